Background: an optimization exercise with open tools, aiming at small area. Do not read the settings as production practice. Only simulation tests tie the RTL to the original design; equivalence was not proved. Order is by start time. A run may have started before the one above it ended, and the first run may already hold edits. Not every run is shown, and edits may drop behaviour that the tests do not exercise.

### flow/config.mk
export PLATFORM = sky130hd
export DESIGN_NAME = mario
export DESIGN_NICKNAME = mario
export VERILOG_FILES = /design/flow/design.v
export SDC_FILE = /design/flow/constraint.sdc
export NUM_CORES = 4
export LEC_CHECK = 0
export CAP_MARGIN = 20
export CORE_MARGIN = 2
export CORE_UTILIZATION = 40
export SLEW_MARGIN = 20
export SYNTH_MEMORY_MAX_BITS = 16384
### flow/constraint.sdc
create_clock -name core_clock -period 30.0 [get_ports {clk}]
set_input_delay 6.0000 -clock core_clock [delete_from_list [all_inputs] [get_ports {clk}]]
set_output_delay 6.0000 -clock core_clock [all_outputs]
set_load 0.01 [all_outputs]
### flow/design.v
`timescale 1ns/1ps
module vga_sync(
	input wire clk, reset,
	output wire hsync, vsync, video_on, p_tick,
	output wire [9:0] pixel_x, pixel_y);
	localparam HD = 640;	
	localparam VD = 480;	
	localparam tamCont = 2;
	localparam HF = 16;		 
	localparam HB = 16;		 
	localparam HR = 96;		 
	localparam VF = 10;		 
	localparam VB = 33;		 
	localparam VR = 2;		 
	reg [tamCont-1:0] mod2_reg;
	reg [tamCont-1:0] mod2_next;
	reg [9:0] h_count_reg, h_count_next;
	reg [9:0] v_count_reg, v_count_next;
	reg v_sync_reg, h_sync_reg;
	wire v_sync_next, h_sync_next;
	wire h_end, v_end;
	reg pixel_tick_next, pixel_tick;
	always @(posedge clk) begin
		if(reset) begin
			mod2_reg <= {tamCont{1'b0}};
			v_count_reg <= 0;
			h_count_reg <= 0;
			v_sync_reg <= 1'b0;
			h_sync_reg <= 1'b0;
			pixel_tick <= 1'b0;
		end
		else begin
			pixel_tick <= pixel_tick_next;
			mod2_reg <= mod2_next;
			v_count_reg <= v_count_next;
			h_count_reg <= h_count_next;
			v_sync_reg <= v_sync_next;
			h_sync_reg <= h_sync_next;
		end
	end
	always @(*) begin
		mod2_next = mod2_reg + 1'b1;
		if(mod2_reg == {tamCont{1'b0}}) 
			pixel_tick_next = 1'b1;
		else
			pixel_tick_next = 1'b0;
	end
	assign h_end = (h_count_reg == (HD+HF+HB+HR-1));
	assign v_end = (v_count_reg == (VD+VF+VB+VR-1));
	always @(*) begin
		if(pixel_tick)
			if(h_end)
				h_count_next = 0;
			else
				h_count_next = h_count_reg + 1'b1;
		else
			h_count_next = h_count_reg;
	end
	always @*
		if(pixel_tick & h_end)
			if(v_end)
				v_count_next = 0;
			else
				v_count_next = v_count_reg + 1'b1;
		else
			v_count_next = v_count_reg;
	assign h_sync_next = (h_count_reg >= (HD+HB) && h_count_reg <= (HD+HB+HR-1));
	assign v_sync_next = (v_count_reg >= (VD+VB)&& v_count_reg <= (VD+VB+VR-1));
	assign video_on = (h_count_reg < HD) && (v_count_reg < VD);
	assign hsync = h_sync_reg;
	assign vsync = v_sync_reg;
	assign pixel_x = (h_count_reg > HF & h_count_reg <= (HD+HF) & v_count_reg > VF & v_count_reg <= (VD+VF)) ? h_count_reg - HF : {10{1'b0}};
	assign pixel_y = (v_count_reg > VF & v_count_reg <= (VD+VF)) ? v_count_reg - VF : {10{1'b0}};
	assign p_tick = (h_count_reg > HF & h_count_reg <= (HD+HF) & v_count_reg > VF & v_count_reg <= (VD+VF)) ? pixel_tick : 1'b0;
endmodule
`timescale 1ns / 1ps
module map(
	input  clk, en,
	input [11-1:0] addr,
	output reg [5-1:0] dataout );
	parameter RAM_WIDTH = 5;
	parameter RAM_ADDR_BITS = 11;
	reg [RAM_WIDTH-1:0] map [2047:0];
	initial
	$readmemb("map.mem", map, 0, 2047);
	always @(posedge clk) begin
		if (en) begin
			dataout <= map[addr];
		end
	end
endmodule
`timescale 1ns / 1ps
module mario_movement(
    input wire clk, reset,
    input wire umovable, dmovable,
    input wire up, input wire backward, input wire forward, input wire down, input wire stop,
    input wire [7:0] shift_map,
    input wire vga_clk,
    input wire [1:0] game_state,
    output reg beginning,
    output reg [2:0] mario_movement,
    output reg [4:0] mario_x, mario_y
);
    parameter UP = 3'd0;
	parameter BACKWARD = 3'd1;
	parameter FORWARD = 3'd2;
	parameter DOWN = 3'd3;
	parameter UP_FORWARD = 3'd4;
	parameter UP_BACKWARD = 3'd5;
	parameter STOP = 3'd6;
	parameter OTHER = 3'd7;
	parameter GAME_END = 2'd0;
	parameter GAME_ING = 2'd1;
	parameter GAME_START = 2'd2;
	reg [4:0] mario_next_x;
	reg [4:0] mario_next_y;
	reg [2:0] up_counter, next_up_counter;
	reg [2:0] next_mario_movement;
	always @(posedge clk) begin
		if (reset || game_state == GAME_START) begin
			mario_movement <= OTHER;
		end
		else begin
			mario_movement <= next_mario_movement;
		end
	end
	always @(*) begin
		case (mario_movement)
			UP: begin
				if (game_state == GAME_END) begin
					if (up_counter == 3)  
						next_mario_movement = DOWN;
					else 
						next_mario_movement = UP;
				end
				else begin
					if (up_counter == 6 || !umovable)  
						next_mario_movement = DOWN;
					else 
						next_mario_movement = UP;
				end
			end
			DOWN: begin
				if (!dmovable || mario_y == 15)  
					next_mario_movement = OTHER;
				else 
					next_mario_movement = DOWN;			
			end
			OTHER: begin
				if (game_state == GAME_END) 
					next_mario_movement = UP;
				else if (up) 
					next_mario_movement = UP;
				else if (dmovable)
					next_mario_movement = DOWN;
				else 
					next_mario_movement = OTHER;
			end
			default: next_mario_movement = OTHER;
		endcase
	end
	always @* begin
		if (beginning) begin
			if (forward) begin
				mario_next_x = mario_x + 1;
			end
			else if (backward && mario_x > 1) begin
				mario_next_x = mario_x - 1;
			end
			else mario_next_x = mario_x;
		end
		else if (shift_map <= 0 && backward && mario_x >= 1) begin
			mario_next_x = mario_x - 1;
		end
		else mario_next_x = mario_x;
	end
    always @* begin
		if (mario_x <= 10) begin
			beginning = 1;
		end
		else begin
			beginning = 0;
		end
	end
    always @(posedge clk) begin
		if (reset || game_state == GAME_START) begin
			mario_x <= 1;
			mario_y <= 12;
		end
		else begin
			mario_x <= mario_next_x;
			mario_y <= mario_next_y;
		end
	end
	always @(posedge clk) begin
		if (reset || game_state == GAME_START) begin
			up_counter <= 1;
		end
		else begin
			up_counter <= next_up_counter;
		end
	end
	always @(*) begin
		case (mario_movement)
			UP: begin
				if (up_counter == 6 || !umovable)  
					next_up_counter = 1;
				else 
					next_up_counter = (vga_clk == 1)? up_counter + 1 : up_counter;
			end
			DOWN: begin
				next_up_counter = up_counter;
			end
			OTHER: begin
				next_up_counter = 1;
			end
			default: begin
				next_up_counter = up_counter;
			end
		endcase
	end	
	always @* begin
		case (mario_movement)
			UP: begin
				mario_next_y = mario_y - vga_clk;
			end
			DOWN: begin
				mario_next_y = mario_y + vga_clk;
			end
			OTHER: begin
				mario_next_y = mario_y;
			end
			default: begin
				mario_next_y = mario_y;
			end
		endcase
	end
endmodule
`timescale 1ns / 1ps
module bitmap_gen(
	input wire clk, reset,
	input wire video_on,
	input wire up, input wire backward, input wire forward, input wire down, input wire stop,
	input wire beginning,
	input wire [4:0] mario_x, mario_y,
	input wire [2:0] mario_movement,
	input wire [9:0] pix_x, pix_y,
	input wire coin_display,
	input wire mario_dir_in,
	input wire [11:0] sprite1_out, sprite2_out,
	output wire [13:0] sprite_addr,
	output reg [11:0] bit_rgb,
	output reg [7:0] shift_map,
	output reg vga_clk,
	output reg umovable, 
	output reg dmovable,
	output reg [1:0] game_state,
	output reg [15:0] game_time 
);  
	parameter TRANSPARENT_COLOR = 12'b111101001111;
    parameter SKY_COLOR = 12'b001010011000; 
    parameter UP = 3'd0;
	parameter BACKWARD = 3'd1;
	parameter FORWARD = 3'd2;
	parameter DOWN = 3'd3;
	parameter UP_FORWARD = 3'd4;
	parameter UP_BACKWARD = 3'd5;
	parameter STOP = 3'd6;
	parameter OTHER = 3'd7;
	parameter GAME_END = 2'd0;
	parameter GAME_ING = 2'd1;
	parameter GAME_START = 2'd2;
	parameter GAME_TICK = 2000;
	parameter [29:0] MS_TICK = 30'd50;
	wire [7:0] shift_map_next;
	wire [10:0] mario_front_addr = shift_map * 15 + 15 * mario_x + mario_y - 1;
	wire [10:0] mario_back_addr = shift_map * 15 + 15 * (mario_x - 2) + mario_y - 1;
	wire [4:0] mario_front_sprite;
	wire [4:0] mario_back_sprite;
	wire [10:0] mario_up_addr = shift_map * 15 + 15*(mario_x - 1) + mario_y - 2;
	wire [10:0] mario_down_addr = shift_map * 15 + 15*(mario_x - 1) + mario_y;
	wire [4:0] mario_up_sprite;
	wire [4:0] mario_down_sprite;
	reg rmovable;
	reg lmovable;
	wire [14-1:0] addr_next;
	wire [10:0] addr_map_next;
	reg sum1, sum2;
	reg [13:0] addr_map_next_reg;
	reg [1:0] next_game_state;
	wire [4:0] sprite_block;
	parameter [8:0] KEY_CODES_a = 9'b0_0001_1100;  
    parameter [8:0] KEY_CODES_d = 9'b0_0010_0011;  
	reg [30:0] vga_counter, next_vga_counter;
	always @* begin
		vga_clk = (vga_counter == GAME_TICK)? 1 : 0;
	end
	wire restart = (mario_y == 15)|| (mario_down_sprite == 13)||
					(mario_down_sprite == 1)|| (mario_up_sprite == 1)|| (mario_front_sprite == 1)|| (mario_back_sprite == 1);
	reg [5:0] restart_counter, next_restart_counter;
	reg [15:0] next_game_time;
	reg [29:0] ms_counter, next_ms_counter;
	always @(posedge clk) begin
		if (reset || game_state == GAME_START) begin
			vga_counter <= 1;
		end
		else begin
			vga_counter <= next_vga_counter;
		end
	end
	always @(*) begin
		if (mario_movement == UP || mario_movement == DOWN || game_state == GAME_END) begin
			if (vga_counter == GAME_TICK)
				next_vga_counter = 1;
			else 
				next_vga_counter = vga_counter+1;
		end
		else begin
			next_vga_counter = 1;
		end
	end
	map map1(.clk(clk), .en(1'b1), .addr(addr_map_next), .dataout(sprite_block));
	assign sprite_addr = addr_next;
	always @(posedge clk) begin
		if (reset) begin
			game_state <= GAME_START;
			restart_counter <= 1;
		end
		else begin
			game_state <= next_game_state;
			restart_counter <= next_restart_counter;
		end
	end
	always @(*) begin
		case (game_state)
			GAME_START: begin 
				next_game_state = (up|| down|| forward|| backward)? GAME_ING : GAME_START;
			end
			GAME_ING: begin
				if (restart)
					next_game_state = GAME_END;
				else 
					next_game_state = GAME_ING;
			end
			GAME_END: begin
				if (restart_counter == 6)  
					next_game_state = GAME_START;
				else 
					next_game_state = GAME_END;			
			end
			default: next_game_state = game_state;
		endcase
	end
	always @(*) begin
		case (game_state)
			GAME_START: begin 
				next_restart_counter = 1;
			end
			GAME_ING: begin
				next_restart_counter = 1;
			end
			GAME_END: begin
				next_restart_counter = restart_counter + vga_clk;
			end
			default: next_restart_counter = restart_counter;
		endcase
	end
	always @(*) begin
		if (pix_x >= 32 * (mario_x - 1) && pix_x < 32 * mario_x - 1 && pix_y >= 32 * (mario_y - 1)  && pix_y <= 32 * mario_y - 1) begin
			if (mario_dir_in == 0) begin
				addr_map_next_reg = 1497;
			end
			else begin
				addr_map_next_reg = 1499;
			end
		end
		else
			addr_map_next_reg = shift_map*15+((pix_x >>5)*15)+(pix_y>>5);
	end
	assign addr_map_next = addr_map_next_reg;
	assign addr_next = (pix_x % 32)+((pix_y%32)<<5)+(sprite_block-1)*32*32;
	map mario_check_front(.clk(clk), .en(1'b1), .addr(mario_front_addr), .dataout(mario_front_sprite));
	map mario_check_back(.clk(clk), .en(1'b1), .addr(mario_back_addr), .dataout(mario_back_sprite));
	map mario_check_up(.clk(clk), .en(1'b1), .addr(mario_up_addr), .dataout(mario_up_sprite));
	map mario_check_down(.clk(clk), .en(1'b1), .addr(mario_down_addr), .dataout(mario_down_sprite));
	always @* begin
		if (beginning) begin
			rmovable = 0;
		end
		else if (
			game_state == GAME_END ||
			mario_front_sprite == 1 ||
			mario_front_sprite == 3 ||
			mario_front_sprite == 5 ||
			mario_front_sprite == 6 ||
			mario_front_sprite == 11 ||
			mario_front_sprite == 14 ||
			mario_front_sprite == 20 ||
			mario_front_sprite == 21 ||
			mario_front_sprite == 22 ||
			mario_front_sprite == 23 ||
			mario_front_sprite == 26 ||
			mario_front_sprite == 27 ||
			mario_front_sprite == 28 ||
			mario_front_sprite == 15 ||
			mario_front_sprite == 29 
		) begin
			rmovable = 0;
		end
		else rmovable = 1;
	end
	always @* begin
		if (beginning) begin
			lmovable = 0;
		end
		else if (
			game_state == GAME_END||
			mario_back_sprite == 1 ||
			mario_back_sprite == 3 ||
			mario_back_sprite == 5 ||
			mario_back_sprite == 6 ||
			mario_back_sprite == 11 ||
			mario_back_sprite == 14 ||
			mario_back_sprite == 20 ||
			mario_back_sprite == 21 ||
			mario_back_sprite == 22 ||
			mario_back_sprite == 23 ||
			mario_back_sprite == 26 ||
			mario_back_sprite == 27 ||
			mario_back_sprite == 28 ||
			mario_back_sprite == 15 ||
			mario_back_sprite == 29 
		) begin
			lmovable = 0;
		end
		else lmovable = 1;
	end
	always @* begin
		if (
			mario_up_sprite == 1 ||
			mario_up_sprite == 3 ||
			mario_up_sprite == 5 ||
			mario_up_sprite == 6 ||
			mario_up_sprite == 11 ||
			mario_up_sprite == 14 ||
			mario_up_sprite == 20 ||
			mario_up_sprite == 21 ||
			mario_up_sprite == 22 ||
			mario_up_sprite == 23 ||
			mario_up_sprite == 26 ||
			mario_up_sprite == 27 ||
			mario_up_sprite == 28 ||
			mario_up_sprite == 15 ||
			mario_up_sprite == 29 
		) begin
			umovable = 0;
		end
		else umovable = 1;
	end
	always @* begin
		if (
			mario_down_sprite == 1 ||
			mario_down_sprite == 3 ||
			mario_down_sprite == 5 ||
			mario_down_sprite == 6 ||
			mario_down_sprite == 11 ||
			mario_down_sprite == 14 ||
			mario_down_sprite == 20 ||
			mario_down_sprite == 21 ||
			mario_down_sprite == 22 ||
			mario_down_sprite == 23 ||
			mario_down_sprite == 26 ||
			mario_down_sprite == 27 ||
			mario_down_sprite == 28 ||
			mario_down_sprite == 15 ||
			mario_down_sprite == 29 
		) begin
			dmovable = 0;
		end
		else dmovable = 1;
	end
	always @* begin
		if (rmovable) begin
			sum1 = shift_map < 80? forward:0;
		end
		else sum1 = 0;
	end
	always @* begin
		if (lmovable) begin
			sum2 = shift_map > 0? backward:0;
		end
		else sum2 = 0;
	end	
	assign shift_map_next = shift_map + sum1 - sum2; 
	always @(posedge clk)
		if (reset || game_state == GAME_START) begin
			shift_map <= 0;
		end
		else begin
			shift_map <= shift_map_next;
		end
	wire is_sprite2, is_sky;
	assign is_sprite2 = (sprite_block > 16);
	assign is_sky = (sprite_block == 5'b00000) ||
					(!coin_display && sprite_block == 5'b01100) ||
					(is_sprite2 && (sprite2_out == TRANSPARENT_COLOR)) ||
					((!is_sprite2) && sprite1_out == TRANSPARENT_COLOR);
	always @(*) begin
		bit_rgb = 12'b000000000000;
		if (video_on)begin
			if (is_sky)
				bit_rgb = SKY_COLOR;
			else 
				bit_rgb = (is_sprite2) ? sprite2_out : sprite1_out;
		end
	end	
	always @(*) begin
        if (ms_counter == MS_TICK) next_ms_counter = 30'd0;
        else begin
            if (game_state == GAME_ING) next_ms_counter = ms_counter + 1;
            else next_ms_counter = 30'd0;    
        end
    end
	always @(posedge clk) begin
		if (reset || (game_state == GAME_START && (up|| down|| forward|| backward))) begin
			game_time <= 0;
			ms_counter <= 0;
		end
		else begin
			game_time <= next_game_time;
			ms_counter <= next_ms_counter;
		end
	end
	always @(*) begin
		case (game_state)
			GAME_START :
				next_game_time = game_time;
			GAME_ING :
				next_game_time = (ms_counter == MS_TICK) ? game_time + 1 : game_time;
			GAME_END : 
				next_game_time = game_time; 
			default :
				next_game_time = game_time;
		endcase
	end
endmodule
module toBCD(out, out_BCD);
    input [3:0] out;
    output [6:0] out_BCD;
    reg [6:0] out_BCD;
    always @(*) begin
        case (out)
            4'd0: out_BCD = 7'b0000001;   
            4'd1: out_BCD = 7'b1001111; 
            4'd2: out_BCD = 7'b0010010;  
            4'd3: out_BCD = 7'b0000110; 
            4'd4: out_BCD = 7'b1001100; 
            4'd5: out_BCD = 7'b0100100;  
            4'd6: out_BCD = 7'b0100000; 
            4'd7: out_BCD = 7'b0001111; 
            4'd8: out_BCD = 7'b0000000;  
            4'd9: out_BCD = 7'b0000100;
            4'd10: out_BCD = 7'b1111111;  
            default: out_BCD = 7'b1111110;  
        endcase
    end
endmodule
module Clock_Divider (clk, reset, display_clk);
    input clk, reset;
    output reg display_clk;
    reg [16:0] d_counter;
    always @(posedge clk) begin
        d_counter <= (reset)? 1'b0 : d_counter + 1'b1;
    end
    always @(posedge clk) begin
        display_clk <= (reset)? 1'b0 : (d_counter == 17'b0);
    end
endmodule
module display_7seg (clk, reset, game_state, game_time, seg, an);
    input clk, reset;
    input [1:0] game_state;
    input [15:0] game_time; 
    output [6:0] seg;
    output [3:0] an;
    wire [6:0] next_seg;
    reg [6:0] seg;
    reg [3:0] an, next_an;
    reg [1:0] an_index;
    reg [3:0] displayed_item;
    reg [3:0] digit_00_01, digit_00_10, digit_01_00, digit_10_00;
    wire display_clk;
    Clock_Divider  c(clk, reset, display_clk);
    toBCD t(displayed_item, next_seg);
    wire [1:0] next_an_index = (display_clk == 1) ? an_index + 1 : an_index;
    always @(*) begin
        digit_00_01 = game_time % 16'd10;
        digit_00_10 = (game_time/16'd10) % 16'd10;
        digit_01_00 = (game_time/16'd100) % 16'd10;
        digit_10_00 = game_time/16'd1000;
    end
    always @(posedge clk) begin
        if (reset) begin
            seg <= 7'b1111111;
            an_index <= 2'b0;
            an <= 4'b1111;
        end
        else begin
            seg <= next_seg;
            an_index <= next_an_index;
            an <= next_an;
        end
    end
    always @(*) begin
        case (an_index)
            2'b11 : displayed_item = digit_10_00;
            2'b10 : displayed_item = digit_01_00;
            2'b01 : displayed_item = digit_00_10; 
            2'b00 : displayed_item = digit_00_01; 
        endcase
    end
    always @(*) begin
        case (an_index)
            2'b00 : next_an = 4'b1110; 
            2'b01 : next_an = 4'b1101; 
            2'b10 : next_an = 4'b1011; 
            2'b11 : next_an = 4'b0111; 
            default : next_an = 4'b1111;
        endcase 
    end
endmodule
`timescale 1ns / 1ps
module mario(
	input wire clk, reset,
	input wire key_valid,           
	input wire [8:0] key_code,      
	input wire key_is_down,         
	input wire coin_display,
	output wire [13:0] sprite_addr,
	input wire [11:0] sprite1_data,
	input wire [11:0] sprite2_data,
	output wire hsync, vsync,
	output wire [11:0] rgb,
	output [6:0] seg,
    output [3:0] an
    );
	wire [9:0] pixel_x, pixel_y;
	wire video_on, pixel_tick;
	reg [11:0] rgb_reg;
	wire [11:0] rgb_next;
	reg [2:0] direction;
	reg up, backward, forward, down, stop;
    wire [8:0] last_change = key_code;
    wire been_ready = key_valid;
	wire beginning;
	wire [2:0] mario_movement;
	wire [7:0] shift_map;
	wire [4:0] mario_x, mario_y;
	wire [1:0] game_state;
	wire [15:0] game_time;
	wire vga_clk;
	wire umovable, dmovable;
	reg mario_dir, mario_next_dir;
	wire mario_dir_in = mario_dir;
    parameter [8:0] KEY_CODES_w = 9'b0_0001_1101;  
    parameter [8:0] KEY_CODES_a = 9'b0_0001_1100;  
    parameter [8:0] KEY_CODES_s = 9'b0_0001_1011;  
    parameter [8:0] KEY_CODES_d = 9'b0_0010_0011;  
	vga_sync vga_unit(
		.clk(clk), .reset(reset), .hsync(hsync), .vsync(vsync),
		.video_on(video_on), .p_tick(pixel_tick),
		.pixel_x(pixel_x), .pixel_y(pixel_y)
	);
	mario_movement mario_move(
		.clk(clk),
		.reset(reset),
		.umovable(umovable),
		.dmovable(dmovable),
		.up(up),
		.backward(backward),
		.forward(forward),
		.down(down),
		.stop(stop),
		.shift_map(shift_map),
		.vga_clk(vga_clk),
		.beginning(beginning),
		.mario_movement(mario_movement),
		.mario_x(mario_x), .mario_y(mario_y),
		.game_state(game_state)
	);
	bitmap_gen bitmap_unit(
		.clk(clk), .reset(reset),
		.up(up), .backward(backward), .forward(forward), .down(down), .stop(stop),
		.beginning(beginning),
		.mario_x(mario_x),
		.mario_y(mario_y),
		.mario_movement(mario_movement),
		.video_on(video_on), .pix_x(pixel_x),
		.pix_y(pixel_y), .bit_rgb(rgb_next),
		.coin_display(coin_display),
		.shift_map(shift_map),
		.vga_clk(vga_clk),
		.umovable(umovable), 
		.dmovable(dmovable),
		.game_state(game_state),
		.game_time(game_time),
		.mario_dir_in(mario_dir_in),
		.sprite1_out(sprite1_data), .sprite2_out(sprite2_data),
		.sprite_addr(sprite_addr)
	);
	display_7seg display(.clk(clk), .reset(reset), 
						 .game_state(game_state), .game_time(game_time), 
						 .seg(seg), .an(an));
    always @ (*) begin
        case (last_change)
            KEY_CODES_w : direction = 3'b000;
            KEY_CODES_a : direction = 3'b001;
            KEY_CODES_s : direction = 3'b010;
            KEY_CODES_d : direction = 3'b011;
            default     : direction = 3'b100;
        endcase
    end
	always @ (*) begin
		up = 0;
		backward = 0;
		forward = 0;
		down = 0;
		stop = 0;
		if (been_ready && key_is_down == 1'b1) begin
			case (direction)
				3'd0: up = 1;
				3'd1: backward = 1;
				3'd2: down = 1;
				3'd3: forward = 1;
				3'd4: stop = 1;
			endcase
		end
	end
	always @(posedge clk) begin
		if (reset)
			rgb_reg <= 12'd0;
		else if (pixel_tick)
			rgb_reg <=  rgb_next;
	end
	always @* begin
		if (last_change == KEY_CODES_d)	begin
			mario_next_dir = 1;
		end
		else if (last_change == KEY_CODES_a) begin
			mario_next_dir = 0;
		end
		else mario_next_dir = mario_dir;
	end
	always @(posedge clk) begin
		if (reset) begin
			mario_dir <= 1;
		end
		else mario_dir <= mario_next_dir;
	end
	assign rgb = rgb_reg;
endmodule
### flow/map.mem
00000
00000
00000
00000
00000
00000
00000
00000
00000
00000
00000
10001
00110
00110
00110
00000
00000
00000
00000
00000
00000
00000
00000
00000
00000
00000
10010
00110
00110
00110
00000
00000
00111
01000
00000
00000
00000
00000
00000
00000
00000
10011
00110
00110
00110
00000
00000
01001
01010
00000
00000
00000
00000
00000
00000
00000
00000
00110
00110
00110
00000
00000
00000
00000
00000
00000
00000
00000
00000
00000
00000
00100
00110
00110
00110
00000
00000
00000
00000
00000
00000
00000
00000
00000
00000
00000
00000
00110
00110
00110
00000
00000
00000
00000
00000
00000
00000
00000
00000
00000
00000
10001
00110
00110
00110
00000
00000
00000
00000
00000
00000
00000
00000
00000
00000
00000
10010
00110
00110
00110
00000
00000
00000
00000
00000
00000
00000
00000
00000
00000
00000
10011
00110
00110
00110
00000
00000
00000
00000
00000
00000
00000
00000
00000
00000
00000
00000
00110
00110
00110
00111
01000
00000
00000
00000
00000
00000
00000
00000
00000
00000
01100
00110
00110
00110
01001
01010
00000
00000
00000
00000
00000
00000
00000
00000
00000
00000
00110
00110
00110
00000
00000
00000
00000
00000
00000
00000
00000
00000
00000
00000
00001
00110
00110
00110
00000
00000
00000
00000
00000
00000
00000
00000
00000
00000
10100
10111
00110
00110
00110
00000
00000
00000
00000
00000
00000
00000
00000
00000
01100
10101
10110
00110
00110
00110
00000
00000
00000
00000
00000
00000
00000
00000
00000
00000
00000
00000
00110
00110
00110
00000
00000
00000
00111
01000
00000
00000
00000
00000
00000
00000
10001
00110
00110
00110
00000
00000
00000
01001
01010
00000
00000
00000
00000
00000
00000
10010
00110
00110
00110
00000
00000
00000
00000
00000
00000
00000
00000
00000
00000
00000
10011
00110
00110
00110
00000
00000
00000
00000
00000
00000
00000
00000
00000
00000
00000
00000
00110
00110
00110
00000
00000
00000
00000
00000
00000
00000
00000
00000
00000
00000
00000
00110
00110
00110
00000
00000
00000
00000
00000
00000
00000
00000
01100
10100
10111
10111
10111
10111
10111
00000
00000
00000
00000
00000
00000
00000
00000
00000
10101
10110
10110
10110
10110
10110
00000
00000
00000
00000
00000
00000
00000
00000
00000
00000
00000
00100
00110
00110
00110
00000
00000
00000
00000
00000
00000
00000
00000
00000
00000
00000
00100
00110
00110
00110
00000
00000
00000
00000
00000
00000
00000
00000
00000
00000
00000
00100
00110
00110
00110
00000
00000
00000
00000
00000
00000
00000
00000
10100
10111
10111
10111
10111
10111
10111
00000
00000
00000
00000
00000
00000
00000
00000
10101
10110
10110
10110
10110
10110
10110
00000
00000
00000
00000
00000
00000
00000
00000
00000
00000
00000
11110
00110
00110
00110
00000
00000
00000
00000
00000
00000
00000
00000
00000
00000
00000
11111
00110
00110
00110
00000
00000
00000
00000
00000
00000
00000
00000
00000
00000
00000
00000
00110
00110
00110
00000
00000
00000
00000
00000
00000
00000
00000
01100
10100
10111
10111
10111
10111
10111
00000
00000
00000
00111
01000
00000
00000
00000
00000
10101
10110
10110
10110
10110
10110
00000
00000
00000
01001
01010
00000
00000
00000
00000
00000
00000
00000
00110
00110
00110
00000
00000
00000
00000
00000
00000
00000
00000
00000
00000
00000
00000
00110
00110
00110
00000
00000
00000
00000
00000
00000
00000
00000
00000
00000
00000
00000
00000
00000
00000
00000
00000
00000
00000
00000
00000
00000
00000
00000
00000
00000
00000
00000
00000
00000
00000
00000
00000
00000
00000
00000
00000
00000
00000
00000
00000
00000
00110
00110
00110
00000
00000
00000
00000
00000
00000
00000
00000
00000
00000
00000
00000
00110
00110
00110
00000
00000
00000
00000
00000
00000
00000
00000
00000
00000
00000
01100
00110
00110
00110
00000
00000
00000
00000
00000
00000
00000
00000
00000
00000
00000
00000
00001
01011
01011
00000
00111
01000
00000
00000
00000
00000
00000
00000
00000
01110
00000
00001
01011
01011
00000
01001
01010
00000
00000
00000
00000
00000
00000
00000
00000
00000
00001
01011
01011
00000
00000
00000
00000
00000
00000
00000
00000
00000
01100
01110
00000
00001
01011
01011
00000
00000
00000
00000
00000
00000
00000
00000
00000
00000
00000
00000
00001
01011
01011
00000
00000
00000
00000
00000
00000
00000
00000
00000
00000
00000
00000
00001
01011
01011
00000
00000
00000
00000
00000
00000
00000
00000
00000
00000
00000
00000
00001
01011
01011
00000
00000
00000
00000
00000
00000
00000
00000
00000
01100
01110
00000
00001
01011
01011
00000
00000
00111
01000
00000
00000
00000
00000
00000
00000
00000
00000
00001
01011
01011
00000
00000
01001
01010
00000
00000
00000
00000
00000
00000
00000
00000
00001
01011
01011
00000
00000
00000
00000
00000
00000
00000
00000
00000
00000
01110
00000
00001
01011
01011
00000
00000
00000
00000
00000
00000
00000
00000
00000
00000
00000
00000
00001
01011
01011
00000
00000
00000
00000
00000
00000
00000
00000
00000
00000
00000
00000
00001
01011
01011
00000
00000
00000
00000
00000
00000
00000
00000
00000
01100
01110
00000
00001
01011
01011
00000
00000
00000
00111
01000
00000
00000
00000
00000
00000
00000
00000
00001
01011
01011
00000
00000
00000
01001
01010
00000
00000
00000
00000
00000
00000
00000
00001
01011
01011
00000
00000
00000
00000
00000
00000
00000
00000
00000
00000
00000
00000
00001
01011
01011
00000
00000
00000
00000
00000
00000
00000
00000
00000
00000
00000
00000
00001
01011
01011
00000
00000
00000
00000
00000
00000
00000
00000
00000
01100
01110
00000
00001
01011
01011
00000
00000
00000
00000
00000
00000
00000
00000
00000
00000
00000
00000
00001
01011
01011
00000
00000
00000
00000
00000
00000
00000
00000
00000
00000
00000
00000
00110
00110
00110
00000
00000
00000
00000
00000
00000
00000
00000
00000
00000
00000
00000
00110
00110
00110
00000
00000
00000
00000
00000
00000
00000
00000
00000
00000
00000
00000
00110
00110
00110
00000
00000
00000
00000
00000
00000
00000
01100
00011
00000
00000
00000
00110
00110
00110
00000
00000
00000
00000
00000
00000
00000
00000
00011
00000
00000
00000
00110
00110
00110
00000
00000
00000
00000
00000
00000
00000
01100
00011
00000
00000
00000
00110
00110
00110
00000
00000
00000
00000
00000
00000
00000
00011
00000
00000
00000
00000
00110
00110
00110
00000
00000
00000
00000
00000
00000
00000
00101
00000
00000
00000
00000
00110
00110
00110
00000
00000
00000
00000
00000
00000
00000
00011
00000
00000
00000
00100
00110
00110
00110
00000
00000
00000
00000
00000
01100
00011
00000
00000
00000
00000
00100
00110
00110
00110
00000
00000
00000
00000
00000
00000
00011
00000
00000
00000
00000
00100
00110
00110
00110
00000
00000
00000
00000
00000
00000
00011
00000
00000
00000
00000
00000
00110
00110
00110
00000
00000
00000
00000
00000
00000
11010
00000
00000
00000
00000
00000
00110
00110
00110
00000
00000
00000
00000
00000
00000
11011
11101
11101
11101
11101
11101
00110
00110
00110
00000
00000
00000
00000
00000
00000
11011
11101
11101
11101
11101
11101
00110
00110
00110
00000
00000
00000
00000
00000
01100
11100
00000
00000
00000
00000
00000
00110
00110
00110
00000
00000
00000
00000
00000
00000
00000
00000
00000
00000
00000
00000
00110
00110
00110
00000
00000
00000
00000
00000
00000
00000
00000
00000
00000
00000
00000
00110
00110
00110
00000
00000
00000
00000
00000
00000
00000
00000
00000
00000
00000
00000
00110
00110
00110
00000
00000
00000
00000
00000
00000
00000
00000
00000
00000
00000
00000
00110
00110
00110
00000
00000
00000
00000
00000
00000
00000
00000
00000
00000
00000
00100
00011
00011
00011
00000
00000
01111
10000
00000
00000
00000
00000
00000
00000
00000
00100
00011
00011
00011
00000
00000
00000
00000
00000
00000
00000
01100
11010
00000
00000
00000
00011
00011
00011
00000
00000
00000
00000
00000
00000
00000
00000
11011
11101
11101
11101
00011
00011
00011
00000
00000
00000
00000
00000
00000
00000
00000
11100
00000
00000
00000
00011
00011
00011
00000
00000
00000
00000
00000
00000
00000
00000
00000
00000
00000
00000
00011
00011
00011
00000
00000
00000
00000
00000
00000
00000
00000
00000
00000
00000
00000
00000
00000
00000
00000
00000
01111
10000
00000
00000
00000
00000
00000
00000
00000
00000
00000
00000
00000
00000
00000
00000
00000
00000
00000
00000
00101
00101
00101
00101
00011
00011
00011
00011
00000
00000
00000
00000
00000
00000
00000
00000
00000
00000
01101
00011
00011
00011
00011
00101
00101
00101
00101
00101
00101
00101
00101
00101
00101
00101
00011
00011
00011
00011
00101
00101
01011
01011
01011
00101
00101
01011
00101
00101
00101
00011
00011
00011
00011
00101
00101
01011
00101
01011
01011
01011
01011
00101
00101
00101
00011
00011
00011
00011
00101
00101
00101
00101
00101
00101
00101
00101
00101
00101
00101
00011
00011
00011
00011
00101
00101
01011
01011
01011
00101
00101
01011
00101
00101
00101
00011
00011
00011
00011
00101
00101
01011
00101
01011
01011
01011
01011
00101
00101
00101
10111
10111
10111
10111
00101
00101
00101
00101
00101
00101
00101
00101
00101
00101
00101
10110
10110
10110
10110
00101
00101
01011
01011
01011
00101
00101
01011
00101
00101
00101
00011
00011
00011
00011
00101
00101
01011
00101
01011
01011
01011
01011
00101
00101
00101
10111
10111
10111
10111
00101
00101
00101
00101
00101
00101
00101
00101
00101
00101
00101
10110
11000
00001
00010
00000
00000
00000
00000
00000
00000
00000
00000
00000
00000
00000
00000
00000
00000
00000
00000
00000
00000
00000
00000
00000
00000
00000
00000
00000
00000
00000
00000
00000
00000
00000
00000
00000
00000
00000
00000
00000
00000
00000
00000
00000
00000
00000
00000
00000
00000
00000
00000
00000
00000
00000
00000
00000
00000
00000
00000
00000
00000
00000
00000
00000
00000
00000
00000
00000
00000
00000
00000
00000
00000
00000
00000
00000
00000
00000
00000
00000
00000
00000
00000
00000
00000
00000
00000
00000
00000
00000
00000
00000
00000
00000
00000
00000
00000
00000
00000
00000
00000
00000
00000
00000
00000
00000
00000
00000
00000
00000
00000
00000
00000
00000
00000
00000
00000
00000
00000
00000
00000
00000
00000
00000
00000
00000
00000
00000
00000
00000
00000
00000
00000
00000
00000
00000
00000
00000
00000
00000
00000
00000
00000
00000
00000
00000
00000
00000
00000
00000
00000
00000
00000
00000
00000
00000
00000
00000
00000
00000
00000
00000
00000
00000
00000
00000
00000
00000
00000
00000
00000
00000
00000
00000
00000
00000
00000
00000
00000
00000
00000
00000
00000
00000
00000
00000
00000
00000
00000
00000
00000
00000
00000
00000
00000
00000
00000
00000
00000
00000
00000
00000
00000
00000
00000
00000
00000
00000
00000
00000
00000
00000
00000
00000
00000
00000
00000
00000
00000
00000
00000
00000
00000
00000
00000
00000
00000
00000
00000
00000
00000
00000
00000
00000
00000
00000
00000
00000
00000
00000
00000
00000
00000
00000
00000
00000
00000
00000
00000
00000
00000
00000
00000
00000
00000
00000
00000
00000
00000
00000
00000
00000
00000
00000
00000
00000
00000
00000
00000
00000
00000
00000
00000
00000
00000
00000
00000
00000
00000
00000
00000
00000
00000
00000
00000
00000
00000
00000
00000
00000
00000
00000
00000
00000
00000
00000
00000
00000
00000
00000
00000
00000
00000
00000
00000
00000
00000
00000
00000
00000
00000
00000
00000
00000
00000
00000
00000
00000
00000
00000
00000
00000
00000
00000
00000
00000
00000
00000
00000
00000
00000
00000
00000
00000
00000
00000
00000
00000
00000
00000
00000
00000
00000
00000
00000
00000
00000
00000
00000
00000
00000
00000
00000
00000
00000
00000
00000
00000
00000
00000
00000
00000
00000
00000
00000
00000
00000
00000
00000
00000
00000
00000
00000
00000
00000
00000
00000
00000
00000
00000
00000
00000
00000
00000
00000
00000
00000
00000
00000
00000
00000
00000
00000
00000
00000
00000
00000
00000
00000
00000
00000
00000
00000
00000
00000
00000
00000
00000
00000
00000
00000
00000
00000
00000
00000
00000
00000
00000
00000
00000
00000
00000
00000
00000
00000
00000
00000
00000
00000
00000
00000
00000
00000
00000
00000
00000
00000
00000
00000
00000
00000
00000
00000
00000
00000
00000
00000
00000
00000
00000
00000
00000
00000
00000
00000
00000
00000
00000
00000
00000
00000
00000
00000
00000
00000
00000
00000
00000
00000
00000
00000
00000
00000
00000
00000
00000
00000
00000
00000
00000
00000
00000
00000
00000
00000
00000
00000
00000
00000
00000
00000
00000
00000
00000
00000
00000
00000
00000
00000
00000
00000
00000
00000
00000
00000
00000
00000
00000
00000
00000
00000
00000
00000
00000
00000
00000
00000
00000
00000
00000
00000
00000
00000
00000
00000
00000
00000
00000
00000
00000
00000
00000
00000
00000
00000
00000
00000
00000
00000
00000
00000
00000
00000
00000
00000
00000
00000
00000
00000
00000
00000
### flow/run.sh
#!/bin/bash
# synth_recipe.tcl (not shown) runs the flow's synth.tcl, then flattens the netlist and writes it again
# the make line also repeats each setting of config.mk as NAME=value (left out here)
make -C /OpenROAD-flow-scripts/flow DESIGN_CONFIG=/design/flow/config.mk WORK_HOME=/design/flow/orfs CLKGATE_MAP_FILE= SYNTH_SCRIPT=/design/flow/synth_recipe.tcl finish
==> results.yml, run 1 <==
status:
  outcome: "no timing/DRC/antenna violations"
worst_setup_path:
  path_buf_inv: 3
  crit_fanout: 15
  startpoint: "display.an_index[0]"
  start_kind: "flip-flop"
  critical-path-top-delay-family: "compound AO/OA/AOI/OAI gates"
  path_common_cell: "ha_1"
  end_kind: "flip-flop"
  critPathKind: "reg2reg"
  cp_data_arrival_time_ps: 28180
  critPathMaxStageDelay_ps: 520
  cp_slowest_cell: "or3b_2"
  r2r-start: "display.an_index[0]"
  required_ps: 30500
synthesis:
  syn-mean-instance-area_um2: 6.58
  synth_mux_area_share_pct: 3.02
  synth_nets: 6815
  synthMostInstantiatedCell: "nand2_1"
  yosysTopAreaCellShare_pct: 10.7
  synth_commonest_cells: "734 x nand2_1, 692 x nor2_1, 580 x a21oi_1, 555 x o21ai_0, 439 x clkbuf_1"
  synth_area_um2: 41700
  yosysWarnings: 8
  ys.flop_type: "dfxtp_1"
  synthSimpleGateAreaFrac_pct: 25.1
  synth_cell_types: 119
  yosysTopAreaCell: "ha_1"
  synth_compound_area_share_pct: 34.5
  seq_area_frac_synth_pct: 9.70
  async_reset_ff_share_pct: 0
  synth_adder_area_share_pct: 14.7
  syn-instance-count: 6337
  synth_xor_area_share_pct: 5.80
  ys_ff_latch: 202
  synth_top_family_by_area: "compound AO/OA/AOI/OAI gates"
  synth_edf_count: 0
  synth_area_leaders: "ha_1 11%, dfxtp_1 9.7%, a21oi_1 7.0%"
floorplan:
  rows: 118
  dieArea_um2: 107000
  io_pins: 77
  start_util_pct: 40.3
  die_h_um: 327
  core_um2: 103000
  fp.dieW_um: 327
clock_tree:
  cts_root_buf: "clkbuf_16"
  cts_sinks: 202
  htree_levels: 1
  clk_path_buf_depth: 3
  numCtsBuffers: 28
  cts_tree: "yes"
  clk_pin_slew_ps: 60
  hold_buffers: 0
  clk_latency_ps: 610
route:
  vias_per_cell: 6.65
  drt_iter0_drc: 8460
  drt.antenna.violating_nets: 0
  firstDrtPassIters: 10
  vias: 49500
  drcViolationCount: 0
  wl_per_cell_um: 22.3
  wl_um: 166000
finish:
  drive_gt1_share_pct: 5.56
  largest_register_ffs: 31
  max_flop_register: "bitmap_unit.vga_counter"
  syn2layout_area_growth_pct: 6.85
  final_cell_area_um2: 44600
  n_antenna_cell: 0
  nets: 6517
hold_path:
  hp-class: "reg2reg"
  hold_start: "vga_unit.mod2_reg[0]"
global_routing:
  groute.usage.overall_pct: 29.3
  grt_start_max_net_pins: 81
  grt_pass1_vias: 44900
  antenna_found_initial: 0
  grt_overflow_total: 0
  grt_pass1_wl_um: 258000
sta:
  fin_crit_ps: 27680
  layout_setup_ws_ps: 2320
  finalSetupViolations: 0
  finClkSkew_ps: 40.8
  slew_violations: 0
  slew_headroom_pct: 22.4
  fin_crit_sh_pct: 92.3
  worst_pin_slew_ps: 1160
  finalHoldViolCount: 0
  max_freq_ghz: 0.0361
  fin_setup_tns_ps: 0
  rsz0062_at_grt: "no"
placement:
  placed_cell_area_um2: 43500
  place.gp.congestion: 1.02
  pre_cts_slack_ps: 1170
  post-dp-hpwl_um: 116000
  port_buffers: 76
job:
  cap_violations: 0
[what timing repair did]
action                                 in CTS  in global routing
setup buffers                               0                  1
setup endpoints to repair                   0                  7
gates resized for setup                     0                 15
endpoints found under the hold margin       0                  0
[worst paths after layout]
path / end / slack (ps) / cells past startpoint
setup / recovery: display.seg[3] / 2320 / 113
hold / removal: vga_unit.mod2_reg[0] / 410 / 1
setup reg to reg: display.seg[3] / 2320 / 113
hold reg to reg: vga_unit.mod2_reg[0] / 410 / 1
[metrics by stage]
step / util (%) / hold slack [ps] / std cells
after floorplan: - / 393 / 6337
after CTS: 43.0 / 410 / 7439
final: 43.1 / 409 / 7440
after global placement: 42.0 / 402 / 7388
after global routing: 43.1 / 470 / 7440
after detailed placement: 42.0 / 402 / 7388
[layer usage]
metal | routed length [um] | vias to the layer above | GRT usage [%]
met3 | 20100 | 686 | 6.31
met4 | 8080 | 0 | 12.3
met2 | 69200 | 3332 | 43.6
met5 | 0 | - | 0
li1 | - | 22600 | -
met1 | 68500 | 22800 | 40.6
[area by class of cell]
type | count | area, um^2
Timing Repair Buffer | 189 | 1600
Clock buffer | 34 | 773
Tap cell | 1380 | 1730
Sequential cell | 202 | 4040
Inverter | 261 | 980
Multi-Input combinational cell | 5357 | 35200
Clock inverter | 17 | 221
Fill cell | 10700 | 58900
[cell usage in the layout (no fill, tap or decap), types with 36 or more instances in the layout]
| cell | count |
|---|---|
| ha_1 | 355 |
| a311oi_1 | 62 |
| nand2b_1 | 61 |
| xor2_1 | 102 |
| nor2_1 | 687 |
| a21o_1 | 50 |
| and2_1 | 41 |
| fa_1 | 80 |
| inv_1 | 256 |
| a31oi_1 | 151 |
| xnor2_1 | 134 |
| a21oi_1 | 580 |
| o211ai_1 | 117 |
| nand3_1 | 233 |
| nor2b_1 | 39 |
| nand2_1 | 734 |
| nand4_1 | 42 |
| o22ai_1 | 65 |
| nor3_1 | 201 |
| a211oi_1 | 103 |
| buf_4 | 113 |
| dfxtp_1 | 202 |
| mux2i_1 | 68 |
| nor4_1 | 51 |
| o21ai_0 | 554 |
| clkdlybuf4s50_1 | 75 |
| o21a_1 | 36 |
| a221oi_1 | 38 |
| o221ai_1 | 39 |
| o21bai_1 | 38 |
| o311ai_0 | 60 |
| and3_1 | 61 |
[logic make-up (layout without fill, tap and decap cells)]
family / count (synthesis) / count (layout)
mux: 105 / 105
flops: 202 / 202
fa+ha+maj: 441 / 441
buf+inv: 778 / 501
xor+xnor: 276 / 276
simple gates: 2297 / 2297
compound gates: 2238 / 2238
Power of run 1 is not shown: the default activity estimate is doubtful for this run.
==> run 2: changes to the inputs <==
==> flow/design.v (replaced) <==
`timescale 1ns/1ps
module vga_sync(
	input wire clk, reset,
	input wire [1:0] phase,
	output wire hsync, vsync, video_on, p_tick,
	output wire [9:0] pixel_x, pixel_y);
	reg [9:0] h_count, v_count;
	wire pixel_tick = (phase == 2'd1);
	wire h_end = (h_count == 10'd767);
	wire v_end = (v_count == 10'd524);
	always @(posedge clk) begin
		if (reset) begin
			h_count <= 10'd0;
			v_count <= 10'd0;
		end
		else if (pixel_tick) begin
			h_count <= h_end ? 10'd0 : h_count + 10'd1;
			if (h_end)
				v_count <= v_end ? 10'd0 : v_count + 10'd1;
		end
	end
	wire h_new = (phase == 2'd2);
	wire v_new = h_new && (h_count == 10'd0);
	assign hsync = h_new ? (h_count >= 10'd657 && h_count <= 10'd752)
	                     : (h_count >= 10'd656 && h_count <= 10'd751);
	assign vsync = v_new ? (v_count == 10'd514 || v_count == 10'd515)
	                     : (v_count == 10'd513 || v_count == 10'd514);
	wire h_in = (h_count > 10'd16) && (h_count <= 10'd656);
	wire v_in = (v_count > 10'd10) && (v_count <= 10'd490);
	assign video_on = (h_count < 10'd640) && (v_count < 10'd480);
	assign pixel_x = (h_in && v_in) ? h_count - 10'd16 : 10'd0;
	assign pixel_y = v_in ? v_count - 10'd10 : 10'd0;
	assign p_tick = h_in && v_in && pixel_tick;
endmodule
module map_pix(
	input wire [6:0] col,
	input wire [3:0] row,
	output reg [4:0] q
);
	always @* begin
		case ({col, row})
			11'd11: q = 5'd17;
			11'd12: q = 5'd6;
			11'd13: q = 5'd6;
			11'd14: q = 5'd6;
			11'd27: q = 5'd18;
			11'd28: q = 5'd6;
			11'd29: q = 5'd6;
			11'd30: q = 5'd6;
			11'd34: q = 5'd7;
			11'd35: q = 5'd8;
			11'd43: q = 5'd19;
			11'd44: q = 5'd6;
			11'd45: q = 5'd6;
			11'd46: q = 5'd6;
			11'd50: q = 5'd9;
			11'd51: q = 5'd10;
			11'd60: q = 5'd6;
			11'd61: q = 5'd6;
			11'd62: q = 5'd6;
			11'd75: q = 5'd4;
			11'd76: q = 5'd6;
			11'd77: q = 5'd6;
			11'd78: q = 5'd6;
			11'd92: q = 5'd6;
			11'd93: q = 5'd6;
			11'd94: q = 5'd6;
			11'd107: q = 5'd17;
			11'd108: q = 5'd6;
			11'd109: q = 5'd6;
			11'd110: q = 5'd6;
			11'd123: q = 5'd18;
			11'd124: q = 5'd6;
			11'd125: q = 5'd6;
			11'd126: q = 5'd6;
			11'd139: q = 5'd19;
			11'd140: q = 5'd6;
			11'd141: q = 5'd6;
			11'd142: q = 5'd6;
			11'd156: q = 5'd6;
			11'd157: q = 5'd6;
			11'd158: q = 5'd6;
			11'd159: q = 5'd7;
			11'd160: q = 5'd7;
			11'd161: q = 5'd8;
			11'd171: q = 5'd12;
			11'd172: q = 5'd6;
			11'd173: q = 5'd6;
			11'd174: q = 5'd6;
			11'd175: q = 5'd9;
			11'd176: q = 5'd9;
			11'd177: q = 5'd10;
			11'd188: q = 5'd6;
			11'd189: q = 5'd6;
			11'd190: q = 5'd6;
			11'd203: q = 5'd1;
			11'd204: q = 5'd6;
			11'd205: q = 5'd6;
			11'd206: q = 5'd6;
			11'd218: q = 5'd20;
			11'd219: q = 5'd23;
			11'd220: q = 5'd6;
			11'd221: q = 5'd6;
			11'd222: q = 5'd6;
			11'd233: q = 5'd12;
			11'd234: q = 5'd21;
			11'd235: q = 5'd22;
			11'd236: q = 5'd6;
			11'd237: q = 5'd6;
			11'd238: q = 5'd6;
			11'd252: q = 5'd6;
			11'd253: q = 5'd6;
			11'd254: q = 5'd6;
			11'd259: q = 5'd7;
			11'd260: q = 5'd8;
			11'd267: q = 5'd17;
			11'd268: q = 5'd6;
			11'd269: q = 5'd6;
			11'd270: q = 5'd6;
			11'd275: q = 5'd9;
			11'd276: q = 5'd10;
			11'd283: q = 5'd18;
			11'd284: q = 5'd6;
			11'd285: q = 5'd6;
			11'd286: q = 5'd6;
			11'd299: q = 5'd19;
			11'd300: q = 5'd6;
			11'd301: q = 5'd6;
			11'd302: q = 5'd6;
			11'd316: q = 5'd6;
			11'd317: q = 5'd6;
			11'd318: q = 5'd6;
			11'd332: q = 5'd6;
			11'd333: q = 5'd6;
			11'd334: q = 5'd6;
			11'd344: q = 5'd12;
			11'd345: q = 5'd20;
			11'd346: q = 5'd23;
			11'd347: q = 5'd23;
			11'd348: q = 5'd23;
			11'd349: q = 5'd23;
			11'd350: q = 5'd23;
			11'd361: q = 5'd21;
			11'd362: q = 5'd22;
			11'd363: q = 5'd22;
			11'd364: q = 5'd22;
			11'd365: q = 5'd22;
			11'd366: q = 5'd22;
			11'd379: q = 5'd4;
			11'd380: q = 5'd6;
			11'd381: q = 5'd6;
			11'd382: q = 5'd6;
			11'd395: q = 5'd4;
			11'd396: q = 5'd6;
			11'd397: q = 5'd6;
			11'd398: q = 5'd6;
			11'd411: q = 5'd4;
			11'd412: q = 5'd6;
			11'd413: q = 5'd6;
			11'd414: q = 5'd6;
			11'd424: q = 5'd20;
			11'd425: q = 5'd23;
			11'd426: q = 5'd23;
			11'd427: q = 5'd23;
			11'd428: q = 5'd23;
			11'd429: q = 5'd23;
			11'd430: q = 5'd23;
			11'd440: q = 5'd21;
			11'd441: q = 5'd22;
			11'd442: q = 5'd22;
			11'd443: q = 5'd22;
			11'd444: q = 5'd22;
			11'd445: q = 5'd22;
			11'd446: q = 5'd22;
			11'd459: q = 5'd30;
			11'd460: q = 5'd6;
			11'd461: q = 5'd6;
			11'd462: q = 5'd6;
			11'd475: q = 5'd31;
			11'd476: q = 5'd6;
			11'd477: q = 5'd6;
			11'd478: q = 5'd6;
			11'd492: q = 5'd6;
			11'd493: q = 5'd6;
			11'd494: q = 5'd6;
			11'd504: q = 5'd12;
			11'd505: q = 5'd20;
			11'd506: q = 5'd23;
			11'd507: q = 5'd23;
			11'd508: q = 5'd23;
			11'd509: q = 5'd23;
			11'd510: q = 5'd23;
			11'd515: q = 5'd7;
			11'd516: q = 5'd8;
			11'd521: q = 5'd21;
			11'd522: q = 5'd22;
			11'd523: q = 5'd22;
			11'd524: q = 5'd22;
			11'd525: q = 5'd22;
			11'd526: q = 5'd22;
			11'd531: q = 5'd9;
			11'd532: q = 5'd10;
			11'd540: q = 5'd6;
			11'd541: q = 5'd6;
			11'd542: q = 5'd6;
			11'd556: q = 5'd6;
			11'd557: q = 5'd6;
			11'd558: q = 5'd6;
			11'd604: q = 5'd6;
			11'd605: q = 5'd6;
			11'd606: q = 5'd6;
			11'd620: q = 5'd6;
			11'd621: q = 5'd6;
			11'd622: q = 5'd6;
			11'd635: q = 5'd12;
			11'd636: q = 5'd6;
			11'd637: q = 5'd6;
			11'd638: q = 5'd6;
			11'd652: q = 5'd1;
			11'd653: q = 5'd11;
			11'd654: q = 5'd11;
			11'd657: q = 5'd7;
			11'd658: q = 5'd8;
			11'd666: q = 5'd14;
			11'd668: q = 5'd1;
			11'd669: q = 5'd11;
			11'd670: q = 5'd11;
			11'd673: q = 5'd9;
			11'd674: q = 5'd10;
			11'd684: q = 5'd1;
			11'd685: q = 5'd11;
			11'd686: q = 5'd11;
			11'd697: q = 5'd12;
			11'd698: q = 5'd14;
			11'd700: q = 5'd1;
			11'd701: q = 5'd11;
			11'd702: q = 5'd11;
			11'd716: q = 5'd1;
			11'd717: q = 5'd11;
			11'd718: q = 5'd11;
			11'd732: q = 5'd1;
			11'd733: q = 5'd11;
			11'd734: q = 5'd11;
			11'd748: q = 5'd1;
			11'd749: q = 5'd11;
			11'd750: q = 5'd11;
			11'd761: q = 5'd12;
			11'd762: q = 5'd14;
			11'd764: q = 5'd1;
			11'd765: q = 5'd11;
			11'd766: q = 5'd11;
			11'd770: q = 5'd7;
			11'd771: q = 5'd8;
			11'd780: q = 5'd1;
			11'd781: q = 5'd11;
			11'd782: q = 5'd11;
			11'd786: q = 5'd9;
			11'd787: q = 5'd10;
			11'd796: q = 5'd1;
			11'd797: q = 5'd11;
			11'd798: q = 5'd11;
			11'd810: q = 5'd14;
			11'd812: q = 5'd1;
			11'd813: q = 5'd11;
			11'd814: q = 5'd11;
			11'd828: q = 5'd1;
			11'd829: q = 5'd11;
			11'd830: q = 5'd11;
			11'd844: q = 5'd1;
			11'd845: q = 5'd11;
			11'd846: q = 5'd11;
			11'd857: q = 5'd12;
			11'd858: q = 5'd14;
			11'd860: q = 5'd1;
			11'd861: q = 5'd11;
			11'd862: q = 5'd11;
			11'd867: q = 5'd7;
			11'd868: q = 5'd8;
			11'd876: q = 5'd1;
			11'd877: q = 5'd11;
			11'd878: q = 5'd11;
			11'd883: q = 5'd9;
			11'd884: q = 5'd10;
			11'd892: q = 5'd1;
			11'd893: q = 5'd11;
			11'd894: q = 5'd11;
			11'd908: q = 5'd1;
			11'd909: q = 5'd11;
			11'd910: q = 5'd11;
			11'd924: q = 5'd1;
			11'd925: q = 5'd11;
			11'd926: q = 5'd11;
			11'd937: q = 5'd12;
			11'd938: q = 5'd14;
			11'd940: q = 5'd1;
			11'd941: q = 5'd11;
			11'd942: q = 5'd11;
			11'd956: q = 5'd1;
			11'd957: q = 5'd11;
			11'd958: q = 5'd11;
			11'd972: q = 5'd6;
			11'd973: q = 5'd6;
			11'd974: q = 5'd6;
			11'd988: q = 5'd6;
			11'd989: q = 5'd6;
			11'd990: q = 5'd6;
			11'd1004: q = 5'd6;
			11'd1005: q = 5'd6;
			11'd1006: q = 5'd6;
			11'd1015: q = 5'd12;
			11'd1016: q = 5'd3;
			11'd1020: q = 5'd6;
			11'd1021: q = 5'd6;
			11'd1022: q = 5'd6;
			11'd1032: q = 5'd3;
			11'd1036: q = 5'd6;
			11'd1037: q = 5'd6;
			11'd1038: q = 5'd6;
			11'd1047: q = 5'd12;
			11'd1048: q = 5'd3;
			11'd1052: q = 5'd6;
			11'd1053: q = 5'd6;
			11'd1054: q = 5'd6;
			11'd1063: q = 5'd3;
			11'd1068: q = 5'd6;
			11'd1069: q = 5'd6;
			11'd1070: q = 5'd6;
			11'd1079: q = 5'd5;
			11'd1084: q = 5'd6;
			11'd1085: q = 5'd6;
			11'd1086: q = 5'd6;
			11'd1095: q = 5'd3;
			11'd1099: q = 5'd4;
			11'd1100: q = 5'd6;
			11'd1101: q = 5'd6;
			11'd1102: q = 5'd6;
			11'd1109: q = 5'd12;
			11'd1110: q = 5'd3;
			11'd1115: q = 5'd4;
			11'd1116: q = 5'd6;
			11'd1117: q = 5'd6;
			11'd1118: q = 5'd6;
			11'd1126: q = 5'd3;
			11'd1131: q = 5'd4;
			11'd1132: q = 5'd6;
			11'd1133: q = 5'd6;
			11'd1134: q = 5'd6;
			11'd1142: q = 5'd3;
			11'd1148: q = 5'd6;
			11'd1149: q = 5'd6;
			11'd1150: q = 5'd6;
			11'd1158: q = 5'd26;
			11'd1164: q = 5'd6;
			11'd1165: q = 5'd6;
			11'd1166: q = 5'd6;
			11'd1174: q = 5'd27;
			11'd1175: q = 5'd29;
			11'd1176: q = 5'd29;
			11'd1177: q = 5'd29;
			11'd1178: q = 5'd29;
			11'd1179: q = 5'd29;
			11'd1180: q = 5'd6;
			11'd1181: q = 5'd6;
			11'd1182: q = 5'd6;
			11'd1190: q = 5'd27;
			11'd1191: q = 5'd29;
			11'd1192: q = 5'd29;
			11'd1193: q = 5'd29;
			11'd1194: q = 5'd29;
			11'd1195: q = 5'd29;
			11'd1196: q = 5'd6;
			11'd1197: q = 5'd6;
			11'd1198: q = 5'd6;
			11'd1205: q = 5'd12;
			11'd1206: q = 5'd28;
			11'd1212: q = 5'd6;
			11'd1213: q = 5'd6;
			11'd1214: q = 5'd6;
			11'd1228: q = 5'd6;
			11'd1229: q = 5'd6;
			11'd1230: q = 5'd6;
			11'd1244: q = 5'd6;
			11'd1245: q = 5'd6;
			11'd1246: q = 5'd6;
			11'd1260: q = 5'd6;
			11'd1261: q = 5'd6;
			11'd1262: q = 5'd6;
			11'd1276: q = 5'd6;
			11'd1277: q = 5'd6;
			11'd1278: q = 5'd6;
			11'd1291: q = 5'd4;
			11'd1292: q = 5'd3;
			11'd1293: q = 5'd3;
			11'd1294: q = 5'd3;
			11'd1298: q = 5'd15;
			11'd1299: q = 5'd16;
			11'd1307: q = 5'd4;
			11'd1308: q = 5'd3;
			11'd1309: q = 5'd3;
			11'd1310: q = 5'd3;
			11'd1319: q = 5'd12;
			11'd1320: q = 5'd26;
			11'd1324: q = 5'd3;
			11'd1325: q = 5'd3;
			11'd1326: q = 5'd3;
			11'd1336: q = 5'd27;
			11'd1337: q = 5'd29;
			11'd1338: q = 5'd29;
			11'd1339: q = 5'd29;
			11'd1340: q = 5'd3;
			11'd1341: q = 5'd3;
			11'd1342: q = 5'd3;
			11'd1352: q = 5'd28;
			11'd1356: q = 5'd3;
			11'd1357: q = 5'd3;
			11'd1358: q = 5'd3;
			11'd1372: q = 5'd3;
			11'd1373: q = 5'd3;
			11'd1374: q = 5'd3;
			11'd1394: q = 5'd15;
			11'd1395: q = 5'd16;
			11'd1415: q = 5'd5;
			11'd1416: q = 5'd5;
			11'd1417: q = 5'd5;
			11'd1418: q = 5'd5;
			11'd1419: q = 5'd3;
			11'd1420: q = 5'd3;
			11'd1421: q = 5'd3;
			11'd1422: q = 5'd3;
			11'd1434: q = 5'd13;
			11'd1435: q = 5'd3;
			11'd1436: q = 5'd3;
			11'd1437: q = 5'd3;
			11'd1438: q = 5'd3;
			11'd1439: q = 5'd5;
			11'd1440: q = 5'd5;
			11'd1441: q = 5'd5;
			11'd1442: q = 5'd5;
			11'd1443: q = 5'd5;
			11'd1444: q = 5'd5;
			11'd1445: q = 5'd5;
			11'd1446: q = 5'd5;
			11'd1447: q = 5'd5;
			11'd1448: q = 5'd5;
			11'd1449: q = 5'd5;
			11'd1450: q = 5'd5;
			11'd1451: q = 5'd3;
			11'd1452: q = 5'd3;
			11'd1453: q = 5'd3;
			11'd1454: q = 5'd3;
			11'd1455: q = 5'd5;
			11'd1456: q = 5'd5;
			11'd1457: q = 5'd5;
			11'd1458: q = 5'd11;
			11'd1459: q = 5'd11;
			11'd1460: q = 5'd11;
			11'd1461: q = 5'd5;
			11'd1462: q = 5'd5;
			11'd1463: q = 5'd11;
			11'd1464: q = 5'd5;
			11'd1465: q = 5'd5;
			11'd1466: q = 5'd5;
			11'd1467: q = 5'd3;
			11'd1468: q = 5'd3;
			11'd1469: q = 5'd3;
			11'd1470: q = 5'd3;
			11'd1471: q = 5'd5;
			11'd1472: q = 5'd5;
			11'd1473: q = 5'd5;
			11'd1474: q = 5'd11;
			11'd1475: q = 5'd5;
			11'd1476: q = 5'd11;
			11'd1477: q = 5'd11;
			11'd1478: q = 5'd11;
			11'd1479: q = 5'd11;
			11'd1480: q = 5'd5;
			11'd1481: q = 5'd5;
			11'd1482: q = 5'd5;
			11'd1483: q = 5'd3;
			11'd1484: q = 5'd3;
			11'd1485: q = 5'd3;
			11'd1486: q = 5'd3;
			11'd1487: q = 5'd5;
			11'd1488: q = 5'd5;
			11'd1489: q = 5'd5;
			11'd1490: q = 5'd5;
			11'd1491: q = 5'd5;
			11'd1492: q = 5'd5;
			11'd1493: q = 5'd5;
			11'd1494: q = 5'd5;
			11'd1495: q = 5'd5;
			11'd1496: q = 5'd5;
			11'd1497: q = 5'd5;
			11'd1498: q = 5'd5;
			11'd1499: q = 5'd3;
			11'd1500: q = 5'd3;
			11'd1501: q = 5'd3;
			11'd1502: q = 5'd3;
			11'd1503: q = 5'd5;
			11'd1504: q = 5'd5;
			11'd1505: q = 5'd5;
			11'd1506: q = 5'd11;
			11'd1507: q = 5'd11;
			11'd1508: q = 5'd11;
			11'd1509: q = 5'd5;
			11'd1510: q = 5'd5;
			11'd1511: q = 5'd11;
			11'd1512: q = 5'd5;
			11'd1513: q = 5'd5;
			11'd1514: q = 5'd5;
			11'd1515: q = 5'd3;
			11'd1516: q = 5'd3;
			11'd1517: q = 5'd3;
			11'd1518: q = 5'd3;
			11'd1519: q = 5'd5;
			11'd1520: q = 5'd5;
			11'd1521: q = 5'd5;
			11'd1522: q = 5'd11;
			11'd1523: q = 5'd5;
			11'd1524: q = 5'd11;
			11'd1525: q = 5'd11;
			11'd1526: q = 5'd11;
			11'd1527: q = 5'd11;
			11'd1528: q = 5'd5;
			11'd1529: q = 5'd5;
			11'd1530: q = 5'd5;
			11'd1531: q = 5'd23;
			11'd1532: q = 5'd23;
			11'd1533: q = 5'd23;
			11'd1534: q = 5'd23;
			11'd1535: q = 5'd5;
			11'd1536: q = 5'd5;
			11'd1537: q = 5'd5;
			11'd1538: q = 5'd5;
			11'd1539: q = 5'd5;
			11'd1540: q = 5'd5;
			11'd1541: q = 5'd5;
			11'd1542: q = 5'd5;
			11'd1543: q = 5'd5;
			11'd1544: q = 5'd5;
			11'd1545: q = 5'd5;
			11'd1546: q = 5'd5;
			11'd1547: q = 5'd22;
			11'd1548: q = 5'd22;
			11'd1549: q = 5'd22;
			11'd1550: q = 5'd22;
			11'd1551: q = 5'd5;
			11'd1552: q = 5'd5;
			11'd1553: q = 5'd5;
			11'd1554: q = 5'd11;
			11'd1555: q = 5'd11;
			11'd1556: q = 5'd11;
			11'd1557: q = 5'd5;
			11'd1558: q = 5'd5;
			11'd1559: q = 5'd11;
			11'd1560: q = 5'd5;
			11'd1561: q = 5'd5;
			11'd1562: q = 5'd5;
			11'd1563: q = 5'd3;
			11'd1564: q = 5'd3;
			11'd1565: q = 5'd3;
			11'd1566: q = 5'd3;
			11'd1567: q = 5'd5;
			11'd1568: q = 5'd5;
			11'd1569: q = 5'd5;
			11'd1570: q = 5'd11;
			11'd1571: q = 5'd5;
			11'd1572: q = 5'd11;
			11'd1573: q = 5'd11;
			11'd1574: q = 5'd11;
			11'd1575: q = 5'd11;
			11'd1576: q = 5'd5;
			11'd1577: q = 5'd5;
			11'd1578: q = 5'd5;
			11'd1579: q = 5'd23;
			11'd1580: q = 5'd23;
			11'd1581: q = 5'd23;
			11'd1582: q = 5'd23;
			11'd1583: q = 5'd5;
			11'd1584: q = 5'd5;
			11'd1585: q = 5'd5;
			11'd1586: q = 5'd5;
			11'd1587: q = 5'd5;
			11'd1588: q = 5'd5;
			11'd1589: q = 5'd5;
			11'd1590: q = 5'd5;
			11'd1591: q = 5'd5;
			11'd1592: q = 5'd5;
			11'd1593: q = 5'd5;
			11'd1594: q = 5'd5;
			11'd1595: q = 5'd22;
			11'd1596: q = 5'd24;
			11'd1597: q = 5'd1;
			11'd1598: q = 5'd2;
			default: q = 5'd0;
		endcase
	end
endmodule
module map_solid(
	input wire [6:0] col,
	input wire [3:0] row,
	output reg [0:0] q
);
	always @* begin
		case ({col, row})
			11'd12: q = 1'd1;
			11'd13: q = 1'd1;
			11'd14: q = 1'd1;
			11'd28: q = 1'd1;
			11'd29: q = 1'd1;
			11'd30: q = 1'd1;
			11'd44: q = 1'd1;
			11'd45: q = 1'd1;
			11'd46: q = 1'd1;
			11'd60: q = 1'd1;
			11'd61: q = 1'd1;
			11'd62: q = 1'd1;
			11'd76: q = 1'd1;
			11'd77: q = 1'd1;
			11'd78: q = 1'd1;
			11'd92: q = 1'd1;
			11'd93: q = 1'd1;
			11'd94: q = 1'd1;
			11'd108: q = 1'd1;
			11'd109: q = 1'd1;
			11'd110: q = 1'd1;
			11'd124: q = 1'd1;
			11'd125: q = 1'd1;
			11'd126: q = 1'd1;
			11'd140: q = 1'd1;
			11'd141: q = 1'd1;
			11'd142: q = 1'd1;
			11'd156: q = 1'd1;
			11'd157: q = 1'd1;
			11'd158: q = 1'd1;
			11'd172: q = 1'd1;
			11'd173: q = 1'd1;
			11'd174: q = 1'd1;
			11'd188: q = 1'd1;
			11'd189: q = 1'd1;
			11'd190: q = 1'd1;
			11'd203: q = 1'd1;
			11'd204: q = 1'd1;
			11'd205: q = 1'd1;
			11'd206: q = 1'd1;
			11'd218: q = 1'd1;
			11'd219: q = 1'd1;
			11'd220: q = 1'd1;
			11'd221: q = 1'd1;
			11'd222: q = 1'd1;
			11'd234: q = 1'd1;
			11'd235: q = 1'd1;
			11'd236: q = 1'd1;
			11'd237: q = 1'd1;
			11'd238: q = 1'd1;
			11'd252: q = 1'd1;
			11'd253: q = 1'd1;
			11'd254: q = 1'd1;
			11'd268: q = 1'd1;
			11'd269: q = 1'd1;
			11'd270: q = 1'd1;
			11'd284: q = 1'd1;
			11'd285: q = 1'd1;
			11'd286: q = 1'd1;
			11'd300: q = 1'd1;
			11'd301: q = 1'd1;
			11'd302: q = 1'd1;
			11'd316: q = 1'd1;
			11'd317: q = 1'd1;
			11'd318: q = 1'd1;
			11'd332: q = 1'd1;
			11'd333: q = 1'd1;
			11'd334: q = 1'd1;
			11'd345: q = 1'd1;
			11'd346: q = 1'd1;
			11'd347: q = 1'd1;
			11'd348: q = 1'd1;
			11'd349: q = 1'd1;
			11'd350: q = 1'd1;
			11'd361: q = 1'd1;
			11'd362: q = 1'd1;
			11'd363: q = 1'd1;
			11'd364: q = 1'd1;
			11'd365: q = 1'd1;
			11'd366: q = 1'd1;
			11'd380: q = 1'd1;
			11'd381: q = 1'd1;
			11'd382: q = 1'd1;
			11'd396: q = 1'd1;
			11'd397: q = 1'd1;
			11'd398: q = 1'd1;
			11'd412: q = 1'd1;
			11'd413: q = 1'd1;
			11'd414: q = 1'd1;
			11'd424: q = 1'd1;
			11'd425: q = 1'd1;
			11'd426: q = 1'd1;
			11'd427: q = 1'd1;
			11'd428: q = 1'd1;
			11'd429: q = 1'd1;
			11'd430: q = 1'd1;
			11'd440: q = 1'd1;
			11'd441: q = 1'd1;
			11'd442: q = 1'd1;
			11'd443: q = 1'd1;
			11'd444: q = 1'd1;
			11'd445: q = 1'd1;
			11'd446: q = 1'd1;
			11'd460: q = 1'd1;
			11'd461: q = 1'd1;
			11'd462: q = 1'd1;
			11'd476: q = 1'd1;
			11'd477: q = 1'd1;
			11'd478: q = 1'd1;
			11'd492: q = 1'd1;
			11'd493: q = 1'd1;
			11'd494: q = 1'd1;
			11'd505: q = 1'd1;
			11'd506: q = 1'd1;
			11'd507: q = 1'd1;
			11'd508: q = 1'd1;
			11'd509: q = 1'd1;
			11'd510: q = 1'd1;
			11'd521: q = 1'd1;
			11'd522: q = 1'd1;
			11'd523: q = 1'd1;
			11'd524: q = 1'd1;
			11'd525: q = 1'd1;
			11'd526: q = 1'd1;
			11'd540: q = 1'd1;
			11'd541: q = 1'd1;
			11'd542: q = 1'd1;
			11'd556: q = 1'd1;
			11'd557: q = 1'd1;
			11'd558: q = 1'd1;
			11'd604: q = 1'd1;
			11'd605: q = 1'd1;
			11'd606: q = 1'd1;
			11'd620: q = 1'd1;
			11'd621: q = 1'd1;
			11'd622: q = 1'd1;
			11'd636: q = 1'd1;
			11'd637: q = 1'd1;
			11'd638: q = 1'd1;
			11'd652: q = 1'd1;
			11'd653: q = 1'd1;
			11'd654: q = 1'd1;
			11'd666: q = 1'd1;
			11'd668: q = 1'd1;
			11'd669: q = 1'd1;
			11'd670: q = 1'd1;
			11'd684: q = 1'd1;
			11'd685: q = 1'd1;
			11'd686: q = 1'd1;
			11'd698: q = 1'd1;
			11'd700: q = 1'd1;
			11'd701: q = 1'd1;
			11'd702: q = 1'd1;
			11'd716: q = 1'd1;
			11'd717: q = 1'd1;
			11'd718: q = 1'd1;
			11'd732: q = 1'd1;
			11'd733: q = 1'd1;
			11'd734: q = 1'd1;
			11'd748: q = 1'd1;
			11'd749: q = 1'd1;
			11'd750: q = 1'd1;
			11'd762: q = 1'd1;
			11'd764: q = 1'd1;
			11'd765: q = 1'd1;
			11'd766: q = 1'd1;
			11'd780: q = 1'd1;
			11'd781: q = 1'd1;
			11'd782: q = 1'd1;
			11'd796: q = 1'd1;
			11'd797: q = 1'd1;
			11'd798: q = 1'd1;
			11'd810: q = 1'd1;
			11'd812: q = 1'd1;
			11'd813: q = 1'd1;
			11'd814: q = 1'd1;
			11'd828: q = 1'd1;
			11'd829: q = 1'd1;
			11'd830: q = 1'd1;
			11'd844: q = 1'd1;
			11'd845: q = 1'd1;
			11'd846: q = 1'd1;
			11'd858: q = 1'd1;
			11'd860: q = 1'd1;
			11'd861: q = 1'd1;
			11'd862: q = 1'd1;
			11'd876: q = 1'd1;
			11'd877: q = 1'd1;
			11'd878: q = 1'd1;
			11'd892: q = 1'd1;
			11'd893: q = 1'd1;
			11'd894: q = 1'd1;
			11'd908: q = 1'd1;
			11'd909: q = 1'd1;
			11'd910: q = 1'd1;
			11'd924: q = 1'd1;
			11'd925: q = 1'd1;
			11'd926: q = 1'd1;
			11'd938: q = 1'd1;
			11'd940: q = 1'd1;
			11'd941: q = 1'd1;
			11'd942: q = 1'd1;
			11'd956: q = 1'd1;
			11'd957: q = 1'd1;
			11'd958: q = 1'd1;
			11'd972: q = 1'd1;
			11'd973: q = 1'd1;
			11'd974: q = 1'd1;
			11'd988: q = 1'd1;
			11'd989: q = 1'd1;
			11'd990: q = 1'd1;
			11'd1004: q = 1'd1;
			11'd1005: q = 1'd1;
			11'd1006: q = 1'd1;
			11'd1016: q = 1'd1;
			11'd1020: q = 1'd1;
			11'd1021: q = 1'd1;
			11'd1022: q = 1'd1;
			11'd1032: q = 1'd1;
			11'd1036: q = 1'd1;
			11'd1037: q = 1'd1;
			11'd1038: q = 1'd1;
			11'd1048: q = 1'd1;
			11'd1052: q = 1'd1;
			11'd1053: q = 1'd1;
			11'd1054: q = 1'd1;
			11'd1063: q = 1'd1;
			11'd1068: q = 1'd1;
			11'd1069: q = 1'd1;
			11'd1070: q = 1'd1;
			11'd1079: q = 1'd1;
			11'd1084: q = 1'd1;
			11'd1085: q = 1'd1;
			11'd1086: q = 1'd1;
			11'd1095: q = 1'd1;
			11'd1100: q = 1'd1;
			11'd1101: q = 1'd1;
			11'd1102: q = 1'd1;
			11'd1110: q = 1'd1;
			11'd1116: q = 1'd1;
			11'd1117: q = 1'd1;
			11'd1118: q = 1'd1;
			11'd1126: q = 1'd1;
			11'd1132: q = 1'd1;
			11'd1133: q = 1'd1;
			11'd1134: q = 1'd1;
			11'd1142: q = 1'd1;
			11'd1148: q = 1'd1;
			11'd1149: q = 1'd1;
			11'd1150: q = 1'd1;
			11'd1158: q = 1'd1;
			11'd1164: q = 1'd1;
			11'd1165: q = 1'd1;
			11'd1166: q = 1'd1;
			11'd1174: q = 1'd1;
			11'd1175: q = 1'd1;
			11'd1176: q = 1'd1;
			11'd1177: q = 1'd1;
			11'd1178: q = 1'd1;
			11'd1179: q = 1'd1;
			11'd1180: q = 1'd1;
			11'd1181: q = 1'd1;
			11'd1182: q = 1'd1;
			11'd1190: q = 1'd1;
			11'd1191: q = 1'd1;
			11'd1192: q = 1'd1;
			11'd1193: q = 1'd1;
			11'd1194: q = 1'd1;
			11'd1195: q = 1'd1;
			11'd1196: q = 1'd1;
			11'd1197: q = 1'd1;
			11'd1198: q = 1'd1;
			11'd1206: q = 1'd1;
			11'd1212: q = 1'd1;
			11'd1213: q = 1'd1;
			11'd1214: q = 1'd1;
			11'd1228: q = 1'd1;
			11'd1229: q = 1'd1;
			11'd1230: q = 1'd1;
			11'd1244: q = 1'd1;
			11'd1245: q = 1'd1;
			11'd1246: q = 1'd1;
			11'd1260: q = 1'd1;
			11'd1261: q = 1'd1;
			11'd1262: q = 1'd1;
			11'd1276: q = 1'd1;
			11'd1277: q = 1'd1;
			11'd1278: q = 1'd1;
			11'd1292: q = 1'd1;
			11'd1293: q = 1'd1;
			11'd1294: q = 1'd1;
			11'd1298: q = 1'd1;
			11'd1308: q = 1'd1;
			11'd1309: q = 1'd1;
			11'd1310: q = 1'd1;
			11'd1320: q = 1'd1;
			11'd1324: q = 1'd1;
			11'd1325: q = 1'd1;
			11'd1326: q = 1'd1;
			11'd1336: q = 1'd1;
			11'd1337: q = 1'd1;
			11'd1338: q = 1'd1;
			11'd1339: q = 1'd1;
			11'd1340: q = 1'd1;
			11'd1341: q = 1'd1;
			11'd1342: q = 1'd1;
			11'd1352: q = 1'd1;
			11'd1356: q = 1'd1;
			11'd1357: q = 1'd1;
			11'd1358: q = 1'd1;
			11'd1372: q = 1'd1;
			11'd1373: q = 1'd1;
			11'd1374: q = 1'd1;
			11'd1394: q = 1'd1;
			11'd1415: q = 1'd1;
			11'd1416: q = 1'd1;
			11'd1417: q = 1'd1;
			11'd1418: q = 1'd1;
			11'd1419: q = 1'd1;
			11'd1420: q = 1'd1;
			11'd1421: q = 1'd1;
			11'd1422: q = 1'd1;
			11'd1435: q = 1'd1;
			11'd1436: q = 1'd1;
			11'd1437: q = 1'd1;
			11'd1438: q = 1'd1;
			11'd1440: q = 1'd1;
			11'd1441: q = 1'd1;
			11'd1442: q = 1'd1;
			11'd1443: q = 1'd1;
			11'd1444: q = 1'd1;
			11'd1445: q = 1'd1;
			11'd1446: q = 1'd1;
			11'd1447: q = 1'd1;
			11'd1448: q = 1'd1;
			11'd1449: q = 1'd1;
			11'd1450: q = 1'd1;
			11'd1451: q = 1'd1;
			11'd1452: q = 1'd1;
			11'd1453: q = 1'd1;
			11'd1454: q = 1'd1;
			11'd1456: q = 1'd1;
			11'd1457: q = 1'd1;
			11'd1458: q = 1'd1;
			11'd1459: q = 1'd1;
			11'd1460: q = 1'd1;
			11'd1461: q = 1'd1;
			11'd1462: q = 1'd1;
			11'd1463: q = 1'd1;
			11'd1464: q = 1'd1;
			11'd1465: q = 1'd1;
			11'd1466: q = 1'd1;
			11'd1467: q = 1'd1;
			11'd1468: q = 1'd1;
			11'd1469: q = 1'd1;
			11'd1470: q = 1'd1;
			11'd1472: q = 1'd1;
			11'd1473: q = 1'd1;
			11'd1474: q = 1'd1;
			11'd1475: q = 1'd1;
			11'd1476: q = 1'd1;
			11'd1477: q = 1'd1;
			11'd1478: q = 1'd1;
			11'd1479: q = 1'd1;
			11'd1480: q = 1'd1;
			11'd1481: q = 1'd1;
			11'd1482: q = 1'd1;
			11'd1483: q = 1'd1;
			11'd1484: q = 1'd1;
			11'd1485: q = 1'd1;
			11'd1486: q = 1'd1;
			11'd1488: q = 1'd1;
			11'd1489: q = 1'd1;
			11'd1490: q = 1'd1;
			11'd1491: q = 1'd1;
			11'd1492: q = 1'd1;
			11'd1493: q = 1'd1;
			11'd1494: q = 1'd1;
			11'd1495: q = 1'd1;
			11'd1496: q = 1'd1;
			11'd1497: q = 1'd1;
			11'd1498: q = 1'd1;
			11'd1499: q = 1'd1;
			11'd1500: q = 1'd1;
			11'd1501: q = 1'd1;
			11'd1502: q = 1'd1;
			11'd1504: q = 1'd1;
			11'd1505: q = 1'd1;
			11'd1506: q = 1'd1;
			11'd1507: q = 1'd1;
			11'd1508: q = 1'd1;
			11'd1509: q = 1'd1;
			11'd1510: q = 1'd1;
			11'd1511: q = 1'd1;
			11'd1512: q = 1'd1;
			11'd1513: q = 1'd1;
			11'd1514: q = 1'd1;
			11'd1515: q = 1'd1;
			11'd1516: q = 1'd1;
			11'd1517: q = 1'd1;
			11'd1518: q = 1'd1;
			11'd1520: q = 1'd1;
			11'd1521: q = 1'd1;
			11'd1522: q = 1'd1;
			11'd1523: q = 1'd1;
			11'd1524: q = 1'd1;
			11'd1525: q = 1'd1;
			11'd1526: q = 1'd1;
			11'd1527: q = 1'd1;
			11'd1528: q = 1'd1;
			11'd1529: q = 1'd1;
			11'd1530: q = 1'd1;
			11'd1531: q = 1'd1;
			11'd1532: q = 1'd1;
			11'd1533: q = 1'd1;
			11'd1534: q = 1'd1;
			11'd1536: q = 1'd1;
			11'd1537: q = 1'd1;
			11'd1538: q = 1'd1;
			11'd1539: q = 1'd1;
			11'd1540: q = 1'd1;
			11'd1541: q = 1'd1;
			11'd1542: q = 1'd1;
			11'd1543: q = 1'd1;
			11'd1544: q = 1'd1;
			11'd1545: q = 1'd1;
			11'd1546: q = 1'd1;
			11'd1547: q = 1'd1;
			11'd1548: q = 1'd1;
			11'd1549: q = 1'd1;
			11'd1550: q = 1'd1;
			11'd1552: q = 1'd1;
			11'd1553: q = 1'd1;
			11'd1554: q = 1'd1;
			11'd1555: q = 1'd1;
			11'd1556: q = 1'd1;
			11'd1557: q = 1'd1;
			11'd1558: q = 1'd1;
			11'd1559: q = 1'd1;
			11'd1560: q = 1'd1;
			11'd1561: q = 1'd1;
			11'd1562: q = 1'd1;
			11'd1563: q = 1'd1;
			11'd1564: q = 1'd1;
			11'd1565: q = 1'd1;
			11'd1566: q = 1'd1;
			11'd1568: q = 1'd1;
			11'd1569: q = 1'd1;
			11'd1570: q = 1'd1;
			11'd1571: q = 1'd1;
			11'd1572: q = 1'd1;
			11'd1573: q = 1'd1;
			11'd1574: q = 1'd1;
			11'd1575: q = 1'd1;
			11'd1576: q = 1'd1;
			11'd1577: q = 1'd1;
			11'd1578: q = 1'd1;
			11'd1579: q = 1'd1;
			11'd1580: q = 1'd1;
			11'd1581: q = 1'd1;
			11'd1582: q = 1'd1;
			11'd1584: q = 1'd1;
			11'd1585: q = 1'd1;
			11'd1586: q = 1'd1;
			11'd1587: q = 1'd1;
			11'd1588: q = 1'd1;
			11'd1589: q = 1'd1;
			11'd1590: q = 1'd1;
			11'd1591: q = 1'd1;
			11'd1592: q = 1'd1;
			11'd1593: q = 1'd1;
			11'd1594: q = 1'd1;
			11'd1595: q = 1'd1;
			11'd1597: q = 1'd1;
			default: q = 1'd0;
		endcase
	end
endmodule
module map_one(
	input wire [6:0] col,
	input wire [3:0] row,
	output reg [0:0] q
);
	always @* begin
		case ({col, row})
			11'd203: q = 1'd1;
			11'd652: q = 1'd1;
			11'd668: q = 1'd1;
			11'd684: q = 1'd1;
			11'd700: q = 1'd1;
			11'd716: q = 1'd1;
			11'd732: q = 1'd1;
			11'd748: q = 1'd1;
			11'd764: q = 1'd1;
			11'd780: q = 1'd1;
			11'd796: q = 1'd1;
			11'd812: q = 1'd1;
			11'd828: q = 1'd1;
			11'd844: q = 1'd1;
			11'd860: q = 1'd1;
			11'd876: q = 1'd1;
			11'd892: q = 1'd1;
			11'd908: q = 1'd1;
			11'd924: q = 1'd1;
			11'd940: q = 1'd1;
			11'd956: q = 1'd1;
			11'd1597: q = 1'd1;
			default: q = 1'd0;
		endcase
	end
endmodule
module map_one13(
	input wire [6:0] col,
	input wire [3:0] row,
	output reg [0:0] q
);
	always @* begin
		case ({col, row})
			11'd203: q = 1'd1;
			11'd652: q = 1'd1;
			11'd668: q = 1'd1;
			11'd684: q = 1'd1;
			11'd700: q = 1'd1;
			11'd716: q = 1'd1;
			11'd732: q = 1'd1;
			11'd748: q = 1'd1;
			11'd764: q = 1'd1;
			11'd780: q = 1'd1;
			11'd796: q = 1'd1;
			11'd812: q = 1'd1;
			11'd828: q = 1'd1;
			11'd844: q = 1'd1;
			11'd860: q = 1'd1;
			11'd876: q = 1'd1;
			11'd892: q = 1'd1;
			11'd908: q = 1'd1;
			11'd924: q = 1'd1;
			11'd940: q = 1'd1;
			11'd956: q = 1'd1;
			11'd1434: q = 1'd1;
			11'd1597: q = 1'd1;
			default: q = 1'd0;
		endcase
	end
endmodule
`timescale 1ns / 1ps
module mario_movement(
    input wire clk, reset,
    input wire umovable, dmovable,
    input wire up, input wire backward, input wire forward,
    input wire shift_zero,
    input wire vga_clk,
    input wire [1:0] game_state,
    output wire beginning,
    output reg mv_up, mv_down,
    output reg [3:0] mario_x,
    output reg [4:0] mario_y
);
	parameter GAME_END = 2'd0;
	parameter GAME_START = 2'd2;
	wire game_end = (game_state == GAME_END);
	wire start = (game_state == GAME_START);
	reg [2:0] up_counter;
	assign beginning = (mario_x <= 4'd10);
	wire up_stop = (up_counter == 3'd6) || !umovable;
	reg n_up, n_down;
	always @* begin
		n_up = 1'b0;
		n_down = 1'b0;
		if (mv_up) begin
			if (game_end ? (up_counter == 3'd3) : up_stop) n_down = 1'b1;
			else n_up = 1'b1;
		end
		else if (mv_down) begin
			n_down = dmovable && (mario_y != 5'd15);
		end
		else begin
			if (game_end || up) n_up = 1'b1;
			else n_down = dmovable;
		end
	end
	always @(posedge clk) begin
		if (reset || start) begin
			mv_up <= 1'b0;
			mv_down <= 1'b0;
			mario_x <= 4'd1;
			mario_y <= 5'd12;
			up_counter <= 3'd1;
		end
		else begin
			mv_up <= n_up;
			mv_down <= n_down;
			if (beginning) begin
				if (forward) mario_x <= mario_x + 4'd1;
				else if (backward && mario_x > 4'd1) mario_x <= mario_x - 4'd1;
			end
			else if (shift_zero && backward)
				mario_x <= mario_x - 4'd1;
			if (mv_up) begin
				mario_y <= mario_y - vga_clk;
				if (up_stop) up_counter <= 3'd1;
				else up_counter <= up_counter + vga_clk;
			end
			else if (mv_down)
				mario_y <= mario_y + vga_clk;
			else
				up_counter <= 3'd1;
		end
	end
endmodule
`timescale 1ns / 1ps
module bitmap_gen(
	input wire clk, reset,
	input wire video_on,
	input wire up, input wire backward, input wire forward, input wire down,
	input wire beginning,
	input wire [3:0] mario_x,
	input wire [4:0] mario_y,
	input wire mv_up, mv_down,
	input wire [9:0] pix_x, pix_y,
	input wire coin_display,
	input wire mario_dir_in,
	input wire [11:0] sprite1_out, sprite2_out,
	output wire [13:0] sprite_addr,
	output wire [11:0] bit_rgb,
	output wire shift_zero,
	output wire vga_clk,
	output wire umovable,
	output wire dmovable,
	output reg [1:0] game_state,
	output reg [3:0] d0, d1, d2,
	output reg [6:0] thou
);
	parameter TRANSPARENT_COLOR = 12'b111101001111;
	parameter SKY_COLOR = 12'b001010011000;
	parameter GAME_END = 2'd0;
	parameter GAME_ING = 2'd1;
	parameter GAME_START = 2'd2;
	wire st_end = (game_state == GAME_END);
	wire st_ing = (game_state == GAME_ING);
	wire st_start = (game_state == GAME_START);
	wire anykey = up || down || forward || backward;
	reg [6:0] shift_map;           
	assign shift_zero = (shift_map == 7'd0);
	reg [10:0] vga_counter;
	assign vga_clk = (vga_counter == 11'd2000);
	always @(posedge clk) begin
		if (reset || st_start || !(mv_up || mv_down || st_end) || vga_clk)
			vga_counter <= 11'd1;
		else
			vga_counter <= vga_counter + 11'd1;
	end
	wire [6:0] c = shift_map + {3'b0, mario_x} - 7'd1;
	function [6:0] rowfix;    
		input [5:0] r;        
		begin
			if (r[5])                rowfix = {3'b111, r[3:0] + 4'd15};
			else if (r < 6'd15)      rowfix = {3'b000, r[3:0]};
			else if (r < 6'd30)      rowfix = {3'b001, r[3:0] - 4'd15};
			else                     rowfix = {3'b010, r[3:0] - 4'd14};
		end
	endfunction
	wire [6:0] rf_m1 = rowfix({1'b0, mario_y} - 6'd1);
	wire [6:0] rf_m2 = rowfix({1'b0, mario_y} - 6'd2);
	wire [6:0] rf_0  = rowfix({1'b0, mario_y});
	wire [7:0] col_f = {1'b0, c} + 8'd1 + {{5{rf_m1[6]}}, rf_m1[6:4]};
	wire [7:0] col_b = {1'b0, c} - 8'd1 + {{5{rf_m1[6]}}, rf_m1[6:4]};
	wire [7:0] col_u = {1'b0, c} + {{5{rf_m2[6]}}, rf_m2[6:4]};
	wire [7:0] col_d = {1'b0, c} + {{5{rf_0[6]}}, rf_0[6:4]};
	wire sf, sb, su, sd, of, ob, ou, od;
	map_solid  solid_f(.col(col_f[6:0]), .row(rf_m1[3:0]), .q(sf));
	map_solid  solid_b(.col(col_b[6:0]), .row(rf_m1[3:0]), .q(sb));
	map_solid  solid_u(.col(col_u[6:0]), .row(rf_m2[3:0]), .q(su));
	map_solid  solid_d(.col(col_d[6:0]), .row(rf_0[3:0]),  .q(sd));
	map_one    one_f(.col(col_f[6:0]), .row(rf_m1[3:0]), .q(of));
	map_one    one_b(.col(col_b[6:0]), .row(rf_m1[3:0]), .q(ob));
	map_one    one_u(.col(col_u[6:0]), .row(rf_m2[3:0]), .q(ou));
	map_one13  one_d(.col(col_d[6:0]), .row(rf_0[3:0]),  .q(od));
	reg front_solid, back_solid, up_solid, down_solid, hit;
	always @(posedge clk) begin
		front_solid <= sf && !col_f[7];
		back_solid  <= sb && !col_b[7];
		up_solid    <= su && !col_u[7];
		down_solid  <= sd && !col_d[7];
		hit <= (of && !col_f[7]) || (ob && !col_b[7]) || (ou && !col_u[7]) || (od && !col_d[7]);
	end
	assign umovable = !up_solid;
	assign dmovable = !down_solid;
	wire rmovable = !beginning && !st_end && !front_solid;
	wire lmovable = !beginning && !st_end && !back_solid;
	wire restart = (mario_y == 5'd15) || hit;
	reg [2:0] restart_counter;
	always @(posedge clk) begin
		if (reset) begin
			game_state <= GAME_START;
			restart_counter <= 3'd1;
		end
		else begin
			case (game_state)
				GAME_START: game_state <= anykey ? GAME_ING : GAME_START;
				GAME_ING:   game_state <= restart ? GAME_END : GAME_ING;
				GAME_END:   game_state <= (restart_counter == 3'd6) ? GAME_START : GAME_END;
				default:    game_state <= game_state;
			endcase
			if (st_end) restart_counter <= restart_counter + vga_clk;
			else restart_counter <= 3'd1;
		end
	end
	always @(posedge clk) begin
		if (reset || st_start)
			shift_map <= 7'd0;
		else if (rmovable && forward && shift_map < 7'd80)
			shift_map <= shift_map + 7'd1;
		else if (lmovable && backward && !shift_zero)
			shift_map <= shift_map - 7'd1;
	end
	wire [4:0] cx = pix_x[9:5];
	wire [4:0] cy = pix_y[9:5];
	wire in_mario = (cx == {1'b0, mario_x} - 5'd1) && (pix_x[4:0] != 5'd31) &&
	                (cy == mario_y - 5'd1);
	wire [6:0] pcol = shift_map + {2'b0, cx};
	wire [4:0] pix_code;
	map_pix pix_rom(.col(pcol), .row(cy[3:0]), .q(pix_code));
	reg [4:0] sprite_block;
	always @(posedge clk)
		sprite_block <= in_mario ? (mario_dir_in ? 5'd2 : 5'd24) : pix_code;
	wire [4:0] sbm1 = sprite_block - 5'd1;
	assign sprite_addr = {sbm1[3:0], pix_y[4:0], pix_x[4:0]};
	wire is_sprite2 = (sprite_block > 5'd16);
	wire [11:0] spr = is_sprite2 ? sprite2_out : sprite1_out;
	wire is_sky = (sprite_block == 5'd0) || (!coin_display && sprite_block == 5'd12) ||
	              (spr == TRANSPARENT_COLOR);
	assign bit_rgb = !video_on ? 12'd0 : is_sky ? SKY_COLOR : spr;
	reg [5:0] ms_counter;
	wire ms_tick = (ms_counter == 6'd50);
	wire time_clear = reset || (st_start && anykey);
	always @(posedge clk) begin
		if (time_clear || ms_tick || !st_ing)
			ms_counter <= 6'd0;
		else
			ms_counter <= ms_counter + 6'd1;
	end
	wire t_wrap = (thou == 7'd65) && (d2 == 4'd5) && (d1 == 4'd3) && (d0 == 4'd5);
	always @(posedge clk) begin
		if (time_clear || (st_ing && ms_tick && t_wrap)) begin
			d0 <= 4'd0; d1 <= 4'd0; d2 <= 4'd0; thou <= 7'd0;
		end
		else if (st_ing && ms_tick) begin
			if (d0 != 4'd9) d0 <= d0 + 4'd1;
			else begin
				d0 <= 4'd0;
				if (d1 != 4'd9) d1 <= d1 + 4'd1;
				else begin
					d1 <= 4'd0;
					if (d2 != 4'd9) d2 <= d2 + 4'd1;
					else begin
						d2 <= 4'd0;
						thou <= thou + 7'd1;
					end
				end
			end
		end
	end
endmodule
module toBCD(out, out_BCD);
    input [3:0] out;
    output [6:0] out_BCD;
    reg [6:0] out_BCD;
    always @(*) begin
        case (out)
            4'd0: out_BCD = 7'b0000001;
            4'd1: out_BCD = 7'b1001111;
            4'd2: out_BCD = 7'b0010010;
            4'd3: out_BCD = 7'b0000110;
            4'd4: out_BCD = 7'b1001100;
            4'd5: out_BCD = 7'b0100100;
            4'd6: out_BCD = 7'b0100000;
            4'd7: out_BCD = 7'b0001111;
            4'd8: out_BCD = 7'b0000000;
            4'd9: out_BCD = 7'b0000100;
            4'd10: out_BCD = 7'b1111111;  
            default: out_BCD = 7'b1111110;  
        endcase
    end
endmodule
module display_7seg (clk, reset, dcnt, d0, d1, d2, thou, seg, an);
    input clk, reset;
    input [16:0] dcnt;
    input [3:0] d0, d1, d2;
    input [6:0] thou;
    output reg [6:0] seg;
    output reg [3:0] an;
    reg [1:0] an_index;
    reg [3:0] displayed_item;
    reg [3:0] next_an;
    wire [6:0] next_seg;
    wire display_clk = (dcnt == 17'd1);
    toBCD t(displayed_item, next_seg);
    always @(*) begin
        case (an_index)
            2'b11 : displayed_item = thou[3:0];
            2'b10 : displayed_item = d2;
            2'b01 : displayed_item = d1;
            default : displayed_item = d0;
        endcase
    end
    always @(*) begin
        case (an_index)
            2'b00 : next_an = 4'b1110;
            2'b01 : next_an = 4'b1101;
            2'b10 : next_an = 4'b1011;
            default : next_an = 4'b0111;
        endcase
    end
    always @(posedge clk) begin
        if (reset) begin
            seg <= 7'b1111111;
            an_index <= 2'b0;
            an <= 4'b1111;
        end
        else begin
            seg <= next_seg;
            an_index <= an_index + display_clk;
            an <= next_an;
        end
    end
endmodule
`timescale 1ns / 1ps
module mario(
	input wire clk, reset,
	input wire key_valid,           
	input wire [8:0] key_code,      
	input wire key_is_down,         
	input wire coin_display,
	output wire [13:0] sprite_addr,
	input wire [11:0] sprite1_data,
	input wire [11:0] sprite2_data,
	output wire hsync, vsync,
	output wire [11:0] rgb,
	output [6:0] seg,
    output [3:0] an
    );
	parameter [8:0] KEY_CODES_w = 9'b0_0001_1101;  
	parameter [8:0] KEY_CODES_a = 9'b0_0001_1100;  
	parameter [8:0] KEY_CODES_s = 9'b0_0001_1011;  
	parameter [8:0] KEY_CODES_d = 9'b0_0010_0011;  
	wire [9:0] pixel_x, pixel_y;
	wire video_on, pixel_tick;
	reg [11:0] rgb_reg;
	wire [11:0] rgb_next;
	wire key_w = (key_code == KEY_CODES_w);
	wire key_a = (key_code == KEY_CODES_a);
	wire key_s = (key_code == KEY_CODES_s);
	wire key_d = (key_code == KEY_CODES_d);
	wire pressed = key_valid && key_is_down;
	wire up = pressed && key_w;
	wire backward = pressed && key_a;
	wire down = pressed && key_s;
	wire forward = pressed && key_d;
	wire beginning, mv_up, mv_down;
	wire [3:0] mario_x;
	wire [4:0] mario_y;
	wire [1:0] game_state;
	wire [3:0] d0, d1, d2;
	wire [6:0] thou;
	wire vga_clk, shift_zero;
	wire umovable, dmovable;
	reg [16:0] dcnt;
	always @(posedge clk)
		dcnt <= reset ? 17'd0 : dcnt + 17'd1;
	reg mario_dir;
	always @(posedge clk) begin
		if (reset) mario_dir <= 1'b1;
		else if (key_d) mario_dir <= 1'b1;
		else if (key_a) mario_dir <= 1'b0;
	end
	vga_sync vga_unit(
		.clk(clk), .reset(reset), .phase(dcnt[1:0]),
		.hsync(hsync), .vsync(vsync),
		.video_on(video_on), .p_tick(pixel_tick),
		.pixel_x(pixel_x), .pixel_y(pixel_y)
	);
	mario_movement mario_move(
		.clk(clk), .reset(reset),
		.umovable(umovable), .dmovable(dmovable),
		.up(up), .backward(backward), .forward(forward),
		.shift_zero(shift_zero),
		.vga_clk(vga_clk),
		.game_state(game_state),
		.beginning(beginning),
		.mv_up(mv_up), .mv_down(mv_down),
		.mario_x(mario_x), .mario_y(mario_y)
	);
	bitmap_gen bitmap_unit(
		.clk(clk), .reset(reset),
		.video_on(video_on),
		.up(up), .backward(backward), .forward(forward), .down(down),
		.beginning(beginning),
		.mario_x(mario_x), .mario_y(mario_y),
		.mv_up(mv_up), .mv_down(mv_down),
		.pix_x(pixel_x), .pix_y(pixel_y),
		.coin_display(coin_display),
		.mario_dir_in(mario_dir),
		.sprite1_out(sprite1_data), .sprite2_out(sprite2_data),
		.sprite_addr(sprite_addr),
		.bit_rgb(rgb_next),
		.shift_zero(shift_zero),
		.vga_clk(vga_clk),
		.umovable(umovable), .dmovable(dmovable),
		.game_state(game_state),
		.d0(d0), .d1(d1), .d2(d2), .thou(thou)
	);
	display_7seg display(.clk(clk), .reset(reset), .dcnt(dcnt),
	                     .d0(d0), .d1(d1), .d2(d2), .thou(thou),
	                     .seg(seg), .an(an));
	always @(posedge clk) begin
		if (reset)
			rgb_reg <= 12'd0;
		else if (pixel_tick)
			rgb_reg <= rgb_next;
	end
	assign rgb = rgb_reg;
endmodule
removed: flow/map.mem
==> results.yml, run 2 <==
status:
  outcome: "no timing/DRC/antenna violations"
finish:
  final_cell_mix: "250 x nor2_1, 183 x nand2_1, 145 x a21oi_1, 135 x dfxtp_1, 114 x ha_1"
  fillCellCount: 3666
  seqCellArea_um2: 2700
  nets: 2211
  drive_gt1_share_pct: 4.75
  n_antenna_cell: 0
  syn2layout_area_growth_pct: 11.0
  multiInputGateArea_um2: 11100
  final_common_cell: "nor2_1"
  largest_register_ffs: 17
clock_tree:
  htree_levels: 4
  clk_path_buf_depth: 2
  cts_root_buf: "clkbuf_16"
  cts_tree: "yes"
  clk_latency_ps: 430
  cts_sinks: 135
  numCtsBuffers: 17
  cts.repair.resized: 0
  clk_pin_slew_ps: 60
  postCtsSetupRepairBufs: 0
  hold_buffers: 0
floorplan:
  die_h_um: 196
  fp.dieW_um: 196
  core_um2: 36300
  start_util_pct: 40.4
  dieArea_um2: 38200
  rows: 70
  io_pins: 77
placement:
  post-dp-hpwl_um: 33300
  port_buffers: 76
  place.gp.congestion: 0.994
worst_setup_path:
  end_kind: "flip-flop"
  cp_slowest_cell: "clkdlybuf4s50_1"
  critical-path-top-delay-family: "simple AND/OR/NAND/NOR gates"
  start_kind: "input pin"
  crit_fanout: 7
  critPathKind: "in2reg"
  critPathMaxStageDelay_ps: 510
  path_buf_inv: 2
  cp_data_arrival_time_ps: 9520
  crit_chain: "clkdlybuf4s50_1, nor4b_1, nand4_1, or2_2, nor4_1, inv_1, fa_1, a21o_1, a21oi_1, o21bai_1, a21oi_1, xor2_1, nand2_1, xor2_1, nor2_1"
  required_ps: 30290
synthesis:
  ys_ff_latch: 135
  syn-instance-count: 2055
  async_reset_ff_share_pct: 0
  syn-mean-instance-area_um2: 7.14
  synth_cell_types: 94
  yosysWarnings: 10
  synth_edf_count: 0
  yosysTopAreaCellShare_pct: 18.4
  ys.flop_type: "dfxtp_1"
  synth_commonest_cells: "251 x nor2_1, 183 x nand2_1, 145 x a21oi_1, 135 x dfxtp_1, 114 x ha_1"
  seq_area_frac_synth_pct: 18.4
  synth_area_leaders: "dfxtp_1 18%, ha_1 9.7%, nor2_1 6.4%"
  synth_area_um2: 14700
  synthMostInstantiatedCell: "nor2_1"
  yosysTopAreaCell: "dfxtp_1"
  synth_nets: 2215
route:
  drt_iter0_drc: 1696
  drcViolationCount: 0
  drt.antenna.violating_nets: 0
  vias: 15700
  firstDrtPassIters: 6
  wl_um: 46500
  wl_per_cell_um: 18.4
  vias_per_cell: 6.19
job:
  cap_violations: 0
sta:
  slew_violations: 0
  finalHoldViolCount: 0
  max_freq_ghz: 0.108
  worst_pin_slew_ps: 1030
  slew_headroom_pct: 30.5
  finClkSkew_ps: 12.5
  rsz0062_at_grt: "no"
  fin_crit_ps: 9230
  finalSetupViolations: 0
  fin_crit_sh_pct: 30.8
  fin_setup_tns_ps: 0
global_routing:
  grt_pass1_vias: 14600
  grt_start_max_net_pins: 61
  grt_overflow_total: 0
  antenna_found_initial: 0
  grt_pass1_wl_um: 75800
  groute.usage.overall_pct: 23.8
hold_path:
  hp-class: "reg2reg"
==> run 2: cell types whose count changed after synthesis, moves of 75 or more <==
cell / change
nor2_1: -441
nand3_1: -155
xnor2_1: -85
fa_1: -75
nor3_1: -140
a31oi_1: -119
ha_1: -243
a211oi_1: -77
clkbuf_1: -343
o21ai_0: -448
inv_1: -152
o211ai_1: -84
a21oi_1: -435
nand2_1: -551
==> run 2: path summary, 6_finish.rpt <==
| kind | start | end | slack, ps | cells past startpoint |
|---|---|---|---|---|
| setup / recovery | key_code[1] | bitmap_unit.shift_map[6] | 20770 | 15 |
| hold / removal | rgb_reg[7] | rgb_reg[7] | 450 | 2 |
| setup reg to reg | vga_unit.v_count[1] | bitmap_unit.sprite_block[1] | 23850 | 18 |
| hold reg to reg | rgb_reg[7] | rgb_reg[7] | 450 | 2 |
==> run 2: logic make-up after synthesis <==
logic type / Yosys count / share of synthesized area [%]
AND/OR/NAND/NOR: 811 / 26.9
AO/OA/AOI/OAI: 580 / 26.5
flip-flops: 135 / 18.4
XOR/XNOR: 140 / 8.50
buffers and inverters: 233 / 6.19
multiplexers: 34 / 2.71
adder cells (fa/ha/maj): 122 / 10.8
==> run 2: layer usage <==
| layer | global-route usage, % | up-vias | share of wire [%] |
|---|---|---|---|
| li1 | - | 7475 | - |
| met1 | 32.0 | 7255 | 44 |
| met2 | 37.9 | 782 | 45 |
| met3 | 3.83 | 167 | 7.6 |
| met4 | 9.53 | 0 | 3.7 |
| met5 | 0 | - | 0 |
==> run 2: worst min-delay path: cells and delay by family (launching register included) <==
family             cells  cell delay (ps)
AOI/OAI and AO/OA      1               50
and+or+nand+nor        1               50
DFF                    1              310
==> run 2: cell type report <==
type	instances	share of cell area (%)
multi-input combinational	1687	68.0
sequential	135	16.6
timing repair buffer	102	5.84
tap	468	3.60
clock buffer	18	2.70
inverter	108	2.50
clock inverter	13	0.761
==> run 2: per-stage QoR <==
stage	cell area, um^2	instances	util [%]	worst slack [ps]	hold slack (ps)
2_1_floorplan	14700	2055	-	21170	430
3_3_place_gp	15700	2500	43.2	20420	444
3_5_place_dp	15700	2500	43.2	20320	449
4_1_cts	16300	2531	44.8	20780	464
5_1_grt	16300	2531	44.8	20440	474
6_report	16300	2531	44.8	20770	455
Power of run 2 is not shown: the default activity estimate is doubtful for this run.
==> run 3: changes to the inputs <==
==> flow/design.v (replaced) <==
`timescale 1ns/1ps
module vga_sync(
	input wire clk, reset,
	input wire [1:0] phase,
	output wire hsync, vsync, video_on, p_tick,
	output wire [9:0] pixel_x, pixel_y);
	reg [9:0] hx, vy;
	wire pixel_tick = (phase == 2'd1);
	wire h_wrap = (hx == 10'd767);
	wire v_wrap = (vy == 10'd524);
	wire h_end = (hx == 10'd751);      
	always @(posedge clk) begin
		if (reset) begin
			hx <= 10'd752;
			vy <= 10'd515;
		end
		else if (pixel_tick) begin
			hx <= h_wrap ? 10'd0 : hx + 10'd1;
			if (h_end)
				vy <= v_wrap ? 10'd0 : vy + 10'd1;
		end
	end
	wire h_new = (phase == 2'd2);
	wire v_new = h_new && (hx == 10'd752);
	assign hsync = h_new ? (hx >= 10'd641 && hx <= 10'd736)
	                     : (hx >= 10'd640 && hx <= 10'd735);
	assign vsync = v_new ? (vy == 10'd504 || vy == 10'd505)
	                     : (vy == 10'd503 || vy == 10'd504);
	wire h_in = (hx != 10'd0) && (hx <= 10'd640);
	wire v_in = (vy != 10'd0) && (vy <= 10'd480);
	assign video_on = (hx < 10'd624 || hx >= 10'd752) && (vy < 10'd470 || vy >= 10'd515);
	assign pixel_x = (h_in && v_in) ? hx : 10'd0;
	assign pixel_y = v_in ? vy : 10'd0;
	assign p_tick = h_in && v_in && pixel_tick;
endmodule
module map_pix(
	input wire [6:0] col,
	input wire [3:0] row,
	output wire [4:0] q
);
  wire new_n17, new_n18, new_n19, new_n20, new_n21, new_n22, new_n23,
    new_n24, new_n25, new_n26, new_n27, new_n28, new_n29, new_n30, new_n31,
    new_n32, new_n33, new_n34, new_n35, new_n36, new_n37, new_n38, new_n39,
    new_n40, new_n41, new_n42, new_n43, new_n44, new_n45, new_n46, new_n47,
    new_n48, new_n49, new_n50, new_n51, new_n52, new_n53, new_n54, new_n55,
    new_n56, new_n57, new_n58, new_n59, new_n60, new_n61, new_n62, new_n63,
    new_n64, new_n65, new_n66, new_n67, new_n68, new_n69, new_n70, new_n71,
    new_n72, new_n73, new_n74, new_n75, new_n76, new_n77, new_n78, new_n79,
    new_n80, new_n81, new_n82, new_n83, new_n84, new_n85, new_n86, new_n87,
    new_n88, new_n89, new_n90, new_n91, new_n92, new_n93, new_n94, new_n95,
    new_n96, new_n97, new_n98, new_n99, new_n100, new_n101, new_n102,
    new_n103, new_n104, new_n105, new_n106, new_n107, new_n108, new_n109,
    new_n110, new_n111, new_n112, new_n113, new_n114, new_n115, new_n116,
    new_n117, new_n118, new_n119, new_n120, new_n121, new_n122, new_n123,
    new_n124, new_n125, new_n126, new_n127, new_n128, new_n129, new_n130,
    new_n131, new_n132, new_n133, new_n134, new_n135, new_n136, new_n137,
    new_n138, new_n139, new_n140, new_n141, new_n142, new_n143, new_n144,
    new_n145, new_n146, new_n147, new_n148, new_n149, new_n150, new_n151,
    new_n152, new_n153, new_n154, new_n155, new_n156, new_n157, new_n158,
    new_n159, new_n160, new_n161, new_n162, new_n163, new_n164, new_n165,
    new_n166, new_n167, new_n168, new_n169, new_n170, new_n171, new_n172,
    new_n173, new_n174, new_n175, new_n176, new_n177, new_n178, new_n179,
    new_n180, new_n181, new_n182, new_n183, new_n184, new_n185, new_n186,
    new_n187, new_n188, new_n189, new_n190, new_n191, new_n192, new_n193,
    new_n194, new_n196, new_n197, new_n198, new_n199, new_n200, new_n201,
    new_n202, new_n203, new_n204, new_n205, new_n206, new_n207, new_n208,
    new_n209, new_n210, new_n211, new_n212, new_n213, new_n214, new_n215,
    new_n216, new_n217, new_n218, new_n219, new_n220, new_n221, new_n222,
    new_n223, new_n224, new_n225, new_n226, new_n227, new_n228, new_n229,
    new_n230, new_n231, new_n232, new_n233, new_n234, new_n235, new_n236,
    new_n237, new_n238, new_n239, new_n240, new_n241, new_n242, new_n243,
    new_n244, new_n245, new_n246, new_n247, new_n248, new_n249, new_n250,
    new_n251, new_n252, new_n253, new_n254, new_n255, new_n256, new_n257,
    new_n258, new_n259, new_n260, new_n261, new_n262, new_n263, new_n264,
    new_n265, new_n266, new_n267, new_n268, new_n269, new_n270, new_n271,
    new_n272, new_n273, new_n274, new_n275, new_n276, new_n277, new_n278,
    new_n279, new_n280, new_n281, new_n282, new_n283, new_n284, new_n285,
    new_n286, new_n287, new_n288, new_n289, new_n290, new_n291, new_n292,
    new_n293, new_n294, new_n295, new_n296, new_n297, new_n298, new_n299,
    new_n300, new_n301, new_n302, new_n303, new_n304, new_n305, new_n306,
    new_n307, new_n308, new_n309, new_n310, new_n311, new_n312, new_n313,
    new_n314, new_n315, new_n316, new_n317, new_n318, new_n319, new_n320,
    new_n321, new_n322, new_n323, new_n324, new_n325, new_n326, new_n327,
    new_n328, new_n329, new_n330, new_n331, new_n332, new_n334, new_n335,
    new_n336, new_n337, new_n338, new_n339, new_n340, new_n341, new_n342,
    new_n343, new_n344, new_n345, new_n346, new_n347, new_n348, new_n349,
    new_n350, new_n351, new_n352, new_n353, new_n354, new_n355, new_n356,
    new_n357, new_n358, new_n359, new_n360, new_n361, new_n362, new_n363,
    new_n364, new_n365, new_n366, new_n367, new_n368, new_n369, new_n370,
    new_n371, new_n372, new_n373, new_n374, new_n375, new_n376, new_n377,
    new_n378, new_n379, new_n380, new_n381, new_n382, new_n383, new_n384,
    new_n385, new_n386, new_n387, new_n388, new_n389, new_n390, new_n391,
    new_n392, new_n393, new_n394, new_n395, new_n396, new_n397, new_n398,
    new_n399, new_n401, new_n402, new_n403, new_n404, new_n405, new_n406,
    new_n407, new_n408, new_n409, new_n410, new_n411, new_n412, new_n413,
    new_n414, new_n415, new_n416, new_n417, new_n418, new_n419, new_n420,
    new_n421, new_n422, new_n423, new_n424, new_n425, new_n426, new_n427,
    new_n428, new_n429, new_n430, new_n431, new_n432, new_n433, new_n434,
    new_n435, new_n436, new_n437, new_n438, new_n439, new_n440, new_n441,
    new_n442, new_n443, new_n444, new_n445, new_n446, new_n447, new_n448,
    new_n449, new_n450, new_n451, new_n452, new_n453, new_n454, new_n456,
    new_n457, new_n458, new_n459, new_n460, new_n461, new_n462, new_n463,
    new_n464, new_n465, new_n466, new_n467, new_n468, new_n469, new_n470,
    new_n471, new_n472, new_n473, new_n474, new_n475, new_n476, new_n477,
    new_n478, new_n479, new_n480, new_n481, new_n482, new_n483, new_n484,
    new_n485, new_n486, new_n487;
  assign new_n17 = row[0]  & row[1] ;
  assign new_n18 = ~row[2]  & ~row[3] ;
  assign new_n19 = new_n17 & new_n18;
  assign new_n20 = ~col[1]  & ~col[2] ;
  assign new_n21 = new_n19 & new_n20;
  assign new_n22 = ~col[4]  & col[5] ;
  assign new_n23 = ~col[0]  & ~col[1] ;
  assign new_n24 = col[2]  & ~new_n23;
  assign new_n25 = ~col[0]  & ~new_n24;
  assign new_n26 = col[4]  & ~col[5] ;
  assign new_n27 = col[0]  & ~col[1] ;
  assign new_n28 = col[2]  & new_n27;
  assign new_n29 = new_n26 & ~new_n28;
  assign new_n30 = ~new_n25 & new_n29;
  assign new_n31 = ~new_n22 & ~new_n30;
  assign new_n32 = ~row[2]  & row[3] ;
  assign new_n33 = ~col[0]  & new_n32;
  assign new_n34 = ~col[1]  & ~row[2] ;
  assign new_n35 = ~row[0]  & ~row[1] ;
  assign new_n36 = ~new_n17 & ~new_n35;
  assign new_n37 = ~new_n34 & new_n36;
  assign new_n38 = ~new_n33 & new_n37;
  assign new_n39 = new_n32 & new_n38;
  assign new_n40 = ~col[2]  & col[3] ;
  assign new_n41 = ~row[0]  & row[1] ;
  assign new_n42 = ~row[2]  & new_n41;
  assign new_n43 = new_n27 & new_n42;
  assign new_n44 = row[3]  & new_n43;
  assign new_n45 = new_n40 & new_n44;
  assign new_n46 = ~row[1]  & ~row[3] ;
  assign new_n47 = row[0]  & new_n46;
  assign new_n48 = ~col[2]  & ~row[2] ;
  assign new_n49 = new_n47 & new_n48;
  assign new_n50 = new_n27 & new_n49;
  assign new_n51 = col[3]  & ~new_n50;
  assign new_n52 = ~new_n45 & new_n51;
  assign new_n53 = ~new_n39 & new_n52;
  assign new_n54 = new_n32 & new_n35;
  assign new_n55 = row[2]  & row[3] ;
  assign new_n56 = ~new_n17 & new_n55;
  assign new_n57 = ~new_n32 & ~new_n56;
  assign new_n58 = ~new_n54 & ~new_n57;
  assign new_n59 = ~new_n19 & ~new_n58;
  assign new_n60 = row[3]  & new_n17;
  assign new_n61 = col[0]  & col[1] ;
  assign new_n62 = new_n60 & new_n61;
  assign new_n63 = col[2]  & new_n62;
  assign new_n64 = ~row[2]  & ~new_n23;
  assign new_n65 = ~col[2]  & ~new_n61;
  assign new_n66 = ~new_n64 & new_n65;
  assign new_n67 = ~new_n63 & ~new_n66;
  assign new_n68 = ~new_n59 & ~new_n67;
  assign new_n69 = new_n24 & new_n56;
  assign new_n70 = ~col[3]  & ~new_n69;
  assign new_n71 = ~new_n68 & new_n70;
  assign new_n72 = ~new_n53 & ~new_n71;
  assign new_n73 = new_n22 & ~new_n72;
  assign new_n74 = row[0]  & ~row[1] ;
  assign new_n75 = new_n33 & new_n74;
  assign new_n76 = ~new_n73 & new_n75;
  assign new_n77 = ~new_n31 & ~new_n76;
  assign new_n78 = ~row[1]  & ~row[2] ;
  assign new_n79 = col[0]  & ~new_n78;
  assign new_n80 = ~new_n57 & new_n79;
  assign new_n81 = new_n26 & ~new_n80;
  assign new_n82 = col[2]  & new_n23;
  assign new_n83 = new_n17 & new_n32;
  assign new_n84 = ~col[0]  & new_n83;
  assign new_n85 = ~new_n82 & new_n84;
  assign new_n86 = new_n81 & ~new_n85;
  assign new_n87 = new_n31 & new_n86;
  assign new_n88 = ~new_n77 & ~new_n87;
  assign new_n89 = ~new_n21 & ~new_n88;
  assign new_n90 = col[1]  & ~col[2] ;
  assign new_n91 = ~row[3]  & new_n42;
  assign new_n92 = new_n90 & new_n91;
  assign new_n93 = ~col[4]  & ~col[5] ;
  assign new_n94 = ~new_n85 & new_n93;
  assign new_n95 = ~new_n92 & new_n94;
  assign new_n96 = ~col[3]  & ~new_n95;
  assign new_n97 = ~new_n89 & new_n96;
  assign new_n98 = new_n54 & new_n61;
  assign new_n99 = new_n26 & ~new_n98;
  assign new_n100 = ~col[0]  & col[1] ;
  assign new_n101 = new_n58 & new_n100;
  assign new_n102 = new_n99 & ~new_n101;
  assign new_n103 = ~new_n27 & ~new_n100;
  assign new_n104 = row[2]  & new_n103;
  assign new_n105 = new_n60 & ~new_n64;
  assign new_n106 = ~new_n104 & new_n105;
  assign new_n107 = col[1]  & new_n35;
  assign new_n108 = new_n18 & new_n107;
  assign new_n109 = new_n93 & ~new_n108;
  assign new_n110 = ~new_n106 & new_n109;
  assign new_n111 = new_n40 & ~new_n110;
  assign new_n112 = ~new_n102 & new_n111;
  assign new_n113 = ~col[1]  & row[3] ;
  assign new_n114 = ~col[0]  & ~row[0] ;
  assign new_n115 = row[1]  & new_n114;
  assign new_n116 = ~new_n113 & new_n115;
  assign new_n117 = new_n32 & new_n116;
  assign new_n118 = ~col[1]  & new_n83;
  assign new_n119 = col[1]  & col[4] ;
  assign new_n120 = ~col[5]  & ~new_n119;
  assign new_n121 = ~new_n118 & new_n120;
  assign new_n122 = ~new_n117 & new_n121;
  assign new_n123 = col[2]  & col[3] ;
  assign new_n124 = ~new_n81 & new_n123;
  assign new_n125 = ~new_n122 & new_n124;
  assign new_n126 = ~new_n112 & ~new_n125;
  assign new_n127 = ~new_n97 & new_n126;
  assign new_n128 = ~col[1]  & ~new_n91;
  assign new_n129 = col[1]  & new_n19;
  assign new_n130 = col[2]  & ~new_n129;
  assign new_n131 = ~col[3]  & ~new_n90;
  assign new_n132 = ~new_n130 & new_n131;
  assign new_n133 = ~new_n128 & new_n132;
  assign new_n134 = new_n61 & new_n123;
  assign new_n135 = new_n54 & new_n134;
  assign new_n136 = new_n56 & ~new_n123;
  assign new_n137 = col[4]  & col[5] ;
  assign new_n138 = ~new_n136 & new_n137;
  assign new_n139 = ~new_n135 & new_n138;
  assign new_n140 = ~new_n133 & new_n139;
  assign new_n141 = new_n49 & ~new_n103;
  assign new_n142 = col[3]  & new_n22;
  assign new_n143 = ~new_n56 & new_n142;
  assign new_n144 = ~new_n141 & new_n143;
  assign new_n145 = ~col[6]  & ~new_n144;
  assign new_n146 = ~new_n140 & new_n145;
  assign new_n147 = ~new_n127 & new_n146;
  assign new_n148 = row[2]  & ~row[3] ;
  assign new_n149 = new_n17 & new_n148;
  assign new_n150 = ~col[0]  & new_n149;
  assign new_n151 = col[0]  & row[1] ;
  assign new_n152 = row[3]  & new_n151;
  assign new_n153 = new_n20 & ~new_n33;
  assign new_n154 = ~new_n152 & new_n153;
  assign new_n155 = ~new_n150 & new_n154;
  assign new_n156 = col[3]  & ~new_n155;
  assign new_n157 = ~new_n20 & ~new_n149;
  assign new_n158 = new_n20 & ~new_n54;
  assign new_n159 = ~new_n157 & ~new_n158;
  assign new_n160 = ~new_n24 & ~new_n159;
  assign new_n161 = row[1]  & new_n148;
  assign new_n162 = ~row[0]  & new_n161;
  assign new_n163 = new_n24 & ~new_n162;
  assign new_n164 = ~new_n160 & ~new_n163;
  assign new_n165 = ~new_n156 & new_n164;
  assign new_n166 = ~new_n32 & ~new_n161;
  assign new_n167 = ~new_n103 & ~new_n166;
  assign new_n168 = new_n40 & new_n167;
  assign new_n169 = ~col[4]  & ~new_n168;
  assign new_n170 = ~new_n165 & new_n169;
  assign new_n171 = ~col[5]  & col[6] ;
  assign new_n172 = ~new_n32 & new_n90;
  assign new_n173 = col[0]  & ~new_n172;
  assign new_n174 = ~new_n56 & ~new_n173;
  assign new_n175 = ~col[2]  & ~col[3] ;
  assign new_n176 = ~new_n128 & new_n175;
  assign new_n177 = new_n61 & new_n91;
  assign new_n178 = ~col[1]  & new_n56;
  assign new_n179 = ~new_n177 & ~new_n178;
  assign new_n180 = ~new_n176 & new_n179;
  assign new_n181 = ~new_n174 & ~new_n180;
  assign new_n182 = col[4]  & ~new_n156;
  assign new_n183 = ~new_n181 & new_n182;
  assign new_n184 = new_n171 & ~new_n183;
  assign new_n185 = ~new_n170 & new_n184;
  assign new_n186 = ~new_n56 & ~new_n83;
  assign new_n187 = col[0]  & row[0] ;
  assign new_n188 = new_n103 & ~new_n187;
  assign new_n189 = ~new_n186 & new_n188;
  assign new_n190 = new_n22 & new_n175;
  assign new_n191 = col[6]  & new_n190;
  assign new_n192 = ~new_n62 & new_n191;
  assign new_n193 = ~new_n189 & new_n192;
  assign new_n194 = ~new_n185 & ~new_n193;
  assign q[0]  = new_n147 | ~new_n194;
  assign new_n196 = ~col[0]  & new_n133;
  assign new_n197 = new_n35 & new_n148;
  assign new_n198 = ~new_n19 & ~new_n197;
  assign new_n199 = new_n61 & ~new_n198;
  assign new_n200 = ~new_n133 & new_n199;
  assign new_n201 = col[2]  & ~col[3] ;
  assign new_n202 = ~new_n44 & new_n201;
  assign new_n203 = ~new_n200 & new_n202;
  assign new_n204 = ~new_n196 & new_n203;
  assign new_n205 = ~col[3]  & new_n34;
  assign new_n206 = ~col[0]  & ~new_n35;
  assign new_n207 = ~new_n198 & ~new_n206;
  assign new_n208 = new_n205 & new_n207;
  assign new_n209 = ~row[3]  & ~new_n205;
  assign new_n210 = new_n116 & ~new_n209;
  assign new_n211 = ~col[2]  & ~new_n210;
  assign new_n212 = ~new_n208 & new_n211;
  assign new_n213 = ~new_n204 & ~new_n212;
  assign new_n214 = new_n36 & new_n55;
  assign new_n215 = ~new_n213 & ~new_n214;
  assign new_n216 = ~new_n56 & new_n123;
  assign new_n217 = ~new_n98 & new_n216;
  assign new_n218 = col[4]  & ~new_n217;
  assign new_n219 = ~new_n215 & new_n218;
  assign new_n220 = ~col[3]  & ~new_n61;
  assign new_n221 = col[1]  & col[3] ;
  assign new_n222 = ~new_n17 & ~new_n221;
  assign new_n223 = ~new_n220 & new_n222;
  assign new_n224 = new_n32 & ~new_n223;
  assign new_n225 = new_n68 & ~new_n224;
  assign new_n226 = ~new_n114 & ~new_n198;
  assign new_n227 = ~new_n67 & new_n226;
  assign new_n228 = row[1]  & new_n32;
  assign new_n229 = ~col[2]  & new_n23;
  assign new_n230 = new_n228 & new_n229;
  assign new_n231 = new_n70 & ~new_n230;
  assign new_n232 = ~new_n227 & new_n231;
  assign new_n233 = ~new_n225 & new_n232;
  assign new_n234 = col[0]  & new_n18;
  assign new_n235 = ~new_n148 & ~new_n234;
  assign new_n236 = new_n38 & new_n235;
  assign new_n237 = col[2]  & ~new_n61;
  assign new_n238 = ~row[2]  & new_n237;
  assign new_n239 = ~new_n78 & ~new_n238;
  assign new_n240 = new_n236 & new_n239;
  assign new_n241 = new_n52 & ~new_n240;
  assign new_n242 = new_n22 & ~new_n241;
  assign new_n243 = ~new_n233 & new_n242;
  assign new_n244 = ~col[4]  & ~new_n56;
  assign new_n245 = new_n40 & ~new_n61;
  assign new_n246 = ~new_n240 & ~new_n245;
  assign new_n247 = col[0]  & new_n55;
  assign new_n248 = ~new_n220 & ~new_n247;
  assign new_n249 = ~new_n108 & new_n248;
  assign new_n250 = ~new_n246 & ~new_n249;
  assign new_n251 = new_n244 & ~new_n250;
  assign new_n252 = ~col[2]  & row[3] ;
  assign new_n253 = col[3]  & row[1] ;
  assign new_n254 = col[2]  & ~row[3] ;
  assign new_n255 = ~new_n253 & ~new_n254;
  assign new_n256 = ~new_n252 & new_n255;
  assign new_n257 = ~row[1]  & ~new_n40;
  assign new_n258 = ~row[2]  & new_n61;
  assign new_n259 = ~new_n257 & new_n258;
  assign new_n260 = new_n256 & new_n259;
  assign new_n261 = col[3]  & new_n230;
  assign new_n262 = ~new_n103 & new_n228;
  assign new_n263 = ~new_n123 & ~new_n175;
  assign new_n264 = new_n262 & ~new_n263;
  assign new_n265 = ~new_n261 & ~new_n264;
  assign new_n266 = ~new_n260 & new_n265;
  assign new_n267 = row[0]  & ~new_n266;
  assign new_n268 = new_n251 & ~new_n267;
  assign new_n269 = ~col[5]  & ~new_n268;
  assign new_n270 = ~new_n243 & ~new_n269;
  assign new_n271 = ~new_n219 & new_n270;
  assign new_n272 = new_n58 & new_n123;
  assign new_n273 = ~new_n61 & ~new_n118;
  assign new_n274 = new_n272 & ~new_n273;
  assign new_n275 = col[1]  & new_n40;
  assign new_n276 = ~new_n57 & new_n275;
  assign new_n277 = ~new_n274 & ~new_n276;
  assign new_n278 = ~new_n54 & ~new_n257;
  assign new_n279 = ~new_n277 & new_n278;
  assign new_n280 = new_n26 & ~new_n56;
  assign new_n281 = ~col[2]  & ~new_n83;
  assign new_n282 = new_n262 & ~new_n281;
  assign new_n283 = ~new_n227 & ~new_n282;
  assign new_n284 = ~col[3]  & ~new_n283;
  assign new_n285 = new_n280 & ~new_n284;
  assign new_n286 = ~new_n279 & new_n285;
  assign new_n287 = ~col[6]  & ~new_n286;
  assign new_n288 = ~new_n271 & new_n287;
  assign new_n289 = row[3]  & ~new_n107;
  assign new_n290 = ~row[0]  & ~new_n166;
  assign new_n291 = new_n17 & new_n55;
  assign new_n292 = ~new_n47 & ~new_n78;
  assign new_n293 = ~new_n291 & new_n292;
  assign new_n294 = ~new_n290 & new_n293;
  assign new_n295 = new_n27 & new_n294;
  assign new_n296 = ~new_n91 & ~new_n148;
  assign new_n297 = new_n100 & ~new_n296;
  assign new_n298 = ~new_n106 & new_n247;
  assign new_n299 = ~new_n297 & ~new_n298;
  assign new_n300 = ~new_n295 & new_n299;
  assign new_n301 = ~new_n289 & ~new_n300;
  assign new_n302 = new_n186 & ~new_n301;
  assign new_n303 = ~row[1]  & new_n61;
  assign new_n304 = new_n191 & ~new_n303;
  assign new_n305 = ~new_n302 & new_n304;
  assign new_n306 = new_n61 & new_n294;
  assign new_n307 = ~col[2]  & ~new_n306;
  assign new_n308 = ~new_n100 & ~new_n113;
  assign new_n309 = new_n294 & ~new_n308;
  assign new_n310 = new_n103 & ~new_n296;
  assign new_n311 = new_n123 & ~new_n310;
  assign new_n312 = ~new_n309 & new_n311;
  assign new_n313 = col[3]  & ~row[3] ;
  assign new_n314 = ~new_n312 & new_n313;
  assign new_n315 = ~new_n307 & new_n314;
  assign new_n316 = col[3]  & ~new_n186;
  assign new_n317 = new_n180 & ~new_n316;
  assign new_n318 = ~new_n54 & new_n175;
  assign new_n319 = ~new_n27 & ~new_n56;
  assign new_n320 = new_n318 & new_n319;
  assign new_n321 = ~new_n317 & ~new_n320;
  assign new_n322 = col[4]  & ~new_n321;
  assign new_n323 = ~new_n315 & new_n322;
  assign new_n324 = new_n161 & new_n187;
  assign new_n325 = ~col[3]  & ~new_n324;
  assign new_n326 = new_n164 & new_n325;
  assign new_n327 = new_n162 & new_n245;
  assign new_n328 = new_n244 & ~new_n327;
  assign new_n329 = ~new_n326 & new_n328;
  assign new_n330 = new_n171 & ~new_n329;
  assign new_n331 = ~new_n323 & new_n330;
  assign new_n332 = ~new_n305 & ~new_n331;
  assign q[1]  = new_n288 | ~new_n332;
  assign new_n334 = ~new_n27 & ~new_n245;
  assign new_n335 = new_n215 & new_n334;
  assign new_n336 = row[3]  & ~new_n123;
  assign new_n337 = ~new_n20 & new_n336;
  assign new_n338 = new_n36 & new_n337;
  assign new_n339 = ~new_n335 & new_n338;
  assign new_n340 = ~new_n56 & ~new_n339;
  assign new_n341 = ~new_n136 & ~new_n340;
  assign new_n342 = new_n134 & new_n149;
  assign new_n343 = new_n137 & ~new_n342;
  assign new_n344 = ~new_n196 & new_n343;
  assign new_n345 = ~new_n341 & new_n344;
  assign new_n346 = row[1]  & new_n27;
  assign new_n347 = ~new_n100 & ~new_n346;
  assign new_n348 = new_n272 & ~new_n347;
  assign new_n349 = ~col[1]  & new_n201;
  assign new_n350 = ~new_n221 & ~new_n349;
  assign new_n351 = new_n84 & ~new_n350;
  assign new_n352 = ~col[5]  & ~new_n351;
  assign new_n353 = ~new_n348 & new_n352;
  assign new_n354 = new_n251 & new_n353;
  assign new_n355 = new_n24 & ~new_n107;
  assign new_n356 = ~col[3]  & ~new_n355;
  assign new_n357 = new_n100 & new_n123;
  assign new_n358 = ~new_n356 & ~new_n357;
  assign new_n359 = new_n225 & ~new_n358;
  assign new_n360 = new_n224 & new_n358;
  assign new_n361 = new_n280 & ~new_n360;
  assign new_n362 = ~new_n359 & new_n361;
  assign new_n363 = ~col[6]  & ~new_n73;
  assign new_n364 = ~new_n362 & new_n363;
  assign new_n365 = ~new_n354 & new_n364;
  assign new_n366 = ~new_n345 & new_n365;
  assign new_n367 = new_n191 & new_n300;
  assign new_n368 = new_n32 & ~new_n206;
  assign new_n369 = ~new_n27 & ~new_n150;
  assign new_n370 = ~new_n368 & new_n369;
  assign new_n371 = new_n176 & ~new_n370;
  assign new_n372 = ~new_n118 & ~new_n371;
  assign new_n373 = new_n318 & ~new_n372;
  assign new_n374 = new_n156 & new_n186;
  assign new_n375 = new_n307 & new_n374;
  assign new_n376 = new_n23 & new_n54;
  assign new_n377 = ~new_n177 & ~new_n376;
  assign new_n378 = new_n201 & ~new_n377;
  assign new_n379 = col[4]  & ~new_n378;
  assign new_n380 = ~new_n312 & new_n379;
  assign new_n381 = ~new_n375 & new_n380;
  assign new_n382 = ~new_n373 & new_n381;
  assign new_n383 = col[0]  & new_n36;
  assign new_n384 = new_n104 & new_n383;
  assign new_n385 = col[3]  & ~new_n384;
  assign new_n386 = ~new_n162 & new_n167;
  assign new_n387 = new_n385 & ~new_n386;
  assign new_n388 = ~col[2]  & ~new_n325;
  assign new_n389 = row[2]  & new_n74;
  assign new_n390 = new_n28 & new_n389;
  assign new_n391 = ~new_n388 & ~new_n390;
  assign new_n392 = ~new_n387 & ~new_n391;
  assign new_n393 = ~col[3]  & new_n83;
  assign new_n394 = new_n237 & new_n393;
  assign new_n395 = new_n244 & ~new_n394;
  assign new_n396 = ~new_n392 & new_n395;
  assign new_n397 = new_n171 & ~new_n396;
  assign new_n398 = ~new_n382 & new_n397;
  assign new_n399 = ~new_n367 & ~new_n398;
  assign q[2]  = new_n366 | ~new_n399;
  assign new_n401 = new_n18 & ~new_n114;
  assign new_n402 = row[1]  & new_n401;
  assign new_n403 = ~col[3]  & new_n402;
  assign new_n404 = ~new_n214 & ~new_n403;
  assign new_n405 = new_n20 & ~new_n404;
  assign new_n406 = col[1]  & new_n201;
  assign new_n407 = new_n207 & new_n406;
  assign new_n408 = new_n343 & ~new_n407;
  assign new_n409 = ~new_n405 & new_n408;
  assign new_n410 = ~new_n339 & new_n409;
  assign new_n411 = col[3]  & ~new_n43;
  assign new_n412 = ~new_n236 & new_n411;
  assign new_n413 = ~col[2]  & new_n83;
  assign new_n414 = ~new_n238 & ~new_n413;
  assign new_n415 = ~new_n412 & new_n414;
  assign new_n416 = new_n22 & ~new_n415;
  assign new_n417 = col[2]  & ~new_n75;
  assign new_n418 = ~col[3]  & ~new_n402;
  assign new_n419 = col[1]  & ~new_n418;
  assign new_n420 = ~new_n417 & new_n419;
  assign new_n421 = new_n93 & ~new_n420;
  assign new_n422 = new_n20 & new_n207;
  assign new_n423 = ~col[3]  & new_n22;
  assign new_n424 = ~new_n83 & new_n423;
  assign new_n425 = new_n28 & new_n54;
  assign new_n426 = new_n26 & ~new_n123;
  assign new_n427 = ~new_n425 & new_n426;
  assign new_n428 = ~new_n424 & ~new_n427;
  assign new_n429 = ~new_n422 & ~new_n428;
  assign new_n430 = col[3]  & ~new_n118;
  assign new_n431 = new_n99 & new_n430;
  assign new_n432 = ~row[1]  & new_n401;
  assign new_n433 = ~col[0]  & new_n60;
  assign new_n434 = ~col[5]  & new_n40;
  assign new_n435 = ~new_n433 & new_n434;
  assign new_n436 = ~new_n432 & new_n435;
  assign new_n437 = ~col[6]  & ~new_n436;
  assign new_n438 = ~new_n431 & new_n437;
  assign new_n439 = ~new_n429 & new_n438;
  assign new_n440 = ~new_n421 & new_n439;
  assign new_n441 = ~new_n416 & new_n440;
  assign new_n442 = ~new_n410 & new_n441;
  assign new_n443 = new_n191 & new_n301;
  assign new_n444 = ~new_n45 & ~new_n371;
  assign new_n445 = new_n379 & new_n444;
  assign new_n446 = ~new_n315 & new_n445;
  assign new_n447 = ~new_n162 & ~new_n167;
  assign new_n448 = new_n46 & ~new_n385;
  assign new_n449 = new_n447 & ~new_n448;
  assign new_n450 = ~new_n391 & ~new_n449;
  assign new_n451 = ~col[4]  & ~new_n450;
  assign new_n452 = new_n171 & ~new_n451;
  assign new_n453 = ~new_n446 & new_n452;
  assign new_n454 = ~new_n443 & ~new_n453;
  assign q[3]  = new_n442 | ~new_n454;
  assign new_n456 = ~new_n82 & new_n220;
  assign new_n457 = new_n58 & new_n456;
  assign new_n458 = col[4]  & ~new_n457;
  assign new_n459 = ~new_n281 & ~new_n458;
  assign new_n460 = new_n277 & ~new_n459;
  assign new_n461 = ~col[5]  & ~new_n460;
  assign new_n462 = new_n23 & new_n423;
  assign new_n463 = new_n58 & new_n462;
  assign new_n464 = ~new_n461 & ~new_n463;
  assign new_n465 = new_n83 & new_n406;
  assign new_n466 = ~col[4]  & ~new_n229;
  assign new_n467 = ~new_n465 & new_n466;
  assign new_n468 = ~new_n264 & new_n467;
  assign new_n469 = ~new_n464 & ~new_n468;
  assign new_n470 = ~col[6]  & ~new_n469;
  assign new_n471 = new_n134 & ~new_n186;
  assign new_n472 = new_n130 & ~new_n376;
  assign new_n473 = ~col[3]  & ~new_n172;
  assign new_n474 = ~new_n472 & new_n473;
  assign new_n475 = ~new_n471 & ~new_n474;
  assign new_n476 = ~new_n19 & new_n20;
  assign new_n477 = new_n26 & ~new_n206;
  assign new_n478 = ~new_n476 & new_n477;
  assign new_n479 = ~new_n475 & new_n478;
  assign new_n480 = new_n40 & new_n93;
  assign new_n481 = ~new_n447 & new_n480;
  assign new_n482 = ~new_n27 & new_n190;
  assign new_n483 = ~new_n186 & new_n482;
  assign new_n484 = ~new_n383 & new_n483;
  assign new_n485 = col[6]  & ~new_n484;
  assign new_n486 = ~new_n481 & new_n485;
  assign new_n487 = ~new_n479 & new_n486;
  assign q[4]  = ~new_n470 & ~new_n487;
endmodule
module map_nbr(
	input wire [6:0] c,
	input wire [4:0] my,
	output wire [4:0] q
);
  wire new_n18, new_n19, new_n20, new_n21, new_n22, new_n23, new_n24,
    new_n25, new_n26, new_n27, new_n28, new_n29, new_n30, new_n31, new_n32,
    new_n33, new_n34, new_n35, new_n36, new_n37, new_n38, new_n39, new_n40,
    new_n41, new_n42, new_n43, new_n44, new_n45, new_n46, new_n47, new_n48,
    new_n49, new_n50, new_n51, new_n52, new_n53, new_n54, new_n55, new_n56,
    new_n57, new_n58, new_n59, new_n60, new_n61, new_n62, new_n63, new_n64,
    new_n65, new_n66, new_n67, new_n68, new_n69, new_n70, new_n71, new_n72,
    new_n73, new_n74, new_n75, new_n76, new_n77, new_n78, new_n79, new_n80,
    new_n81, new_n82, new_n83, new_n84, new_n85, new_n86, new_n87, new_n88,
    new_n89, new_n90, new_n91, new_n92, new_n93, new_n94, new_n95, new_n96,
    new_n97, new_n98, new_n99, new_n100, new_n101, new_n102, new_n103,
    new_n104, new_n105, new_n106, new_n107, new_n108, new_n109, new_n110,
    new_n111, new_n112, new_n113, new_n114, new_n115, new_n116, new_n117,
    new_n118, new_n119, new_n120, new_n121, new_n122, new_n123, new_n124,
    new_n125, new_n126, new_n127, new_n128, new_n129, new_n130, new_n131,
    new_n132, new_n133, new_n134, new_n135, new_n136, new_n137, new_n138,
    new_n139, new_n140, new_n141, new_n142, new_n143, new_n144, new_n145,
    new_n146, new_n147, new_n148, new_n149, new_n150, new_n151, new_n152,
    new_n153, new_n154, new_n155, new_n156, new_n157, new_n158, new_n159,
    new_n160, new_n161, new_n162, new_n163, new_n164, new_n165, new_n166,
    new_n167, new_n168, new_n169, new_n170, new_n171, new_n172, new_n173,
    new_n174, new_n175, new_n176, new_n177, new_n178, new_n179, new_n180,
    new_n181, new_n182, new_n183, new_n184, new_n185, new_n186, new_n187,
    new_n188, new_n189, new_n190, new_n191, new_n192, new_n193, new_n194,
    new_n195, new_n196, new_n197, new_n198, new_n199, new_n200, new_n201,
    new_n202, new_n203, new_n204, new_n205, new_n206, new_n207, new_n208,
    new_n209, new_n210, new_n211, new_n212, new_n213, new_n214, new_n215,
    new_n216, new_n217, new_n218, new_n219, new_n220, new_n221, new_n222,
    new_n223, new_n224, new_n225, new_n226, new_n227, new_n228, new_n229,
    new_n230, new_n231, new_n233, new_n234, new_n235, new_n236, new_n237,
    new_n238, new_n239, new_n240, new_n241, new_n242, new_n243, new_n244,
    new_n245, new_n246, new_n247, new_n248, new_n249, new_n250, new_n251,
    new_n252, new_n253, new_n254, new_n255, new_n256, new_n257, new_n258,
    new_n259, new_n260, new_n261, new_n262, new_n263, new_n264, new_n265,
    new_n266, new_n267, new_n268, new_n269, new_n270, new_n271, new_n272,
    new_n273, new_n274, new_n275, new_n276, new_n277, new_n278, new_n279,
    new_n280, new_n281, new_n282, new_n283, new_n284, new_n285, new_n286,
    new_n287, new_n288, new_n289, new_n290, new_n291, new_n292, new_n293,
    new_n294, new_n295, new_n296, new_n297, new_n298, new_n299, new_n300,
    new_n301, new_n302, new_n303, new_n304, new_n305, new_n306, new_n307,
    new_n308, new_n309, new_n310, new_n311, new_n312, new_n313, new_n314,
    new_n315, new_n316, new_n317, new_n318, new_n320, new_n321, new_n322,
    new_n323, new_n324, new_n325, new_n326, new_n327, new_n328, new_n329,
    new_n330, new_n331, new_n332, new_n333, new_n334, new_n335, new_n336,
    new_n337, new_n338, new_n339, new_n340, new_n341, new_n342, new_n343,
    new_n344, new_n345, new_n346, new_n347, new_n348, new_n349, new_n350,
    new_n351, new_n352, new_n353, new_n354, new_n355, new_n356, new_n357,
    new_n358, new_n359, new_n360, new_n361, new_n362, new_n363, new_n364,
    new_n365, new_n366, new_n367, new_n368, new_n369, new_n370, new_n371,
    new_n372, new_n373, new_n374, new_n375, new_n376, new_n377, new_n378,
    new_n379, new_n380, new_n381, new_n382, new_n383, new_n384, new_n385,
    new_n386, new_n387, new_n388, new_n389, new_n390, new_n391, new_n392,
    new_n393, new_n394, new_n395, new_n396, new_n397, new_n398, new_n400,
    new_n401, new_n402, new_n403, new_n404, new_n405, new_n406, new_n407,
    new_n408, new_n409, new_n410, new_n411, new_n412, new_n413, new_n414,
    new_n415, new_n416, new_n417, new_n418, new_n419, new_n420, new_n421,
    new_n422, new_n423, new_n424, new_n425, new_n426, new_n427, new_n428,
    new_n429, new_n430, new_n431, new_n432, new_n433, new_n434, new_n435,
    new_n436, new_n437, new_n438, new_n439, new_n440, new_n441, new_n442,
    new_n443, new_n444, new_n445, new_n446, new_n447, new_n448, new_n449,
    new_n450, new_n451, new_n452, new_n453, new_n454, new_n455, new_n456,
    new_n457, new_n458, new_n459, new_n460, new_n461, new_n462, new_n463,
    new_n465, new_n466, new_n467, new_n468, new_n469, new_n470, new_n471,
    new_n472, new_n473, new_n474, new_n475, new_n476, new_n477, new_n478,
    new_n479;
  assign new_n18 = ~c[0]  & ~my[4] ;
  assign new_n19 = ~c[1]  & new_n18;
  assign new_n20 = c[1]  & ~new_n18;
  assign new_n21 = ~new_n19 & ~new_n20;
  assign new_n22 = c[0]  & my[4] ;
  assign new_n23 = ~new_n18 & ~new_n22;
  assign new_n24 = ~new_n21 & ~new_n23;
  assign new_n25 = ~c[1]  & ~new_n22;
  assign new_n26 = ~new_n24 & ~new_n25;
  assign new_n27 = c[3]  & ~new_n21;
  assign new_n28 = ~c[2]  & ~new_n27;
  assign new_n29 = my[0]  & my[4] ;
  assign new_n30 = ~my[0]  & ~my[4] ;
  assign new_n31 = my[1]  & ~new_n30;
  assign new_n32 = my[3]  & ~new_n18;
  assign new_n33 = new_n31 & new_n32;
  assign new_n34 = ~new_n29 & new_n33;
  assign new_n35 = new_n28 & new_n34;
  assign new_n36 = ~new_n26 & new_n35;
  assign new_n37 = my[3]  & new_n22;
  assign new_n38 = c[2]  & new_n37;
  assign new_n39 = ~my[0]  & ~my[1] ;
  assign new_n40 = c[3]  & new_n39;
  assign new_n41 = new_n38 & new_n40;
  assign new_n42 = my[2]  & my[3] ;
  assign new_n43 = ~my[1]  & new_n30;
  assign new_n44 = ~my[2]  & ~my[3] ;
  assign new_n45 = new_n43 & new_n44;
  assign new_n46 = ~new_n42 & ~new_n45;
  assign new_n47 = my[1]  & new_n29;
  assign new_n48 = my[3]  & new_n43;
  assign new_n49 = ~new_n47 & ~new_n48;
  assign new_n50 = ~new_n46 & new_n49;
  assign new_n51 = ~new_n29 & ~new_n30;
  assign new_n52 = ~my[1]  & my[3] ;
  assign new_n53 = c[0]  & ~my[0] ;
  assign new_n54 = new_n52 & ~new_n53;
  assign new_n55 = new_n51 & new_n54;
  assign new_n56 = ~new_n50 & ~new_n55;
  assign new_n57 = c[1]  & c[2] ;
  assign new_n58 = c[3]  & new_n57;
  assign new_n59 = ~new_n42 & ~new_n44;
  assign new_n60 = ~new_n58 & new_n59;
  assign new_n61 = ~new_n56 & ~new_n60;
  assign new_n62 = ~new_n41 & ~new_n61;
  assign new_n63 = ~new_n36 & new_n62;
  assign new_n64 = c[4]  & ~new_n63;
  assign new_n65 = c[1]  & ~c[2] ;
  assign new_n66 = ~c[1]  & c[2] ;
  assign new_n67 = ~c[3]  & new_n66;
  assign new_n68 = ~new_n58 & ~new_n67;
  assign new_n69 = ~new_n65 & new_n68;
  assign new_n70 = ~my[2]  & my[3] ;
  assign new_n71 = ~new_n31 & new_n42;
  assign new_n72 = new_n47 & new_n70;
  assign new_n73 = ~new_n71 & ~new_n72;
  assign new_n74 = ~new_n43 & new_n70;
  assign new_n75 = new_n73 & ~new_n74;
  assign new_n76 = new_n18 & ~new_n75;
  assign new_n77 = new_n70 & ~new_n76;
  assign new_n78 = ~c[1]  & ~my[3] ;
  assign new_n79 = ~c[0]  & new_n78;
  assign new_n80 = ~new_n77 & ~new_n79;
  assign new_n81 = ~new_n69 & ~new_n80;
  assign new_n82 = ~c[0]  & new_n47;
  assign new_n83 = ~new_n18 & ~new_n82;
  assign new_n84 = my[1]  & ~my[4] ;
  assign new_n85 = new_n44 & ~new_n84;
  assign new_n86 = ~new_n83 & new_n85;
  assign new_n87 = my[2]  & ~my[3] ;
  assign new_n88 = c[0]  & new_n87;
  assign new_n89 = new_n43 & new_n88;
  assign new_n90 = ~new_n37 & ~new_n89;
  assign new_n91 = ~new_n86 & new_n90;
  assign new_n92 = ~c[2]  & ~c[3] ;
  assign new_n93 = ~c[1]  & new_n92;
  assign new_n94 = my[4]  & new_n93;
  assign new_n95 = ~new_n91 & new_n94;
  assign new_n96 = ~c[3]  & new_n65;
  assign new_n97 = new_n91 & new_n96;
  assign new_n98 = ~my[0]  & new_n22;
  assign new_n99 = new_n33 & new_n98;
  assign new_n100 = ~c[4]  & new_n99;
  assign new_n101 = ~new_n50 & ~new_n100;
  assign new_n102 = ~new_n97 & ~new_n101;
  assign new_n103 = ~new_n95 & new_n102;
  assign new_n104 = ~new_n81 & new_n103;
  assign new_n105 = ~c[3]  & c[4] ;
  assign new_n106 = new_n66 & ~new_n105;
  assign new_n107 = c[3]  & ~c[4] ;
  assign new_n108 = ~new_n66 & ~new_n107;
  assign new_n109 = ~new_n106 & ~new_n108;
  assign new_n110 = ~c[0]  & my[0] ;
  assign new_n111 = my[3]  & new_n84;
  assign new_n112 = new_n110 & new_n111;
  assign new_n113 = new_n109 & new_n112;
  assign new_n114 = ~new_n104 & ~new_n113;
  assign new_n115 = ~new_n64 & new_n114;
  assign new_n116 = ~c[6]  & ~new_n115;
  assign new_n117 = c[5]  & ~new_n116;
  assign new_n118 = ~my[1]  & ~new_n29;
  assign new_n119 = my[2]  & ~new_n118;
  assign new_n120 = ~my[2]  & new_n118;
  assign new_n121 = ~new_n119 & ~new_n120;
  assign new_n122 = my[1]  & my[2] ;
  assign new_n123 = new_n51 & new_n122;
  assign new_n124 = my[4]  & new_n123;
  assign new_n125 = my[0]  & my[1] ;
  assign new_n126 = ~new_n59 & new_n125;
  assign new_n127 = ~my[3]  & ~new_n125;
  assign new_n128 = ~new_n22 & ~new_n127;
  assign new_n129 = ~new_n126 & new_n128;
  assign new_n130 = ~new_n124 & ~new_n129;
  assign new_n131 = new_n121 & ~new_n130;
  assign new_n132 = ~new_n68 & new_n131;
  assign new_n133 = my[1]  & new_n59;
  assign new_n134 = ~new_n52 & ~new_n133;
  assign new_n135 = new_n22 & ~new_n134;
  assign new_n136 = ~new_n55 & ~new_n135;
  assign new_n137 = new_n32 & ~new_n136;
  assign new_n138 = ~my[0]  & ~my[2] ;
  assign new_n139 = new_n18 & ~new_n138;
  assign new_n140 = my[1]  & new_n44;
  assign new_n141 = new_n139 & new_n140;
  assign new_n142 = ~new_n50 & ~new_n141;
  assign new_n143 = ~new_n137 & new_n142;
  assign new_n144 = my[4]  & ~new_n39;
  assign new_n145 = ~new_n143 & new_n144;
  assign new_n146 = ~c[3]  & ~new_n65;
  assign new_n147 = c[1]  & c[3] ;
  assign new_n148 = ~new_n146 & ~new_n147;
  assign new_n149 = new_n145 & new_n148;
  assign new_n150 = ~new_n132 & ~new_n149;
  assign new_n151 = c[4]  & ~new_n150;
  assign new_n152 = new_n73 & ~new_n99;
  assign new_n153 = ~new_n65 & ~new_n66;
  assign new_n154 = new_n24 & ~new_n153;
  assign new_n155 = c[2]  & ~new_n22;
  assign new_n156 = new_n78 & new_n155;
  assign new_n157 = new_n32 & new_n65;
  assign new_n158 = ~new_n156 & ~new_n157;
  assign new_n159 = ~new_n154 & new_n158;
  assign new_n160 = ~new_n152 & ~new_n159;
  assign new_n161 = ~new_n31 & ~new_n118;
  assign new_n162 = new_n66 & ~new_n161;
  assign new_n163 = new_n131 & new_n162;
  assign new_n164 = ~new_n160 & ~new_n163;
  assign new_n165 = new_n107 & ~new_n164;
  assign new_n166 = ~c[2]  & c[3] ;
  assign new_n167 = c[4]  & new_n166;
  assign new_n168 = new_n21 & new_n167;
  assign new_n169 = ~new_n75 & new_n168;
  assign new_n170 = ~c[5]  & ~c[6] ;
  assign new_n171 = ~new_n50 & new_n170;
  assign new_n172 = ~new_n169 & new_n171;
  assign new_n173 = ~new_n165 & new_n172;
  assign new_n174 = ~new_n151 & new_n173;
  assign new_n175 = ~c[1]  & ~c[2] ;
  assign new_n176 = new_n143 & new_n175;
  assign new_n177 = new_n50 & new_n139;
  assign new_n178 = new_n98 & new_n140;
  assign new_n179 = ~new_n45 & ~new_n178;
  assign new_n180 = ~new_n177 & new_n179;
  assign new_n181 = new_n66 & new_n180;
  assign new_n182 = new_n105 & ~new_n181;
  assign new_n183 = new_n42 & new_n83;
  assign new_n184 = ~new_n23 & ~new_n47;
  assign new_n185 = new_n70 & ~new_n184;
  assign new_n186 = ~c[0]  & ~my[3] ;
  assign new_n187 = my[2]  & new_n47;
  assign new_n188 = new_n186 & new_n187;
  assign new_n189 = ~new_n141 & ~new_n188;
  assign new_n190 = ~new_n185 & new_n189;
  assign new_n191 = ~new_n183 & new_n190;
  assign new_n192 = new_n57 & new_n191;
  assign new_n193 = new_n56 & ~new_n76;
  assign new_n194 = new_n65 & new_n193;
  assign new_n195 = ~new_n192 & ~new_n194;
  assign new_n196 = new_n182 & new_n195;
  assign new_n197 = ~new_n176 & new_n196;
  assign new_n198 = c[2]  & c[3] ;
  assign new_n199 = new_n180 & new_n198;
  assign new_n200 = ~new_n123 & ~new_n135;
  assign new_n201 = c[3]  & ~new_n65;
  assign new_n202 = new_n200 & ~new_n201;
  assign new_n203 = c[3]  & ~new_n20;
  assign new_n204 = ~c[2]  & ~new_n203;
  assign new_n205 = ~c[1]  & new_n130;
  assign new_n206 = ~new_n204 & ~new_n205;
  assign new_n207 = ~new_n202 & new_n206;
  assign new_n208 = ~new_n199 & new_n207;
  assign new_n209 = new_n18 & new_n55;
  assign new_n210 = ~my[2]  & new_n43;
  assign new_n211 = c[0]  & new_n210;
  assign new_n212 = new_n47 & new_n87;
  assign new_n213 = ~new_n211 & ~new_n212;
  assign new_n214 = ~new_n209 & new_n213;
  assign new_n215 = new_n93 & ~new_n214;
  assign new_n216 = c[0]  & new_n124;
  assign new_n217 = ~new_n188 & ~new_n210;
  assign new_n218 = ~new_n216 & new_n217;
  assign new_n219 = new_n96 & ~new_n218;
  assign new_n220 = ~new_n50 & ~new_n219;
  assign new_n221 = ~new_n215 & new_n220;
  assign new_n222 = ~new_n208 & new_n221;
  assign new_n223 = ~c[4]  & ~new_n222;
  assign new_n224 = c[0]  & c[1] ;
  assign new_n225 = new_n167 & ~new_n224;
  assign new_n226 = new_n19 & new_n46;
  assign new_n227 = new_n225 & ~new_n226;
  assign new_n228 = c[6]  & ~new_n227;
  assign new_n229 = ~new_n223 & new_n228;
  assign new_n230 = ~new_n197 & new_n229;
  assign new_n231 = ~new_n174 & ~new_n230;
  assign q[0]  = ~new_n117 & new_n231;
  assign new_n233 = new_n66 & new_n145;
  assign new_n234 = new_n57 & new_n131;
  assign new_n235 = ~new_n50 & ~new_n234;
  assign new_n236 = ~new_n233 & new_n235;
  assign new_n237 = new_n153 & ~new_n180;
  assign new_n238 = ~c[1]  & ~my[2] ;
  assign new_n239 = ~c[2]  & ~new_n238;
  assign new_n240 = ~new_n143 & new_n239;
  assign new_n241 = ~new_n237 & ~new_n240;
  assign new_n242 = ~c[1]  & new_n191;
  assign new_n243 = new_n67 & ~new_n193;
  assign new_n244 = ~new_n19 & ~new_n175;
  assign new_n245 = ~new_n200 & ~new_n244;
  assign new_n246 = new_n65 & ~new_n130;
  assign new_n247 = c[3]  & ~new_n50;
  assign new_n248 = ~new_n246 & new_n247;
  assign new_n249 = ~new_n245 & new_n248;
  assign new_n250 = ~c[4]  & ~new_n249;
  assign new_n251 = ~new_n243 & ~new_n250;
  assign new_n252 = new_n242 & ~new_n251;
  assign new_n253 = ~new_n241 & new_n252;
  assign new_n254 = ~new_n236 & ~new_n253;
  assign new_n255 = ~c[3]  & ~new_n254;
  assign new_n256 = c[1]  & new_n145;
  assign new_n257 = ~new_n75 & ~new_n159;
  assign new_n258 = c[3]  & ~new_n257;
  assign new_n259 = ~new_n256 & new_n258;
  assign new_n260 = c[4]  & ~new_n259;
  assign new_n261 = ~new_n161 & new_n234;
  assign new_n262 = c[2]  & new_n21;
  assign new_n263 = ~new_n152 & new_n262;
  assign new_n264 = ~new_n261 & ~new_n263;
  assign new_n265 = ~c[4]  & ~new_n264;
  assign new_n266 = ~new_n50 & ~new_n265;
  assign new_n267 = ~new_n260 & new_n266;
  assign new_n268 = ~new_n255 & ~new_n267;
  assign new_n269 = ~c[6]  & ~new_n268;
  assign new_n270 = ~c[3]  & ~new_n241;
  assign new_n271 = c[1]  & ~my[4] ;
  assign new_n272 = new_n46 & new_n271;
  assign new_n273 = new_n225 & ~new_n272;
  assign new_n274 = ~new_n242 & new_n273;
  assign new_n275 = c[6]  & ~new_n274;
  assign new_n276 = new_n251 & new_n275;
  assign new_n277 = ~new_n270 & new_n276;
  assign new_n278 = new_n66 & ~new_n218;
  assign new_n279 = new_n65 & ~new_n214;
  assign new_n280 = ~c[3]  & ~c[4] ;
  assign new_n281 = new_n57 & new_n122;
  assign new_n282 = new_n52 & new_n175;
  assign new_n283 = ~new_n281 & ~new_n282;
  assign new_n284 = new_n51 & ~new_n283;
  assign new_n285 = new_n280 & ~new_n284;
  assign new_n286 = ~new_n50 & new_n285;
  assign new_n287 = ~new_n279 & new_n286;
  assign new_n288 = ~new_n278 & new_n287;
  assign new_n289 = ~c[5]  & ~new_n288;
  assign new_n290 = ~new_n277 & new_n289;
  assign new_n291 = ~new_n269 & new_n290;
  assign new_n292 = c[5]  & ~c[6] ;
  assign new_n293 = my[1]  & ~new_n53;
  assign new_n294 = new_n51 & new_n293;
  assign new_n295 = ~new_n159 & new_n294;
  assign new_n296 = new_n112 & new_n146;
  assign new_n297 = ~new_n41 & ~new_n67;
  assign new_n298 = ~new_n296 & new_n297;
  assign new_n299 = ~new_n295 & new_n298;
  assign new_n300 = new_n66 & ~new_n99;
  assign new_n301 = c[4]  & ~new_n300;
  assign new_n302 = ~new_n299 & new_n301;
  assign new_n303 = ~new_n66 & new_n99;
  assign new_n304 = new_n112 & ~new_n153;
  assign new_n305 = ~new_n303 & ~new_n304;
  assign new_n306 = new_n107 & ~new_n305;
  assign new_n307 = ~new_n50 & ~new_n306;
  assign new_n308 = ~new_n26 & ~new_n153;
  assign new_n309 = ~new_n186 & ~new_n308;
  assign new_n310 = ~new_n57 & new_n186;
  assign new_n311 = new_n280 & ~new_n310;
  assign new_n312 = ~new_n309 & new_n311;
  assign new_n313 = ~new_n307 & ~new_n312;
  assign new_n314 = new_n175 & new_n280;
  assign new_n315 = new_n131 & new_n314;
  assign new_n316 = ~new_n313 & ~new_n315;
  assign new_n317 = ~new_n302 & new_n316;
  assign new_n318 = new_n292 & ~new_n317;
  assign q[1]  = new_n291 | new_n318;
  assign new_n320 = ~new_n154 & ~new_n262;
  assign new_n321 = new_n107 & ~new_n320;
  assign new_n322 = ~new_n73 & new_n321;
  assign new_n323 = ~new_n267 & new_n322;
  assign new_n324 = new_n26 & new_n167;
  assign new_n325 = c[4]  & new_n198;
  assign new_n326 = new_n20 & new_n325;
  assign new_n327 = new_n105 & new_n262;
  assign new_n328 = ~new_n326 & ~new_n327;
  assign new_n329 = ~new_n161 & ~new_n328;
  assign new_n330 = ~new_n324 & ~new_n329;
  assign new_n331 = my[3]  & new_n121;
  assign new_n332 = ~new_n330 & new_n331;
  assign new_n333 = ~new_n59 & ~new_n121;
  assign new_n334 = ~c[4]  & ~my[4] ;
  assign new_n335 = new_n92 & new_n334;
  assign new_n336 = ~new_n80 & new_n335;
  assign new_n337 = new_n333 & ~new_n336;
  assign new_n338 = new_n170 & ~new_n337;
  assign new_n339 = ~new_n332 & new_n338;
  assign new_n340 = ~new_n323 & new_n339;
  assign new_n341 = my[3]  & new_n161;
  assign new_n342 = new_n176 & new_n341;
  assign new_n343 = ~c[2]  & ~new_n25;
  assign new_n344 = c[2]  & new_n19;
  assign new_n345 = ~new_n343 & ~new_n344;
  assign new_n346 = new_n51 & ~new_n345;
  assign new_n347 = new_n120 & new_n346;
  assign new_n348 = c[2]  & ~new_n19;
  assign new_n349 = ~new_n187 & ~new_n210;
  assign new_n350 = new_n348 & ~new_n349;
  assign new_n351 = ~new_n347 & ~new_n350;
  assign new_n352 = ~new_n342 & new_n351;
  assign new_n353 = new_n280 & ~new_n352;
  assign new_n354 = new_n80 & ~new_n193;
  assign new_n355 = ~new_n18 & new_n333;
  assign new_n356 = new_n25 & ~new_n355;
  assign new_n357 = ~new_n354 & new_n356;
  assign new_n358 = new_n225 & ~new_n357;
  assign new_n359 = new_n131 & ~new_n139;
  assign new_n360 = ~new_n333 & ~new_n359;
  assign new_n361 = ~new_n175 & ~new_n348;
  assign new_n362 = ~new_n360 & new_n361;
  assign new_n363 = ~c[2]  & ~new_n78;
  assign new_n364 = ~new_n161 & new_n363;
  assign new_n365 = ~new_n66 & ~new_n364;
  assign new_n366 = ~new_n91 & new_n365;
  assign new_n367 = ~new_n362 & ~new_n366;
  assign new_n368 = new_n105 & ~new_n367;
  assign new_n369 = ~c[1]  & ~c[3] ;
  assign new_n370 = ~new_n38 & new_n369;
  assign new_n371 = c[4]  & ~new_n370;
  assign new_n372 = ~new_n21 & new_n218;
  assign new_n373 = ~my[3]  & ~new_n187;
  assign new_n374 = new_n166 & ~new_n373;
  assign new_n375 = ~new_n372 & new_n374;
  assign new_n376 = ~new_n333 & ~new_n375;
  assign new_n377 = ~new_n371 & ~new_n376;
  assign new_n378 = c[6]  & ~new_n377;
  assign new_n379 = ~new_n368 & new_n378;
  assign new_n380 = ~new_n358 & new_n379;
  assign new_n381 = ~new_n353 & new_n380;
  assign new_n382 = ~new_n159 & new_n280;
  assign new_n383 = ~c[6]  & ~new_n382;
  assign new_n384 = c[5]  & ~new_n383;
  assign new_n385 = new_n139 & new_n315;
  assign new_n386 = new_n23 & new_n109;
  assign new_n387 = c[4]  & ~new_n20;
  assign new_n388 = new_n343 & new_n387;
  assign new_n389 = ~new_n386 & ~new_n388;
  assign new_n390 = ~new_n50 & ~new_n73;
  assign new_n391 = ~new_n389 & new_n390;
  assign new_n392 = new_n326 & new_n341;
  assign new_n393 = c[5]  & ~new_n333;
  assign new_n394 = ~new_n392 & new_n393;
  assign new_n395 = ~new_n391 & new_n394;
  assign new_n396 = ~new_n385 & new_n395;
  assign new_n397 = ~new_n384 & ~new_n396;
  assign new_n398 = ~new_n381 & new_n397;
  assign q[2]  = ~new_n340 & new_n398;
  assign new_n400 = ~new_n118 & new_n321;
  assign new_n401 = new_n328 & ~new_n400;
  assign new_n402 = c[2]  & ~new_n30;
  assign new_n403 = ~my[1]  & ~new_n402;
  assign new_n404 = ~my[2]  & ~new_n403;
  assign new_n405 = ~new_n401 & new_n404;
  assign new_n406 = ~new_n324 & ~new_n405;
  assign new_n407 = ~new_n42 & ~new_n373;
  assign new_n408 = ~new_n406 & new_n407;
  assign new_n409 = ~c[5]  & ~new_n408;
  assign new_n410 = ~my[0]  & new_n344;
  assign new_n411 = ~new_n76 & new_n280;
  assign new_n412 = ~new_n410 & ~new_n411;
  assign new_n413 = ~new_n409 & new_n412;
  assign new_n414 = ~c[6]  & ~new_n413;
  assign new_n415 = new_n341 & ~new_n389;
  assign new_n416 = ~new_n48 & ~new_n212;
  assign new_n417 = new_n326 & ~new_n416;
  assign new_n418 = ~c[1]  & new_n280;
  assign new_n419 = c[5]  & ~new_n418;
  assign new_n420 = ~new_n417 & new_n419;
  assign new_n421 = ~new_n415 & new_n420;
  assign new_n422 = ~new_n414 & ~new_n421;
  assign new_n423 = new_n73 & ~new_n422;
  assign new_n424 = new_n28 & ~new_n134;
  assign new_n425 = new_n154 & ~new_n208;
  assign new_n426 = new_n161 & ~new_n198;
  assign new_n427 = ~new_n344 & ~new_n426;
  assign new_n428 = my[2]  & ~new_n427;
  assign new_n429 = ~new_n425 & new_n428;
  assign new_n430 = ~new_n424 & ~new_n429;
  assign new_n431 = ~my[3]  & new_n346;
  assign new_n432 = ~new_n43 & ~new_n82;
  assign new_n433 = ~c[1]  & ~new_n432;
  assign new_n434 = new_n92 & ~new_n433;
  assign new_n435 = ~new_n431 & new_n434;
  assign new_n436 = ~c[4]  & ~new_n435;
  assign new_n437 = ~new_n430 & new_n436;
  assign new_n438 = c[1]  & ~new_n77;
  assign new_n439 = new_n200 & ~new_n438;
  assign new_n440 = ~new_n57 & ~new_n212;
  assign new_n441 = ~new_n439 & new_n440;
  assign new_n442 = new_n48 & ~new_n53;
  assign new_n443 = new_n66 & new_n73;
  assign new_n444 = ~new_n442 & new_n443;
  assign new_n445 = ~new_n53 & ~new_n110;
  assign new_n446 = new_n44 & ~new_n445;
  assign new_n447 = new_n161 & new_n446;
  assign new_n448 = new_n153 & ~new_n447;
  assign new_n449 = ~new_n135 & new_n448;
  assign new_n450 = new_n105 & ~new_n449;
  assign new_n451 = ~new_n444 & new_n450;
  assign new_n452 = ~new_n441 & new_n451;
  assign new_n453 = ~new_n28 & ~new_n130;
  assign new_n454 = new_n25 & ~new_n33;
  assign new_n455 = ~new_n453 & new_n454;
  assign new_n456 = new_n225 & ~new_n455;
  assign new_n457 = c[4]  & ~new_n28;
  assign new_n458 = ~new_n73 & ~new_n457;
  assign new_n459 = c[6]  & ~new_n458;
  assign new_n460 = ~new_n456 & new_n459;
  assign new_n461 = ~new_n452 & new_n460;
  assign new_n462 = ~new_n437 & new_n461;
  assign new_n463 = ~new_n384 & ~new_n462;
  assign q[3]  = ~new_n423 & new_n463;
  assign new_n465 = new_n161 & new_n176;
  assign new_n466 = new_n291 & new_n465;
  assign new_n467 = my[0]  & new_n154;
  assign new_n468 = new_n167 & new_n467;
  assign new_n469 = new_n325 & ~new_n467;
  assign new_n470 = ~new_n30 & new_n57;
  assign new_n471 = ~new_n110 & new_n470;
  assign new_n472 = new_n280 & ~new_n471;
  assign new_n473 = ~new_n73 & new_n292;
  assign new_n474 = ~new_n472 & new_n473;
  assign new_n475 = ~new_n469 & new_n474;
  assign new_n476 = ~new_n468 & new_n475;
  assign new_n477 = new_n165 & ~new_n445;
  assign new_n478 = new_n338 & new_n477;
  assign new_n479 = ~new_n476 & ~new_n478;
  assign q[4]  = new_n466 | ~new_n479;
endmodule
`timescale 1ns / 1ps
module mario_movement(
    input wire clk, reset,
    input wire umovable, dmovable,
    input wire up, input wire backward, input wire forward,
    input wire shift_zero,
    input wire vga_clk,
    input wire [1:0] game_state,
    output wire beginning,
    output reg mv_up, mv_down,
    output reg [3:0] mario_x,
    output reg [4:0] mario_y
);
	parameter GAME_END = 2'd0;
	parameter GAME_START = 2'd2;
	wire game_end = (game_state == GAME_END);
	wire start = (game_state == GAME_START);
	reg [2:0] up_counter;
	assign beginning = (mario_x <= 4'd10);
	wire up_stop = (up_counter == 3'd6) || !umovable;
	reg n_up, n_down;
	always @* begin
		n_up = 1'b0;
		n_down = 1'b0;
		if (mv_up) begin
			if (game_end ? (up_counter == 3'd3) : up_stop) n_down = 1'b1;
			else n_up = 1'b1;
		end
		else if (mv_down) begin
			n_down = dmovable && (mario_y != 5'd15);
		end
		else begin
			if (game_end || up) n_up = 1'b1;
			else n_down = dmovable;
		end
	end
	always @(posedge clk) begin
		if (reset || start) begin
			mv_up <= 1'b0;
			mv_down <= 1'b0;
			mario_x <= 4'd1;
			mario_y <= 5'd12;
			up_counter <= 3'd1;
		end
		else begin
			mv_up <= n_up;
			mv_down <= n_down;
			if (beginning) begin
				if (forward) mario_x <= mario_x + 4'd1;
				else if (backward && mario_x > 4'd1) mario_x <= mario_x - 4'd1;
			end
			else if (shift_zero && backward)
				mario_x <= mario_x - 4'd1;
			if (mv_up) begin
				mario_y <= mario_y - vga_clk;
				if (up_stop) up_counter <= 3'd1;
				else up_counter <= up_counter + vga_clk;
			end
			else if (mv_down)
				mario_y <= mario_y + vga_clk;
			else
				up_counter <= 3'd1;
		end
	end
endmodule
`timescale 1ns / 1ps
module bitmap_gen(
	input wire clk, reset,
	input wire video_on,
	input wire up, input wire backward, input wire forward, input wire down,
	input wire beginning,
	input wire [3:0] mario_x,
	input wire [4:0] mario_y,
	input wire mv_up, mv_down,
	input wire [9:0] pix_x, pix_y,
	input wire coin_display,
	input wire mario_dir_in,
	input wire [11:0] sprite1_out, sprite2_out,
	output wire [13:0] sprite_addr,
	output wire [11:0] bit_rgb,
	output wire shift_zero,
	output wire vga_clk,
	output wire umovable,
	output wire dmovable,
	output reg [1:0] game_state,
	output reg [3:0] d0, d1, d2,
	output reg [6:0] thou
);
	parameter TRANSPARENT_COLOR = 12'b111101001111;
	parameter SKY_COLOR = 12'b001010011000;
	parameter GAME_END = 2'd0;
	parameter GAME_ING = 2'd1;
	parameter GAME_START = 2'd2;
	wire st_end = (game_state == GAME_END);
	wire st_ing = (game_state == GAME_ING);
	wire st_start = (game_state == GAME_START);
	wire anykey = up || down || forward || backward;
	reg [6:0] shift_map;           
	assign shift_zero = (shift_map == 7'd0);
	reg [10:0] vga_counter;
	assign vga_clk = (vga_counter == 11'd2000);
	always @(posedge clk) begin
		if (reset || st_start || !(mv_up || mv_down || st_end) || vga_clk)
			vga_counter <= 11'd1;
		else
			vga_counter <= vga_counter + 11'd1;
	end
	wire [6:0] c = shift_map + {3'b0, mario_x} - 7'd1;
	wire [4:0] nq;
	map_nbr nbr_rom(.c(c), .my(mario_y), .q(nq));
	reg front_solid, back_solid, up_solid, down_solid, hit;
	always @(posedge clk)
		{hit, down_solid, up_solid, back_solid, front_solid} <= nq;
	assign umovable = !up_solid;
	assign dmovable = !down_solid;
	wire rmovable = !beginning && !st_end && !front_solid;
	wire lmovable = !beginning && !st_end && !back_solid;
	wire restart = (mario_y == 5'd15) || hit;
	reg [2:0] restart_counter;
	always @(posedge clk) begin
		if (reset) begin
			game_state <= GAME_START;
			restart_counter <= 3'd1;
		end
		else begin
			case (game_state)
				GAME_START: game_state <= anykey ? GAME_ING : GAME_START;
				GAME_ING:   game_state <= restart ? GAME_END : GAME_ING;
				GAME_END:   game_state <= (restart_counter == 3'd6) ? GAME_START : GAME_END;
				default:    game_state <= game_state;
			endcase
			if (st_end) restart_counter <= restart_counter + vga_clk;
			else restart_counter <= 3'd1;
		end
	end
	always @(posedge clk) begin
		if (reset || st_start)
			shift_map <= 7'd0;
		else if (rmovable && forward && shift_map < 7'd80)
			shift_map <= shift_map + 7'd1;
		else if (lmovable && backward && !shift_zero)
			shift_map <= shift_map - 7'd1;
	end
	wire [4:0] cx = pix_x[9:5];
	wire [4:0] cy = pix_y[9:5];
	wire in_mario = (cx == {1'b0, mario_x} - 5'd1) && (pix_x[4:0] != 5'd31) &&
	                (cy == mario_y - 5'd1);
	wire [6:0] pcol = shift_map + {2'b0, cx};
	wire [4:0] pix_code;
	map_pix pix_rom(.col(pcol), .row(cy[3:0]), .q(pix_code));
	reg [4:0] sprite_block;
	always @(posedge clk)
		sprite_block <= in_mario ? (mario_dir_in ? 5'd2 : 5'd24) : pix_code;
	wire [4:0] sbm1 = sprite_block - 5'd1;
	assign sprite_addr = {sbm1[3:0], pix_y[4:0], pix_x[4:0]};
	wire is_sprite2 = (sprite_block > 5'd16);
	wire [11:0] spr = is_sprite2 ? sprite2_out : sprite1_out;
	wire is_sky = (sprite_block == 5'd0) || (!coin_display && sprite_block == 5'd12) ||
	              (spr == TRANSPARENT_COLOR);
	assign bit_rgb = !video_on ? 12'd0 : is_sky ? SKY_COLOR : spr;
	reg [5:0] ms_counter;
	wire ms_tick = (ms_counter == 6'd50);
	wire time_clear = reset || (st_start && anykey);
	always @(posedge clk) begin
		if (time_clear || ms_tick || !st_ing)
			ms_counter <= 6'd0;
		else
			ms_counter <= ms_counter + 6'd1;
	end
	wire t_wrap = (thou == 7'd65) && (d2 == 4'd5) && (d1 == 4'd3) && (d0 == 4'd5);
	always @(posedge clk) begin
		if (time_clear || (st_ing && ms_tick && t_wrap)) begin
			d0 <= 4'd0; d1 <= 4'd0; d2 <= 4'd0; thou <= 7'd0;
		end
		else if (st_ing && ms_tick) begin
			if (d0 != 4'd9) d0 <= d0 + 4'd1;
			else begin
				d0 <= 4'd0;
				if (d1 != 4'd9) d1 <= d1 + 4'd1;
				else begin
					d1 <= 4'd0;
					if (d2 != 4'd9) d2 <= d2 + 4'd1;
					else begin
						d2 <= 4'd0;
						thou <= thou + 7'd1;
					end
				end
			end
		end
	end
endmodule
module toBCD(out, out_BCD);
    input [3:0] out;
    output [6:0] out_BCD;
    reg [6:0] out_BCD;
    always @(*) begin
        case (out)
            4'd0: out_BCD = 7'b0000001;
            4'd1: out_BCD = 7'b1001111;
            4'd2: out_BCD = 7'b0010010;
            4'd3: out_BCD = 7'b0000110;
            4'd4: out_BCD = 7'b1001100;
            4'd5: out_BCD = 7'b0100100;
            4'd6: out_BCD = 7'b0100000;
            4'd7: out_BCD = 7'b0001111;
            4'd8: out_BCD = 7'b0000000;
            4'd9: out_BCD = 7'b0000100;
            4'd10: out_BCD = 7'b1111111;  
            default: out_BCD = 7'b1111110;  
        endcase
    end
endmodule
module display_7seg (clk, reset, dcnt, d0, d1, d2, thou, seg, an);
    input clk, reset;
    input [16:0] dcnt;
    input [3:0] d0, d1, d2;
    input [6:0] thou;
    output reg [6:0] seg;
    output reg [3:0] an;
    reg [1:0] an_index;
    reg [3:0] displayed_item;
    reg [3:0] next_an;
    wire [6:0] next_seg;
    wire display_clk = (dcnt == 17'd1);
    toBCD t(displayed_item, next_seg);
    always @(*) begin
        case (an_index)
            2'b11 : displayed_item = thou[3:0];
            2'b10 : displayed_item = d2;
            2'b01 : displayed_item = d1;
            default : displayed_item = d0;
        endcase
    end
    always @(*) begin
        case (an_index)
            2'b00 : next_an = 4'b1110;
            2'b01 : next_an = 4'b1101;
            2'b10 : next_an = 4'b1011;
            default : next_an = 4'b0111;
        endcase
    end
    always @(posedge clk) begin
        if (reset) begin
            seg <= 7'b1111111;
            an_index <= 2'b0;
            an <= 4'b1111;
        end
        else begin
            seg <= next_seg;
            an_index <= an_index + display_clk;
            an <= next_an;
        end
    end
endmodule
`timescale 1ns / 1ps
module mario(
	input wire clk, reset,
	input wire key_valid,           
	input wire [8:0] key_code,      
	input wire key_is_down,         
	input wire coin_display,
	output wire [13:0] sprite_addr,
	input wire [11:0] sprite1_data,
	input wire [11:0] sprite2_data,
	output wire hsync, vsync,
	output wire [11:0] rgb,
	output [6:0] seg,
    output [3:0] an
    );
	parameter [8:0] KEY_CODES_w = 9'b0_0001_1101;  
	parameter [8:0] KEY_CODES_a = 9'b0_0001_1100;  
	parameter [8:0] KEY_CODES_s = 9'b0_0001_1011;  
	parameter [8:0] KEY_CODES_d = 9'b0_0010_0011;  
	wire [9:0] pixel_x, pixel_y;
	wire video_on, pixel_tick;
	reg [11:0] rgb_reg;
	wire [11:0] rgb_next;
	wire key_w = (key_code == KEY_CODES_w);
	wire key_a = (key_code == KEY_CODES_a);
	wire key_s = (key_code == KEY_CODES_s);
	wire key_d = (key_code == KEY_CODES_d);
	wire pressed = key_valid && key_is_down;
	wire up = pressed && key_w;
	wire backward = pressed && key_a;
	wire down = pressed && key_s;
	wire forward = pressed && key_d;
	wire beginning, mv_up, mv_down;
	wire [3:0] mario_x;
	wire [4:0] mario_y;
	wire [1:0] game_state;
	wire [3:0] d0, d1, d2;
	wire [6:0] thou;
	wire vga_clk, shift_zero;
	wire umovable, dmovable;
	reg [16:0] dcnt;
	always @(posedge clk)
		dcnt <= reset ? 17'd0 : dcnt + 17'd1;
	reg mario_dir;
	always @(posedge clk) begin
		if (reset) mario_dir <= 1'b1;
		else if (key_d) mario_dir <= 1'b1;
		else if (key_a) mario_dir <= 1'b0;
	end
	vga_sync vga_unit(
		.clk(clk), .reset(reset), .phase(dcnt[1:0]),
		.hsync(hsync), .vsync(vsync),
		.video_on(video_on), .p_tick(pixel_tick),
		.pixel_x(pixel_x), .pixel_y(pixel_y)
	);
	mario_movement mario_move(
		.clk(clk), .reset(reset),
		.umovable(umovable), .dmovable(dmovable),
		.up(up), .backward(backward), .forward(forward),
		.shift_zero(shift_zero),
		.vga_clk(vga_clk),
		.game_state(game_state),
		.beginning(beginning),
		.mv_up(mv_up), .mv_down(mv_down),
		.mario_x(mario_x), .mario_y(mario_y)
	);
	bitmap_gen bitmap_unit(
		.clk(clk), .reset(reset),
		.video_on(video_on),
		.up(up), .backward(backward), .forward(forward), .down(down),
		.beginning(beginning),
		.mario_x(mario_x), .mario_y(mario_y),
		.mv_up(mv_up), .mv_down(mv_down),
		.pix_x(pixel_x), .pix_y(pixel_y),
		.coin_display(coin_display),
		.mario_dir_in(mario_dir),
		.sprite1_out(sprite1_data), .sprite2_out(sprite2_data),
		.sprite_addr(sprite_addr),
		.bit_rgb(rgb_next),
		.shift_zero(shift_zero),
		.vga_clk(vga_clk),
		.umovable(umovable), .dmovable(dmovable),
		.game_state(game_state),
		.d0(d0), .d1(d1), .d2(d2), .thou(thou)
	);
	display_7seg display(.clk(clk), .reset(reset), .dcnt(dcnt),
	                     .d0(d0), .d1(d1), .d2(d2), .thou(thou),
	                     .seg(seg), .an(an));
	always @(posedge clk) begin
		if (reset)
			rgb_reg <= 12'd0;
		else if (pixel_tick)
			rgb_reg <= rgb_next;
	end
	assign rgb = rgb_reg;
endmodule
--- a/flow/config.mk
+++ b/flow/config.mk
@@ -5,6 +5,7 @@
 export SDC_FILE = /design/flow/constraint.sdc
 export NUM_CORES = 4
 export LEC_CHECK = 0
+export ABC_AREA = 1
 export CAP_MARGIN = 20
 export CORE_MARGIN = 2
 export CORE_UTILIZATION = 40
==> results.yml, run 3 <==
status:
  outcome: "no timing/DRC/antenna violations"
synthesis:
  ys.flop_type: "dfxtp_1"
  synth_edf_count: 0
  async_reset_ff_share_pct: 0
  synth_nets: 1957
  synth_area_leaders: "dfxtp_1 24%, nand2_1 12%, ha_1 9.3%"
  synthMostInstantiatedCell: "nand2_1"
  synth_area_um2: 11400
  syn-instance-count: 1831
  synth_cell_types: 60
  synth_commonest_cells: "356 x nand2_1, 272 x inv_1, 260 x nor2_1, 135 x dfxtp_1, 125 x nand3_1"
  yosysTopAreaCellShare_pct: 23.7
  ys_ff_latch: 135
  yosysTopAreaCell: "dfxtp_1"
  seq_area_frac_synth_pct: 23.7
  syn-mean-instance-area_um2: 6.23
  yosysWarnings: 6
floorplan:
  rows: 61
  io_pins: 77
  dieArea_um2: 29900
  die_h_um: 173
  core_um2: 27900
  start_util_pct: 40.9
  fp.dieW_um: 173
finish:
  nets: 2027
  drive_gt1_share_pct: 4.02
  n_antenna_cell: 0
  largest_register_ffs: 17
  fillCellCount: 2970
  syn2layout_area_growth_pct: 15.3
  final_common_cell: "nand2_1"
  final_core_utilization_pct: 47.1
  fin_cells: 2292
  final_cell_mix: "356 x nand2_1, 272 x inv_1, 260 x nor2_1, 135 x dfxtp_1, 125 x nand3_1"
sta:
  fin_setup_tns_ps: 0
  finalSetupViolations: 0
  fin_crit_sh_pct: 29.8
  worst_pin_slew_ps: 1140
  slew_headroom_pct: 22.8
  finalHoldViolCount: 0
  fin_crit_ps: 8940
  finClkSkew_ps: 11.7
  max_freq_ghz: 0.112
  rsz0062_at_grt: "no"
  slew_violations: 0
global_routing:
  grt_start_max_net_pins: 32
  grt_pass1_vias: 12200
  grt_pass1_wl_um: 64000
  groute.usage.overall_pct: 26.3
  grt_overflow_total: 0
  antenna_found_initial: 0
clock_tree:
  clk_pin_slew_ps: 60
  cts.repair.resized: 0
  hold_buffers: 0
  cts_sinks: 135
  cts_tree: "yes"
  clk_path_buf_depth: 2
  postCtsSetupRepairBufs: 0
  numCtsBuffers: 17
  clk_latency_ps: 420
  htree_levels: 4
  cts_root_buf: "clkbuf_16"
worst_setup_path:
  end_kind: "output pin"
  cp_data_arrival_time_ps: 2940
  critPathKind: "reg2out"
  required_ps: 24000
  start_kind: "flip-flop"
  crit_fanout: 9
route:
  vias_per_cell: 5.57
  drt.antenna.violating_nets: 0
  drt_iter0_drc: 1311
  firstDrtPassIters: 6
  wl_um: 39800
  wl_per_cell_um: 17.4
  drcViolationCount: 0
  vias: 12800
placement:
  place.gp.congestion: 0.981
  dp_cells: 2260
  post-dp-hpwl_um: 31100
  port_buffers: 76
job:
  cap_violations: 0
hold_path:
  hp-class: "reg2reg"
[run 3: logic make-up after synthesis]
group           after synthesis  share of synthesized area (%)
compound gates              341                           17.5
xor+xnor                     35                           2.75
fa+ha+maj                    88                           9.84
buf+inv                     315                           10.6
flops                       135                           23.7
mux                          12                           1.14
simple gates                905                           34.5
[run 3: path summary, 6_finish.rpt]
path / start / slack (ps) / depth (start not counted) / endpoint
worst max-delay path: vga_unit.hx[1] / 21060 / 11 / sprite_addr[4]
worst min-delay path: bitmap_unit.vga_counter[0] / 420 / 1 / bitmap_unit.vga_counter[0]
worst max register to register: vga_unit.hx[1] / 24680 / 25 / bitmap_unit.sprite_block[2]
worst min register to register: bitmap_unit.vga_counter[0] / 420 / 1 / bitmap_unit.vga_counter[0]
[run 3: layout make-up]
type                            instances  area (um^2)  area share [%]
Tap cell                              378          473            3.59
Multi-Input combinational cell       1381         7500            57.0
Clock inverter                         14          165            1.26
Sequential cell                       135         2700            20.5
Inverter                              284         1070            8.10
Clock buffer                           18          439            3.34
Timing Repair Buffer                   82          806            6.12
[run 3: metal layers]
metal / global-route usage (%) / vias up / share of wire [%]
li1: - / 6247 / -
met1: 34.1 / 5794 / 44
met2: 41.5 / 573 / 44
met3: 5.67 / 158 / 8.3
met4: 12.3 / 0 / 4.6
met5: 0 / - / 0
[run 3: through the flow]
stage | setup slack (ps) | hold slack, ps | area [um^2]
6_report | 21060 | 417 | 13200
5_1_grt | 20790 | 443 | 13200
4_1_cts | 21010 | 425 | 13200
3_5_place_dp | 21030 | 408 | 12600
3_3_place_gp | 21070 | 403 | 12600
2_1_floorplan | 21870 | 383 | 11400
[run 3: worst max-delay path, cell delays in order, from the launching register on]
cell and delay [ps]:
dfxtp_1 310, inv_1 160, ha_1 230, inv_1 50, nor2_1 110, nand3_1 80
nand2_1 150, nand2_1 80, nor2_2 150, clkinv_1 270, nor2_1 320, clkdlybuf4s50_1 600
Power of run 3 is not shown: the default activity estimate is doubtful for this run.
--- run 4: outline of the changes from run 3 ---
flow/design.v: 1463 -> 3427 lines; modules unchanged: 0
  mario: edited, 95 -> 3427 lines, shown in part
  removed: vga_sync, map_pix, map_nbr, mario_movement, bitmap_gen, toBCD, display_7seg
  code outside the modules changed too, not shown
==> module mario as of run 4, first 106 of 3427 lines <==
module mario(clk, reset, key_valid, key_code, key_is_down, coin_display, sprite_addr, sprite1_data, sprite2_data, hsync, vsync, rgb, seg, an);
  input clk;
  wire clk;
  input reset;
  wire reset;
  input key_valid;
  wire key_valid;
  input [8:0] key_code;
  wire [8:0] key_code;
  input key_is_down;
  wire key_is_down;
  input coin_display;
  wire coin_display;
  output [13:0] sprite_addr;
  wire [13:0] sprite_addr;
  input [11:0] sprite1_data;
  wire [11:0] sprite1_data;
  input [11:0] sprite2_data;
  wire [11:0] sprite2_data;
  output hsync;
  wire hsync;
  output vsync;
  wire vsync;
  output [11:0] rgb;
  reg [11:0] rgb;
  output [6:0] seg;
  reg [6:0] seg;
  output [3:0] an;
  wire [3:0] an;
  wire [6:0] n0000;
  wire n0001;
  wire n0002;
  wire n0003;
  wire n0004;
  wire n0005;
  wire n0006;
  wire n0007;
  wire n0008;
  wire n0009;
  wire n0010;
  wire n0011;
  wire n0012;
  wire n0013;
  wire n0014;
  wire n0015;
  wire n0016;
  wire n0017;
  wire n0018;
  wire n0019;
  wire n0020;
  wire n0021;
  wire n0022;
  wire n0023;
  wire n0024;
  wire n0025;
  wire n0026;
  wire n0027;
  wire n0028;
  wire n0029;
  wire n0030;
  wire n0031;
  wire n0032;
  wire n0033;
  wire n0034;
  wire n0035;
  wire n0036;
  wire n0037;
  wire n0038;
  wire n0039;
  wire n0040;
  wire n0041;
  wire n0042;
  wire n0043;
  wire n0044;
  wire n0045;
  wire n0046;
  wire n0047;
  wire n0048;
  wire n0049;
  wire n0050;
  wire n0051;
  wire n0052;
  wire n0053;
  wire n0054;
  wire n0055;
  wire n0056;
  wire n0057;
  wire n0058;
  wire n0059;
  wire n0060;
  wire n0061;
  wire n0062;
  wire n0063;
  wire n0064;
  wire n0065;
  wire n0066;
  wire n0067;
  wire n0068;
  wire n0069;
  wire n0070;
  wire n0071;
  wire n0072;
  wire n0073;
  wire n0074;
  wire n0075;
  wire n0076;
removed: flow/run.sh
==> flow/flow/run.sh (new file) <==
#!/bin/bash
# Own layout flow: the standard flow (standard.sh) with three changes.
#  1. After the standard synthesis, the logic between the registers is mapped
#     again by ABC for area (remap.tcl); registers, their names and cell types
#     are kept as the standard synthesis made them.
#  2. The port buffers that global placement inserts use the smallest buffer.
#  3. CTS builds the clock tree from clkbuf_8 cells and inserts no dummy loads.
# Each tool writes its full output to a log here (synth.log, remap.log,
# layout.log) besides ORFS's own logs under orfs/logs/.
set -euo pipefail
export BUFFER_PORTS_ARGS="-buffer_cell sky130_fd_sc_hd__buf_1"
export CTS_ARGS="-sink_clustering_enable -repair_clock_nets -dont_use_dummy_load -buf_list sky130_fd_sc_hd__clkbuf_8"
RES=orfs/results/${FLOW_PLATFORM}/mario/base
bash standard.sh synth > synth.log 2>&1
cp $RES/1_2_yosys.v std_1_2_yosys.v
"$FLOW_HOME/../tools/install/yosys/bin/yosys" -c flow/remap.tcl > remap.log 2>&1
cp remapped.v $RES/1_2_yosys.v
bash standard.sh > layout.log 2>&1
==> flow/flow/dont_use.txt (new file) <==
sky130_fd_sc_hd__probe_p_8
sky130_fd_sc_hd__probec_p_8
sky130_fd_sc_hd__lpflow_bleeder_1
sky130_fd_sc_hd__lpflow_clkbufkapwr_1
sky130_fd_sc_hd__lpflow_clkbufkapwr_16
sky130_fd_sc_hd__lpflow_clkbufkapwr_2
sky130_fd_sc_hd__lpflow_clkbufkapwr_4
sky130_fd_sc_hd__lpflow_clkbufkapwr_8
sky130_fd_sc_hd__lpflow_clkinvkapwr_1
sky130_fd_sc_hd__lpflow_clkinvkapwr_16
sky130_fd_sc_hd__lpflow_clkinvkapwr_2
sky130_fd_sc_hd__lpflow_clkinvkapwr_4
sky130_fd_sc_hd__lpflow_clkinvkapwr_8
sky130_fd_sc_hd__lpflow_decapkapwr_12
sky130_fd_sc_hd__lpflow_decapkapwr_3
sky130_fd_sc_hd__lpflow_decapkapwr_4
sky130_fd_sc_hd__lpflow_decapkapwr_6
sky130_fd_sc_hd__lpflow_decapkapwr_8
sky130_fd_sc_hd__lpflow_inputiso0n_1
sky130_fd_sc_hd__lpflow_inputiso0p_1
sky130_fd_sc_hd__lpflow_inputiso1n_1
sky130_fd_sc_hd__lpflow_inputiso1p_1
sky130_fd_sc_hd__lpflow_inputisolatch_1
sky130_fd_sc_hd__lpflow_isobufsrc_1
sky130_fd_sc_hd__lpflow_isobufsrc_16
sky130_fd_sc_hd__lpflow_isobufsrc_2
sky130_fd_sc_hd__lpflow_isobufsrc_4
sky130_fd_sc_hd__lpflow_isobufsrc_8
sky130_fd_sc_hd__lpflow_isobufsrckapwr_16
sky130_fd_sc_hd__lpflow_lsbuf_lh_hl_isowell_tap_1
sky130_fd_sc_hd__lpflow_lsbuf_lh_hl_isowell_tap_2
sky130_fd_sc_hd__lpflow_lsbuf_lh_hl_isowell_tap_4
sky130_fd_sc_hd__lpflow_lsbuf_lh_isowell_4
sky130_fd_sc_hd__lpflow_lsbuf_lh_isowell_tap_1
sky130_fd_sc_hd__lpflow_lsbuf_lh_isowell_tap_2
sky130_fd_sc_hd__lpflow_lsbuf_lh_isowell_tap_4
sky130_fd_sc_hd__fill_1
sky130_fd_sc_hd__fill_2
sky130_fd_sc_hd__fill_4
sky130_fd_sc_hd__fill_8
==> flow/flow/remap.tcl (new file) <==
# Re-map the logic between the registers of the standard synthesis netlist
# (std_1_2_yosys.v) for area; writes remapped.v. Registers and tie cells are
# kept as they are (same instances, names and cell types).
yosys -import
set lib $::env(FLOW_HOME)/platforms/sky130hd/lib/sky130_fd_sc_hd__tt_025C_1v80.lib
# the platform's don't-use cells (platforms/sky130hd/config.mk DONT_USE_CELLS)
set dont_use {}
set f [open flow/dont_use.txt r]
foreach c [split [string trim [read $f]] "\n"] { lappend dont_use -dont_use $c }
close $f
read_liberty -ignore_miss_func $lib
# kept cells: black boxes with their port directions
delete sky130_fd_sc_hd__dfxtp_1 sky130_fd_sc_hd__conb_1
read_verilog -lib flow/seq_stub.v
read_verilog std_1_2_yosys.v
hierarchy -top $::env(FLOW_TOP)
flatten
opt_clean
# no register may have been turned into logic (only the stubbed cell is kept)
select -assert-none {t:$dff} {t:$_DFF_*} {t:$_SDFF_*} {t:$_DFFE_*} {t:$adff} {t:$dlatch} {t:$_DLATCH_*}
tee -o remap_stat_before.txt stat
abc -liberty $lib {*}$dont_use -script {+strash;dch,-f;amap;strash;dch,-f;amap;strash;dch,-f;amap}
# names of the flattened library cells' pins (_123_.A) are internal
yosys rename -hide w:_*_.*
opt_clean -purge
hilomap -singleton -hicell sky130_fd_sc_hd__conb_1 HI -locell sky130_fd_sc_hd__conb_1 LO
splitnets
opt_clean -purge
insbuf -buf sky130_fd_sc_hd__buf_1 A X
tee -o remap_stat.txt stat -liberty $lib
write_verilog -noattr -nohex -nodec remapped.v
# the written netlist, read back against the cell library, must be sound
design -reset
read_liberty -lib $lib
read_verilog remapped.v
hierarchy -check -top $::env(FLOW_TOP)
check -assert
==> flow/flow/seq_stub.v (new file) <==
// Port directions of the cells remap.tcl keeps as they are.
module sky130_fd_sc_hd__dfxtp_1(input CLK, input D, output Q); endmodule
module sky130_fd_sc_hd__conb_1(output HI, output LO); endmodule
==> flow/standard.sh (new file) <==
#!/bin/bash
# synth_recipe.tcl (not shown) runs the flow's synth.tcl, then flattens the netlist and writes it again
# the make line also repeats each setting of config.mk as NAME=value (left out here)
make -C /OpenROAD-flow-scripts/flow DESIGN_CONFIG=/design/flow/config.mk WORK_HOME=/design/flow/orfs CLKGATE_MAP_FILE= SYNTH_SCRIPT=/design/flow/synth_recipe.tcl "${@:-finish}"
==> results.yml, run 4 <==
status:
  outcome: "no timing/DRC/antenna violations"
worst_setup_path:
  critPathMaxStageDelay_ps: 440
  crit_fanout: 11
  crit_chain: "clkinv_1, nor2_1, nand3_1, o211ai_1, a21oi_1, o21ai_0, a41o_1, nor2_1, buf_1"
  cp_data_arrival_time_ps: 2610
  end_kind: "output pin"
  cp_slowest_cell: "dfxtp_1"
  path_common_cell: "nor2_1"
  critPathKind: "reg2out"
  rrSetupSlack_ps: 23190
  timing.rr.end: "bitmap_unit.sbm1_reg[4]"
  required_ps: 24000
  start_kind: "flip-flop"
  worstRegToRegCells: 33
  r2r-start: "vga_unit.vy[5]"
  path_buf_inv: 2
  critical-path-top-delay-family: "compound AO/OA/AOI/OAI gates"
synthesis:
  syn-mean-instance-area_um2: 6.48
  syn-instance-count: 1279
  synth_nets: 1317
  yosysWarnings: 1
  synth_area_um2: 8290
placement:
  dp_cells: 1634
  post-dp-hpwl_um: 24000
  place.gp.congestion: 1.02
  placed_cell_area_um2: 8990
  port_buffers: 76
route:
  firstDrtPassIters: 8
  wl_um: 31200
  vias_per_cell: 5.95
  vias: 9827
  wl_per_cell_um: 18.9
  drt.antenna.violating_nets: 0
  drt_iter0_drc: 995
  drcViolationCount: 0
finish:
  fin_cells: 1651
  max_flop_register: "dcnt"
  largest_register_ffs: 17
  final_common_cell: "nor2_1"
  final_cell_mix: "318 x nor2_1, 180 x clkinv_1, 130 x dfxtp_1, 103 x nand2_1, 98 x o21ai_0"
  final_cell_area_um2: 9230
  syn2layout_area_growth_pct: 11.4
  drive_gt1_share_pct: 2.24
  n_antenna_cell: 0
  fillCellCount: 2233
  final_core_utilization_pct: 45.5
  nets: 1421
floorplan:
  start_util_pct: 40.8
  dieArea_um2: 21900
  die_h_um: 148
  io_pins: 77
  core_um2: 20300
  fp.dieW_um: 148
  rows: 52
clock_tree:
  clk_latency_ps: 450
  clk_pin_slew_ps: 60
  cts_sinks: 130
  cts.repair.resized: 0
  postCtsSetupRepairBufs: 0
  hold_buffers: 0
  cts_root_buf: "clkbuf_8"
  cts_tree: "yes"
  numCtsBuffers: 17
  clk_path_buf_depth: 2
  htree_levels: 4
hold_path:
  holdPathEnd: "dcnt[5]"
  hp-class: "reg2reg"
  hold_start: "dcnt[4]"
  min_path_cells: 2
global_routing:
  groute.usage.overall_pct: 28.8
  grt_pass1_wl_um: 49300
  grt_overflow_total: 0
  antenna_found_initial: 0
  grt_start_max_net_pins: 37
  grt_pass1_vias: 9100
sta:
  finalHoldViolCount: 0
  fin_crit_sh_pct: 28.7
  fin_crit_ps: 8610
  rsz0062_at_grt: "no"
  max_freq_ghz: 0.116
  fin_setup_tns_ps: 0
  finClkSkew_ps: 34.1
  worst_pin_slew_ps: 1060
  finalSetupViolations: 0
  slew_violations: 0
  slew_headroom_pct: 28.1
job:
  cap_violations: 0
run 4: worst max-delay path by stage:
| stage | from | endpoint | slack (ps) | cells after the start |
|---|---|---|---|---|
| 3_3_place_gp | reset | bitmap_unit.vga_counter[0] | 21130 | 8 |
| 4_1_cts | vga_unit.vy[5] | sprite_addr[1] | 21400 | 9 |
| 3_5_place_dp | reset | seg[2] | 21230 | 11 |
| 2_1_floorplan | key_code[7] | bitmap_unit.nbr_rom.c[6] | 22160 | 12 |
| 6_report | vga_unit.vy[5] | sprite_addr[1] | 21390 | 9 |
| 5_1_grt | vga_unit.vy[5] | sprite_addr[0] | 21150 | 9 |
run 4: worst min-delay path, cell delays in order, from the launching register on:
cell and delay, ps:
dfxtp_1 300, clkinv_1 40, nor2_1 30
run 4: through the flow:
| stage | hold slack, ps | setup slack (ps) |
|---|---|---|
| 4_1_cts | 413 | 21400 |
| 5_1_grt | 430 | 21150 |
| 6_report | 412 | 21390 |
| 3_3_place_gp | 407 | 21130 |
| 3_5_place_dp | 404 | 21230 |
| 2_1_floorplan | 397 | 22160 |
run 4: area by class of cell:
type	instances	area, um^2	area share [%]
clock buffer	17	234	2.54
timing repair buffer	89	384	4.16
sequential	130	2600	28.2
inverter	180	676	7.32
tap	270	338	3.66
multi-input combinational	965	4990	54.1
run 4: per-layer routing:
metal	GRT usage (%)	share of wire (%)	up-vias
met3	4.85	7.4	130
met2	47.4	45	504
met1	36.0	42	4441
met4	15.5	5.7	0
li1	-	-	4752
met5	0	0	-
Power of run 4 is not shown: the default activity estimate is doubtful for this run.
==> run 5: changes to the inputs <==
--- a/flow/flow/run.sh
+++ b/flow/flow/run.sh
@@ -9,7 +9,7 @@
 # layout.log) besides ORFS's own logs under orfs/logs/.
 set -euo pipefail
 export BUFFER_PORTS_ARGS="-buffer_cell sky130_fd_sc_hd__buf_1"
-export CTS_ARGS="-sink_clustering_enable -repair_clock_nets -dont_use_dummy_load -buf_list sky130_fd_sc_hd__clkbuf_8"
+export CTS_ARGS="-sink_clustering_enable -sink_clustering_size 30 -sink_clustering_max_diameter 150 -repair_clock_nets -dont_use_dummy_load -buf_list sky130_fd_sc_hd__clkbuf_8"
 RES=orfs/results/${FLOW_PLATFORM}/mario/base
 bash standard.sh synth > synth.log 2>&1
 cp $RES/1_2_yosys.v std_1_2_yosys.v
==> results.yml, run 5 <==
sta:
  rsz0062_at_grt: "no"
  slew_violations: 0
  max_freq_ghz: 0.116
  finClkSkew_ps: 34.1
  finalSetupViolations: 0
  worst_pin_slew_ps: 1060
  fin_setup_tns_ps: 0
  whs_ps: 412
  finalHoldViolCount: 0
  layout_setup_ws_ps: 21390
  fin_crit_ps: 8610
  slew_headroom_pct: 28.1
  fin_crit_sh_pct: 28.7
floorplan:
  dieArea_um2: 21900
  core_um2: 20300
  die_h_um: 148
  fp.dieW_um: 148
  io_pins: 77
  rows: 52
  start_util_pct: 40.8
global_routing:
  grt_pass1_vias: 9100
  grt_overflow_total: 0
  grt_start_max_net_pins: 37
  antenna_found_initial: 0
  grt_pass1_wl_um: 49300
  groute.usage.overall_pct: 28.8
route:
  drcViolationCount: 0
  drt.antenna.violating_nets: 0
  drt_iter0_drc: 995
  vias_per_cell: 5.95
  vias: 9827
  wl_um: 31200
  wl_per_cell_um: 18.9
  firstDrtPassIters: 8
clock_tree:
  clk_latency_ps: 450
  clk_path_buf_depth: 2
  cts_sinks: 130
  hold_buffers: 0
  postCtsSetupRepairBufs: 0
  htree_levels: 4
  numCtsBuffers: 17
  cts.repair.resized: 0
  clk_pin_slew_ps: 60
  cts_tree: "yes"
  cts_root_buf: "clkbuf_8"
worst_setup_path:
  critPathKind: "reg2out"
  path_common_cell: "nor2_1"
  end_kind: "output pin"
  cp_data_arrival_time_ps: 2610
  critPathMaxStageDelay_ps: 440
  cp_slowest_cell: "dfxtp_1"
  crit_fanout: 11
  start_kind: "flip-flop"
  path_buf_inv: 2
  critical-path-top-delay-family: "compound AO/OA/AOI/OAI gates"
  required_ps: 24000
  crit_chain: "clkinv_1, nor2_1, nand3_1, o211ai_1, a21oi_1, o21ai_0, a41o_1, nor2_1, buf_1"
synthesis:
  syn-mean-instance-area_um2: 6.48
  yosysWarnings: 1
  syn-instance-count: 1279
  synth_area_um2: 8290
  synth_nets: 1317
finish:
  largest_register_ffs: 17
  nets: 1421
  fin_cells: 1651
  n_antenna_cell: 0
  final_common_cell: "nor2_1"
  max_flop_register: "dcnt"
  drive_gt1_share_pct: 2.24
  syn2layout_area_growth_pct: 11.4
  final_cell_mix: "318 x nor2_1, 180 x clkinv_1, 130 x dfxtp_1, 103 x nand2_1, 98 x o21ai_0"
placement:
  port_buffers: 76
  pre_cts_slack_ps: 21230
  place.gp.congestion: 1.02
  dp_cells: 1634
  post-dp-hpwl_um: 24000
job:
  cap_violations: 0
status:
  outcome: "no timing/DRC/antenna violations"
hold_path:
  hp-class: "reg2reg"
run 5: cell counts in the layout (fill, tap and decap cells not counted):
Identical to the previous run, type by type.
run 5: worst register-to-register path, delay by kind of cell (launching register included):
family          cells  cell delay, ps
flops               1             440
buf+inv             4             810
simple gates       12            1670
compound gates     17            3850
run 5: routing by layer:
| metal | wire [um] | vias to the layer above | track usage, % |
|---|---|---|---|
| met5 | 0 | - | 0 |
| met4 | 1780 | 0 | 15.5 |
| li1 | - | 4752 | - |
| met2 | 14100 | 504 | 47.4 |
| met3 | 2310 | 130 | 4.85 |
| met1 | 13000 | 4441 | 36.0 |
run 5: final timing paths:
kind         slack, ps  cells past startpoint                 endpoint            from
max              21390                      9           sprite_addr[1]  vga_unit.vy[5]
min reg2reg        410                      2                  dcnt[5]         dcnt[4]
max reg2reg      23190                     33  bitmap_unit.sbm1_reg[4]  vga_unit.vy[5]
min                410                      2                  dcnt[5]         dcnt[4]
run 5: through the flow:
step	utilization, %	area [um^2]
after floorplan	-	8290
after global placement	44.3	8990
after detailed placement	44.3	8990
after CTS	45.5	9230
after global routing	45.5	9230
final	45.5	9230
run 5: final cells by class:
type,count,area (um^2)
fillers,2233,11100
multi-input cells,965,4990
flip-flops and latches,130,2600
inverters,180,676
repair buffers,89,384
well taps,270,338
clock buffers,17,234
Power of run 5 is not shown: the default activity estimate is doubtful for this run.
==> run 6: changes to the inputs <==
--- a/flow/flow/run.sh
+++ b/flow/flow/run.sh
@@ -9,7 +9,7 @@
 # layout.log) besides ORFS's own logs under orfs/logs/.
 set -euo pipefail
 export BUFFER_PORTS_ARGS="-buffer_cell sky130_fd_sc_hd__buf_1"
-export CTS_ARGS="-sink_clustering_enable -sink_clustering_size 30 -sink_clustering_max_diameter 150 -repair_clock_nets -dont_use_dummy_load -buf_list sky130_fd_sc_hd__clkbuf_8"
+export CTS_ARGS="-sink_clustering_enable -repair_clock_nets -dont_use_dummy_load -buf_list sky130_fd_sc_hd__clkbuf_8"
 RES=orfs/results/${FLOW_PLATFORM}/mario/base
 bash standard.sh synth > synth.log 2>&1
 cp $RES/1_2_yosys.v std_1_2_yosys.v
--- a/flow/config.mk
+++ b/flow/config.mk
@@ -6,8 +6,8 @@
 export NUM_CORES = 4
 export LEC_CHECK = 0
 export ABC_AREA = 1
-export CAP_MARGIN = 20
+export CAP_MARGIN = 0
 export CORE_MARGIN = 2
-export CORE_UTILIZATION = 40
-export SLEW_MARGIN = 20
+export CORE_UTILIZATION = 55
+export SLEW_MARGIN = 0
 export SYNTH_MEMORY_MAX_BITS = 16384
==> results.yml, run 6 <==
hold_path:
  hp-class: "reg2reg"
  hold_start: "dcnt[4]"
  min_path_cells: 2
  holdPathEnd: "dcnt[5]"
placement:
  port_buffers: 76
  dp_cells: 1543
  post-dp-hpwl_um: 20600
  place.gp.congestion: 1.12
finish:
  final_common_cell: "nor2_1"
  syn2layout_area_growth_pct: 9.62
  fillCellCount: 1391
  multiInputGateArea_um2: 4990
  max_flop_register: "dcnt"
  nets: 1416
  drive_gt1_share_pct: 1.89
  final_cell_mix: "318 x nor2_1, 180 x clkinv_1, 130 x dfxtp_1, 103 x nand2_1, 99 x o21ai_0"
  n_antenna_cell: 0
  seqCellArea_um2: 2600
  largest_register_ffs: 17
  fin_cells: 1560
clock_tree:
  numCtsBuffers: 17
  cts_root_buf: "clkbuf_8"
  hold_buffers: 0
  cts_tree: "yes"
  htree_levels: 4
  clk_pin_slew_ps: 60
  cts_sinks: 130
  clk_latency_ps: 460
  cts.repair.resized: 0
  clk_path_buf_depth: 2
  postCtsSetupRepairBufs: 0
global_routing:
  groute.usage.overall_pct: 33.6
  grt_start_max_net_pins: 37
  grt_pass1_vias: 8959
  grt.met2_usage_pct: 51.5
  grt_util_met1_pct: 44.5
  grt_pass1_wl_um: 43900
  grt_overflow_total: 0
  grt-busiest-layer: "met2"
  grtUsageMet3_pct: 6.96
  antenna_found_initial: 0
synthesis:
  synth_area_um2: 8290
  syn-mean-instance-area_um2: 6.48
  synth_nets: 1317
  syn-instance-count: 1279
  yosysWarnings: 1
floorplan:
  rows: 44
  core_um2: 14600
  dieArea_um2: 16100
  fp.dieW_um: 127
  io_pins: 77
  start_util_pct: 56.6
  die_h_um: 127
sta:
  fin_crit_ps: 8620
  fin_setup_tns_ps: 0
  slew_headroom_pct: 29.4
  slew_violations: 0
  rsz0062_at_grt: "no"
  finalSetupViolations: 0
  finClkSkew_ps: 32.7
  worst_pin_slew_ps: 1050
  finalHoldViolCount: 0
  max_freq_ghz: 0.116
  fin_crit_sh_pct: 28.7
route:
  wl_um: 27400
  drt_iter0_drc: 1178
  drcViolationCount: 0
  vias_per_cell: 6.40
  firstDrtPassIters: 7
  drt.antenna.violating_nets: 0
  vias: 9990
  wl_per_cell_um: 17.5
worst_setup_path:
  end_kind: "output pin"
  r2r-start: "vga_unit.vy[7]"
  cp_data_arrival_time_ps: 2620
  worstRegToRegCells: 32
  required_ps: 24000
  rrSetupSlack_ps: 23000
  critPathKind: "reg2out"
  timing.rr.end: "bitmap_unit.sbm1_reg[4]"
  start_kind: "flip-flop"
  crit_fanout: 11
job:
  cap_violations: 0
status:
  outcome: "no timing/DRC/antenna violations"
## run 6: worst max path at each step
| stage | from | endpoint | slack (ps) | cells past startpoint |
|---|---|---|---|---|
| floorplan | key_code[7] | bitmap_unit.nbr_rom.c[6] | 22160 | 12 |
| global placement | reset | bitmap_unit.vga_counter[0] | 21330 | 8 |
| detailed placement | reset | bitmap_unit.vga_counter[0] | 21240 | 8 |
| CTS | vga_unit.vy[5] | sprite_addr[1] | 21390 | 9 |
| global route | vga_unit.vy[5] | sprite_addr[1] | 21110 | 9 |
| finish | vga_unit.vy[5] | sprite_addr[1] | 21380 | 9 |
## run 6: layout make-up
type / instances / area share, %
timing repair buffer: 84 / 3.82
tap: 184 / 2.53
multi-input combinational: 965 / 55.0
clock buffer: 17 / 2.58
inverter: 180 / 7.44
sequential: 130 / 28.7
## run 6: through the flow
step	area, um^2	utilization, %	hold WS [ps]	worst slack, ps
after floorplan	8290	-	397	22160
after detailed placement	8850	60.4	410	21240
final	9080	62.0	420	21380
after global routing	9080	62.0	446	21110
after global placement	8850	60.4	407	21330
after CTS	9080	62.0	420	21390
## run 6: critical path, cell delays in order, from the launching register on
cell and delay, ps:
dfxtp_1 440, clkinv_1 170, nor2_1 260, nand3_1 130, o211ai_1 330, a21oi_1 100, o21ai_0 170, a41o_1 370
nor2_1 70, buf_1 140
## run 6: metal layers
metal / vias up / wire, um
li1: 4723 / -
met1: 4423 / 11500
met2: 702 / 11600
met3: 142 / 2990
met4: 0 / 1280
met5: - / 0
Power of run 6 is not shown: the default activity estimate is doubtful for this run.
## Run 7: large edit since run 6, in outline
flow/design.v: 3427 -> 3403 lines; modules unchanged: 0
  mario: edited, 3427 -> 3403 lines, shown in part
==> module mario, changes in run 7, first 61 of 3179 lines <==
@@ -1468,28 +1468,16 @@
   wire n1438;
   wire n1439;
   wire n1440;
-  wire n1441;
-  wire n1442;
-  wire n1443;
-  wire n1444;
-  wire n1445;
-  wire n1446;
-  wire n1447;
-  wire n1448;
-  wire n1449;
-  wire n1450;
-  wire n1451;
-  wire n1452;
-  wire [11:0] n1453;
-  wire [2:0] n1454;
-  wire [2:0] n1455;
-  wire [1:0] n1456;
-  wire [1:0] n1457;
-  wire [6:0] n1458;
-  wire [6:0] n1459;
-  wire [4:0] n1460;
-  wire [11:0] n1461;
-  wire [1:0] n1462;
+  wire [11:0] n1441;
+  wire [2:0] n1442;
+  wire [2:0] n1443;
+  wire [1:0] n1444;
+  wire [1:0] n1445;
+  wire [6:0] n1446;
+  wire [6:0] n1447;
+  wire [4:0] n1448;
+  wire [11:0] n1449;
+  wire [1:0] n1450;
   reg \bitmap_unit.back_solid ;
   reg [3:0] \bitmap_unit.d0 ;
   reg [3:0] \bitmap_unit.d1 ;
@@ -1521,1517 +1509,1505 @@
   wire pixel_tick;
   reg [11:0] \vga_unit.hc ;
   reg [9:0] \vga_unit.vy ;
-  assign n0216 = 4'h8 >> { n0215, n0838 };
-  assign n0217 = 4'h2 >> { n1434, n0819 };
-  assign n0218 = 4'h8 >> { n0217, n1443 };
-  assign n0219 = 4'h1 >> { n0218, n0216 };
-  assign n0220 = 4'h2 >> { n0219, \bitmap_unit.mario_y [4] };
-  assign n0221 = 4'h4 >> { n0219, \bitmap_unit.mario_y [4] };
-  assign n1460[4] = 4'h1 >> { n0221, n0220 };
-  assign n0222 = 4'h1 >> { n0838, n0819 };
-  assign n0223 = 4'h2 >> { n0222, n0215 };
-  assign n0224 = 4'h4 >> { n0222, n0215 };
-  assign n1460[3] = 4'h1 >> { n0224, n0223 };
-  assign n0225 = 4'h1 >> { n1441, \bitmap_unit.mario_y [1] };
-  assign n1460[1] = 4'h1 >> { n0225, n1442 };
-  assign n0226 = 4'h2 >> { n1420, \bitmap_unit.mario_y [0] };
-  assign n1460[0] = 4'he >> { n0226, n1438 };
-  assign n0227 = 4'h8 >> { n1408, \vga_unit.hc [3] };
-  assign n0228 = 4'h1 >> { n1408, \vga_unit.hc [3] };
-  assign n1461[3] = 4'h1 >> { n0228, n0227 };
==> results.yml, run 7 <==
status:
  outcome: "no timing/DRC/antenna violations"
worst_setup_path:
  cp_data_arrival_time_ps: 3010
  crit_fanout: 10
  required_ps: 24000
  critical_path.endpoint: "sprite_addr[4]"
  start_kind: "flip-flop"
  r2r-start: "vga_unit.vy[7]"
  rrSetupSlack_ps: 22260
  timing.rr.end: "bitmap_unit.sbm1_reg[4]"
  startpoint: "vga_unit.vy[7]"
  critPathKind: "reg2out"
  worstRegToRegCells: 36
  end_kind: "output pin"
job:
  cap_violations: 0
finish:
  seqCellArea_um2: 2600
  final_cell_area_um2: 9090
  final_common_cell: "nor2_1"
  fin_cells: 1561
  nets: 1417
  drive_gt1_share_pct: 2.25
  max_flop_register: "dcnt"
  syn2layout_area_growth_pct: 10.1
  fillCellCount: 1237
  n_antenna_cell: 0
  multiInputGateArea_um2: 5000
  final_cell_mix: "315 x nor2_1, 171 x clkinv_1, 130 x dfxtp_1, 96 x o21ai_0, 94 x nand2_1"
  largest_register_ffs: 17
synthesis:
  synth_area_um2: 8260
  syn-instance-count: 1275
  syn-mean-instance-area_um2: 6.48
  yosysWarnings: 1
  synth_nets: 1313
placement:
  placed_cell_area_um2: 8860
  dp_cells: 1544
  port_buffers: 76
  post-dp-hpwl_um: 22300
  place.gp.congestion: 1.04
global_routing:
  grt_pass1_vias: 9613
  antenna_found_initial: 0
  grt_pass1_wl_um: 47600
  grt_start_max_net_pins: 47
  groute.usage.overall_pct: 36.7
  grt_overflow_total: 0
sta:
  finalSetupViolations: 0
  worst_pin_slew_ps: 1190
  fin_setup_tns_ps: 0
  slew_headroom_pct: 19.7
  finalHoldViolCount: 0
  fin_crit_sh_pct: 30.0
  finClkSkew_ps: 37.5
  max_freq_ghz: 0.111
  slew_violations: 0
  whs_ps: 404
  rsz0062_at_grt: "no"
  fin_crit_ps: 9010
floorplan:
  rows: 44
  fp.dieW_um: 127
  io_pins: 77
  start_util_pct: 56.6
  die_h_um: 127
  dieArea_um2: 16000
  core_um2: 14600
clock_tree:
  clk_path_buf_depth: 2
  numCtsBuffers: 17
  cts.repair.resized: 0
  htree_levels: 4
  postCtsSetupRepairBufs: 0
  cts_tree: "yes"
  clk_pin_slew_ps: 80
  cts_root_buf: "clkbuf_8"
  cts_sinks: 130
  clk_latency_ps: 440
  hold_buffers: 0
hold_path:
  hp-class: "reg2reg"
  hold_start: "dcnt[5]"
route:
  drcViolationCount: 0
  met1_length_um: 11200
  firstDrtPassIters: 8
  vias_per_cell: 6.57
  wl_met2_um: 13600
  vias: 10300
  drt.antenna.violating_nets: 0
  wl_um: 30100
  drt_iter0_drc: 1498
  wl_per_cell_um: 19.3
  top_layer: "met4"
  route.met3.wl_um: 3350
==> run 7: metrics by stage <==
step | setup slack (ps) | utilization, %
2_1_floorplan | 21930 | -
3_3_place_gp | 21290 | 60.7
3_5_place_dp | 21130 | 60.7
4_1_cts | 21030 | 62.3
5_1_grt | 20740 | 62.3
6_report | 20990 | 62.3
==> run 7: worst min-delay path by stage <==
stage	endpoint	slack, ps	cells after the start
2_1_floorplan	dcnt[6]	400	2
3_3_place_gp	dcnt[6]	400	2
3_5_place_dp	dcnt[7]	410	2
4_1_cts	bitmap_unit.vga_counter[2]	400	2
5_1_grt	bitmap_unit.vga_counter[2]	420	2
6_report	dcnt[6]	400	2
==> run 7: final cells by class <==
cell class	instances	area share, %
multi-input cells	970	55.0
flip-flops and latches	130	28.6
inverters	171	7.06
repair buffers	89	4.23
clock buffers	17	2.57
well taps	184	2.53
==> run 7: worst max-delay path, cell delays in order, from the launching register on <==
cell and delay, ps:
dfxtp_1 510, clkinv_1 290, nor2_1 240, nand3_1 160
o21ai_0 400, a21oi_1 130, o31ai_1 170, a41o_1 400
nor2_1 150, buf_1 160
==> run 7: metal layers <==
metal  GRT usage (%)  up-vias
met2            60.0      784
met4            22.6        0
met1            44.1     4543
met3            7.84      197
li1                -     4734
met5               0        -
Power of run 7 is not shown: the default activity estimate is doubtful for this run.
==> run 8: changes to the inputs <==
--- a/flow/flow/run.sh
+++ b/flow/flow/run.sh
@@ -9,7 +9,7 @@
 # layout.log) besides ORFS's own logs under orfs/logs/.
 set -euo pipefail
 export BUFFER_PORTS_ARGS="-buffer_cell sky130_fd_sc_hd__buf_1"
-export CTS_ARGS="-sink_clustering_enable -repair_clock_nets -dont_use_dummy_load -buf_list sky130_fd_sc_hd__clkbuf_8"
+export CTS_ARGS="-sink_clustering_enable -repair_clock_nets -dont_use_dummy_load -buf_list {sky130_fd_sc_hd__clkbuf_4 sky130_fd_sc_hd__clkbuf_8}"
 RES=orfs/results/${FLOW_PLATFORM}/mario/base
 bash standard.sh synth > synth.log 2>&1
 cp $RES/1_2_yosys.v std_1_2_yosys.v
==> results.yml, run 8 <==
clock_tree:
  cts.repair.resized: 0
  cts_root_buf: "clkbuf_8"
  cts_sinks: 130
  postCtsSetupRepairBufs: 0
  hold_buffers: 0
  htree_levels: 4
  numCtsBuffers: 17
  cts_tree: "yes"
  clk_pin_slew_ps: 80
  clk_path_buf_depth: 2
  clk_latency_ps: 440
floorplan:
  start_util_pct: 56.6
  rows: 44
  die_h_um: 127
  core_um2: 14600
  fp.dieW_um: 127
  dieArea_um2: 16000
  io_pins: 77
global_routing:
  grt-busiest-layer: "met2"
  antenna_found_initial: 0
  grt.met2_usage_pct: 60.0
  grt_overflow_total: 0
  grtUsageMet3_pct: 7.84
  grt_util_met1_pct: 44.1
  grt_start_max_net_pins: 47
  groute.usage.overall_pct: 36.7
  grt_pass1_wl_um: 47600
  grt_pass1_vias: 9613
finish:
  max_flop_register: "dcnt"
  largest_register_ffs: 17
  final_common_cell: "nor2_1"
  final_cell_mix: "315 x nor2_1, 171 x clkinv_1, 130 x dfxtp_1, 96 x o21ai_0, 94 x nand2_1"
  syn2layout_area_growth_pct: 10.1
  fin_cells: 1561
  nets: 1417
  drive_gt1_share_pct: 2.25
  n_antenna_cell: 0
  fillCellCount: 1237
  final_core_utilization_pct: 62.3
job:
  cap_violations: 0
route:
  drcViolationCount: 0
  drt.antenna.violating_nets: 0
  wl_um: 30100
  vias: 10300
  wl_per_cell_um: 19.3
  firstDrtPassIters: 8
  vias_per_cell: 6.57
  drt_iter0_drc: 1498
worst_setup_path:
  cp_data_arrival_time_ps: 3010
  crit_fanout: 10
  end_kind: "output pin"
  cp_slowest_cell: "dfxtp_1"
  critical-path-top-delay-family: "compound AO/OA/AOI/OAI gates"
  crit_chain: "clkinv_1, nor2_1, nand3_1, o21ai_0, a21oi_1, o31ai_1, a41o_1, nor2_1, buf_1"
  critPathMaxStageDelay_ps: 510
  required_ps: 24000
  start_kind: "flip-flop"
  critPathKind: "reg2out"
  path_common_cell: "nor2_1"
  path_buf_inv: 2
placement:
  place.gp.congestion: 1.04
  port_buffers: 76
  post-dp-hpwl_um: 22300
  dp_cells: 1544
hold_path:
  hp-class: "reg2reg"
sta:
  rsz0062_at_grt: "no"
  fin_crit_sh_pct: 30.0
  fin_setup_tns_ps: 0
  finClkSkew_ps: 37.5
  finalHoldViolCount: 0
  fin_crit_ps: 9010
  finalSetupViolations: 0
  worst_pin_slew_ps: 1190
  max_freq_ghz: 0.111
  slew_violations: 0
  slew_headroom_pct: 19.7
synthesis:
  syn-mean-instance-area_um2: 6.48
  synth_area_um2: 8260
  yosysWarnings: 1
  syn-instance-count: 1275
  synth_nets: 1313
status:
  outcome: "no timing/DRC/antenna violations"
## run 8: metal layers
layer,part of all wire [%],vias to the layer above
met5,0,-
li1,-,4734
met3,11,197
met4,6.5,0
met2,45,784
met1,37,4543
## run 8: layout make-up
type	count	area, um^2	share of cell area, %
sequential	130	2600	28.6
multi-input combinational	970	5000	55.0
tap	184	230	2.53
timing repair buffer	89	384	4.23
inverter	171	642	7.06
clock buffer	17	234	2.57
## run 8: path summary, 6_finish.rpt
| check | startpoint | endpoint | slack (ps) | cells past startpoint |
|---|---|---|---|---|
| max | vga_unit.vy[7] | sprite_addr[4] | 20990 | 9 |
| min | dcnt[5] | dcnt[6] | 400 | 2 |
| max reg2reg | vga_unit.vy[7] | bitmap_unit.sbm1_reg[4] | 22260 | 36 |
| min reg2reg | dcnt[5] | dcnt[6] | 400 | 2 |
## run 8: tightest hold or removal path, stage by stage (launching register included)
cell	delay, ps
dfxtp_1	310
clkinv_1	50
nor2_1	30
## run 8: per-stage QoR
stage,setup WS [ps],area (um^2),hold WS [ps]
2_1_floorplan,21930,8260,397
3_3_place_gp,21290,8860,402
3_5_place_dp,21130,8860,413
4_1_cts,21030,9090,404
5_1_grt,20740,9090,420
6_report,20990,9090,404
Power of run 8 is not shown: the default activity estimate is doubtful for this run.

separate check: timing with driven ports:
In the flow no input, the clock included, has a driving cell. The finished layouts below were timed again as built, in two steps.
Step 1: set_driving_cell puts a clkbuf_16 on clk and a buf_2 on each other input, an assumption about the parent block.
Step 2 adds t to the input delays and takes it off the output delays; t is the mean of the earliest and latest rising clock arrival at the registers after step 1. Input paths then give back, and output paths get back, about the clock's delay inside the block.
a / b / c = ideal ports / drivers / drivers and shift; a / b = the first two.
run | t, ns | setup WS [ns] | hold slack, ns | worst register clock-pin slew, ns | cell pins on the clock port's net
run 1 | 0.643 | 2.325 / 2.325 / 2.325 | 0.409 / 0.409 / 0.409 | 0.07 / 0.07 | 1
run 2 | 0.474 | 20.765 / 20.789 / 20.315 | 0.455 / 0.455 / 0.455 | 0.07 / 0.07 | 1
run 3 | 0.463 | 21.057 / 21.014 / 20.999 | 0.417 / 0.417 / 0.417 | 0.07 / 0.07 | 1
run 4 | 0.473 | 21.385 / 21.349 / 21.246 | 0.412 / 0.412 / 0.412 | 0.09 / 0.09 | 1
run 5 | 0.473 | 21.385 / 21.349 / 21.246 | 0.412 / 0.412 / 0.412 | 0.09 / 0.09 | 1
run 6 | 0.479 | 21.376 / 21.338 / 21.236 | 0.420 / 0.420 / 0.420 | 0.09 / 0.09 | 1
run 7 | 0.461 | 20.986 / 20.951 / 21.013 | 0.404 / 0.404 / 0.404 | 0.09 / 0.09 | 1
run 8 | 0.461 | 20.986 / 20.951 / 21.013 | 0.404 / 0.404 / 0.404 | 0.09 / 0.09 | 1
After both steps every run listed still meets setup and hold. The setup slack of run 2, which loses most, moves by +0.024 ns with the drivers and by -0.450 ns with both steps.
